This is an optimization exercise on Yosys and OpenROAD, whose aim is small area, not a production implementation. Where RTL was checked, it was by simulation tests only, not by an equivalence proof against the original. Order is by start time. A run may have started before the one above it ended, and the first run may already hold edits. Not every run is shown, and edits may drop behaviour that the tests do not exercise. The RTL of runs 1 to 6, 15, 18, 24 and 28 was laid out without a check of its function.

## design/flow/run.sh

```bash
#!/bin/bash
# synth_recipe.tcl (not shown) runs the flow's synth.tcl, then flattens the netlist and writes it again
# the make line also repeats each setting of config.mk as NAME=value (left out here)
make -C /OpenROAD-flow-scripts/flow DESIGN_CONFIG=/design/flow/config.mk WORK_HOME=/design/flow/orfs CLKGATE_MAP_FILE= SYNTH_SCRIPT=/design/flow/synth_recipe.tcl finish
```

## design/flow/design.v

```verilog
module FIR2_MultiplyBlock (
   X,
   Y1,
   Y2,
   Y3,
   Y4,
   Y5,
   Y6,
   Y7,
   Y8,
   Y9,
   Y10,
   Y11,
   Y12,
   Y13,
   Y14,
   Y15,
   Y16,
   Y17,
   Y18,
   Y19,
   Y20,
   Y21,
   Y22,
   Y23,
   Y24,
   Y25,
   Y26,
   Y27,
   Y28,
   Y29,
   Y30,
   Y31,
   Y32,
   Y33,
   Y34,
   Y35,
   Y36,
   Y37,
   Y38,
   Y39,
   Y40,
   Y41,
   Y42,
   Y43,
   Y44,
   Y45,
   Y46,
   Y47,
   Y48,
   Y49,
   Y50,
   Y51,
   Y52,
   Y53,
   Y54,
   Y55,
   Y56,
   Y57,
   Y58,
   Y59
);
   input signed   [11:0] X;
   output signed [11:0] Y2,  Y4,  Y6,  Y8,  Y10, Y12, Y14, Y16, Y18, Y20, Y22, Y24, Y26, Y28,
                       Y32, Y34, Y36, Y38, Y40, Y42, Y44, Y46, Y48, Y50, Y52, Y54, Y56, Y58;
   output signed [14:0] Y1, Y59;
   output signed [16:0] Y3, Y57;
   output signed [17:0] Y5, Y55;
   output signed [18:0] Y7, Y53;
   output signed [19:0] Y9, Y51;
   output signed [20:0] Y11, Y49;
   output signed [21:0] Y13, Y47;
   output signed [22:0] Y15, Y17, Y43, Y45;
   output signed [23:0] Y19, Y41;
   output signed [24:0] Y21, Y23, Y37, Y39;
   output signed [25:0] Y25, Y27, Y33, Y35;
   output signed [27:0] Y29, Y30, Y31;
   wire signed [11:0] W1,  W3,  W5,  W7,  W9, W11, W13, W15, W17, W19, W21, W23, W25, W27,
                        W31, W33, W35, W37, W39, W41, W43, W45, W47, W49, W51, W53, W55, W57;
   wire signed [14:0] W0, W58;
   wire signed [16:0] W2, W56;
   wire signed [17:0] W4, W54;
   wire signed [18:0] W6, W52;
   wire signed [19:0] W8, W50;
   wire signed [20:0] W10, W48;
   wire signed [21:0] W12, W46;
   wire signed [22:0] W14, W16, W42, W44;
   wire signed [23:0] W18, W40;
   wire signed [24:0] W20, W22, W36, W38;
   wire signed [25:0] W24, W26, W32, W34;
   wire signed [27:0] W28, W29, W30;
   assign Y1 = W0;
   assign Y2 = W1;
   assign Y3 = W2;
   assign Y4 = W3;
   assign Y5 = W4;
   assign Y6 = W5;
   assign Y7 = W6;
   assign Y8 = W7;
   assign Y9 = W8;
   assign Y10 = W9;
   assign Y11 = W10;
   assign Y12 = W11;
   assign Y13 = W12;
   assign Y14 = W13;
   assign Y15 = W14;
   assign Y16 = W15;
   assign Y17 = W16;
   assign Y18 = W17;
   assign Y19 = W18;
   assign Y20 = W19;
   assign Y21 = W20;
   assign Y22 = W21;
   assign Y23 = W22;
   assign Y24 = W23;
   assign Y25 = W24;
   assign Y26 = W25;
   assign Y27 = W26;
   assign Y28 = W27;
   assign Y29 = W28;
   assign Y30 = W29;
   assign Y31 = W30;
   assign Y32 = W31;
   assign Y33 = W32;
   assign Y34 = W33;
   assign Y35 = W34;
   assign Y36 = W35;
   assign Y37 = W36;
   assign Y38 = W37;
   assign Y39 = W38;
   assign Y40 = W39;
   assign Y41 = W40;
   assign Y42 = W41;
   assign Y43 = W42;
   assign Y44 = W43;
   assign Y45 = W44;
   assign Y46 = W45;
   assign Y47 = W46;
   assign Y48 = W47;
   assign Y49 = W48;
   assign Y50 = W49;
   assign Y51 = W50;
   assign Y52 = W51;
   assign Y53 = W52;
   assign Y54 = W53;
   assign Y55 = W54;
   assign Y56 = W55;
   assign Y57 = W56;
   assign Y58 = W57;
   assign Y59 = W58;
   wire signed [11:0] w0, w1;
   wire signed [13:0] w3, w4;
   wire signed [14:0] w5, w7, w8;
   wire signed [15:0] w11, w16;
   wire signed [16:0] w17, w17_, w32;
   wire signed [17:0] w33, w44;
   wire signed [18:0] w96, w96_, w112;
   wire signed [19:0] w187, w192;
   wire signed [20:0] w264, w269, w272, w335, w335_, w352;
   wire signed [21:0] w453, w565, w640, w885, w896;
   wire signed [22:0] w906, w906_, w1401, w1408;
   wire signed [23:0] w2112, w2112_, w2260;
   wire signed [24:0] w3145, w4723, w4723_, w7080, w7168;
   wire signed [25:0] w7415, w8608, w13331, w13331_, w13595, w14160;
   wire signed [26:0] w20763;
   wire signed [27:0] w41526, w65536;
   assign w1 = X;
   assign w0 = 0;
   assign w11 = w3 + w8;
   assign w112 = w7 << 4;
   assign w13331 = w13595 - w264;
   assign w13331_ = -1 * w13331;
   assign w13595 = w14160 - w565;
   assign w1401 = w1408 - w7;
   assign w1408 = w11 << 7;
   assign w14160 = w885 << 4;
   assign w16 = w1 << 4;
   assign w17 = w1 + w16;
   assign w17_ = -1 * w17;
   assign w187 = w192 - w5;
   assign w192 = w3 << 6;
   assign w20763 = w13595 + w7168;
   assign w2112 = w33 << 6;
   assign w2112_ = -1 * w2112;
   assign w2260 = w565 << 2;
   assign w264 = w33 << 3;
   assign w269 = w272 - w3;
   assign w272 = w17 << 4;
   assign w3 = w4 - w1;
   assign w3145 = w885 + w2260;
   assign w32 = w1 << 5;
   assign w33 = w1 + w32;
   assign w335 = w352 - w17;
   assign w335_ = -1 * w335;
   assign w352 = w11 << 5;
   assign w4 = w1 << 2;
   assign w41526 = w20763 << 1;
   assign w44 = w11 << 2;
   assign w453 = w640 - w187;
   assign w4723 = w13331 - w8608;
   assign w4723_ = -1 * w4723;
   assign w5 = w1 + w4;
   assign w565 = w453 + w112;
   assign w640 = w5 << 7;
   assign w65536 = w1 << 16;
   assign w7 = w8 - w1;
   assign w7080 = w885 << 3;
   assign w7168 = w7 << 10;
   assign w7415 = w335 + w7080;
   assign w8 = w1 << 3;
   assign w8608 = w269 << 5;
   assign w885 = w896 - w11;
   assign w896 = w7 << 7;
   assign w906 = w453 << 1;
   assign w906_ = -1 * w906;
   assign w96 = w3 << 5;
   assign w96_ = -1 * w96;
   assign W0 = w5;
   assign W1 = w0;
   assign W2 = w17_;
   assign W3 = w0;
   assign W4 = w44;
   assign W5 = w0;
   assign W6 = w96_;
   assign W7 = w0;
   assign W8 = w187;
   assign W9 = w0;
   assign W10 = w335_;
   assign W11 = w0;
   assign W12 = w565;
   assign W13 = w0;
   assign W14 = w906_;
   assign W15 = w0;
   assign W16 = w1401;
   assign W17 = w0;
   assign W18 = w2112_;
   assign W19 = w0;
   assign W20 = w3145;
   assign W21 = w0;
   assign W22 = w4723_;
   assign W23 = w0;
   assign W24 = w7415; 
   assign W25 = w0;
   assign W26 = w13331_;
   assign W27 = w0;
   assign W28 = w41526;
   assign W29 = w65536;
   assign W30 = w41526;
   assign W31 = w0;
   assign W32 = w13331_;
   assign W33 = w0;
   assign W34 = w7415;
   assign W35 = w0;
   assign W36 = w4723_;
   assign W37 = w0;
   assign W38 = w3145;
   assign W39 = w0;
   assign W40 = w2112_;
   assign W41 = w0;
   assign W42 = w1401;
   assign W43 = w0;
   assign W44 = w906_;
   assign W45 = w0;
   assign W46 = w565;
   assign W47 = w0;
   assign W48 = w335_;
   assign W49 = w0;
   assign W50 = w187;
   assign W51 = w0;
   assign W52 = w96_;
   assign W53 = w0;
   assign W54 = w44;
   assign W55 = w0;
   assign W56 = w17_;
   assign W57 = w0;
   assign W58 = w5;
endmodule
module FIR2 (
   X,
   clk,
   Y,
   reset
);
   input  [11:0] X;
   input  clk;
   output [13:0] Y;
   input  reset;
   reg [13:0] Y;
   wire [29:0] Y_in;
   always@(posedge clk or posedge reset) begin
      if(reset) begin
         Y <= 14'h0000;
      end  else begin
         Y <= Y_in[29:16];
      end
   end
   wire signed [11:0] multProducts1,  multProducts3,  multProducts5,  multProducts7,  multProducts9, 
                      multProducts11, multProducts13, multProducts15, multProducts17, multProducts19, 
                      multProducts21, multProducts23, multProducts25, multProducts27, multProducts31, 
                      multProducts33, multProducts35, multProducts37, multProducts39, multProducts41, 
                      multProducts43, multProducts45, multProducts47, multProducts49, multProducts51, 
                      multProducts53, multProducts55, multProducts57;
   wire signed [14:0] multProducts0,  multProducts58;
   wire signed [16:0] multProducts2,  multProducts56;
   wire signed [17:0] multProducts4,  multProducts54;
   wire signed [18:0] multProducts6,  multProducts52;
   wire signed [19:0] multProducts8,  multProducts50;
   wire signed [20:0] multProducts10, multProducts48;
   wire signed [21:0] multProducts12, multProducts46;
   wire signed [22:0] multProducts14, multProducts16, multProducts42, multProducts44;
   wire signed [23:0] multProducts18, multProducts40;
   wire signed [24:0] multProducts20, multProducts22, multProducts36, multProducts38;
   wire signed [25:0] multProducts24, multProducts26, multProducts32, multProducts34;
   wire signed [27:0] multProducts28, multProducts29, multProducts30;
   FIR2_MultiplyBlock fir_multiply(
      .X(X),
      .Y1(multProducts0),
      .Y2(multProducts1),
      .Y3(multProducts2),
      .Y4(multProducts3),
      .Y5(multProducts4),
      .Y6(multProducts5),
      .Y7(multProducts6),
      .Y8(multProducts7),
      .Y9(multProducts8),
      .Y10(multProducts9),
      .Y11(multProducts10),
      .Y12(multProducts11),
      .Y13(multProducts12),
      .Y14(multProducts13),
      .Y15(multProducts14),
      .Y16(multProducts15),
      .Y17(multProducts16),
      .Y18(multProducts17),
      .Y19(multProducts18),
      .Y20(multProducts19),
      .Y21(multProducts20),
      .Y22(multProducts21),
      .Y23(multProducts22),
      .Y24(multProducts23),
      .Y25(multProducts24),
      .Y26(multProducts25),
      .Y27(multProducts26),
      .Y28(multProducts27),
      .Y29(multProducts28),
      .Y30(multProducts29),
      .Y31(multProducts30),
      .Y32(multProducts31),
      .Y33(multProducts32),
      .Y34(multProducts33),
      .Y35(multProducts34),
      .Y36(multProducts35),
      .Y37(multProducts36),
      .Y38(multProducts37),
      .Y39(multProducts38),
      .Y40(multProducts39),
      .Y41(multProducts40),
      .Y42(multProducts41),
      .Y43(multProducts42),
      .Y44(multProducts43),
      .Y45(multProducts44),
      .Y46(multProducts45),
      .Y47(multProducts46),
      .Y48(multProducts47),
      .Y49(multProducts48),
      .Y50(multProducts49),
      .Y51(multProducts50),
      .Y52(multProducts51),
      .Y53(multProducts52),
      .Y54(multProducts53),
      .Y55(multProducts54),
      .Y56(multProducts55),
      .Y57(multProducts56),
      .Y58(multProducts57),
      .Y59(multProducts58)
  );
   reg signed [14:0] firStep0, firStep1;
   reg signed [16:0] firStep2, firStep3;
   reg signed [18:0] firStep4, firStep5;
   reg signed [19:0] firStep6, firStep7;
   reg signed [20:0] firStep8, firStep9;
   reg signed [21:0] firStep10, firStep11;
   reg signed [22:0] firStep12, firStep13;
   reg signed [23:0] firStep14, firStep15, firStep16, firStep17;
   reg signed [24:0] firStep18, firStep19;
   reg signed [25:0] firStep20, firStep21, firStep22, firStep23;
   reg signed [26:0] firStep24, firStep25;
   reg signed [27:0] firStep26, firStep27;
   reg signed [28:0] firStep28;
   reg signed [29:0] firStep29;
   reg signed [29:0] firStep30, firStep31, firStep32, firStep33, firStep34, firStep35, firStep36, firStep37,
                     firStep38, firStep39, firStep40, firStep41, firStep42, firStep43, firStep44, firStep45,
                     firStep46, firStep47, firStep48, firStep49, firStep50, firStep51, firStep52, firStep53,
                     firStep54, firStep55, firStep56, firStep57;
   always@(posedge clk or posedge reset) begin
      if(reset) begin
         firStep0  <= 15'h0000;
         firStep1  <= 15'h0000;
         firStep2  <= 17'h00000;
         firStep3  <= 17'h00000;
         firStep4  <= 18'h00000;
         firStep5  <= 18'h00000;
         firStep6  <= 19'h00000;
         firStep7  <= 19'h00000;
         firStep8  <= 20'h00000;
         firStep9  <= 20'h00000;
         firStep10 <= 21'h000000;
         firStep11 <= 21'h000000;
         firStep12 <= 22'h000000;
         firStep13 <= 22'h000000;
         firStep14 <= 22'h000000;
         firStep15 <= 22'h000000;
         firStep16 <= 23'h000000;
         firStep17 <= 23'h000000;
         firStep18 <= 24'h000000;
         firStep19 <= 24'h000000;
         firStep20 <= 24'h000000;
         firStep21 <= 24'h000000;
         firStep22 <= 25'h0000000;
         firStep23 <= 25'h0000000;
         firStep24 <= 25'h0000000;
         firStep25 <= 25'h0000000;
         firStep26 <= 26'h0000000;
         firStep27 <= 26'h0000000;
         firStep28 <= 28'h0000000;
         firStep29 <= 29'h00000000;
         firStep30 <= 30'h00000000;
         firStep31 <= 30'h00000000;
         firStep32 <= 30'h00000000;
         firStep33 <= 30'h00000000;
         firStep34 <= 30'h00000000;
         firStep35 <= 30'h00000000;
         firStep36 <= 30'h00000000;
         firStep37 <= 30'h00000000;
         firStep38 <= 30'h00000000;
         firStep39 <= 30'h00000000;
         firStep40 <= 30'h00000000;
         firStep41 <= 30'h00000000;
         firStep42 <= 30'h00000000;
         firStep43 <= 30'h00000000;
         firStep44 <= 30'h00000000;
         firStep45 <= 30'h00000000;
         firStep46 <= 30'h00000000;
         firStep47 <= 30'h00000000;
         firStep48 <= 30'h00000000;
         firStep49 <= 30'h00000000;
         firStep50 <= 30'h00000000;
         firStep51 <= 30'h00000000;
         firStep52 <= 30'h00000000;
         firStep53 <= 30'h00000000;
         firStep54 <= 30'h00000000;
         firStep55 <= 30'h00000000;
         firStep56 <= 30'h00000000;
         firStep57 <= 30'h00000000;
      end
      else begin
         firStep0  <=  multProducts0;
         firStep1  <=  firStep0 + multProducts1;
         firStep2  <=  firStep1 + multProducts2;
         firStep3  <=  firStep2 + multProducts3;
         firStep4  <=  firStep3 + multProducts4;
         firStep5  <=  firStep4 + multProducts5;
         firStep6  <=  firStep5 + multProducts6;
         firStep7  <=  firStep6 + multProducts7;
         firStep8  <=  firStep7 + multProducts8;
         firStep9  <=  firStep8 + multProducts9;
         firStep10 <=  firStep9 + multProducts10;
         firStep11 <=  firStep10 + multProducts11;
         firStep12 <=  firStep11 + multProducts12;
         firStep13 <=  firStep12 + multProducts13;
         firStep14 <=  firStep13 + multProducts14;
         firStep15 <=  firStep14 + multProducts15;
         firStep16 <=  firStep15 + multProducts16;
         firStep17 <=  firStep16 + multProducts17;
         firStep18 <=  firStep17 + multProducts18;
         firStep19 <=  firStep18 + multProducts19;
         firStep20 <=  firStep19 + multProducts20;
         firStep21 <=  firStep20 + multProducts21;
         firStep22 <=  firStep21 + multProducts22;
         firStep23 <=  firStep22 + multProducts23;
         firStep24 <=  firStep23 + multProducts24;
         firStep25 <=  firStep24 + multProducts25;
         firStep26 <=  firStep25 + multProducts26;
         firStep27 <=  firStep26 + multProducts27;
         firStep28 <=  firStep27 + multProducts28;
         firStep29 <=  firStep28 + multProducts29;
         firStep30 <=  firStep29 + multProducts30;
         firStep31 <=  firStep30 + multProducts31;
         firStep32 <=  firStep31 + multProducts32;
         firStep33 <=  firStep32 + multProducts33;
         firStep34 <=  firStep33 + multProducts34;
         firStep35 <=  firStep34 + multProducts35;
         firStep36 <=  firStep35 + multProducts36;
         firStep37 <=  firStep36 + multProducts37;
         firStep38 <=  firStep37 + multProducts38;
         firStep39 <=  firStep38 + multProducts39;
         firStep40 <=  firStep39 + multProducts40;
         firStep41 <=  firStep40 + multProducts41;
         firStep42 <=  firStep41 + multProducts42;
         firStep43 <=  firStep42 + multProducts43;
         firStep44 <=  firStep43 + multProducts44;
         firStep45 <=  firStep44 + multProducts45;
         firStep46 <=  firStep45 + multProducts46;
         firStep47 <=  firStep46 + multProducts47;
         firStep48 <=  firStep47 + multProducts48;
         firStep49 <=  firStep48 + multProducts49;
         firStep50 <=  firStep49 + multProducts50;
         firStep51 <=  firStep50 + multProducts51;
         firStep52 <=  firStep51 + multProducts52;
         firStep53 <=  firStep52 + multProducts53;
         firStep54 <=  firStep53 + multProducts54;
         firStep55 <=  firStep54 + multProducts55;
         firStep56 <=  firStep55 + multProducts56;
         firStep57 <=  firStep56 + multProducts57;
      end
   end
   assign Y_in = firStep57+ multProducts58;
endmodule
```

## design/flow/constraint.sdc

```tcl
create_clock -name core_clock -period 15.0 [get_ports {clk}]
set_input_delay 3.0000 -clock core_clock [delete_from_list [all_inputs] [get_ports {clk}]]
set_output_delay 3.0000 -clock core_clock [all_outputs]
set_load 0.01 [all_outputs]
```

## design/flow/config.mk

```make
export PLATFORM = sky130hd
export DESIGN_NAME = FIR2
export DESIGN_NICKNAME = FIR2
export VERILOG_FILES = /design/flow/design.v
export SDC_FILE = /design/flow/constraint.sdc
export NUM_CORES = 4
export LEC_CHECK = 0
export CAP_MARGIN = 20
export CORE_MARGIN = 2
export CORE_UTILIZATION = 40
export SLEW_MARGIN = 20
```

==> impl_metrics.yaml, run 1 <==
sta:
  fin_crit_sh_pct: 96.43
  fin_ws_ns: 0.5360
  max-slew-margin-rel_pct: 11.06
  worst_slew_pin_slew_ns: 1.322
  fmax_ghz: 0.06914
  skew_ns: 0.05210
  fin_crit_ns: 14.46
  final_max_slew_viol_count: 0
  setup_viol: 0
  hold_viol: 0
final_layout:
  n_fill_cell: 18684
  syn2layout_area_growth_pct: 18.05
  multi_input_area_mm2: 0.04325
  num-nets-final: 9533
  layoutNonFillerInstCount: 11408
  final_common_cell: "dfrtp_1"
  seqCellArea_mm2: 0.03871
  drive_above_1_share_pct: 12.72
  layout_common_cells: "1547 x dfrtp_1, 1002 x ha_1, 763 x xnor2_1"
route:
  via_per_inst: 5.328
  ant_nets: 0
  vias: 60784
  drt_iter0_drc: 4328
  drc: 0
  dr.pass1.iters: 6
  wirelength_mm: 250.2
  wl_per_cell_um: 21.93
floorplan:
  start_util_pct: 40.31
  ios: 28
  die_width_um: 461.3
  row_count: 167
  core_area_mm2: 0.2075
  dieHeight_um: 461.3
  die-area_mm2: 0.2128
setup_path:
  worstPathMaxFanout: 4
  arrival_ns: 15.18
  path_class: "in2reg"
  critPathMostFrequentCell: "buf_4"
  reg2reg_slack_ns: 9.49
  ff2ff_path_depth: 16
  cp_slowest_cell: "xnor2_1"
  critPathLaunchType: "input port"
  crit_start: "X[3]"
  critPathMaxStageDelay_ns: 0.51
  r2r_start: "firStep15[0]"
  worst_setup_path_end_kind: "register"
  r2r_end: "firStep16[22]"
  cp.required_ns: 15.71
min_path:
  min_to: "firStep25[18]"
  holdPathStages: 0
  min_from: "firStep24[18]"
  min_path_type: "reg2reg"
clock_tree:
  cts_root_buffer: "clkbuf_16"
  cts-htree-levels: 4
  clkSinkCount: 1547
  clk_latency_ns: 0.86
  cts_tree: "yes"
  cts_made_buffers: 170
  clkTransAtPathRegs_ns: 0.06
  clockBufferDepth: 3
yosys:
  ys.flop_type: "dfrtp_1"
  yosysSeqAreaShare_pct: 46.29
  ys_ff_latch: 1547
  synthCells: 7646
  synthDistinctLibCells: 108
  synth_edf_count: 0
  async_flop_share_pct: 100.0
  ys_warn_count: 1
  synth_area_per_cell_um2: 10.94
  netlist_area_mm2: 0.08364
  yosysTopAreaCell: "dfrtp_1"
  yosys.area.top_type_share_pct: 46.29
  yosys-top-cells-area: "dfrtp_1 46%, ha_1 15%, xnor2_1 8.0%, a21oi_1 3.8%, xor2_1 2.5%"
grt:
  grt_max_degree: 180
  grt_pass1_vias: 62346
  grtUsageTotal_pct: 23.79
  grt_pass1_wl_mm: 380.3
  grt.overflow.total: 0
  antenna_found_initial: 12
placement:
  io_buffers: 27
  place_ws_ns: -0.7760
  dp_cells: 11091
  dp_hpwl_mm: 199.1
  gp_congestion: 0.9424
job:
  maxCapViolations: 0
outcome:
  outcome: "timing/DRC/antenna clean"
synthesized netlist by cell type (all sizes together) (16+ instances only):
library cell  number
dfrtp           1547
ha              1003
xnor2            772
a21oi            643
nor2             495
inv              452
nand2            278
o21ai            271
xor2             238
a21o             218
o21bai           213
nor3             212
nand3            146
o21a             109
nand2b            88
nor2b             86
a211oi            55
or3               55
and3              54
a31oi             50
and2              43
o31ai             40
o211ai            38
fa                37
or2               37
o41ai             27
nor4              26
a211o             25
a31o              24
nand4             24
a21boi            22
a2111oi           20
clkbuf            19
buf               18
o31a              17
a41oi             16
o21ba             16
what timing repair did:
action | CTS | global route
hold buffers | 0 | 0
setup buffers | 0 | 3
gates resized for setup | 0 | 39
endpoints found under the setup margin | 0 | 18
how the worst max path moves through the flow:
stage                    end  depth (start not counted)
6_report       firStep36[29]                         58
5_1_grt        firStep36[28]                         59
4_1_cts        firStep36[28]                         61
3_5_place_dp   firStep36[28]                         61
3_3_place_gp   firStep36[28]                         61
2_1_floorplan           Y[0]                          1
critical path, delay by kind of cell:
| kind | cells | cell delay, ns |
|---|---|---|
| and+or+nand+nor | 12 | 2.01 |
| adders and majority gates | 8 | 2.57 |
| xor gates and xnor gates | 8 | 2.10 |
| AOI/OAI and AO/OA | 15 | 3.27 |
| buffers and inverters | 15 | 2.22 |
layer usage:
layer,vias up,GRT usage [%],part of all wire [%]
met4,8,6.704,2.8
met2,1275,38.06,45
met3,367,3.281,4.4
met5,-,0,0.022
met1,30326,33.61,48
li1,28808,-,-
cell families (layout without fill, tap and decap cells):
family                     Yosys count  after routing  share of synthesized area, %
adders and majority gates         1043           1043                         15.93
xor gates and xnor gates          1023           1023                         10.98
and+or+nand+nor                   1610           1610                         9.404
other                                0              2                             0
AOI/OAI and AO/OA                 1932           1932                         15.15
buffers and inverters              489           1461                         2.232
muxes                                2              2                       0.02543
DFF                               1547           1547                         46.29
cell type report:
| cell class | instances | area share, % |
|---|---|---|
| clock buffers | 245 | 5.034 |
| diodes | 2 | 0.005069 |
| repair buffers | 698 | 5.498 |
| well taps | 2788 | 3.533 |
| flip-flops and latches | 1547 | 39.21 |
| multi-input cells | 5610 | 43.81 |
| inverters | 452 | 1.722 |
| clock inverters | 66 | 1.190 |
through the flow:
stage | instance area, µm² | utilization, % | setup TNS, ns | hold slack (ns)
after floorplan | 83640 | - | - | 0.3312
after global placement | 92360 | 44.52 | -2.369 | 0.3311
after detailed placement | 92360 | 44.52 | -5.534 | 0.3347
after CTS | 98510 | 47.48 | 0 | 0.3100
after global routing | 98720 | 47.58 | -0.1568 | 0.3104
final | 98730 | 47.58 | 0 | 0.3120
Power of run 1 is not shown: default switching activity piles up to over one toggle a cycle in this logic, so the estimate is an artifact.
## Run 2: large edit since run 1, in outline
design/flow/design.v: 518 -> 1184 lines; modules unchanged: 0
  FIR2: edited, 241 -> 1172 lines, shown in part
  FIR2_fa: new, 6 lines
  FIR2_ha: new, 6 lines
  removed: FIR2_MultiplyBlock
==> module FIR2, changes in run 2, first 66 of 1406 lines <==
@@ -1,241 +1,1172 @@
-module FIR2 (
-   X,
-   clk,
-   Y,
-   reset
-);
+module FIR2 (X, clk, Y, reset);
    input  [11:0] X;
    input  clk;
    output [13:0] Y;
    input  reset;
    reg [13:0] Y;
-   wire [29:0] Y_in;
-   always@(posedge clk or posedge reset) begin
-      if(reset) begin
-         Y <= 14'h0000;
-      end  else begin
-         Y <= Y_in[29:16];
+   reg [11:0] d1, d2, d3, d4, d5, d6, d7, d8, d9, d10, d11, d12, d13, d14, d15, d16, d17, d18, d19, d20, d21, d22, d23, d24, d25, d26, d27, d28, d29, d30, d31, d32, d33, d34, d35, d36, d37, d38, d39, d40, d41, d42, d43, d44, d45, d46, d47, d48, d49, d50, d51, d52, d53, d54, d55, d56, d57, d58;
+   always @(posedge clk or posedge reset) begin
+      if (reset) begin
+         d1 <= 12'd0;
+         d2 <= 12'd0;
+         d3 <= 12'd0;
+         d4 <= 12'd0;
+         d5 <= 12'd0;
+         d6 <= 12'd0;
+         d7 <= 12'd0;
+         d8 <= 12'd0;
+         d9 <= 12'd0;
+         d10 <= 12'd0;
+         d11 <= 12'd0;
+         d12 <= 12'd0;
+         d13 <= 12'd0;
+         d14 <= 12'd0;
+         d15 <= 12'd0;
+         d16 <= 12'd0;
+         d17 <= 12'd0;
+         d18 <= 12'd0;
+         d19 <= 12'd0;
+         d20 <= 12'd0;
+         d21 <= 12'd0;
+         d22 <= 12'd0;
+         d23 <= 12'd0;
+         d24 <= 12'd0;
+         d25 <= 12'd0;
+         d26 <= 12'd0;
+         d27 <= 12'd0;
+         d28 <= 12'd0;
+         d29 <= 12'd0;
+         d30 <= 12'd0;
+         d31 <= 12'd0;
+         d32 <= 12'd0;
+         d33 <= 12'd0;
+         d34 <= 12'd0;
+         d35 <= 12'd0;
+         d36 <= 12'd0;
+         d37 <= 12'd0;
+         d38 <= 12'd0;
+         d39 <= 12'd0;
+         d40 <= 12'd0;
+         d41 <= 12'd0;
+         d42 <= 12'd0;
+         d43 <= 12'd0;
+         d44 <= 12'd0;
==> module FIR2_fa as of run 2 <==
module FIR2_fa (a, b, c, s, co);
   input a, b, c;
   output s, co;
   assign s = a ^ b ^ c;
   assign co = (a & b) | (a & c) | (b & c);
endmodule
==> module FIR2_ha as of run 2 <==
module FIR2_ha (a, b, s, co);
   input a, b;
   output s, co;
   assign s = a ^ b;
   assign co = a & b;
endmodule
--- a/design/flow/config.mk
+++ b/design/flow/config.mk
@@ -9,3 +9,4 @@
 export CORE_MARGIN = 2
 export CORE_UTILIZATION = 40
 export SLEW_MARGIN = 20
+export SYNTH_HIERARCHICAL = 1
==> run 2 against run 1 <==
  * First-iteration DRC count decreased by 74%
  * Die area decreased by 55%
  * Final cell count decreased by 70%
  * Global-route usage decreased by 2.7 points
  * Fmax decreased by 1.5%
  * Sequential share of layout area increased by 1.3 points
  * Critical path depth decreased by 23
==> impl_metrics.yaml, run 2 <==
outcome:
  outcome: "timing/DRC/antenna clean"
final_layout:
  num-nets-final: 3080
  syn2layout_area_growth_pct: 17.22
  largest_register_ff_count: 14
  drive_above_1_share_pct: 19.79
  final_common_cell: "fa_1"
  layout_common_cells: "876 x fa_1, 710 x dfrtp_1, 207 x buf_4"
  n_fill_cell: 7814
  antennaDiodeCount: 0
  multi_input_area_mm2: 0.01977
  seqCellArea_mm2: 0.01777
  final_area_mm2: 0.04387
  regMostFlops: "Y"
  layoutNonFillerInstCount: 3397
sta:
  max-slew-margin-rel_pct: 44.80
  fin_setup_tns_ns: 0
  setup_viol: 0
  hold_viol: 0
  final_max_slew_viol_count: 0
  fin_crit_ns: 14.68
  fmax_ghz: 0.06812
  rsz0062_at_grt: "yes"
  hold_slack_ns: 0.3264
  fin_crit_sh_pct: 97.87
  skew_ns: 0.03254
  worst_slew_pin_slew_ns: 0.8281
setup_path:
  worstPathMaxFanout: 2
  critPathMaxStageDelay_ns: 0.53
  critPathLaunchType: "input port"
  path_class: "in2reg"
  critPathMostFrequentCell: "fa_2"
  cp.required_ns: 15.59
  arrival_ns: 15.27
  cp_slowest_cell: "fa_1"
  worst_setup_path_end_kind: "register"
yosys:
  async_flop_share_pct: 100.0
  yosys.cell_count.top_type: "fa_1"
  ys.flop_type: "dfrtp_1"
  synth_edf_count: 0
  ys_warn_count: 7
  yosysSeqAreaShare_pct: 47.47
  synthDistinctLibCells: 5
  synth_area_per_cell_um2: 21.39
  netlist_area_mm2: 0.03742
  yosysTopAreaCell: "fa_1"
  ys_ff_latch: 710
  yosys-top-cells-area: "fa_1 51%, dfrtp_1 47%, ha_1 0.90%, inv_1 0.58%, conb_1 0.010%"
  synthCells: 1750
  ys_top_cells_by_count: "954 x fa_1, 710 x dfrtp_1, 58 x inv_1, 27 x ha_1, 1 x conb_1"
  yosys.area.top_type_share_pct: 51.03
floorplan:
  die_width_um: 309.9
  core_area_mm2: 0.09305
  row_count: 112
  ios: 28
  start_util_pct: 40.22
  die-area_mm2: 0.09603
  dieHeight_um: 309.9
placement:
  io_buffers: 27
  gp_congestion: 0.9015
  place_area_mm2: 0.04109
  dp_hpwl_mm: 80.28
  dp_cells: 3260
grt:
  antenna_found_initial: 4
  grt_max_degree: 211
  grtUsageTotal_pct: 21.08
  grt.overflow.total: 0
  grt_pass1_wl_mm: 137.9
  grt_pass1_vias: 20196
route:
  dr.pass1.iters: 5
  wl_per_cell_um: 27.47
  drt_iter0_drc: 1137
  ant_nets: 0
  via_per_inst: 4.624
  vias: 15708
  drc: 0
  wirelength_mm: 93.31
clock_tree:
  cts_made_buffers: 72
  cts_tree: "yes"
  cts_root_buffer: "clkbuf_16"
  clkSinkCount: 710
  clkTransAtPathRegs_ns: 0.07
  cts-htree-levels: 3
  clockBufferDepth: 3
  clk_latency_ns: 0.64
job:
  maxCapViolations: 0
min_path:
  min_path_type: "reg2reg"
## run 2: cell types whose count changed after synthesis, moves of 213 or more
cell and change:
nor2_1 -494, dfrtp_1 -837, xnor2_1 -768, nand2_1 -278, a21oi_1 -640, o21bai_1 -213, o21ai_0 -266, inv_1 -390
a21o_1 -218, ha_1 -976, xor2_1 -237, fa_1 +917
## run 2: final timing paths
kind / start / slack, ns / cells after the start / end
hold / removal: d13[8] / 0.33 / 0 / d14[8]
max in group asynchronous: reset / 9.16 / 6 / d41[3]
min in group asynchronous: reset / 2.84 / 2 / d55[11]
setup reg to reg: d20[0] / 0.33 / 38 / Y[13]
setup / recovery: X[0] / 0.32 / 35 / Y[13]
hold reg to reg: d13[8] / 0.33 / 0 / d14[8]
## run 2: repair_timing
item,in CTS,in global routing
pin swaps,26,25
resized for setup,56,22
setup buffers,3,0
hold buffers,0,0
setup endpoints to repair,3,2
## run 2: area by class of cell
type	count	share of cell area, %
clock buffers	102	4.729
clock inverters	30	0.8671
inverters	58	0.5048
multi-input cells	996	45.06
flip-flops and latches	710	40.50
well taps	1254	3.577
repair buffers	247	4.766
## run 2: Yosys stat by module, one instance, submodules excluded
module | flip-flops and latches | copies in the design | area [µm²]
FIR2_fa | 0 | 954 | 20.02
FIR2_ha | 0 | 27 | 12.51
FIR2 | 710 | 1 | 17990
## run 2: stage by stage
step	setup slack, ns	util (%)
after floorplan	0.03425	-
after global placement	-1.034	44.16
after detailed placement	-1.134	44.16
after CTS	-0.01115	47.00
after global routing	-0.02989	47.15
final	0.3191	47.15
## run 2: kinds of logic after synthesis
group	synth area share [%]
adders and majority gates	51.93
buffers and inverters	0.5817
DFF	47.47
other	0.01002
## run 2: worst max-delay path, delay by kind of cell
| family | cells | cell delay, ns |
|---|---|---|
| buffers and inverters | 1 | 0.43 |
| adders and majority gates | 34 | 11.81 |
## run 2: metal layers
layer	vias to the layer above	GRT usage, %	part of all wire [%]
met4	0	4.438	1.8
li1	5964	-	-
met5	-	0	0
met2	334	32.26	48
met3	110	6.483	7.1
met1	9300	30.11	44
Power of run 2 is left out for the same reason.
## Run 3: large edit since run 2, in outline
design/flow/design.v: 1184 -> 1208 lines; modules unchanged: 2
  FIR2: edited, 1172 -> 1196 lines, shown in part
==> module FIR2 as of run 3, first 74 of 1196 lines <==
module FIR2 (X, clk, Y, reset);
   input  [11:0] X;
   input  clk;
   output [13:0] Y;
   input  reset;
   reg [13:0] Y;
   reg [11:0] d1, d2, d3, d4, d5, d6, d7, d8, d9, d10, d11, d12, d13, d14, d15, d16, d17, d18, d19, d20, d21, d22, d23, d24, d25, d26, d27, d28, d29, d30, d31, d32, d33, d34, d35, d36, d37, d38, d39, d40, d41, d42, d43, d44, d45, d46, d47, d48, d49, d50, d51, d52, d53, d54, d55, d56, d57, d58;
   always @(posedge clk) begin
      d1 <= X;
      d2 <= d1;
      d3 <= d2;
      d4 <= d3;
      d5 <= d4;
      d6 <= d5;
      d7 <= d6;
      d8 <= d7;
      d9 <= d8;
      d10 <= d9;
      d11 <= d10;
      d12 <= d11;
      d13 <= d12;
      d14 <= d13;
      d15 <= d14;
      d16 <= d15;
      d17 <= d16;
      d18 <= d17;
      d19 <= d18;
      d20 <= d19;
      d21 <= d20;
      d22 <= d21;
      d23 <= d22;
      d24 <= d23;
      d25 <= d24;
      d26 <= d25;
      d27 <= d26;
      d28 <= d27;
      d29 <= d28;
      d30 <= d29;
      d31 <= d30;
      d32 <= d31;
      d33 <= d32;
      d34 <= d33;
      d35 <= d34;
      d36 <= d35;
      d37 <= d36;
      d38 <= d37;
      d39 <= d38;
      d40 <= d39;
      d41 <= d40;
      d42 <= d41;
      d43 <= d42;
      d44 <= d43;
      d45 <= d44;
      d46 <= d45;
      d47 <= d46;
      d48 <= d47;
      d49 <= d48;
      d50 <= d49;
      d51 <= d50;
      d52 <= d51;
      d53 <= d52;
      d54 <= d53;
      d55 <= d54;
      d56 <= d55;
      d57 <= d56;
      d58 <= d57;
   end
   reg [5:0] cnt;
   always @(posedge clk or posedge reset)
      if (reset) cnt <= 6'd0;
      else if (cnt != 6'd63) cnt <= cnt + 6'd1;
   wire v2 = (cnt[5] | (cnt[4] | (cnt[3] | (cnt[2] | cnt[1]))));
   wire [11:0] m2 = ~(d2 & {12{v2}});
   wire v4 = (cnt[5] | (cnt[4] | (cnt[3] | cnt[2])));
--- a/design/flow/config.mk
+++ b/design/flow/config.mk
@@ -7,6 +7,7 @@
 export LEC_CHECK = 0
 export CAP_MARGIN = 20
 export CORE_MARGIN = 2
-export CORE_UTILIZATION = 40
+export CORE_UTILIZATION = 60
+export CTS_BUF_LIST = sky130_fd_sc_hd__clkbuf_4 sky130_fd_sc_hd__clkbuf_8
 export SLEW_MARGIN = 20
 export SYNTH_HIERARCHICAL = 1
==> run 3 against run 2 <==
  * First-iteration DRC count is 41% higher
  * Global-route usage is 14 points higher
  * Clock-buffer cell count is 58 higher
  * Register-to-register slack worse by 0.02 ns
  * Synthesized area is 3.9% lower
  * Flip-flop and latch count is 6 higher
  * Die area is 36% lower
  * Clock skew is 0.034 ns higher
  * Via count is 19% higher
  * Final cell count is 0.32% higher
  * Setup slack worse by 0.0050 ns
==> impl_metrics.yaml, run 3 <==
outcome:
  outcome: "timing/DRC/antenna clean"
yosys:
  synthCells: 2236
  yosys-top-cells-area: "fa_1 53%, dfxtp_1 39%, nand2_1 3.9%, dfrtp_1 1.4%, ha_1 1.1%"
  synth_top_family_by_area: "adder cells"
  yosys.area_share.xor_xnor_pct: 0.02436
  yosysSeqAreaShare_pct: 40.14
  yosys.area.top_type_share_pct: 52.62
  yosys.cell_count.top_type: "fa_1"
  yosys-mux-area-fraction_pct: 0.05916
  async_flop_share_pct: 2.793
  yosysTopAreaCell: "fa_1"
  synthDistinctLibCells: 32
  netlist_area_mm2: 0.03596
  ys_warn_count: 7
  synth_edf_count: 0
  ys_top_cells_by_count: "945 x fa_1, 696 x dfxtp_1, 375 x nand2_1, 70 x inv_1, 31 x ha_1"
  synth-compound-area-share_pct: 0.4350
  synth_area_per_cell_um2: 16.08
  synthSimpleGateAreaFrac_pct: 4.374
  synthAdderAreaFrac_pct: 53.69
  ys_ff_latch: 716
  ys.flop_type: "dfxtp_1"
sta:
  worst_slew_pin_slew_ns: 0.6942
  fin_crit_sh_pct: 97.91
  fmax_ghz: 0.06809
  skew_ns: 0.06609
  final_max_slew_viol_count: 0
  max-slew-margin-rel_pct: 53.51
  fin_ws_ns: 0.3141
  fin_crit_ns: 14.69
  setup_viol: 0
  hold_viol: 0
final_layout:
  layout_common_cells: "875 x fa_1, 696 x dfxtp_1, 372 x nand2_1"
  largest_register_ff_count: 14
  antennaDiodeCount: 0
  multi_input_area_mm2: 0.02132
  n_fill_cell: 3871
  regMostFlops: "Y"
  final_util_pct: 70.19
  syn2layout_area_growth_pct: 15.43
  seqCellArea_mm2: 0.01444
  num-nets-final: 3546
  drive_above_1_share_pct: 19.24
  final_common_cell: "fa_1"
grt:
  grt_max_degree: 21
  antenna_found_initial: 3
  grtUsageTotal_pct: 35.20
  grt.overflow.total: 0
  grt_pass1_vias: 22281
  grt_pass1_wl_mm: 149.0
clock_tree:
  clk_latency_ns: 0.79
  clkTransAtPathRegs_ns: 0.06
  cts-htree-levels: 3
  clockBufferDepth: 3
  cts_hold_buf: 0
  cts_made_buffers: 106
  clkSinkCount: 716
  cts_root_buffer: "clkbuf_8"
  cts_tree: "yes"
setup_path:
  cp.required_ns: 15.62
  worstPathMaxFanout: 7
  critPathMostFrequentCell: "fa_1"
  critPathMaxStageDelay_ns: 0.66
  cp_slowest_cell: "fa_2"
  arrival_ns: 15.30
  path_class: "reg2reg"
  critPathLaunchType: "register"
  worst_setup_path_end_kind: "register"
  reg2reg_slack_ns: 0.31
route:
  wl_per_cell_um: 30.37
  dr.pass1.iters: 5
  ant_nets: 0
  dr_wl_met3_mm: 10.28
  drc: 0
  m1WireLength_mm: 42.31
  wirelength_mm: 103.5
  via_per_inst: 5.495
  drt_iter0_drc: 1604
  vias: 18728
  top_layer: "met5"
  wl_met2_mm: 47.96
placement:
  dp_hpwl_mm: 90.39
  gp_congestion: 1.053
  place_ws_ns: -0.4733
  io_buffers: 27
floorplan:
  dieHeight_um: 248.8
  core_area_mm2: 0.05913
  ios: 28
  die-area_mm2: 0.06190
  row_count: 89
  die_width_um: 248.8
  start_util_pct: 60.81
min_path:
  min_path_type: "reg2reg"
job:
  maxCapViolations: 0
[run 3: worst paths after layout]
path	startpoint	endpoint	cells after the start
max	cnt[4]	Y[12]	38
min	d57[2]	d58[2]	0
max reg2reg	cnt[4]	Y[12]	38
min reg2reg	d57[2]	d58[2]	0
max in group asynchronous	reset	cnt[4]	3
min in group asynchronous	reset	Y[4]	3
[run 3: cell type report]
cell class | instances | share of cell area (%)
timing repair buffer | 248 | 4.790
inverter | 71 | 0.6482
multi-input combinational | 1413 | 51.37
clock inverter | 27 | 1.137
sequential | 716 | 34.79
clock buffer | 160 | 4.929
tap | 773 | 2.330
[run 3: layer usage]
| metal | up-vias | track usage (%) |
|---|---|---|
| met5 | - | 0 |
| met4 | 2 | 10.10 |
| met3 | 156 | 11.08 |
| met1 | 10366 | 49.48 |
| li1 | 7445 | - |
| met2 | 759 | 53.79 |
[run 3: kinds of logic after synthesis]
family | Yosys count
and+or+nand+nor | 409
DFF | 716
muxes | 2
xor gates and xnor gates | 1
buffers and inverters | 107
AOI/OAI and AO/OA | 25
adders and majority gates | 976
[run 3: modules after synthesis (local to each module, per instance)]
module / cell area, µm² / times used / cells inside / flip-flops and latches
FIR2_ha: 12.51 / 17 / 1 / 0
FIR2_fa: 20.02 / 945 / 1 / 0
FIR2: 16820 / 1 / 1274 / 716
[run 3: stage by stage]
| stage | setup TNS, ns | instance area, µm² | hold WS (ns) | std cells |
|---|---|---|---|---|
| floorplan | 0 | 35960 | 0.3096 | 2236 |
| global placement | -0.6335 | 38590 | 0.3097 | 3205 |
| detailed placement | -0.9260 | 38590 | 0.3121 | 3205 |
| CTS | 0 | 41160 | 0.2977 | 3394 |
| global route | -0.05040 | 41500 | 0.2986 | 3408 |
| finish | 0 | 41500 | 0.3017 | 3408 |
[run 3: worst max-delay path: cells and delay by family (launching register included)]
family / cells / cell delay (ns)
flops: 1 / 0.44
simple gates: 3 / 0.25
buf+inv: 3 / 0.44
fa+ha+maj: 32 / 13.41
[run 3: what timing repair did]
action,4_1_cts,5_1_grt
setup buffers,2,14
gates resized for setup,15,88
pin swaps,5,16
setup endpoints to repair,3,2
Power of run 3 is left out for the same reason.
==> run 4: changes to the inputs <==
--- a/design/flow/config.mk
+++ b/design/flow/config.mk
@@ -7,7 +7,6 @@
 export LEC_CHECK = 0
 export CAP_MARGIN = 20
 export CORE_MARGIN = 2
-export CORE_UTILIZATION = 60
-export CTS_BUF_LIST = sky130_fd_sc_hd__clkbuf_4 sky130_fd_sc_hd__clkbuf_8
+export CORE_UTILIZATION = 40
 export SLEW_MARGIN = 20
 export SYNTH_HIERARCHICAL = 1
==> run 4 against run 3 <==
  * Register-to-register slack better by 0.02 ns
  * Still clean on timing, DRC and antenna
  * Clock-buffer cell count down 63
  * Setup slack better by 0.019 ns
  * Global-route usage down 11 points
  * Critical path depth down 2
  * Die area up 49%
  * Flip-flop and latch count unchanged
==> impl_metrics.yaml, run 4 <==
outcome:
  outcome: "timing/DRC/antenna clean"
setup_path:
  critPathMaxStageDelay_ns: 0.57
  r2r_start: "cnt[3]"
  r2r_end: "Y[12]"
  crit_buf_inv: 2
  worst_setup_path_end_kind: "register"
  crit_start: "cnt[3]"
  crit_path_end: "Y[12]"
  cp_slowest_cell: "fa_2"
  ff2ff_path_depth: 36
  arrival_ns: 15.18
  worstPathMaxFanout: 6
  critical_path_depth: 36
  path_delay_family: "adder cells"
  critPathLaunchType: "register"
  critPathMostFrequentCell: "fa_1"
  path_class: "reg2reg"
  reg2reg_slack_ns: 0.33
  cp.required_ns: 15.52
grt:
  grtUsageTotal_pct: 24.44
  grt_pass1_wl_mm: 154.7
  grt_max_degree: 21
  antenna_found_initial: 4
  grt_pass1_vias: 21783
  grt.overflow.total: 0
route:
  wl_per_cell_um: 28.73
  ant_nets: 0
  drt_iter0_drc: 1439
  vias: 18064
  via_per_inst: 4.799
  drc: 0
  dr.pass1.iters: 5
  wirelength_mm: 108.1
sta:
  worst_slew_pin_slew_ns: 0.6866
  final_max_slew_viol_count: 0
  hold_viol: 0
  setup_viol: 0
  fin_crit_sh_pct: 97.78
  fmax_ghz: 0.06818
  max-slew-margin-rel_pct: 54.22
  skew_ns: 0.02736
  fin_crit_ns: 14.67
  fin_ws_ns: 0.3329
clock_tree:
  cts-htree-levels: 3
  clkTransAtPathRegs_ns: 0.06
  clockBufferDepth: 3
  cts_made_buffers: 75
  cts_tree: "yes"
  cts_hold_buf: 0
  clkSinkCount: 716
  clk_latency_ns: 0.65
  cts_root_buffer: "clkbuf_16"
yosys:
  yosysTopAreaCell: "fa_1"
  synthCells: 2236
  yosys.cell_count.top_type: "fa_1"
  ys_top_cells_by_count: "945 x fa_1, 696 x dfxtp_1, 375 x nand2_1, 70 x inv_1, 31 x ha_1"
  synth_area_per_cell_um2: 16.08
  synth_edf_count: 0
  synthDistinctLibCells: 32
  ys_warn_count: 7
  netlist_area_mm2: 0.03596
  async_flop_share_pct: 2.793
  yosys-top-cells-area: "fa_1 53%, dfxtp_1 39%, nand2_1 3.9%, dfrtp_1 1.4%, ha_1 1.1%"
  yosys.area.top_type_share_pct: 52.62
  ys.flop_type: "dfxtp_1"
  yosysSeqAreaShare_pct: 40.14
  ys_ff_latch: 716
floorplan:
  core_area_mm2: 0.08878
  start_util_pct: 40.50
  ios: 28
  row_count: 109
  dieHeight_um: 303.8
  die-area_mm2: 0.09230
  die_width_um: 303.8
placement:
  dp_hpwl_mm: 96.08
  io_buffers: 27
  gp_congestion: 0.9662
  place_ws_ns: -0.1586
final_layout:
  num-nets-final: 3537
  drive_above_1_share_pct: 16.38
  largest_register_ff_count: 14
  layout_common_cells: "900 x fa_1, 696 x dfxtp_1, 373 x nand2_1"
  regMostFlops: "Y"
  syn2layout_area_growth_pct: 17.10
  final_common_cell: "fa_1"
  final_util_pct: 47.42
min_path:
  min_path_type: "reg2reg"
job:
  maxCapViolations: 0
run 4: kinds of logic after synthesis:
family	after synthesis	share of synthesized area, %
buf+inv	107	1.270
compound gates	25	0.4350
simple gates	409	4.374
mux	2	0.05916
flops	716	40.14
xor+xnor	1	0.02436
fa+ha+maj	976	53.69
run 4: how the worst min path moves through the flow:
| stage | start | endpoint | slack [ns] | depth (start not counted) |
|---|---|---|---|---|
| floorplan | d9[0] | d10[0] | 0.31 | 0 |
| detailed placement | d15[7] | d16[7] | 0.31 | 0 |
| global route | d47[0] | d48[0] | 0.32 | 0 |
| CTS | d55[2] | d56[2] | 0.31 | 0 |
| global placement | d39[6] | d40[6] | 0.31 | 0 |
| finish | d55[2] | d56[2] | 0.31 | 0 |
run 4: layout make-up:
type | count | area [µm²]
diodes | 4 | 10.01
clock buffers | 97 | 2081
clock inverters | 28 | 345.3
fillers | 7631 | 46680
inverters | 71 | 269.0
multi-input cells | 1413 | 21220
flip-flops and latches | 716 | 14440
well taps | 1165 | 1458
repair buffers | 270 | 2283
run 4: modules after synthesis, one instance, submodules excluded:
module | cells inside | area, µm² | copies in the design
FIR2 | 1274 | 16820 | 1
FIR2_fa | 1 | 20.02 | 945
FIR2_ha | 1 | 12.51 | 17
run 4: per-layer routing:
layer / vias to the layer above / track usage (%) / share of wire [%]
met5: - / 0 / 0.012
met4: 2 / 7.567 / 3.0
met3: 149 / 6.818 / 7.5
met2: 547 / 37.61 / 46
met1: 9959 / 33.87 / 44
li1: 7407 / - / -
run 4: per-stage QoR:
stage	hold WS, ns	area [µm²]	instances	TNS [ns]
floorplan	0.3096	35960	2236	0
global placement	0.3101	39440	3628	-0.1688
detailed placement	0.3121	39440	3628	-0.2498
CTS	0.3099	41870	3753	0
global route	0.3233	42090	3760	-0.01594
finish	0.3113	42100	3764	0
run 4: what timing repair did:
item | CTS | global route
setup buffers | 0 | 7
pin swaps | 0 | 5
endpoints found under the setup margin | 2 | 3
gates cloned | 0 | 0
gates resized for setup | 3 | 63
run 4: worst reg2reg max path, delay by kind of cell (launching register included):
kind / cells / cell delay [ns]
adders and majority gates: 32 / 13.26
buffers and inverters: 2 / 0.34
DFF: 1 / 0.43
and+or+nand+nor: 2 / 0.51
Power of run 4 is left out for the same reason.
==> run 5: too many edits to list; what changed since run 4 <==
design/flow/design.v: 1208 -> 1168 lines; modules unchanged: 2
  FIR2: edited, 1196 -> 1156 lines, shown in part
==> module FIR2 as of run 5, first 74 of 1156 lines <==
module FIR2 (X, clk, Y, reset);
   input  [11:0] X;
   input  clk;
   output [13:0] Y;
   input  reset;
   reg [13:0] Y;
   reg [11:0] d1, d2, d3, d4, d5, d6, d7, d8, d9, d10, d11, d12, d13, d14, d15, d16, d17, d18, d19, d20, d21, d22, d23, d24, d25, d26, d27, d28, d29, d30, d31, d32, d33, d34, d35, d36, d37, d38, d39, d40, d41, d42, d43, d44, d45, d46, d47, d48, d49, d50, d51, d52, d53, d54, d55, d56, d57, d58;
   always @(posedge clk) begin
      d1 <= X;
      d2 <= d1;
      d3 <= d2;
      d4 <= d3;
      d5 <= d4;
      d6 <= d5;
      d7 <= d6;
      d8 <= d7;
      d9 <= d8;
      d10 <= d9;
      d11 <= d10;
      d12 <= d11;
      d13 <= d12;
      d14 <= d13;
      d15 <= d14;
      d16 <= d15;
      d17 <= d16;
      d18 <= d17;
      d19 <= d18;
      d20 <= d19;
      d21 <= d20;
      d22 <= d21;
      d23 <= d22;
      d24 <= d23;
      d25 <= d24;
      d26 <= d25;
      d27 <= d26;
      d28 <= d27;
      d29 <= d28;
      d30 <= d29;
      d31 <= d30;
      d32 <= d31;
      d33 <= d32;
      d34 <= d33;
      d35 <= d34;
      d36 <= d35;
      d37 <= d36;
      d38 <= d37;
      d39 <= d38;
      d40 <= d39;
      d41 <= d40;
      d42 <= d41;
      d43 <= d42;
      d44 <= d43;
      d45 <= d44;
      d46 <= d45;
      d47 <= d46;
      d48 <= d47;
      d49 <= d48;
      d50 <= d49;
      d51 <= d50;
      d52 <= d51;
      d53 <= d52;
      d54 <= d53;
      d55 <= d54;
      d56 <= d55;
      d57 <= d56;
      d58 <= d57;
   end
   reg [5:0] cnt;
   always @(posedge clk or posedge reset)
      if (reset) cnt <= 6'd0;
      else if (cnt != 6'd63) cnt <= cnt + 6'd1;
   wire v2 = (cnt[5] | (cnt[4] | (cnt[3] | (cnt[2] | cnt[1]))));
   wire [11:0] m2 = ~(d2 & {12{v2}});
   wire v4 = (cnt[5] | (cnt[4] | (cnt[3] | cnt[2])));
--- a/design/flow/config.mk
+++ b/design/flow/config.mk
@@ -8,5 +8,6 @@
 export CAP_MARGIN = 20
 export CORE_MARGIN = 2
 export CORE_UTILIZATION = 40
+export GPL_TIMING_DRIVEN = 0
 export SLEW_MARGIN = 20
 export SYNTH_HIERARCHICAL = 1
==> run 5 against run 4 <==
  * The layout now fails its checks (setup timing)
  * Setup slack lost 1.7 ns
  * Synthesized area down 8.4%
  * Final area shrank 10%
  * Fmax decreased by 10%
==> impl_metrics.yaml, run 5 <==
setup_path:
  r2r_start: "cnt[1]"
  critPathLaunchType: "register"
  critPathMostFrequentCell: "fa_2"
  worstPathMaxFanout: 4
  crit_start: "cnt[1]"
  arrival_ns: 16.88
  critPathMaxStageDelay_ns: 0.67
  path_class: "reg2reg"
  cp_slowest_cell: "fa_2"
  cp.required_ns: 15.56
  worst_setup_path_end_kind: "register"
yosys:
  ys_warn_count: 7
  ys_ff_latch: 716
  ys.flop_type: "dfxtp_1"
  netlist_area_mm2: 0.03292
  synthDistinctLibCells: 41
  yosys-top-cells-area: "fa_1 45%, dfxtp_1 42%, nand2_1 4.3%, ha_1 3.0%, inv_1 2.4%"
  synth_area_per_cell_um2: 14.82
  async_flop_share_pct: 2.793
  yosys.area.top_type_share_pct: 44.63
  synth_edf_count: 0
  ys_top_cells_by_count: "734 x fa_1, 696 x dfxtp_1, 374 x nand2_1, 213 x inv_1, 79 x ha_1"
  yosys.cell_count.top_type: "fa_1"
  yosysTopAreaCell: "fa_1"
  yosysSeqAreaShare_pct: 43.84
  synthCells: 2221
grt:
  grt_pass1_vias: 18830
  grt_max_degree: 21
  antenna_found_initial: 1
  grt_pass1_wl_mm: 133.9
  grtUsageTotal_pct: 22.96
  grt.overflow.total: 0
placement:
  place_ws_ns: -2.164
  io_buffers: 27
  dp_hpwl_mm: 80.78
  gp_congestion: 0.9686
outcome:
  so.violations: "setup timing"
  outcome: "finished with violations"
final_layout:
  n_fill_cell: 7107
  num-nets-final: 3185
  antennaDiodeCount: 0
  drive_above_1_share_pct: 14.93
  syn2layout_area_growth_pct: 15.07
  largest_register_ff_count: 14
  regMostFlops: "Y"
  final_common_cell: "dfxtp_1"
  layout_common_cells: "696 x dfxtp_1, 611 x fa_1, 369 x nand2_1"
  final_util_pct: 46.29
min_path:
  min_path_type: "reg2reg"
  min_from: "d43[9]"
sta:
  fmax_ghz: 0.06128
  fin_ws_ns: -1.320
  max-slew-margin-rel_pct: 36.72
  rsz0062_at_grt: "yes"
  worst_slew_pin_slew_ns: 0.9440
  final_max_slew_viol_count: 0
  setup_viol: 5
  hold_viol: 0
  fin_crit_sh_pct: 108.8
  skew_ns: 0.03352
  fin_crit_ns: 16.32
clock_tree:
  cts_hold_buf: 0
  cts_root_buffer: "clkbuf_16"
  clockBufferDepth: 3
  clkSinkCount: 716
  cts_made_buffers: 71
  cts_tree: "yes"
  clk_latency_ns: 0.63
  clkTransAtPathRegs_ns: 0.06
  cts-htree-levels: 3
route:
  vias: 16479
  wirelength_mm: 93.71
  via_per_inst: 4.734
  ant_nets: 0
  drt_iter0_drc: 1286
  drc: 0
  wl_per_cell_um: 26.92
  dr.pass1.iters: 5
floorplan:
  row_count: 105
  die_width_um: 290.9
  ios: 28
  dieHeight_um: 290.9
  core_area_mm2: 0.08185
  die-area_mm2: 0.08462
  start_util_pct: 40.22
job:
  maxCapViolations: 0
run 5: cell type report:
class	count	area, µm²	area share [%]
Multi-Input combinational cell	1255	18050	47.65
Sequential cell	716	14440	38.11
Clock buffer	98	2081	5.492
Tap cell	1070	1339	3.534
Inverter	214	812.0	2.143
Timing Repair Buffer	64	564.3	1.489
Clock inverter	28	347.8	0.9181
Buffer	36	252.7	0.6671
run 5: final timing paths:
check	endpoint	slack [ns]	depth (start not counted)
max	Y[13]	-1.32	45
min	d44[9]	0.30	0
max reg2reg	Y[13]	-1.32	45
min reg2reg	d44[9]	0.30	0
max in group asynchronous	cnt[3]	11.53	2
min in group asynchronous	Y[4]	2.85	2
run 5: per-stage QoR:
stage          cells  hold WS [ns]  area (µm²)  TNS, ns
3_5_place_dp    3318        0.3121       34890   -9.031
2_1_floorplan   2221        0.3096       33280   -1.863
6_report        3481        0.3014       37890   -4.139
4_1_cts         3476        0.3028       37790   -4.519
3_3_place_gp    3318        0.3110       34890   -8.096
5_1_grt         3481        0.3098       37890   -5.696
run 5: worst max-delay path: cells and delay by family, from the launching register on:
family	cells	cell delay [ns]
simple gates	1	0.06
fa+ha+maj	39	14.99
flops	1	0.37
buf+inv	4	0.51
compound gates	1	0.29
run 5: kinds of logic after synthesis:
group | share of synthesized area, %
AO/OA/AOI/OAI | 0.4751
adder cells (fa/ha/maj) | 47.66
flip-flops | 43.84
multiplexers | 0.06461
XOR/XNOR | 0.02661
AND/OR/NAND/NOR | 4.887
buffers and inverters | 3.040
run 5: metal layers:
metal | GRT usage, % | wire length (µm)
met2 | 37.80 | 45400
met1 | 30.92 | 39580
met4 | 8.417 | 3652
met5 | 0 | 0
met3 | 3.596 | 5080
run 5: per-module statistics from Yosys (local to each module, per instance):
module,flip-flops and latches,times used
FIR2,716,1
FIR2_fa,0,734
FIR2_ha,0,59
run 5: timing repair:
action / 4_1_cts / 5_1_grt
endpoints found under the setup margin: 8 / 7
resized for setup: 64 / 16
pin swaps: 58 / 18
setup buffers: 32 / 5
Power of run 5 is left out for the same reason.
--- run 6: outline of the changes from run 5 ---
design/flow/design.v: 1168 -> 1208 lines; modules unchanged: 2
  FIR2: edited, 1156 -> 1196 lines, shown in part
==> module FIR2 as of run 6, first 74 of 1196 lines <==
module FIR2 (X, clk, Y, reset);
   input  [11:0] X;
   input  clk;
   output [13:0] Y;
   input  reset;
   reg [13:0] Y;
   reg [11:0] d1, d2, d3, d4, d5, d6, d7, d8, d9, d10, d11, d12, d13, d14, d15, d16, d17, d18, d19, d20, d21, d22, d23, d24, d25, d26, d27, d28, d29, d30, d31, d32, d33, d34, d35, d36, d37, d38, d39, d40, d41, d42, d43, d44, d45, d46, d47, d48, d49, d50, d51, d52, d53, d54, d55, d56, d57, d58;
   always @(posedge clk) begin
      d1 <= X;
      d2 <= d1;
      d3 <= d2;
      d4 <= d3;
      d5 <= d4;
      d6 <= d5;
      d7 <= d6;
      d8 <= d7;
      d9 <= d8;
      d10 <= d9;
      d11 <= d10;
      d12 <= d11;
      d13 <= d12;
      d14 <= d13;
      d15 <= d14;
      d16 <= d15;
      d17 <= d16;
      d18 <= d17;
      d19 <= d18;
      d20 <= d19;
      d21 <= d20;
      d22 <= d21;
      d23 <= d22;
      d24 <= d23;
      d25 <= d24;
      d26 <= d25;
      d27 <= d26;
      d28 <= d27;
      d29 <= d28;
      d30 <= d29;
      d31 <= d30;
      d32 <= d31;
      d33 <= d32;
      d34 <= d33;
      d35 <= d34;
      d36 <= d35;
      d37 <= d36;
      d38 <= d37;
      d39 <= d38;
      d40 <= d39;
      d41 <= d40;
      d42 <= d41;
      d43 <= d42;
      d44 <= d43;
      d45 <= d44;
      d46 <= d45;
      d47 <= d46;
      d48 <= d47;
      d49 <= d48;
      d50 <= d49;
      d51 <= d50;
      d52 <= d51;
      d53 <= d52;
      d54 <= d53;
      d55 <= d54;
      d56 <= d55;
      d57 <= d56;
      d58 <= d57;
   end
   reg [5:0] cnt;
   always @(posedge clk or posedge reset)
      if (reset) cnt <= 6'd0;
      else if (cnt != 6'd63) cnt <= cnt + 6'd1;
   wire v2 = (cnt[5] | (cnt[4] | (cnt[3] | (cnt[2] | cnt[1]))));
   wire [11:0] m2 = ~(d2 & {12{v2}});
   wire v4 = (cnt[5] | (cnt[4] | (cnt[3] | cnt[2])));
==> run 6 against run 5 <==
  * Now clean on timing, DRC and antenna
  * Flip-flop and latch count stayed put
  * Clock-buffer cell count stayed put
  * Non-clock buffer count is 40 higher
  * Synthesized area is 9.3% higher
==> impl_metrics.yaml, run 6 <==
outcome:
  outcome: "timing/DRC/antenna clean"
setup_path:
  critPathMaxStageDelay_ns: 1.01
  r2r_end: "Y[12]"
  reg2reg_slack_ns: 0.35
  ff2ff_path_depth: 37
  cp.required_ns: 15.52
  critPathMostFrequentCell: "fa_1"
  worstPathMaxFanout: 10
  path_class: "reg2reg"
  critPathLaunchType: "register"
  arrival_ns: 15.16
  r2r_start: "cnt[2]"
  worst_setup_path_end_kind: "register"
  cp_slowest_cell: "fa_1"
final_layout:
  final_util_pct: 46.93
  largest_register_ff_count: 14
  layout_common_cells: "852 x fa_1, 696 x dfxtp_1, 369 x nand2_1"
  layoutNonFillerInstCount: 3645
  num-nets-final: 3411
  syn2layout_area_growth_pct: 15.80
  drive_above_1_share_pct: 14.97
  n_fill_cell: 7561
  final_common_cell: "fa_1"
  regMostFlops: "Y"
yosys:
  ys_ff_latch: 716
  synth_edf_count: 0
  ys_top_cells_by_count: "945 x fa_1, 696 x dfxtp_1, 375 x nand2_1, 71 x inv_1, 31 x ha_1"
  synthDistinctLibCells: 33
  yosys-top-cells-area: "fa_1 53%, dfxtp_1 39%, nand2_1 3.9%, dfrtp_1 1.4%, ha_1 1.1%"
  ys_warn_count: 7
  ys.flop_type: "dfxtp_1"
  synth_area_per_cell_um2: 16.05
  yosys.cell_count.top_type: "fa_1"
  yosysTopAreaCell: "fa_1"
  synthCells: 2241
  yosysSeqAreaShare_pct: 40.12
  async_flop_share_pct: 2.793
  netlist_area_mm2: 0.03598
  yosys.area.top_type_share_pct: 52.58
sta:
  skew_ns: 0.03083
  final_max_slew_viol_count: 0
  rsz0062_at_grt: "no"
  fin_crit_ns: 14.65
  max-slew-margin-rel_pct: 44.56
  hold_viol: 0
  fin_crit_sh_pct: 97.64
  fin_setup_tns_ns: 0
  fmax_ghz: 0.06828
  setup_viol: 0
  fin_ws_ns: 0.3546
  worst_slew_pin_slew_ns: 0.8307
min_path:
  min_to: "d40[2]"
  min_from: "d39[2]"
  min_path_type: "reg2reg"
  holdPathStages: 0
grt:
  grt.overflow.total: 0
  grt_max_degree: 16
  grt_pass1_vias: 21028
  grt_pass1_wl_mm: 147.3
  antenna_found_initial: 1
  grtUsageTotal_pct: 23.14
clock_tree:
  clockBufferDepth: 3
  cts_made_buffers: 74
  clk_latency_ns: 0.64
  clkSinkCount: 716
  cts_root_buffer: "clkbuf_16"
  clkTransAtPathRegs_ns: 0.06
  cts_tree: "yes"
  cts-htree-levels: 3
placement:
  dp_cells: 3434
  dp_hpwl_mm: 87.77
  io_buffers: 27
  place_ws_ns: -0.7412
  gp_congestion: 0.9260
job:
  maxCapViolations: 0
route:
  wirelength_mm: 103.6
  via_per_inst: 4.888
  wl_per_cell_um: 28.42
  ant_nets: 0
  drt_iter0_drc: 1372
  vias: 17816
  dr.pass1.iters: 5
  drc: 0
floorplan:
  row_count: 109
  die-area_mm2: 0.09236
  die_width_um: 303.9
  start_util_pct: 40.52
  core_area_mm2: 0.08878
  dieHeight_um: 303.9
  ios: 28
-- run 6: cell types whose count changed after synthesis, sizes merged, moves of 2 or more --
cell / previous run / this run
fa: 734 / 945
inv: 214 / 72
ha: 79 / 31
o211ai: 0 / 3
a22oi: 0 / 2
and3: 1 / 3
nand3: 5 / 7
-- run 6: per-module statistics from Yosys, one instance, submodules excluded --
module	flops+latches	area, µm²
FIR2_fa	0	20.02
FIR2	716	16850
FIR2_ha	0	12.51
-- run 6: what timing repair did --
| item | in CTS | in global routing |
|---|---|---|
| buffers inserted | 27 | 48 |
| hold buffers | 0 | 0 |
| pin swaps | 22 | 32 |
| setup endpoints to repair | 3 | 3 |
| resized for setup | 117 | 86 |
| gates cloned | 0 | 1 |
-- run 6: layout make-up --
type	count	area, µm²	area share, %
clock buffer	98	2043	4.904
multi-input combinational	1417	21560	51.75
sequential	716	14440	34.65
clock inverter	36	576.8	1.384
timing repair buffer	104	978.4	2.348
inverter	72	285.3	0.6847
antenna	1	2.502	0.006006
buffer	36	321.6	0.7718
tap	1165	1458	3.499
-- run 6: how the worst max path moves through the flow --
| stage | endpoint | slack, ns | startpoint |
|---|---|---|---|
| after floorplan | Y[12] | 0.78 | cnt[4] |
| after global placement | Y[12] | -0.70 | cnt[1] |
| after detailed placement | Y[12] | -0.74 | cnt[1] |
| after CTS | Y[12] | 0.001 | cnt[1] |
| after global routing | Y[12] | 0.0009 | cnt[4] |
| final | Y[12] | 0.35 | cnt[2] |
-- run 6: cells by family (layout without fill, tap and decap cells) --
kind of cell | count (synthesis) | count (layout) | synth area share, %
AOI/OAI and AO/OA | 24 | 24 | 0.4138
xor gates and xnor gates | 1 | 1 | 0.02435
adders and majority gates | 976 | 976 | 53.66
buffers and inverters | 108 | 346 | 1.280
DFF | 716 | 716 | 40.12
muxes | 2 | 2 | 0.05912
other | 0 | 1 | 0
and+or+nand+nor | 414 | 414 | 4.444
-- run 6: stage by stage --
stage               instance area [µm²]  hold WS, ns
floorplan                         35980       0.3096
global placement                  37710       0.3099
detailed placement                37740       0.3121
CTS                               40960       0.3073
global route                      41660       0.3139
finish                            41660       0.3106
-- run 6: layer usage --
metal / track usage (%) / wire, µm
met1: 31.88 / 44190
met2: 36.59 / 49160
met3: 5.843 / 7200
met4: 6.479 / 3031
met5: 0 / 0
-- run 6: worst max-delay path: cells and delay by family (launching register included) --
family | cells | cell delay (ns)
DFF | 1 | 0.41
adders and majority gates | 32 | 13.23
AOI/OAI and AO/OA | 1 | 0.24
buffers and inverters | 2 | 0.38
and+or+nand+nor | 2 | 0.21
Power of run 6 is left out for the same reason.
--- run 7: outline of the changes from run 6 ---
design/flow/design.v: 1208 -> 1179 lines; modules unchanged: 2
  FIR2: edited, 1196 -> 1167 lines, shown in part
==> module FIR2 as of run 7, first 74 of 1167 lines <==
module FIR2 (X, clk, Y, reset);
   input  [11:0] X;
   input  clk;
   output [13:0] Y;
   input  reset;
   reg [13:0] Y;
   reg [11:0] d1, d2, d3, d4, d5, d6, d7, d8, d9, d10, d11, d12, d13, d14, d15, d16, d17, d18, d19, d20, d21, d22, d23, d24, d25, d26, d27, d28, d29, d30, d31, d32, d33, d34, d35, d36, d37, d38, d39, d40, d41, d42, d43, d44, d45, d46, d47, d48, d49, d50, d51, d52, d53, d54, d55, d56, d57, d58;
   always @(posedge clk) begin
      d1 <= X;
      d2 <= d1;
      d3 <= d2;
      d4 <= d3;
      d5 <= d4;
      d6 <= d5;
      d7 <= d6;
      d8 <= d7;
      d9 <= d8;
      d10 <= d9;
      d11 <= d10;
      d12 <= d11;
      d13 <= d12;
      d14 <= d13;
      d15 <= d14;
      d16 <= d15;
      d17 <= d16;
      d18 <= d17;
      d19 <= d18;
      d20 <= d19;
      d21 <= d20;
      d22 <= d21;
      d23 <= d22;
      d24 <= d23;
      d25 <= d24;
      d26 <= d25;
      d27 <= d26;
      d28 <= d27;
      d29 <= d28;
      d30 <= d29;
      d31 <= d30;
      d32 <= d31;
      d33 <= d32;
      d34 <= d33;
      d35 <= d34;
      d36 <= d35;
      d37 <= d36;
      d38 <= d37;
      d39 <= d38;
      d40 <= d39;
      d41 <= d40;
      d42 <= d41;
      d43 <= d42;
      d44 <= d43;
      d45 <= d44;
      d46 <= d45;
      d47 <= d46;
      d48 <= d47;
      d49 <= d48;
      d50 <= d49;
      d51 <= d50;
      d52 <= d51;
      d53 <= d52;
      d54 <= d53;
      d55 <= d54;
      d56 <= d55;
      d57 <= d56;
      d58 <= d57;
   end
   reg [5:0] cnt;
   always @(posedge clk or posedge reset)
      if (reset) cnt <= 6'd0;
      else if (cnt != 6'd63) cnt <= cnt + 6'd1;
   wire v2 = (cnt[5] | (cnt[4] | (cnt[3] | (cnt[2] | cnt[1]))));
   wire [11:0] m2 = ~(d2 & {12{v2}});
   wire v4 = (cnt[5] | (cnt[4] | (cnt[3] | cnt[2])));
==> run 7 against run 6 <==
  * Register-to-register slack improved by 0.27 ns
  * Utilization decreased by 1.9 points
  * Non-clock buffer count decreased by 75
  * Global-route usage increased by 0.46 points
  * Critical path depth unchanged
  * Via count decreased by 6.6%
  * Largest cell class unchanged
==> impl_metrics.yaml, run 7 <==
outcome:
  outcome: "timing/DRC/antenna clean"
yosys:
  yosys.area_share.xor_xnor_pct: 0.2092
  synth-compound-area-share_pct: 0.7734
  ys.flop_type: "dfxtp_1"
  yosysTopAreaCell: "fa_1"
  synthSimpleGateAreaFrac_pct: 4.962
  synthAdderAreaFrac_pct: 48.75
  synthCells: 2215
  synth_edf_count: 0
  yosys-mux-area-fraction_pct: 0.06352
  ys_warn_count: 7
  yosys-top-cells-area: "fa_1 46%, dfxtp_1 42%, nand2_1 4.2%, ha_1 2.2%, inv_1 1.6%"
  ys_ff_latch: 716
  ys_top_cells_by_count: "777 x fa_1, 696 x dfxtp_1, 375 x nand2_1, 147 x inv_1, 60 x ha_1"
  synth_top_family_by_area: "adder cells"
  yosys.cell_count.top_type: "fa_1"
  synthDistinctLibCells: 41
  async_flop_share_pct: 2.793
  yosys.area.top_type_share_pct: 46.45
  yosysSeqAreaShare_pct: 43.10
  netlist_area_mm2: 0.03349
  synth_area_per_cell_um2: 15.12
clock_tree:
  clkSinkCount: 716
  clk_latency_ns: 0.64
  cts_made_buffers: 73
  clockBufferDepth: 3
  cts_hold_buf: 0
  ctsResizeCount: 0
  cts-htree-levels: 3
  cts_root_buffer: "clkbuf_16"
  post_cts.repair.setup_buffers: 0
  clkTransAtPathRegs_ns: 0.06
  cts_tree: "yes"
final_layout:
  n_fill_cell: 7361
  drive_above_1_share_pct: 6.103
  largest_register_ff_count: 14
  regMostFlops: "Y"
  layout_common_cells: "777 x fa_1, 696 x dfxtp_1, 375 x nand2_1"
  syn2layout_area_growth_pct: 12.09
  num-nets-final: 3170
  final_common_cell: "fa_1"
route:
  wirelength_mm: 97.74
  dr.pass1.iters: 7
  drc: 0
  via_per_inst: 4.815
  wl_per_cell_um: 28.27
  drt_iter0_drc: 1048
  ant_nets: 0
  vias: 16646
setup_path:
  path_class: "reg2reg"
  worst_setup_path_end_kind: "register"
  cp.required_ns: 15.52
  cp_slowest_cell: "a211oi_2"
  critPathLaunchType: "register"
  arrival_ns: 14.90
  critPathMostFrequentCell: "fa_1"
  critPathMaxStageDelay_ns: 0.87
  worstPathMaxFanout: 11
sta:
  fin_crit_sh_pct: 95.83
  final_max_slew_viol_count: 0
  hold_viol: 0
  fmax_ghz: 0.06957
  worst_slew_pin_slew_ns: 1.031
  rsz0062_at_grt: "no"
  fin_setup_tns_ns: 0
  fin_crit_ns: 14.37
  fin_ws_ns: 0.6255
  max-slew-margin-rel_pct: 30.55
  skew_ns: 0.03658
  setup_viol: 0
floorplan:
  ios: 28
  die_width_um: 293.3
  core_area_mm2: 0.08329
  dieHeight_um: 293.3
  die-area_mm2: 0.08605
  row_count: 106
  start_util_pct: 40.21
placement:
  place_ws_ns: 0.4774
  gp_congestion: 0.9737
  dp_hpwl_mm: 86.35
  io_buffers: 27
grt:
  grt.overflow.total: 0
  grt_pass1_vias: 19063
  antenna_found_initial: 0
  grt_pass1_wl_mm: 137.9
  grt_max_degree: 21
  grtUsageTotal_pct: 23.60
job:
  maxCapViolations: 0
min_path:
  min_path_type: "reg2reg"
[run 7: cell types whose count changed after synthesis, sizes merged, moves of 3 or more]
cell,previous run,this run
buf,34,21
xnor2,1,6
nor3,3,6
ha,31,60
fa,945,777
inv,72,147
nor2,19,24
o2111ai,0,4
a21oi,8,12
clkbuf,2,15
[run 7: critical path, delay by kind of cell, from the launching register on]
family	cells	cell delay [ns]
AO/OA/AOI/OAI	3	1.40
XOR/XNOR	1	0.14
adder cells (fa/ha/maj)	24	10.41
buffers and inverters	6	1.64
flip-flops	1	0.31
AND/OR/NAND/NOR	3	0.36
[run 7: logic make-up (layout without fill, tap and decap cells)]
logic type               Yosys count  in the layout
adder cells (fa/ha/maj)          839            839
other                              0              1
multiplexers                       2              2
flip-flops                       716            716
AO/OA/AOI/OAI                     39             39
buffers and inverters            184            345
AND/OR/NAND/NOR                  427            427
XOR/XNOR                           8              8
[run 7: cell type report]
class | instances | area [µm²] | area share, %
antenna | 1 | 2.502 | 0.006666
buffer | 36 | 160.2 | 0.4266
clock buffer | 101 | 2053 | 5.470
clock inverter | 31 | 350.3 | 0.9333
inverter | 148 | 555.5 | 1.480
multi-input combinational | 1315 | 18350 | 48.87
sequential | 716 | 14430 | 38.45
tap | 1080 | 1351 | 3.600
timing repair buffer | 29 | 285.3 | 0.7600
[run 7: layer usage]
metal / track usage (%) / vias up / routed length, µm
met2: 37.28 / 474 / 45810
met5: 0 / - / 0
li1: - / 6919 / -
met4: 6.720 / 0 / 2729
met1: 32.68 / 9132 / 42620
met3: 5.575 / 121 / 6580
[run 7: stage by stage]
| step | hold slack (ns) | std cells | area (µm²) | util [%] |
|---|---|---|---|---|
| 2_1_floorplan | 0.3096 | 2215 | 33490 | - |
| 3_3_place_gp | 0.3104 | 3322 | 35110 | 42.15 |
| 3_5_place_dp | 0.3121 | 3324 | 35130 | 42.18 |
| 4_1_cts | 0.3024 | 3456 | 37530 | 45.06 |
| 5_1_grt | 0.3135 | 3456 | 37540 | 45.07 |
| 6_report | 0.3007 | 3457 | 37540 | 45.07 |
[run 7: path summary, 6_finish.rpt]
kind | startpoint | to | slack [ns] | depth (start not counted)
worst max-delay path | cnt[5] | Y[8] | 0.63 | 37
min in group asynchronous | reset | Y[6] | 2.84 | 2
worst max register to register | cnt[5] | Y[8] | 0.63 | 37
worst min-delay path | d39[0] | d40[0] | 0.30 | 0
max in group asynchronous | reset | cnt[3] | 11.60 | 2
worst min register to register | d39[0] | d40[0] | 0.30 | 0
[run 7: modules after synthesis, one instance, submodules excluded]
module | times used | flip-flops and latches
FIR2 | 1 | 716
FIR2_fa | 774 | 0
FIR2_ha | 35 | 0
Power of run 7 is left out for the same reason.
==> run 8: changes to the inputs <==
--- a/design/flow/config.mk
+++ b/design/flow/config.mk
@@ -8,6 +8,5 @@
 export CAP_MARGIN = 20
 export CORE_MARGIN = 2
 export CORE_UTILIZATION = 40
-export GPL_TIMING_DRIVEN = 0
 export SLEW_MARGIN = 20
 export SYNTH_HIERARCHICAL = 1
==> run 8 against run 7 <==
  * Still clean
  * First-iteration DRC count is 31% higher
  * Sequential share of layout area down 0.096 points
  * Critical path depth is 5 lower
  * Fmax increased by 3.5%
  * Final cell count shrank 0.43%
  * Via count is 0.85% higher
  * Clock skew rose by 0.0046 ns
  * Die area is the same
  * Setup slack improved by 0.49 ns
  * Final area is 0.25% higher
  * Utilization is 0.11 points higher
  * Non-clock buffer count shrank 16
  * Critical path type unchanged
  * Critical endpoint is now Y[7]
==> impl_metrics.yaml, run 8 <==
outcome:
  outcome: "timing/DRC/antenna clean"
route:
  wirelength_mm: 97.84
  drt_iter0_drc: 1368
  wl_per_cell_um: 28.43
  dr.pass1.iters: 5
  via_per_inst: 4.877
  ant_nets: 0
  vias: 16787
  drc: 0
setup_path:
  worstPathMaxFanout: 19
  reg2reg_slack_ns: 1.11
  critPathLaunchType: "register"
  ff2ff_path_depth: 32
  worst_setup_path_end_kind: "register"
  crit_start: "cnt[5]"
  crit_path_end: "Y[7]"
  critPathMaxStageDelay_ns: 0.93
  arrival_ns: 14.43
  cp_slowest_cell: "nor2_1"
  critPathMostFrequentCell: "fa_1"
  cp.required_ns: 15.54
  r2r_end: "Y[7]"
  r2r_start: "cnt[5]"
  path_class: "reg2reg"
floorplan:
  die_width_um: 293.3
  dieHeight_um: 293.3
  row_count: 106
  ios: 28
  core_area_mm2: 0.08329
  start_util_pct: 40.21
  die-area_mm2: 0.08605
final_layout:
  multi_input_area_mm2: 0.01834
  largest_register_ff_count: 14
  regMostFlops: "Y"
  final_common_cell: "fa_1"
  n_fill_cell: 7308
  drive_above_1_share_pct: 6.102
  num-nets-final: 3153
  layout_common_cells: "777 x fa_1, 696 x dfxtp_1, 375 x nand2_1"
  syn2layout_area_growth_pct: 12.37
  seqCellArea_mm2: 0.01443
sta:
  fmax_ghz: 0.07200
  worst_slew_pin_slew_ns: 1.011
  rsz0062_at_grt: "no"
  fin_crit_sh_pct: 92.59
  final_max_slew_viol_count: 0
  skew_ns: 0.04123
  hold_viol: 0
  fin_crit_ns: 13.89
  fin_setup_tns_ns: 0
  max-slew-margin-rel_pct: 32.36
  setup_viol: 0
clock_tree:
  ctsResizeCount: 0
  post_cts.repair.setup_buffers: 0
  cts-htree-levels: 3
  cts_tree: "yes"
  clkSinkCount: 716
  cts_hold_buf: 0
  clockBufferDepth: 3
  clkTransAtPathRegs_ns: 0.07
  clk_latency_ns: 0.66
  cts_made_buffers: 72
  cts_root_buffer: "clkbuf_16"
yosys:
  async_flop_share_pct: 2.793
  yosys.cell_count.top_type: "fa_1"
  synthCells: 2215
  synth_edf_count: 0
  yosys-top-cells-area: "fa_1 46%, dfxtp_1 42%, nand2_1 4.2%, ha_1 2.2%, inv_1 1.6%"
  yosysTopAreaCell: "fa_1"
  ys_ff_latch: 716
  yosys.area.top_type_share_pct: 46.45
  synthDistinctLibCells: 41
  ys_warn_count: 7
  synth_area_per_cell_um2: 15.12
  ys_top_cells_by_count: "777 x fa_1, 696 x dfxtp_1, 375 x nand2_1, 147 x inv_1, 60 x ha_1"
  ys.flop_type: "dfxtp_1"
  netlist_area_mm2: 0.03349
  yosysSeqAreaShare_pct: 43.10
placement:
  gp_congestion: 0.9871
  io_buffers: 27
  dp_hpwl_mm: 86.15
min_path:
  min_path_type: "reg2reg"
grt:
  grt_pass1_wl_mm: 139.1
  grtUsageTotal_pct: 23.58
  grt.overflow.total: 0
  antenna_found_initial: 12
  grt_max_degree: 21
  grt_pass1_vias: 19545
job:
  maxCapViolations: 0
run 8: cell counts after synthesis:
No cell type changed its count.
run 8: critical path, delay by kind of cell, from the launching register on:
kind | cells | cell delay (ns)
AOI/OAI and AO/OA | 2 | 0.49
adders and majority gates | 23 | 10.85
buffers and inverters | 3 | 0.75
DFF | 1 | 0.32
and+or+nand+nor | 4 | 1.37
run 8: how the worst min path moves through the flow:
stage          cells after the start  endpoint     from
3_3_place_gp                       0    d18[2]   d17[2]
2_1_floorplan                      0    d10[0]    d9[0]
3_5_place_dp                       0   d14[10]  d13[10]
4_1_cts                            0    d42[3]   d41[3]
5_1_grt                            0    d46[7]   d45[7]
6_report                           0    d42[3]   d41[3]
run 8: layout make-up:
cell class              count  area share [%]
flip-flops and latches    716           38.35
inverters                 148           1.476
clock inverters            29           1.180
clock buffers             103           5.496
diodes                      2         0.01330
repair buffers             49           1.157
multi-input cells        1315           48.73
well taps                1080           3.591
run 8: logic make-up after synthesis:
| kind of cell | count (synthesis) | synth area share [%] |
|---|---|---|
| AOI/OAI and AO/OA | 39 | 0.7734 |
| muxes | 2 | 0.06351 |
| buffers and inverters | 184 | 2.137 |
| DFF | 716 | 43.10 |
| adders and majority gates | 839 | 48.75 |
| xor gates and xnor gates | 8 | 0.2092 |
| and+or+nand+nor | 427 | 4.962 |
run 8: metrics by stage:
step,instances,setup WS [ns],utilization [%],hold WS [ns],instance area [µm²]
5_1_grt,3440,0.5914,45.18,0.3157,37630
2_1_floorplan,2215,2.864,-,0.3096,33490
3_3_place_gp,3308,1.246,42.16,0.3098,35110
3_5_place_dp,3308,1.106,42.16,0.3121,35110
4_1_cts,3440,1.109,45.18,0.2967,37630
6_report,3442,1.112,45.18,0.2998,37630
run 8: per-layer routing:
metal | global-route usage [%] | routed length, µm | up-vias
met1 | 33.07 | 43150 | 9190
met5 | 0 | 0 | -
met2 | 37.41 | 45750 | 564
li1 | - | - | 6887
met3 | 4.826 | 6260 | 146
met4 | 6.583 | 2678 | 0
run 8: per-module statistics from Yosys (local to each module, per instance):
| module | copies in the design | cells inside | area (µm²) | flip-flops and latches |
|---|---|---|---|---|
| FIR2 | 1 | 1406 | 17560 | 716 |
| FIR2_fa | 774 | 1 | 20.02 | 0 |
| FIR2_ha | 35 | 1 | 12.51 | 0 |
Power of run 8 is left out for the same reason.
==> run 9: changes to the inputs <==
--- a/design/flow/config.mk
+++ b/design/flow/config.mk
@@ -8,5 +8,7 @@
 export CAP_MARGIN = 20
 export CORE_MARGIN = 2
 export CORE_UTILIZATION = 40
+export CTS_CLUSTER_DIAMETER = 100
+export CTS_CLUSTER_SIZE = 30
 export SLEW_MARGIN = 20
 export SYNTH_HIERARCHICAL = 1
==> run 9 against run 8 <==
  * Fmax down 0.40%
  * Die area unchanged
  * Clock-buffer cell count down 70
==> impl_metrics.yaml, run 9 <==
outcome:
  outcome: "timing/DRC/antenna clean"
grt:
  grt_pass1_wl_mm: 136.6
  grt_max_degree: 32
  gr-max-usage-layer: "met2"
  antenna_found_initial: 13
  use_met1_pct: 32.88
  use_met2_pct: 37.04
  grt_pass1_vias: 18972
  grt.overflow.total: 0
  grtUsageTotal_pct: 23.04
  use_met3_pct: 4.236
final_layout:
  layoutNonFillerInstCount: 3350
  num-nets-final: 3112
  layout_common_cells: "777 x fa_1, 696 x dfxtp_1, 375 x nand2_1"
  final_common_cell: "fa_1"
  final_area_mm2: 0.03604
  largest_register_ff_count: 14
  drive_above_1_share_pct: 2.953
  regMostFlops: "Y"
  syn2layout_area_growth_pct: 7.626
yosys:
  netlist_area_mm2: 0.03349
  ys.flop_type: "dfxtp_1"
  ys_top_cells_by_count: "777 x fa_1, 696 x dfxtp_1, 375 x nand2_1, 147 x inv_1, 60 x ha_1"
  yosys-top-cells-area: "fa_1 46%, dfxtp_1 42%, nand2_1 4.2%, ha_1 2.2%, inv_1 1.6%"
  ys_ff_latch: 716
  async_flop_share_pct: 2.793
  synth_edf_count: 0
  synthCells: 2215
  yosysTopAreaCell: "fa_1"
  yosys.cell_count.top_type: "fa_1"
  synthDistinctLibCells: 41
  yosys.area.top_type_share_pct: 46.45
  synth_area_per_cell_um2: 15.12
  ys_warn_count: 7
  yosysSeqAreaShare_pct: 43.10
sta:
  hold_viol: 0
  fin_crit_ns: 13.94
  rsz0062_at_grt: "no"
  skew_ns: 0.04776
  fin_crit_sh_pct: 92.96
  fin_setup_tns_ns: 0
  setup_viol: 0
  final_max_slew_viol_count: 0
  worst_slew_pin_slew_ns: 1.057
  max-slew-margin-rel_pct: 29.25
  fmax_ghz: 0.07172
setup_path:
  arrival_ns: 14.50
  path_delay_family: "adder cells"
  critPathMostFrequentCell: "fa_1"
  critPathLaunchType: "register"
  cp.required_ns: 15.56
  worstPathMaxFanout: 19
  crit_buf_inv: 3
  worst_setup_path_end_kind: "register"
  cp_slowest_cell: "nor2_1"
  ff2ff_path_depth: 32
  critical_path_depth: 32
  critPathMaxStageDelay_ns: 0.96
  path_class: "reg2reg"
route:
  ant_nets: 0
  wirelength_mm: 96.38
  dr.pass1.iters: 5
  drc: 0
  via_per_inst: 4.893
  wl_per_cell_um: 28.77
  drt_iter0_drc: 1335
  vias: 16392
clock_tree:
  cts-htree-levels: 1
  cts_hold_buf: 0
  ctsResizeCount: 0
  clk_latency_ns: 0.66
  clkSinkCount: 716
  cts_made_buffers: 31
  post_cts.repair.setup_buffers: 0
  cts_root_buffer: "clkbuf_16"
  clockBufferDepth: 3
  clkTransAtPathRegs_ns: 0.12
  cts_tree: "yes"
floorplan:
  start_util_pct: 40.21
  core_area_mm2: 0.08329
  ios: 28
  die-area_mm2: 0.08605
  die_width_um: 293.3
  row_count: 106
  dieHeight_um: 293.3
placement:
  dp_hpwl_mm: 86.15
  gp_congestion: 0.9871
  io_buffers: 27
  place_area_mm2: 0.03511
  dp_cells: 3308
min_path:
  min_path_type: "reg2reg"
  holdPathStages: 0
job:
  maxCapViolations: 0
## run 9: cell counts after synthesis
Identical to the previous run, type by type.
## run 9: worst reg2reg max path: cells and delay by family, from the launching register on
| family | cells | cell delay (ns) |
|---|---|---|
| compound gates | 2 | 0.49 |
| flops | 1 | 0.34 |
| fa+ha+maj | 23 | 10.87 |
| buf+inv | 3 | 0.74 |
| simple gates | 4 | 1.41 |
## run 9: kinds of logic (layout without fill, tap and decap cells)
family | count (synthesis) | count (layout) | synth area share [%]
other | 0 | 1 | 0
and+or+nand+nor | 427 | 427 | 4.962
AOI/OAI and AO/OA | 39 | 39 | 0.7734
xor gates and xnor gates | 8 | 8 | 0.2092
muxes | 2 | 2 | 0.06351
adders and majority gates | 839 | 839 | 48.75
buffers and inverters | 184 | 238 | 2.137
DFF | 716 | 716 | 43.10
## run 9: modules after synthesis, one instance, submodules excluded
module   cell area, µm²  times used  cells
FIR2_ha           12.51          35      1
FIR2_fa           20.02         774      1
FIR2              17560           1   1406
## run 9: worst paths after layout
path	start	end	slack, ns
min in group asynchronous	reset	Y[6]	2.74
worst min register to register	d21[8]	d22[8]	0.32
worst min-delay path	d21[8]	d22[8]	0.32
worst max-delay path	cnt[5]	Y[7]	1.06
worst max register to register	cnt[5]	Y[7]	1.06
max in group asynchronous	reset	Y[5]	11.79
## run 9: area by class of cell
| cell class | instances | area [µm²] |
|---|---|---|
| fillers | 7445 | 47250 |
| flip-flops and latches | 716 | 14430 |
| clock buffers | 33 | 783.3 |
| multi-input cells | 1315 | 18340 |
| inverters | 148 | 555.5 |
| diodes | 1 | 2.502 |
| well taps | 1080 | 1351 |
| repair buffers | 49 | 435.4 |
| clock inverters | 8 | 141.4 |
## run 9: layer usage
metal	wire length (µm)	vias to the layer above
li1	-	6753
met1	42630	9018
met2	45320	506
met3	6274	115
met4	2149	0
met5	0	-
## run 9: per-stage QoR
step | utilization, % | hold slack (ns) | setup slack (ns)
global route | 43.27 | 0.3294 | 0.5683
finish | 43.27 | 0.3182 | 1.056
global placement | 42.16 | 0.3098 | 1.246
CTS | 43.27 | 0.3279 | 1.097
detailed placement | 42.16 | 0.3121 | 1.106
floorplan | - | 0.3096 | 2.864
Power of run 9 is left out for the same reason.
==> run 10: changes to the inputs <==
--- a/design/flow/config.mk
+++ b/design/flow/config.mk
@@ -8,7 +8,7 @@
 export CAP_MARGIN = 20
 export CORE_MARGIN = 2
 export CORE_UTILIZATION = 40
-export CTS_CLUSTER_DIAMETER = 100
-export CTS_CLUSTER_SIZE = 30
+export CTS_CLUSTER_DIAMETER = 80
+export CTS_CLUSTER_SIZE = 20
 export SLEW_MARGIN = 20
 export SYNTH_HIERARCHICAL = 1
==> run 10 against run 9 <==
  * Sequential share of layout area is 0.43 points lower
  * Non-clock buffer count unchanged
  * Clock-buffer cell count rose by 15
  * Setup slack better by 0.014 ns
  * First-iteration DRC count decreased by 2.6%
  * Flip-flop and latch count unchanged
  * Fmax about the same
==> impl_metrics.yaml, run 10 <==
sta:
  fmax_ghz: 0.07179
  fin_setup_tns_ns: 0
  setup_viol: 0
  final_max_slew_viol_count: 0
  skew_ns: 0.02430
  worst_slew_pin_slew_ns: 1.012
  rsz0062_at_grt: "no"
  fin_crit_sh_pct: 92.87
  hold_viol: 0
  fin_crit_ns: 13.93
  max-slew-margin-rel_pct: 32.29
yosys:
  ys_warn_count: 7
  synth_edf_count: 0
  ys_top_cells_by_count: "777 x fa_1, 696 x dfxtp_1, 375 x nand2_1, 147 x inv_1, 60 x ha_1"
  ys.flop_type: "dfxtp_1"
  yosys.cell_count.top_type: "fa_1"
  async_flop_share_pct: 2.793
  yosys.area.top_type_share_pct: 46.45
  yosys-top-cells-area: "fa_1 46%, dfxtp_1 42%, nand2_1 4.2%, ha_1 2.2%, inv_1 1.6%"
  synthDistinctLibCells: 41
  synth_area_per_cell_um2: 15.12
  ys_ff_latch: 716
  yosysTopAreaCell: "fa_1"
  yosysSeqAreaShare_pct: 43.10
  synthCells: 2215
  netlist_area_mm2: 0.03349
final_layout:
  seqCellArea_mm2: 0.01443
  layout_common_cells: "777 x fa_1, 696 x dfxtp_1, 375 x nand2_1"
  final_common_cell: "fa_1"
  largest_register_ff_count: 14
  syn2layout_area_growth_pct: 8.799
  antennaDiodeCount: 0
  multi_input_area_mm2: 0.01834
  n_fill_cell: 7434
  regMostFlops: "Y"
  drive_above_1_share_pct: 3.759
  num-nets-final: 3126
floorplan:
  row_count: 106
  die-area_mm2: 0.08605
  start_util_pct: 40.21
  die_width_um: 293.3
  core_area_mm2: 0.08329
  ios: 28
  dieHeight_um: 293.3
grt:
  grt.overflow.total: 0
  grt_pass1_wl_mm: 137.1
  grt_pass1_vias: 19108
  antenna_found_initial: 11
  grt_max_degree: 22
  grtUsageTotal_pct: 23.20
setup_path:
  critPathMostFrequentCell: "fa_1"
  cp_slowest_cell: "nor2_1"
  arrival_ns: 14.44
  cp.required_ns: 15.51
  worstPathMaxFanout: 19
  worst_setup_path_end_kind: "register"
  reg2reg_slack_ns: 1.07
  path_class: "reg2reg"
  critPathLaunchType: "register"
  critPathMaxStageDelay_ns: 0.93
  ff2ff_path_depth: 32
clock_tree:
  cts_root_buffer: "clkbuf_16"
  clkTransAtPathRegs_ns: 0.09
  cts_hold_buf: 0
  clkSinkCount: 716
  clk_latency_ns: 0.62
  cts-htree-levels: 2
  ctsResizeCount: 0
  cts_made_buffers: 45
  cts_tree: "yes"
  clockBufferDepth: 3
  post_cts.repair.setup_buffers: 0
outcome:
  outcome: "timing/DRC/antenna clean"
route:
  ant_nets: 0
  vias: 16634
  drt_iter0_drc: 1300
  dr.pass1.iters: 5
  drc: 0
  wl_per_cell_um: 28.73
  wirelength_mm: 96.77
  via_per_inst: 4.939
placement:
  gp_congestion: 0.9871
  dp_hpwl_mm: 86.15
  io_buffers: 27
job:
  maxCapViolations: 0
min_path:
  holdPathStages: 0
  min_path_type: "reg2reg"
-- run 10: cell count changes in the layout (fill, tap and decap cells not counted) --
| cell | change |
|---|---|
| clkbuf_16 | +15 |
| clkinv_2 | +3 |
| clkinv_16 | -2 |
| inv_16 | +2 |
| bufinv_16 | +1 |
| diode_2 | -1 |
| inv_12 | -1 |
| inv_8 | +1 |
-- run 10: cell type report --
class | instances | area share, %
Multi-Input combinational cell | 1315 | 50.33
Sequential cell | 716 | 39.62
Tap cell | 1080 | 3.709
Clock buffer | 48 | 3.180
Inverter | 148 | 1.525
Timing Repair Buffer | 49 | 1.195
Clock inverter | 12 | 0.4430
-- run 10: worst paths after layout --
check	from	to
worst max-delay path	cnt[5]	Y[7]
worst min-delay path	d13[7]	d14[7]
worst max register to register	cnt[5]	Y[7]
worst min register to register	d13[7]	d14[7]
max in group asynchronous	reset	cnt[5]
min in group asynchronous	reset	Y[6]
-- run 10: critical path, delay by kind of cell (launching register included) --
family | cells | cell delay (ns)
AO/OA/AOI/OAI | 2 | 0.51
adder cells (fa/ha/maj) | 23 | 10.87
buffers and inverters | 3 | 0.74
flip-flops | 1 | 0.33
AND/OR/NAND/NOR | 4 | 1.37
-- run 10: Yosys stat by module (local to each module, per instance) --
module	flops+latches	cells	copies in the design
FIR2	716	1406	1
FIR2_ha	0	1	35
FIR2_fa	0	1	774
-- run 10: logic make-up after synthesis --
family	Yosys count	synth area share (%)
simple gates	427	4.962
buf+inv	184	2.137
fa+ha+maj	839	48.75
compound gates	39	0.7734
xor+xnor	8	0.2092
mux	2	0.06351
flops	716	43.10
-- run 10: stage by stage --
stage                     setup slack (ns)  instance area [µm²]  std cells  hold slack (ns)  util, %
after floorplan                      2.864                33490       2215           0.3096        -
final                                1.070                36430       3368           0.3186    43.74
after global routing                0.5699                36430       3368           0.3232    43.74
after CTS                            1.105                36430       3368           0.3236    43.74
after global placement               1.246                35110       3308           0.3098    42.16
after detailed placement             1.106                35110       3308           0.3121    42.16
-- run 10: per-layer routing --
metal	track usage (%)	vias up	routed length (µm)
met5	0	-	0
met4	5.699	0	2626
met3	4.508	134	6506
met2	37.02	574	45160
met1	32.82	9147	42480
li1	-	6779	-
Power of run 10 is left out for the same reason.
==> run 11: changes to the inputs <==
--- a/design/flow/config.mk
+++ b/design/flow/config.mk
@@ -8,7 +8,8 @@
 export CAP_MARGIN = 20
 export CORE_MARGIN = 2
 export CORE_UTILIZATION = 40
-export CTS_CLUSTER_DIAMETER = 80
-export CTS_CLUSTER_SIZE = 20
+export CTS_BUF_LIST = sky130_fd_sc_hd__clkbuf_8
+export CTS_CLUSTER_DIAMETER = 60
+export CTS_CLUSTER_SIZE = 16
 export SLEW_MARGIN = 20
 export SYNTH_HIERARCHICAL = 1
==> run 11 against run 10 <==
  * Still clean
  * Synthesized cell count stayed put
  * Utilization is 0.38 points lower
  * Critical path depth is 3 higher
  * Non-clock buffer count stayed put
  * First-iteration DRC count is 3.8% lower
  * Largest cell class unchanged
==> impl_metrics.yaml, run 11 <==
grt:
  grt.overflow.total: 0
  grt_max_degree: 21
  antenna_found_initial: 9
  grt_pass1_wl_mm: 136.6
  grt_pass1_vias: 19237
  grtUsageTotal_pct: 23.22
clock_tree:
  cts_hold_buf: 0
  cts_made_buffers: 56
  cts-htree-levels: 2
  clockBufferDepth: 3
  cts_root_buffer: "clkbuf_8"
  clkSinkCount: 716
  cts_tree: "yes"
  clkTransAtPathRegs_ns: 0.09
  ctsResizeCount: 0
  post_cts.repair.setup_buffers: 0
  clk_latency_ns: 0.70
yosys:
  synthCells: 2215
  yosysTopAreaCell: "fa_1"
  synth_area_per_cell_um2: 15.12
  ys_ff_latch: 716
  yosys-top-cells-area: "fa_1 46%, dfxtp_1 42%, nand2_1 4.2%, ha_1 2.2%, inv_1 1.6%"
  yosys.cell_count.top_type: "fa_1"
  yosys.area.top_type_share_pct: 46.45
  yosysSeqAreaShare_pct: 43.10
  netlist_area_mm2: 0.03349
  async_flop_share_pct: 2.793
  ys_top_cells_by_count: "777 x fa_1, 696 x dfxtp_1, 375 x nand2_1, 147 x inv_1, 60 x ha_1"
  synthDistinctLibCells: 41
  ys.flop_type: "dfxtp_1"
  synth_edf_count: 0
  ys_warn_count: 7
final_layout:
  syn2layout_area_growth_pct: 7.846
  num-nets-final: 3137
  layout_common_cells: "777 x fa_1, 696 x dfxtp_1, 375 x nand2_1"
  final_common_cell: "fa_1"
  largest_register_ff_count: 14
  drive_above_1_share_pct: 4.463
  regMostFlops: "Y"
sta:
  fin_ws_ns: 1.091
  hold_viol: 0
  worst_slew_pin_slew_ns: 1.026
  fmax_ghz: 0.07190
  fin_setup_tns_ns: 0
  final_max_slew_viol_count: 0
  skew_ns: 0.02609
  max-slew-margin-rel_pct: 31.32
  fin_crit_ns: 13.91
  setup_viol: 0
  fin_crit_sh_pct: 92.72
  rsz0062_at_grt: "no"
route:
  via_per_inst: 4.894
  m1WireLength_mm: 41.49
  drc: 0
  drt_iter0_drc: 1250
  ant_nets: 0
  wl_per_cell_um: 28.52
  wirelength_mm: 96.68
  dr_wl_met3_mm: 7.510
  wl_met2_mm: 45.19
  dr.pass1.iters: 5
  vias: 16591
  top_layer: "met4"
outcome:
  outcome: "timing/DRC/antenna clean"
placement:
  place_ws_ns: 1.106
  dp_hpwl_mm: 86.15
  io_buffers: 27
  gp_congestion: 0.9871
floorplan:
  ios: 28
  start_util_pct: 40.21
  core_area_mm2: 0.08329
  die-area_mm2: 0.08605
  row_count: 106
  dieHeight_um: 293.3
  die_width_um: 293.3
setup_path:
  path_delay_family: "adder cells"
  path_class: "reg2reg"
  crit_start: "cnt[5]"
  arrival_ns: 14.49
  critPathMaxStageDelay_ns: 0.93
  r2r_start: "cnt[5]"
  worst_setup_path_end_kind: "register"
  cp_slowest_cell: "nor2_1"
  worstPathMaxFanout: 19
  crit_buf_inv: 3
  cp.required_ns: 15.58
  critPathMostFrequentCell: "fa_1"
  critPathLaunchType: "register"
min_path:
  min_path_type: "reg2reg"
  min_from: "d47[10]"
job:
  maxCapViolations: 0
-- run 11: cell types whose count changed in the layout (fill, tap and decap cells not counted), moves of 2 or more --
cell	delta
diode_2	+2
clkinv_8	+2
inv_16	-3
clkbuf_16	-46
clkinvlp_4	+2
clkbuf_1	-2
inv_1	+5
clkbuf_8	+58
clkinv_2	+2
-- run 11: layout make-up --
type / instances / area [µm²]
Antenna cell: 2 / 5.005
Clock buffer: 58 / 798.3
Clock inverter: 22 / 197.7
Fill cell: 7474 / 47170
Inverter: 148 / 555.5
Multi-Input combinational cell: 1315 / 18340
Sequential cell: 716 / 14430
Tap cell: 1080 / 1351
Timing Repair Buffer: 49 / 435.4
-- run 11: kinds of logic (layout without fill, tap and decap cells) --
family	after synthesis	after routing	share of synthesized area [%]
mux	2	2	0.06351
buf+inv	184	277	2.137
compound gates	39	39	0.7734
simple gates	427	427	4.962
fa+ha+maj	839	839	48.75
other cells	0	2	0
flops	716	716	43.10
xor+xnor	8	8	0.2092
-- run 11: modules after synthesis, one instance, submodules excluded --
module	times used	cell area [µm²]	cells inside
FIR2	1	17560	1406
FIR2_fa	774	20.02	1
FIR2_ha	35	12.51	1
-- run 11: worst reg2reg max path: cells and delay by family, from the launching register on --
family / cells / cell delay, ns
xor+xnor: 1 / 0.14
fa+ha+maj: 25 / 10.65
simple gates: 4 / 1.38
flops: 1 / 0.33
buf+inv: 3 / 0.77
compound gates: 2 / 0.51
-- run 11: routing by layer --
layer	vias to the layer above	track usage (%)
li1	6813	-
met1	9087	31.81
met2	564	36.94
met3	127	6.218
met4	0	5.650
met5	-	0
-- run 11: worst paths after layout --
kind	to	slack, ns	cells past startpoint
worst min register to register	d48[10]	0.32	0
worst min-delay path	d48[10]	0.32	0
worst max-delay path	Y[8]	1.09	35
max in group asynchronous	cnt[5]	11.85	2
min in group asynchronous	cnt[0]	2.70	2
worst max register to register	Y[8]	1.09	35
-- run 11: metrics by stage --
step	std cells	instance area, µm²	util (%)	hold WS [ns]
after floorplan	2215	33490	-	0.3096
after global placement	3308	35110	42.16	0.3098
after detailed placement	3308	35110	42.16	0.3121
after CTS	3388	36110	43.36	0.3200
after global routing	3389	36110	43.36	0.3282
final	3390	36120	43.36	0.3214
Power of run 11 is left out for the same reason.
==> run 12: changes to the inputs <==
--- a/design/flow/config.mk
+++ b/design/flow/config.mk
@@ -8,8 +8,7 @@
 export CAP_MARGIN = 20
 export CORE_MARGIN = 2
 export CORE_UTILIZATION = 40
-export CTS_BUF_LIST = sky130_fd_sc_hd__clkbuf_8
-export CTS_CLUSTER_DIAMETER = 60
-export CTS_CLUSTER_SIZE = 16
+export CTS_CLUSTER_DIAMETER = 90
+export CTS_CLUSTER_SIZE = 25
 export SLEW_MARGIN = 20
 export SYNTH_HIERARCHICAL = 1
==> run 12 against run 11 <==
  * Die area unchanged
  * Critical path depth down 3
  * Register-to-register slack about the same
  * Final cell count down 0.91%
  * First-iteration DRC count up 1.5%
  * Fmax about the same
  * Flip-flop and latch count unchanged
  * Sequential share of layout area down 0.13 points
  * Highest routed layer unchanged
==> impl_metrics.yaml, run 12 <==
outcome:
  outcome: "timing/DRC/antenna clean"
yosys:
  ys_top_cells_by_count: "777 x fa_1, 696 x dfxtp_1, 375 x nand2_1, 147 x inv_1, 60 x ha_1"
  async_flop_share_pct: 2.793
  synth_edf_count: 0
  yosys.area.top_type_share_pct: 46.45
  synth_area_per_cell_um2: 15.12
  synthCells: 2215
  yosysTopAreaCell: "fa_1"
  ys.flop_type: "dfxtp_1"
  netlist_area_mm2: 0.03349
  yosys.cell_count.top_type: "fa_1"
  yosysSeqAreaShare_pct: 43.10
  ys_warn_count: 7
  synthDistinctLibCells: 41
  ys_ff_latch: 716
  yosys-top-cells-area: "fa_1 46%, dfxtp_1 42%, nand2_1 4.2%, ha_1 2.2%, inv_1 1.6%"
setup_path:
  arrival_ns: 14.41
  ff2ff_path_depth: 32
  critPathLaunchType: "register"
  critPathMostFrequentCell: "fa_1"
  reg2reg_slack_ns: 1.10
  path_class: "reg2reg"
  worst_setup_path_end_kind: "register"
  r2r_start: "cnt[5]"
  cp_slowest_cell: "nor2_1"
  r2r_end: "Y[7]"
  critPathMaxStageDelay_ns: 0.92
  cp.required_ns: 15.51
  worstPathMaxFanout: 19
sta:
  skew_ns: 0.04456
  fin_setup_tns_ns: 0
  max-slew-margin-rel_pct: 32.92
  hold_viol: 0
  fin_ws_ns: 1.099
  final_max_slew_viol_count: 0
  setup_viol: 0
  rsz0062_at_grt: "no"
  fin_crit_sh_pct: 92.67
  fin_crit_ns: 13.90
  hold_slack_ns: 0.3091
  fmax_ghz: 0.07194
  worst_slew_pin_slew_ns: 1.002
final_layout:
  syn2layout_area_growth_pct: 8.186
  final_area_mm2: 0.03623
  num-nets-final: 3118
  seqCellArea_mm2: 0.01443
  largest_register_ff_count: 14
  n_fill_cell: 7439
  drive_above_1_share_pct: 3.292
  layout_common_cells: "777 x fa_1, 696 x dfxtp_1, 375 x nand2_1"
  regMostFlops: "Y"
  multi_input_area_mm2: 0.01834
  final_common_cell: "fa_1"
placement:
  place_ws_ns: 1.106
  gp_congestion: 0.9871
  dp_hpwl_mm: 86.15
  place_area_mm2: 0.03511
  io_buffers: 27
min_path:
  holdPathStages: 0
  min_to: "d46[3]"
  min_from: "d45[3]"
  min_path_type: "reg2reg"
clock_tree:
  clkTransAtPathRegs_ns: 0.10
  ctsResizeCount: 0
  clockBufferDepth: 3
  cts_root_buffer: "clkbuf_16"
  cts_hold_buf: 0
  cts-htree-levels: 2
  clk_latency_ns: 0.61
  cts_tree: "yes"
  clkSinkCount: 716
  cts_made_buffers: 37
  post_cts.repair.setup_buffers: 0
grt:
  grt_max_degree: 27
  antenna_found_initial: 12
  grt_pass1_vias: 19022
  grt.overflow.total: 0
  grtUsageTotal_pct: 23.23
  grt_pass1_wl_mm: 137.1
floorplan:
  die_width_um: 293.3
  row_count: 106
  dieHeight_um: 293.3
  die-area_mm2: 0.08605
  core_area_mm2: 0.08329
  start_util_pct: 40.21
  ios: 28
route:
  drc: 0
  vias: 16542
  dr.pass1.iters: 5
  drt_iter0_drc: 1269
  wl_per_cell_um: 28.80
  wirelength_mm: 96.73
  ant_nets: 0
  via_per_inst: 4.925
job:
  maxCapViolations: 0
run 12: cell counts after synthesis:
No cell type changed its count.
run 12: critical path, delay by kind of cell (launching register included):
| kind | cells | cell delay, ns |
|---|---|---|
| simple gates | 4 | 1.37 |
| flops | 1 | 0.33 |
| compound gates | 2 | 0.50 |
| fa+ha+maj | 23 | 10.86 |
| buf+inv | 3 | 0.74 |
run 12: modules after synthesis, one instance, submodules excluded:
module,flip-flops and latches,copies in the design,area (µm²),cells
FIR2_ha,0,35,12.51,1
FIR2,716,1,17560,1406
FIR2_fa,0,774,20.02,1
run 12: stage by stage:
stage          instances  util [%]
2_1_floorplan       2215         -
3_3_place_gp        3308     42.16
3_5_place_dp        3308     42.16
4_1_cts             3358     43.50
5_1_grt             3358     43.50
6_report            3359     43.50
run 12: layout make-up:
cell class,count,share of cell area (%)
Antenna cell,1,0.006907
Clock buffer,41,2.625
Clock inverter,9,0.4455
Inverter,148,1.533
Multi-Input combinational cell,1315,50.62
Sequential cell,716,39.84
Tap cell,1080,3.730
Timing Repair Buffer,49,1.202
run 12: metal layers:
layer	GRT usage (%)	wire length, µm
met1	33.14	43400
met2	37.12	45340
met3	4.274	5502
met4	5.314	2499
met5	0	0
run 12: worst max-delay path by stage:
stage	start	endpoint	slack [ns]	cells after the start
CTS	cnt[5]	Y[8]	1.10	32
detailed placement	cnt[5]	Y[8]	1.11	32
floorplan	cnt[5]	Y[8]	2.86	35
global route	cnt[5]	Y[8]	0.57	35
finish	cnt[5]	Y[7]	1.10	32
global placement	cnt[5]	Y[7]	1.25	32
run 12: cell families (layout without fill, tap and decap cells):
kind of cell / count (synthesis) / after routing / synth area share, %
other: 0 / 1 / 0
DFF: 716 / 716 / 43.10
adders and majority gates: 839 / 839 / 48.75
buffers and inverters: 184 / 247 / 2.137
xor gates and xnor gates: 8 / 8 / 0.2092
AOI/OAI and AO/OA: 39 / 39 / 0.7734
muxes: 2 / 2 / 0.06351
and+or+nand+nor: 427 / 427 / 4.962
Power of run 12 is left out for the same reason.
==> run 13: changes to the inputs <==
--- a/design/flow/config.mk
+++ b/design/flow/config.mk
@@ -7,8 +7,9 @@
 export LEC_CHECK = 0
 export CAP_MARGIN = 20
 export CORE_MARGIN = 2
-export CORE_UTILIZATION = 40
-export CTS_CLUSTER_DIAMETER = 90
-export CTS_CLUSTER_SIZE = 25
+export CORE_UTILIZATION = 65
+export CTS_BUF_LIST = sky130_fd_sc_hd__clkbuf_8
+export CTS_CLUSTER_DIAMETER = 60
+export CTS_CLUSTER_SIZE = 20
 export SLEW_MARGIN = 20
 export SYNTH_HIERARCHICAL = 1
==> run 13 against run 12 <==
  * Still clean
  * First-iteration DRC count rose by 38%
  * Register-to-register slack improved by 0.15 ns
  * Fmax rose by 1.1%
  * Final cell count fell by 11%
  * Setup slack improved by 0.15 ns
  * Global-route usage rose by 15 points
  * Non-clock buffer count rose by 5
  * Clock skew fell by 0.012 ns
  * Critical path depth rose by 3
==> impl_metrics.yaml, run 13 <==
outcome:
  outcome: "timing/DRC/antenna clean"
setup_path:
  crit_buf_inv: 4
  critPathMaxStageDelay_ns: 0.72
  path_delay_family: "adder cells"
  worstPathMaxFanout: 19
  cp_slowest_cell: "fa_1"
  cp.required_ns: 15.61
  critPathLaunchType: "register"
  worst_setup_path_end_kind: "register"
  arrival_ns: 14.36
  path_class: "reg2reg"
  critPathMostFrequentCell: "fa_1"
yosys:
  yosysSeqAreaShare_pct: 43.10
  synthSimpleGateAreaFrac_pct: 4.962
  ys_ff_latch: 716
  netlist_area_mm2: 0.03349
  yosysTopAreaCell: "fa_1"
  ys_top_cells_by_count: "777 x fa_1, 696 x dfxtp_1, 375 x nand2_1, 147 x inv_1, 60 x ha_1"
  yosys-mux-area-fraction_pct: 0.06352
  ys_warn_count: 7
  synth_top_family_by_area: "adder cells"
  synth_area_per_cell_um2: 15.12
  async_flop_share_pct: 2.793
  yosys.area.top_type_share_pct: 46.45
  synthCells: 2215
  yosys.area_share.xor_xnor_pct: 0.2092
  yosys.cell_count.top_type: "fa_1"
  synthAdderAreaFrac_pct: 48.75
  synth-compound-area-share_pct: 0.7734
  ys.flop_type: "dfxtp_1"
  synth_edf_count: 0
  synthDistinctLibCells: 41
  yosys-top-cells-area: "fa_1 46%, dfxtp_1 42%, nand2_1 4.2%, ha_1 2.2%, inv_1 1.6%"
route:
  dr.pass1.iters: 5
  drc: 0
  dr_wl_met3_mm: 10.18
  m1WireLength_mm: 40.32
  wl_met2_mm: 44.13
  wl_per_cell_um: 32.59
  drt_iter0_drc: 1754
  via_per_inst: 5.866
  wirelength_mm: 97.28
  ant_nets: 0
  vias: 17510
  top_layer: "met4"
grt:
  grt.overflow.total: 0
  grtUsageTotal_pct: 38.60
  grt_pass1_wl_mm: 138.6
  grt_max_degree: 22
  antenna_found_initial: 4
  grt_pass1_vias: 19694
placement:
  dp_hpwl_mm: 85.61
  gp_congestion: 1.005
  io_buffers: 27
final_layout:
  largest_register_ff_count: 14
  final_common_cell: "fa_1"
  regMostFlops: "Y"
  multi_input_area_mm2: 0.01834
  layout_common_cells: "777 x fa_1, 696 x dfxtp_1, 375 x nand2_1"
  drive_above_1_share_pct: 4.386
  num-nets-final: 3136
  syn2layout_area_growth_pct: 6.490
  seqCellArea_mm2: 0.01443
  final_util_pct: 69.80
  n_fill_cell: 3363
floorplan:
  dieHeight_um: 231.0
  start_util_pct: 65.54
  ios: 28
  row_count: 83
  die_width_um: 231.0
  die-area_mm2: 0.05335
  core_area_mm2: 0.05109
clock_tree:
  cts_tree: "yes"
  cts_made_buffers: 50
  cts_root_buffer: "clkbuf_8"
  cts-htree-levels: 2
  clk_latency_ns: 0.73
  cts_hold_buf: 0
  clockBufferDepth: 3
  clkSinkCount: 716
  ctsResizeCount: 0
  clkTransAtPathRegs_ns: 0.12
  post_cts.repair.setup_buffers: 0
sta:
  max-slew-margin-rel_pct: 33.99
  rsz0062_at_grt: "no"
  fin_crit_ns: 13.75
  fin_setup_tns_ns: 0
  fmax_ghz: 0.07273
  fin_crit_sh_pct: 91.67
  hold_viol: 0
  skew_ns: 0.03227
  setup_viol: 0
  final_max_slew_viol_count: 0
  worst_slew_pin_slew_ns: 0.9865
min_path:
  min_path_type: "reg2reg"
job:
  maxCapViolations: 0
run 13: cell counts after synthesis:
No cell type changed its count.
run 13: path summary, 6_finish.rpt:
path / depth (start not counted) / slack [ns] / end / start
hold / removal: 0 / 0.32 / d52[6] / d51[6]
min in group asynchronous: 2 / 2.56 / Y[3] / reset
max in group asynchronous: 3 / 11.96 / Y[13] / reset
hold reg to reg: 0 / 0.32 / d52[6] / d51[6]
setup / recovery: 35 / 1.25 / Y[7] / cnt[5]
setup reg to reg: 35 / 1.25 / Y[7] / cnt[5]
run 13: modules after synthesis, one instance, submodules excluded:
module   cells  times used
FIR2_fa      1         774
FIR2      1406           1
FIR2_ha      1          35
run 13: logic make-up (layout without fill, tap and decap cells):
kind of cell    count (synthesis)  in the layout
fa+ha+maj                     839            839
flops                         716            716
simple gates                  427            427
buf+inv                       184            272
compound gates                 39             39
xor+xnor                        8              8
mux                             2              2
other cells                     0              2
run 13: per-stage QoR:
step	cell area [µm²]	hold slack, ns	instances	setup WS, ns
finish	35660	0.3228	2985	1.250
detailed placement	34640	0.3121	2912	1.532
global route	35660	0.3099	2984	0.8856
CTS	35640	0.3233	2982	1.472
global placement	34640	0.3096	2912	1.708
floorplan	33490	0.3096	2215	2.864
run 13: area by class of cell:
cell class                      instances  share of cell area, %
Tap cell                              680                  2.386
Clock inverter                         20                 0.8666
Antenna cell                            2                0.01403
Inverter                              148                  1.558
Clock buffer                           50                  1.930
Sequential cell                       716                  40.47
Timing Repair Buffer                   54                  1.347
Multi-Input combinational cell       1315                  51.42
run 13: metal layers:
layer	GRT usage, %	vias up
li1	-	6814
met1	57.24	9548
met2	58.31	981
met3	9.770	167
met4	9.718	0
met5	0	-
Power of run 13 is left out for the same reason.
==> run 14: changes to the inputs <==
--- a/design/flow/config.mk
+++ b/design/flow/config.mk
@@ -7,7 +7,7 @@
 export LEC_CHECK = 0
 export CAP_MARGIN = 20
 export CORE_MARGIN = 2
-export CORE_UTILIZATION = 65
+export CORE_UTILIZATION = 50
 export CTS_BUF_LIST = sky130_fd_sc_hd__clkbuf_8
 export CTS_CLUSTER_DIAMETER = 60
 export CTS_CLUSTER_SIZE = 20
==> run 14 against run 13 <==
  * Global-route usage fell by 9.2 points
  * Still clean on timing, DRC and antenna
  * Critical path type unchanged
  * Flip-flop and latch count did not move
  * Register-to-register slack got worse by 0.14 ns
  * Via count fell by 5.8%
  * Final cell count rose by 6.0%
==> impl_metrics.yaml, run 14 <==
outcome:
  outcome: "timing/DRC/antenna clean"
route:
  ant_nets: 0
  drc: 0
  dr.pass1.iters: 5
  via_per_inst: 5.214
  wl_per_cell_um: 30.93
  drt_iter0_drc: 1315
  vias: 16493
  wirelength_mm: 97.83
yosys:
  yosys-mux-area-fraction_pct: 0.06352
  synthSimpleGateAreaFrac_pct: 4.962
  synthCells: 2215
  yosys-top-cells-area: "fa_1 46%, dfxtp_1 42%, nand2_1 4.2%, ha_1 2.2%, inv_1 1.6%"
  synth_edf_count: 0
  ys_ff_latch: 716
  ys_warn_count: 7
  ys_top_cells_by_count: "777 x fa_1, 696 x dfxtp_1, 375 x nand2_1, 147 x inv_1, 60 x ha_1"
  netlist_area_mm2: 0.03349
  synthDistinctLibCells: 41
  synth_area_per_cell_um2: 15.12
  yosysTopAreaCell: "fa_1"
  synthAdderAreaFrac_pct: 48.75
  synth-compound-area-share_pct: 0.7734
  async_flop_share_pct: 2.793
  yosys.area.top_type_share_pct: 46.45
  yosys.cell_count.top_type: "fa_1"
  yosysSeqAreaShare_pct: 43.10
  ys.flop_type: "dfxtp_1"
  synth_top_family_by_area: "adder cells"
  yosys.area_share.xor_xnor_pct: 0.2092
final_layout:
  multi_input_area_mm2: 0.01835
  n_fill_cell: 5387
  layout_common_cells: "777 x fa_1, 696 x dfxtp_1, 375 x nand2_1"
  regMostFlops: "Y"
  largest_register_ff_count: 14
  final_common_cell: "fa_1"
  final_util_pct: 54.28
  drive_above_1_share_pct: 4.181
  num-nets-final: 3125
  seqCellArea_mm2: 0.01443
  syn2layout_area_growth_pct: 6.945
placement:
  io_buffers: 27
  place_ws_ns: 1.222
  dp_hpwl_mm: 87.11
  gp_congestion: 0.9627
setup_path:
  reg2reg_slack_ns: 1.11
  cp_slowest_cell: "fa_1"
  r2r_end: "Y[7]"
  ff2ff_path_depth: 32
  cp.required_ns: 15.60
  path_delay_family: "adder cells"
  critPathLaunchType: "register"
  worstPathMaxFanout: 19
  critPathMaxStageDelay_ns: 0.91
  crit_buf_inv: 3
  path_class: "reg2reg"
  critPathMostFrequentCell: "fa_1"
  worst_setup_path_end_kind: "register"
  arrival_ns: 14.48
  r2r_start: "cnt[5]"
sta:
  hold_viol: 0
  skew_ns: 0.05234
  fin_crit_sh_pct: 92.58
  max-slew-margin-rel_pct: 24.91
  fmax_ghz: 0.07201
  fin_setup_tns_ns: 0
  rsz0062_at_grt: "no"
  worst_slew_pin_slew_ns: 1.119
  hold_slack_ns: 0.3071
  fin_ws_ns: 1.113
  setup_viol: 0
  final_max_slew_viol_count: 0
  fin_crit_ns: 13.89
grt:
  grt.overflow.total: 0
  grtUsageTotal_pct: 29.43
  grt_max_degree: 21
  grt_pass1_wl_mm: 137.4
  grt_pass1_vias: 18655
  antenna_found_initial: 5
clock_tree:
  cts_tree: "yes"
  cts_root_buffer: "clkbuf_8"
  cts_hold_buf: 0
  ctsResizeCount: 0
  clk_latency_ns: 0.71
  clkSinkCount: 716
  clockBufferDepth: 3
  cts-htree-levels: 2
  cts_made_buffers: 50
  clkTransAtPathRegs_ns: 0.11
  post_cts.repair.setup_buffers: 0
min_path:
  min_path_type: "reg2reg"
  min_from: "d47[6]"
  holdPathStages: 0
  min_to: "d48[6]"
floorplan:
  ios: 28
  die-area_mm2: 0.06906
  die_width_um: 262.8
  row_count: 94
  start_util_pct: 50.75
  dieHeight_um: 262.8
  core_area_mm2: 0.06598
job:
  maxCapViolations: 0
-- run 14: cell counts after synthesis --
Identical to the previous run, type by type.
-- run 14: worst max-delay path by stage --
| stage | startpoint | endpoint | cells after the start |
|---|---|---|---|
| 2_1_floorplan | cnt[5] | Y[8] | 35 |
| 3_3_place_gp | cnt[5] | Y[7] | 33 |
| 3_5_place_dp | cnt[5] | Y[7] | 32 |
| 4_1_cts | cnt[5] | Y[7] | 32 |
| 5_1_grt | cnt[5] | Y[12] | 31 |
| 6_report | cnt[5] | Y[7] | 32 |
-- run 14: metrics by stage --
step / instance area, µm² / cells
2_1_floorplan: 33490 / 2215
3_3_place_gp: 34800 / 3085
3_5_place_dp: 34800 / 3085
4_1_cts: 35790 / 3159
5_1_grt: 35810 / 3161
6_report: 35810 / 3163
-- run 14: cells by family (layout without fill, tap and decap cells) --
kind of cell / after synthesis / in the layout
muxes: 2 / 2
other: 0 / 3
DFF: 716 / 716
buffers and inverters: 184 / 265
and+or+nand+nor: 427 / 427
AOI/OAI and AO/OA: 39 / 39
xor gates and xnor gates: 8 / 8
adders and majority gates: 839 / 839
-- run 14: modules after synthesis, one instance, submodules excluded --
| module | flip-flops and latches | copies in the design |
|---|---|---|
| FIR2 | 716 | 1 |
| FIR2_fa | 0 | 774 |
| FIR2_ha | 0 | 35 |
-- run 14: routing by layer --
layer	vias to the layer above	GRT usage, %	part of all wire (%)
met3	104	7.328	7.4
met2	505	44.91	46
met4	0	5.545	1.9
met5	-	0	0
met1	9102	43.44	45
li1	6782	-	-
-- run 14: area by class of cell --
type | instances | area share, %
diodes | 3 | 0.02096
clock buffers | 51 | 1.960
clock inverters | 23 | 0.8105
inverters | 148 | 1.551
multi-input cells | 1315 | 51.23
flip-flops and latches | 716 | 40.30
well taps | 864 | 3.018
repair buffers | 43 | 1.111
Power of run 14 is left out for the same reason.
==> run 15: too many edits to list; what changed since run 14 <==
design/flow/design.v: 1179 -> 1177 lines; modules unchanged: 2
  FIR2: edited, 1167 -> 1165 lines, shown in part
==> module FIR2 as of run 15, first 74 of 1165 lines <==
module FIR2 (X, clk, Y, reset);
   input  [11:0] X;
   input  clk;
   output [13:0] Y;
   input  reset;
   reg [13:0] Y;
   reg [11:0] d1, d2, d3, d4, d5, d6, d7, d8, d9, d10, d11, d12, d13, d14, d15, d16, d17, d18, d19, d20, d21, d22, d23, d24, d25, d26, d27, d28, d29, d30, d31, d32, d33, d34, d35, d36, d37, d38, d39, d40, d41, d42, d43, d44, d45, d46, d47, d48, d49, d50, d51, d52, d53, d54, d55, d56, d57, d58;
   always @(posedge clk) begin
      d1 <= X;
      d2 <= d1;
      d3 <= d2;
      d4 <= d3;
      d5 <= d4;
      d6 <= d5;
      d7 <= d6;
      d8 <= d7;
      d9 <= d8;
      d10 <= d9;
      d11 <= d10;
      d12 <= d11;
      d13 <= d12;
      d14 <= d13;
      d15 <= d14;
      d16 <= d15;
      d17 <= d16;
      d18 <= d17;
      d19 <= d18;
      d20 <= d19;
      d21 <= d20;
      d22 <= d21;
      d23 <= d22;
      d24 <= d23;
      d25 <= d24;
      d26 <= d25;
      d27 <= d26;
      d28 <= d27;
      d29 <= d28;
      d30 <= d29;
      d31 <= d30;
      d32 <= d31;
      d33 <= d32;
      d34 <= d33;
      d35 <= d34;
      d36 <= d35;
      d37 <= d36;
      d38 <= d37;
      d39 <= d38;
      d40 <= d39;
      d41 <= d40;
      d42 <= d41;
      d43 <= d42;
      d44 <= d43;
      d45 <= d44;
      d46 <= d45;
      d47 <= d46;
      d48 <= d47;
      d49 <= d48;
      d50 <= d49;
      d51 <= d50;
      d52 <= d51;
      d53 <= d52;
      d54 <= d53;
      d55 <= d54;
      d56 <= d55;
      d57 <= d56;
      d58 <= d57;
   end
   reg [5:0] cnt;
   always @(posedge clk or posedge reset)
      if (reset) cnt <= 6'd0;
      else if (cnt != 6'd63) cnt <= cnt + 6'd1;
   wire v2 = (cnt[5] | (cnt[4] | (cnt[3] | (cnt[2] | cnt[1]))));
   wire [11:0] m2 = ~(d2 & {12{v2}});
   wire v4 = (cnt[5] | (cnt[4] | (cnt[3] | cnt[2])));
--- a/design/flow/config.mk
+++ b/design/flow/config.mk
@@ -7,9 +7,9 @@
 export LEC_CHECK = 0
 export CAP_MARGIN = 20
 export CORE_MARGIN = 2
-export CORE_UTILIZATION = 50
+export CORE_UTILIZATION = 40
 export CTS_BUF_LIST = sky130_fd_sc_hd__clkbuf_8
 export CTS_CLUSTER_DIAMETER = 60
-export CTS_CLUSTER_SIZE = 20
+export CTS_CLUSTER_SIZE = 16
 export SLEW_MARGIN = 20
 export SYNTH_HIERARCHICAL = 1
==> run 15 against run 14 <==
  * First-iteration DRC count shrank 26%
  * Largest cell class unchanged
  * Via count down 3.9%
  * Register-to-register slack improved by 0.09 ns
  * Synthesized area fell by 1.7%
  * Non-clock buffer count rose by 5
  * Fmax rose by 0.65%
  * Die area up 22%
  * Worst hold slack improved by 0.0098 ns
  * Clock-buffer cell count increased by 13
==> impl_metrics.yaml, run 15 <==
route:
  ant_nets: 0
  dr.pass1.iters: 5
  via_per_inst: 4.730
  wl_per_cell_um: 27.33
  drc: 0
  wirelength_mm: 91.57
  vias: 15851
  drt_iter0_drc: 969
sta:
  worst_slew_pin_slew_ns: 1.024
  hold_viol: 0
  setup_viol: 0
  fin_crit_ns: 13.80
  rsz0062_at_grt: "no"
  max-slew-margin-rel_pct: 31.70
  final_max_slew_viol_count: 0
  fmax_ghz: 0.07248
  skew_ns: 0.03646
  fin_setup_tns_ns: 0
  fin_crit_sh_pct: 91.98
floorplan:
  ios: 28
  die-area_mm2: 0.08459
  start_util_pct: 40.28
  die_width_um: 290.9
  dieHeight_um: 290.9
  core_area_mm2: 0.08172
  row_count: 105
clock_tree:
  post_cts.repair.setup_buffers: 0
  clk_latency_ns: 0.73
  cts-htree-levels: 2
  cts_tree: "yes"
  ctsResizeCount: 0
  clkTransAtPathRegs_ns: 0.10
  cts_made_buffers: 60
  clkSinkCount: 716
  cts_hold_buf: 0
  clockBufferDepth: 3
  cts_root_buffer: "clkbuf_8"
placement:
  gp_congestion: 0.9216
  dp_hpwl_mm: 80.83
  io_buffers: 27
yosys:
  synth_edf_count: 0
  async_flop_share_pct: 2.793
  synthDistinctLibCells: 34
  yosysSeqAreaShare_pct: 43.85
  synthCells: 2179
  yosys.area.top_type_share_pct: 45.80
  yosys.cell_count.top_type: "fa_1"
  ys.flop_type: "dfxtp_1"
  yosys-top-cells-area: "fa_1 46%, dfxtp_1 42%, nand2_1 4.2%, ha_1 2.2%, inv_1 1.7%"
  ys_warn_count: 7
  ys_top_cells_by_count: "753 x fa_1, 696 x dfxtp_1, 365 x nand2_1, 147 x inv_1, 57 x ha_1"
  yosysTopAreaCell: "fa_1"
  synth_area_per_cell_um2: 15.10
  ys_ff_latch: 716
  netlist_area_mm2: 0.03291
grt:
  grt_pass1_vias: 18551
  grt_pass1_wl_mm: 131.0
  grt.overflow.total: 0
  antenna_found_initial: 2
  grt_max_degree: 21
  grtUsageTotal_pct: 22.40
final_layout:
  regMostFlops: "Y"
  n_fill_cell: 7338
  seqCellArea_mm2: 0.01443
  syn2layout_area_growth_pct: 8.542
  layout_common_cells: "753 x fa_1, 696 x dfxtp_1, 365 x nand2_1"
  drive_above_1_share_pct: 5.307
  final_common_cell: "fa_1"
  largest_register_ff_count: 14
  multi_input_area_mm2: 0.01779
  num-nets-final: 3078
setup_path:
  worstPathMaxFanout: 14
  reg2reg_slack_ns: 1.20
  arrival_ns: 14.46
  critPathLaunchType: "register"
  cp.required_ns: 15.66
  path_class: "reg2reg"
  crit_buf_inv: 2
  r2r_end: "Y[11]"
  worst_setup_path_end_kind: "register"
  ff2ff_path_depth: 39
  cp_slowest_cell: "fa_1"
  critPathMaxStageDelay_ns: 0.76
  r2r_start: "cnt[3]"
  critPathMostFrequentCell: "fa_1"
  path_delay_family: "adder cells"
min_path:
  min_from: "d31[11]"
  holdPathStages: 0
  min_to: "d32[11]"
  min_path_type: "reg2reg"
job:
  maxCapViolations: 0
outcome:
  outcome: "timing/DRC/antenna clean"
## run 15: changes by cell type after synthesis, moves of 4 or more
cell,change
fa_1,-24
buf_2,-20
clkbuf_1,+20
o21ai_1,+12
and2_1,+11
nand2_1,-10
o21ai_0,-7
nor2_1,-4
o2111ai_1,-4
## run 15: metrics by stage
stage	hold slack, ns	instances	instance area (µm²)	worst slack (ns)	util [%]
2_1_floorplan	0.3096	2179	32910	2.560	-
3_3_place_gp	0.3098	3262	34550	1.176	42.29
3_5_place_dp	0.3121	3262	34560	1.136	42.29
4_1_cts	0.3208	3350	35720	1.120	43.71
5_1_grt	0.3191	3351	35720	0.5289	43.72
6_report	0.3169	3351	35720	1.203	43.72
## run 15: logic make-up after synthesis
group,synth area share [%]
xor gates and xnor gates,0.2129
muxes,0.06463
AOI/OAI and AO/OA,0.7413
adders and majority gates,48.04
buffers and inverters,2.121
DFF,43.85
and+or+nand+nor,4.969
## run 15: per-module statistics from Yosys, one instance, submodules excluded
module,cells,flip-flops and latches
FIR2,1393,716
FIR2_fa,1,0
FIR2_ha,1,0
## run 15: worst register-to-register path: cells and delay by family, from the launching register on
family	cells	cell delay [ns]
fa+ha+maj	22	10.00
compound gates	10	2.08
simple gates	5	0.77
flops	1	0.60
buf+inv	2	0.27
## run 15: final cells by class
class	instances	share of cell area [%]
multi-input cells	1277	49.80
inverters	151	1.587
diodes	1	0.007005
repair buffers	48	1.198
flip-flops and latches	716	40.40
clock inverters	24	0.7915
well taps	1070	3.748
clock buffers	64	2.466
## run 15: worst max path at each step
stage,start,endpoint,slack [ns],cells after the start
global route,cnt[3],Y[11],0.53,39
finish,cnt[3],Y[11],1.20,39
floorplan,X[0],Y[11],2.56,31
CTS,cnt[3],Y[11],1.12,39
detailed placement,X[0],Y[11],1.14,32
global placement,cnt[3],Y[11],1.18,39
## run 15: metal layers
metal | share of wire (%) | GRT usage (%) | routed length (µm) | vias to the layer above
met5 | 0.0098 | 0 | 9 | -
li1 | - | - | - | 6693
met3 | 6.1 | 5.223 | 5580 | 104
met2 | 47 | 35.51 | 43060 | 383
met1 | 45 | 31.48 | 40780 | 8669
met4 | 2.3 | 5.131 | 2145 | 2
Power of run 15 is left out for the same reason.
==> run 16: too many edits to list; what changed since run 15 <==
design/flow/design.v: 1177 -> 1169 lines; modules unchanged: 2
  FIR2: edited, 1165 -> 1157 lines, shown in part
==> module FIR2 as of run 16, first 74 of 1157 lines <==
module FIR2 (X, clk, Y, reset);
   input  [11:0] X;
   input  clk;
   output [13:0] Y;
   input  reset;
   reg [13:0] Y;
   reg [11:0] d1, d2, d3, d4, d5, d6, d7, d8, d9, d10, d11, d12, d13, d14, d15, d16, d17, d18, d19, d20, d21, d22, d23, d24, d25, d26, d27, d28, d29, d30, d31, d32, d33, d34, d35, d36, d37, d38, d39, d40, d41, d42, d43, d44, d45, d46, d47, d48, d49, d50, d51, d52, d53, d54, d55, d56, d57, d58;
   always @(posedge clk) begin
      d1 <= X;
      d2 <= d1;
      d3 <= d2;
      d4 <= d3;
      d5 <= d4;
      d6 <= d5;
      d7 <= d6;
      d8 <= d7;
      d9 <= d8;
      d10 <= d9;
      d11 <= d10;
      d12 <= d11;
      d13 <= d12;
      d14 <= d13;
      d15 <= d14;
      d16 <= d15;
      d17 <= d16;
      d18 <= d17;
      d19 <= d18;
      d20 <= d19;
      d21 <= d20;
      d22 <= d21;
      d23 <= d22;
      d24 <= d23;
      d25 <= d24;
      d26 <= d25;
      d27 <= d26;
      d28 <= d27;
      d29 <= d28;
      d30 <= d29;
      d31 <= d30;
      d32 <= d31;
      d33 <= d32;
      d34 <= d33;
      d35 <= d34;
      d36 <= d35;
      d37 <= d36;
      d38 <= d37;
      d39 <= d38;
      d40 <= d39;
      d41 <= d40;
      d42 <= d41;
      d43 <= d42;
      d44 <= d43;
      d45 <= d44;
      d46 <= d45;
      d47 <= d46;
      d48 <= d47;
      d49 <= d48;
      d50 <= d49;
      d51 <= d50;
      d52 <= d51;
      d53 <= d52;
      d54 <= d53;
      d55 <= d54;
      d56 <= d55;
      d57 <= d56;
      d58 <= d57;
   end
   reg [5:0] cnt;
   always @(posedge clk or posedge reset)
      if (reset) cnt <= 6'd0;
      else if (cnt != 6'd63) cnt <= cnt + 6'd1;
   wire v2 = (cnt[5] | (cnt[4] | (cnt[3] | (cnt[2] | cnt[1]))));
   wire [11:0] m2 = ~(d2 & {12{v2}});
   wire v4 = (cnt[5] | (cnt[4] | (cnt[3] | cnt[2])));
==> run 16 against run 15 <==
  * Highest routed layer is now met4
  * Clock skew grew 0.016 ns
  * Critical path type unchanged
  * Final cell count shrank 0.87%
  * Via count shrank 0.44%
  * Setup slack lost 0.0063 ns
  * Synthesized area shrank 1.0%
  * Largest cell class unchanged
  * Flip-flop and latch count is the same
  * Still clean
  * Fmax is essentially flat
==> impl_metrics.yaml, run 16 <==
yosys:
  yosys.cell_count.top_type: "fa_1"
  synthCells: 2162
  synth_edf_count: 0
  ys_warn_count: 7
  synthDistinctLibCells: 44
  ys_top_cells_by_count: "732 x fa_1, 696 x dfxtp_1, 366 x nand2_1, 149 x inv_1, 59 x ha_1"
  yosys.area.top_type_share_pct: 44.99
  synth_area_per_cell_um2: 15.06
  synth_top_family_by_area: "adder cells"
  yosysSeqAreaShare_pct: 44.32
  netlist_area_mm2: 0.03257
  yosys.area_share.xor_xnor_pct: 0.2689
  yosys-mux-area-fraction_pct: 0.06531
  async_flop_share_pct: 2.793
  synthSimpleGateAreaFrac_pct: 4.998
  synth-compound-area-share_pct: 0.8567
  yosys-top-cells-area: "fa_1 45%, dfxtp_1 43%, nand2_1 4.2%, ha_1 2.3%, inv_1 1.7%"
  ys_ff_latch: 716
  synthAdderAreaFrac_pct: 47.29
  ys.flop_type: "dfxtp_1"
  yosysTopAreaCell: "fa_1"
final_layout:
  syn2layout_area_growth_pct: 8.498
  regMostFlops: "Y"
  largest_register_ff_count: 14
  final_common_cell: "fa_1"
  n_fill_cell: 7152
  final_util_pct: 43.87
  drive_above_1_share_pct: 4.867
  layout_common_cells: "732 x fa_1, 696 x dfxtp_1, 366 x nand2_1"
  num-nets-final: 3042
route:
  via_per_inst: 4.751
  wl_per_cell_um: 25.35
  wirelength_mm: 84.21
  ant_nets: 0
  drc: 0
  vias: 15782
  dr.pass1.iters: 5
  drt_iter0_drc: 1111
grt:
  grt_pass1_vias: 18341
  grt.overflow.total: 0
  grtUsageTotal_pct: 21.12
  grt_pass1_wl_mm: 122.7
  antenna_found_initial: 1
  grt_max_degree: 21
setup_path:
  path_class: "reg2reg"
  worstPathMaxFanout: 20
  crit_start: "cnt[5]"
  r2r_end: "Y[13]"
  critPathLaunchType: "register"
  cp.required_ns: 15.59
  worst_setup_path_end_kind: "register"
  critPathMaxStageDelay_ns: 0.73
  cp_slowest_cell: "fa_1"
  arrival_ns: 14.39
  reg2reg_slack_ns: 1.20
  crit_path_end: "Y[13]"
  critPathMostFrequentCell: "fa_1"
  ff2ff_path_depth: 35
  r2r_start: "cnt[5]"
sta:
  hold_slack_ns: 0.2930
  fin_setup_tns_ns: 0
  fmax_ghz: 0.07245
  skew_ns: 0.05291
  rsz0062_at_grt: "no"
  max-slew-margin-rel_pct: 40.93
  setup_viol: 0
  fin_crit_ns: 13.80
  hold_viol: 0
  fin_crit_sh_pct: 92.02
  worst_slew_pin_slew_ns: 0.8851
  final_max_slew_viol_count: 0
placement:
  io_buffers: 27
  dp_hpwl_mm: 73.79
  gp_congestion: 0.9492
clock_tree:
  cts_hold_buf: 0
  clockBufferDepth: 3
  cts_root_buffer: "clkbuf_8"
  post_cts.repair.setup_buffers: 0
  cts_made_buffers: 59
  ctsResizeCount: 0
  cts-htree-levels: 2
  clk_latency_ns: 0.72
  cts_tree: "yes"
  clkSinkCount: 716
  clkTransAtPathRegs_ns: 0.10
floorplan:
  die_width_um: 289.3
  start_util_pct: 40.43
  ios: 28
  dieHeight_um: 289.3
  row_count: 104
  die-area_mm2: 0.08372
  core_area_mm2: 0.08055
job:
  maxCapViolations: 0
outcome:
  outcome: "timing/DRC/antenna clean"
min_path:
  min_path_type: "reg2reg"
==> run 16: cell types whose count changed after synthesis, moves of 3 or more <==
cell and change:
a21oi_1 -5, buf_2 +15, o21ai_1 -11, a31oi_1 +3, o21ai_0 +6, inv_2 -3, clkbuf_1 -16, fa_1 -21
==> run 16: layout make-up <==
type                    instances  area (µm²)  area share [%]
clock buffers                  62       853.3           2.415
inverters                     151       566.8           1.604
diodes                          2       5.005         0.01416
clock inverters                22       290.3          0.8215
repair buffers                 49       435.4           1.232
flip-flops and latches        716       14430           40.85
well taps                    1060        1326           3.753
multi-input cells            1260       17430           49.31
==> run 16: routing by layer <==
layer	track usage, %	routed length (µm)	vias up
li1	-	-	6654
met1	29.51	36720	8539
met2	33.42	39350	467
met3	4.480	5701	122
met4	6.031	2436	0
met5	0	0	-
==> run 16: worst min path at each step <==
stage | cells past startpoint | to | startpoint
final | 0 | d42[0] | d41[0]
after global routing | 0 | d14[10] | d13[10]
after CTS | 0 | d42[0] | d41[0]
after detailed placement | 0 | d20[3] | d19[3]
after global placement | 0 | d50[11] | d49[11]
after floorplan | 0 | d10[0] | d9[0]
==> run 16: per-stage QoR <==
stage,instances,worst slack (ns),cell area [µm²]
after floorplan,2162,1.947,32570
after global placement,3236,1.012,34190
after detailed placement,3236,0.9151,34190
after CTS,3320,1.170,35330
after global routing,3321,0.6379,35330
final,3322,1.197,35340
==> run 16: cell families (layout without fill, tap and decap cells) <==
family / after synthesis / in the layout
fa+ha+maj: 792 / 792
flops: 716 / 716
simple gates: 417 / 417
buf+inv: 186 / 284
compound gates: 39 / 39
xor+xnor: 10 / 10
mux: 2 / 2
other cells: 0 / 2
==> run 16: critical path, delay by kind of cell, from the launching register on <==
kind,cells,cell delay [ns]
fa+ha+maj,23,10.43
compound gates,7,1.40
buf+inv,2,0.70
simple gates,2,0.68
flops,1,0.33
xor+xnor,1,0.14
==> run 16: Yosys stat by module, one instance, submodules excluded <==
| module | cells | flip-flops and latches |
|---|---|---|
| FIR2_ha | 1 | 0 |
| FIR2_fa | 1 | 0 |
| FIR2 | 1392 | 716 |
Power of run 16 is left out for the same reason.
--- run 17: outline of the changes from run 16 ---
design/flow/design.v: 1169 -> 1176 lines; modules unchanged: 2
  FIR2: edited, 1157 -> 1164 lines, shown in part
==> module FIR2 as of run 17, first 74 of 1164 lines <==
module FIR2 (X, clk, Y, reset);
   input  [11:0] X;
   input  clk;
   output [13:0] Y;
   input  reset;
   reg [13:0] Y;
   reg [11:0] d1, d2, d3, d4, d5, d6, d7, d8, d9, d10, d11, d12, d13, d14, d15, d16, d17, d18, d19, d20, d21, d22, d23, d24, d25, d26, d27, d28, d29, d30, d31, d32, d33, d34, d35, d36, d37, d38, d39, d40, d41, d42, d43, d44, d45, d46, d47, d48, d49, d50, d51, d52, d53, d54, d55, d56, d57, d58;
   always @(posedge clk) begin
      d1 <= X;
      d2 <= d1;
      d3 <= d2;
      d4 <= d3;
      d5 <= d4;
      d6 <= d5;
      d7 <= d6;
      d8 <= d7;
      d9 <= d8;
      d10 <= d9;
      d11 <= d10;
      d12 <= d11;
      d13 <= d12;
      d14 <= d13;
      d15 <= d14;
      d16 <= d15;
      d17 <= d16;
      d18 <= d17;
      d19 <= d18;
      d20 <= d19;
      d21 <= d20;
      d22 <= d21;
      d23 <= d22;
      d24 <= d23;
      d25 <= d24;
      d26 <= d25;
      d27 <= d26;
      d28 <= d27;
      d29 <= d28;
      d30 <= d29;
      d31 <= d30;
      d32 <= d31;
      d33 <= d32;
      d34 <= d33;
      d35 <= d34;
      d36 <= d35;
      d37 <= d36;
      d38 <= d37;
      d39 <= d38;
      d40 <= d39;
      d41 <= d40;
      d42 <= d41;
      d43 <= d42;
      d44 <= d43;
      d45 <= d44;
      d46 <= d45;
      d47 <= d46;
      d48 <= d47;
      d49 <= d48;
      d50 <= d49;
      d51 <= d50;
      d52 <= d51;
      d53 <= d52;
      d54 <= d53;
      d55 <= d54;
      d56 <= d55;
      d57 <= d56;
      d58 <= d57;
   end
   reg [5:0] cnt;
   always @(posedge clk or posedge reset)
      if (reset) cnt <= 6'd0;
      else if (cnt != 6'd63) cnt <= cnt + 6'd1;
   wire v2 = (cnt[5] | (cnt[4] | (cnt[3] | (cnt[2] | cnt[1]))));
   wire [11:0] m2 = ~(d2 & {12{v2}});
   wire v4 = (cnt[5] | (cnt[4] | (cnt[3] | cnt[2])));
==> run 17 against run 16 <==
  * Largest cell class unchanged
  * Final cell count up 1.0%
  * Clock-buffer cell count down 1
  * Register-to-register slack worse by 0.64 ns
  * Global-route usage down 0.70 points
  * Critical path type unchanged
  * Flip-flop and latch count unchanged
  * Critical path depth up 1
==> impl_metrics.yaml, run 17 <==
route:
  top_layer: "met4"
  m1WireLength_mm: 37.56
  dr.pass1.iters: 5
  wl_met2_mm: 38.22
  vias: 15680
  wl_per_cell_um: 24.21
  drt_iter0_drc: 931
  wirelength_mm: 81.26
  dr_wl_met3_mm: 3.653
  via_per_inst: 4.672
  ant_nets: 0
  drc: 0
yosys:
  ys_ff_latch: 716
  synth_top_family_by_area: "adder cells"
  yosysSeqAreaShare_pct: 44.47
  synth_edf_count: 0
  yosys.area.top_type_share_pct: 43.85
  synth_area_per_cell_um2: 14.82
  async_flop_share_pct: 2.793
  synth-compound-area-share_pct: 0.9482
  synthDistinctLibCells: 42
  synthAdderAreaFrac_pct: 46.66
  yosys-top-cells-area: "fa_1 44%, dfxtp_1 43%, nand2_1 4.2%, ha_1 2.8%, inv_1 2.0%"
  netlist_area_mm2: 0.03246
  ys_warn_count: 7
  synthCells: 2191
  yosys-mux-area-fraction_pct: 0.06553
  ys_top_cells_by_count: "711 x fa_1, 696 x dfxtp_1, 366 x nand2_1, 176 x inv_1, 72 x ha_1"
  yosys.area_share.xor_xnor_pct: 0.2159
  yosys.cell_count.top_type: "fa_1"
  synthSimpleGateAreaFrac_pct: 5.073
  yosysTopAreaCell: "fa_1"
  ys.flop_type: "dfxtp_1"
grt:
  grt_pass1_wl_mm: 119.9
  antenna_found_initial: 1
  grt_pass1_vias: 18098
  grtUsageTotal_pct: 20.42
  grt.overflow.total: 0
  grt_max_degree: 21
setup_path:
  critPathLaunchType: "register"
  path_class: "reg2reg"
  cp_slowest_cell: "fa_1"
  critPathMaxStageDelay_ns: 0.70
  worstPathMaxFanout: 14
  ff2ff_path_depth: 36
  cp.required_ns: 15.58
  worst_setup_path_end_kind: "register"
  reg2reg_slack_ns: 0.56
  r2r_start: "cnt[2]"
  critPathMostFrequentCell: "fa_1"
  arrival_ns: 15.02
  r2r_end: "Y[8]"
sta:
  setup_viol: 0
  skew_ns: 0.05609
  fin_crit_sh_pct: 96.26
  final_max_slew_viol_count: 0
  max-slew-margin-rel_pct: 32.92
  fin_crit_ns: 14.44
  hold_viol: 0
  fin_setup_tns_ns: 0
  fin_ws_ns: 0.5607
  fmax_ghz: 0.06926
  rsz0062_at_grt: "no"
  worst_slew_pin_slew_ns: 1.000
min_path:
  holdPathStages: 0
  min_path_type: "reg2reg"
  min_from: "d45[4]"
  min_to: "d46[4]"
final_layout:
  largest_register_ff_count: 14
  final_common_cell: "fa_1"
  drive_above_1_share_pct: 4.884
  syn2layout_area_growth_pct: 8.322
  num-nets-final: 3067
  n_fill_cell: 7220
  layout_common_cells: "711 x fa_1, 696 x dfxtp_1, 366 x nand2_1"
  regMostFlops: "Y"
floorplan:
  row_count: 104
  die_width_um: 288.9
  die-area_mm2: 0.08344
  start_util_pct: 40.36
  dieHeight_um: 288.9
  core_area_mm2: 0.08042
  ios: 28
job:
  maxCapViolations: 0
clock_tree:
  ctsResizeCount: 0
  clockBufferDepth: 3
  cts_hold_buf: 0
  post_cts.repair.setup_buffers: 0
  cts_made_buffers: 57
  clkTransAtPathRegs_ns: 0.10
  cts_tree: "yes"
  clkSinkCount: 716
  cts-htree-levels: 2
  cts_root_buffer: "clkbuf_8"
  clk_latency_ns: 0.73
placement:
  place_ws_ns: 0.1256
  io_buffers: 27
  gp_congestion: 0.9357
  dp_hpwl_mm: 70.99
outcome:
  outcome: "timing/DRC/antenna clean"
## run 17: changes by cell type after synthesis, moves of 2 or more
cell | previous run | this run
ha_1 | 59 | 72
buf_2 | 15 | 20
a21oi_1 | 8 | 12
o221ai_1 | 1 | 3
inv_1 | 149 | 176
a31oi_1 | 3 | 0
xnor2_1 | 5 | 3
clkbuf_1 | 19 | 15
o21ai_0 | 8 | 11
nand3_1 | 5 | 10
nand4_1 | 1 | 3
fa_1 | 732 | 711
## run 17: logic make-up after synthesis
family          after synthesis
flops                       716
simple gates                421
xor+xnor                      8
compound gates               45
buf+inv                     215
fa+ha+maj                   784
mux                           2
## run 17: final cells by class
type                            count  area [µm²]  share of cell area [%]
Clock inverter                     21       200.2                  0.5694
Sequential cell                   716       14430                   41.05
Clock buffer                       61       839.6                   2.388
Timing Repair Buffer               57       495.5                   1.409
Inverter                          178       668.1                   1.900
Tap cell                         1060        1326                   3.772
Antenna cell                        3       7.507                 0.02135
Multi-Input combinational cell   1260       17190                   48.89
## run 17: worst max-delay path, delay by kind of cell, from the launching register on
kind                     cells  cell delay, ns
AO/OA/AOI/OAI                4            1.08
XOR/XNOR                     1            0.14
buffers and inverters        2            0.36
adder cells (fa/ha/maj)     27           11.89
flip-flops                   1            0.59
AND/OR/NAND/NOR              2            0.22
## run 17: worst max path at each step
stage,from,endpoint,slack [ns],cells past startpoint
floorplan,X[0],Y[8],1.23,30
global placement,X[0],Y[8],0.22,31
detailed placement,X[0],Y[8],0.13,31
CTS,cnt[2],Y[8],0.54,36
global route,cnt[2],Y[13],0.01,35
finish,cnt[2],Y[8],0.56,36
## run 17: metrics by stage
step	instance area (µm²)	std cells	util (%)	hold WS, ns
5_1_grt	35160	3356	43.72	0.3041
3_5_place_dp	34110	3271	42.42	0.3121
6_report	35160	3356	43.72	0.2930
4_1_cts	35150	3353	43.71	0.2897
2_1_floorplan	32460	2191	-	0.3096
3_3_place_gp	34110	3271	42.42	0.3115
## run 17: Yosys stat by module (local to each module, per instance)
module / copies in the design / flops+latches / area (µm²)
FIR2: 1 / 716 / 17700
FIR2_fa: 708 / 0 / 20.02
FIR2_ha: 47 / 0 / 12.51
## run 17: metal layers
layer  up-vias  global-route usage, %
met5         -                      0
met4         0                  4.665
met2       323                  32.49
li1       6743                      -
met1      8527                  29.55
met3        87                  3.362
Power of run 17 is left out for the same reason.
--- run 18: outline of the changes from run 17 ---
design/flow/design.v: 1176 -> 1157 lines; modules unchanged: 2
  FIR2: edited, 1164 -> 1145 lines, shown in part
==> module FIR2 as of run 18, first 74 of 1145 lines <==
module FIR2 (X, clk, Y, reset);
   input  [11:0] X;
   input  clk;
   output [13:0] Y;
   input  reset;
   reg [13:0] Y;
   reg [11:0] d1, d2, d3, d4, d5, d6, d7, d8, d9, d10, d11, d12, d13, d14, d15, d16, d17, d18, d19, d20, d21, d22, d23, d24, d25, d26, d27, d28, d29, d30, d31, d32, d33, d34, d35, d36, d37, d38, d39, d40, d41, d42, d43, d44, d45, d46, d47, d48, d49, d50, d51, d52, d53, d54, d55, d56, d57, d58;
   always @(posedge clk) begin
      d1 <= X;
      d2 <= d1;
      d3 <= d2;
      d4 <= d3;
      d5 <= d4;
      d6 <= d5;
      d7 <= d6;
      d8 <= d7;
      d9 <= d8;
      d10 <= d9;
      d11 <= d10;
      d12 <= d11;
      d13 <= d12;
      d14 <= d13;
      d15 <= d14;
      d16 <= d15;
      d17 <= d16;
      d18 <= d17;
      d19 <= d18;
      d20 <= d19;
      d21 <= d20;
      d22 <= d21;
      d23 <= d22;
      d24 <= d23;
      d25 <= d24;
      d26 <= d25;
      d27 <= d26;
      d28 <= d27;
      d29 <= d28;
      d30 <= d29;
      d31 <= d30;
      d32 <= d31;
      d33 <= d32;
      d34 <= d33;
      d35 <= d34;
      d36 <= d35;
      d37 <= d36;
      d38 <= d37;
      d39 <= d38;
      d40 <= d39;
      d41 <= d40;
      d42 <= d41;
      d43 <= d42;
      d44 <= d43;
      d45 <= d44;
      d46 <= d45;
      d47 <= d46;
      d48 <= d47;
      d49 <= d48;
      d50 <= d49;
      d51 <= d50;
      d52 <= d51;
      d53 <= d52;
      d54 <= d53;
      d55 <= d54;
      d56 <= d55;
      d57 <= d56;
      d58 <= d57;
   end
   reg [5:0] cnt;
   always @(posedge clk or posedge reset)
      if (reset) cnt <= 6'd0;
      else if (cnt != 6'd63) cnt <= cnt + 6'd1;
   wire v2 = (cnt[5] | (cnt[4] | (cnt[3] | (cnt[2] | cnt[1]))));
   wire [11:0] m2 = ~(d2 & {12{v2}});
   wire v4 = (cnt[5] | (cnt[4] | (cnt[3] | cnt[2])));
==> run 18 against run 17 <==
  * Setup slack got worse by 0.085 ns
  * Die area increased by 0.11%
  * Via count increased by 0.38%
  * Utilization about the same
  * Fmax decreased by 0.58%
  * Worst hold slack improved by 0.018 ns
  * Final cell count decreased by 0.95%
  * First-iteration DRC count decreased by 0.43%
  * Critical path depth decreased by 2
==> impl_metrics.yaml, run 18 <==
route:
  drc: 0
  ant_nets: 0
  drt_iter0_drc: 927
  vias: 15740
  wirelength_mm: 83.36
  dr.pass1.iters: 7
  via_per_inst: 4.735
  wl_per_cell_um: 25.08
grt:
  antenna_found_initial: 3
  grt_pass1_wl_mm: 122.0
  grt.overflow.total: 0
  grt_pass1_vias: 18109
  grt_max_degree: 21
  grtUsageTotal_pct: 20.90
final_layout:
  n_fill_cell: 7231
  largest_register_ff_count: 14
  drive_above_1_share_pct: 5.524
  syn2layout_area_growth_pct: 8.197
  final_common_cell: "fa_1"
  layout_common_cells: "719 x fa_1, 696 x dfxtp_1, 369 x nand2_1"
  final_area_mm2: 0.03516
  regMostFlops: "Y"
  layoutNonFillerInstCount: 3324
  num-nets-final: 3043
clock_tree:
  cts_tree: "yes"
  cts_root_buffer: "clkbuf_8"
  clkSinkCount: 716
  cts_hold_buf: 0
  cts_made_buffers: 56
  cts-htree-levels: 2
  clockBufferDepth: 3
  ctsResizeCount: 0
  clkTransAtPathRegs_ns: 0.10
  post_cts.repair.setup_buffers: 0
  clk_latency_ns: 0.71
yosys:
  yosys.area.top_type_share_pct: 44.29
  synthCells: 2163
  yosys-mux-area-fraction_pct: 0.06546
  ys.flop_type: "dfxtp_1"
  synth_top_family_by_area: "adder cells"
  async_flop_share_pct: 2.793
  ys_top_cells_by_count: "719 x fa_1, 696 x dfxtp_1, 369 x nand2_1, 153 x inv_1, 62 x ha_1"
  yosysTopAreaCell: "fa_1"
  synth-compound-area-share_pct: 0.8086
  ys_warn_count: 7
  synth_edf_count: 0
  synth_area_per_cell_um2: 15.02
  yosysSeqAreaShare_pct: 44.42
  netlist_area_mm2: 0.03250
  yosys.area_share.xor_xnor_pct: 0.2965
  yosys-top-cells-area: "fa_1 44%, dfxtp_1 43%, nand2_1 4.3%, ha_1 2.4%, inv_1 1.8%"
  synthSimpleGateAreaFrac_pct: 5.283
  synthDistinctLibCells: 51
  synthAdderAreaFrac_pct: 46.71
  ys_ff_latch: 716
  yosys.cell_count.top_type: "fa_1"
setup_path:
  cp_slowest_cell: "fa_1"
  crit_buf_inv: 3
  path_delay_family: "adder cells"
  arrival_ns: 15.12
  critPathMaxStageDelay_ns: 0.51
  cp.required_ns: 15.59
  critPathLaunchType: "input port"
  worst_setup_path_end_kind: "register"
  path_class: "in2reg"
  worstPathMaxFanout: 3
  critPathMostFrequentCell: "fa_1"
min_path:
  min_path_type: "reg2reg"
outcome:
  outcome: "timing/DRC/antenna clean"
sta:
  final_max_slew_viol_count: 0
  fmax_ghz: 0.06885
  worst_slew_pin_slew_ns: 1.023
  max-slew-margin-rel_pct: 31.37
  setup_viol: 0
  fin_crit_sh_pct: 96.83
  fin_crit_ns: 14.52
  hold_viol: 0
  rsz0062_at_grt: "no"
  skew_ns: 0.04657
job:
  maxCapViolations: 0
placement:
  dp_hpwl_mm: 73.25
  gp_congestion: 0.9686
  place_area_mm2: 0.03415
  io_buffers: 27
  dp_cells: 3250
floorplan:
  ios: 28
  start_util_pct: 40.41
  die-area_mm2: 0.08354
  core_area_mm2: 0.08042
  row_count: 104
  dieHeight_um: 289.0
  die_width_um: 289.0
## run 18: layout make-up
class	count	area (µm²)	share of cell area (%)
Tap cell	1060	1326	3.772
Timing Repair Buffer	62	533.0	1.516
Inverter	155	581.8	1.655
Clock buffer	57	784.5	2.231
Multi-Input combinational cell	1257	17280	49.14
Clock inverter	16	221.5	0.6299
Sequential cell	716	14430	41.05
Antenna cell	1	2.502	0.007117
## run 18: cell families after synthesis
group | count (synthesis)
and+or+nand+nor | 425
adders and majority gates | 782
DFF | 716
xor gates and xnor gates | 11
muxes | 2
buffers and inverters | 190
AOI/OAI and AO/OA | 37
## run 18: per-module statistics from Yosys, one instance, submodules excluded
module | flops+latches | times used | cells
FIR2_ha | 0 | 41 | 1
FIR2 | 716 | 1 | 1407
FIR2_fa | 0 | 715 | 1
## run 18: through the flow
stage / hold WS, ns / TNS, ns / setup slack, ns / util [%]
after floorplan: 0.3096 / 0 / 0.8949 / -
after global placement: 0.3105 / -0.03124 / -0.02619 / 42.47
after detailed placement: 0.3121 / -1.373 / -0.2485 / 42.47
after CTS: 0.3018 / 0 / 0.4521 / 43.72
after global routing: 0.3094 / 0 / 0.1560 / 43.72
final: 0.3109 / 0 / 0.4759 / 43.72
## run 18: worst paths after layout
kind | start | end | slack (ns) | cells after the start
max | X[0] | Y[13] | 0.48 | 34
min reg2reg | d41[3] | d42[3] | 0.31 | 0
min | d41[3] | d42[3] | 0.31 | 0
min in group asynchronous | reset | cnt[2] | 2.72 | 2
max reg2reg | cnt[3] | Y[8] | 0.62 | 38
max in group asynchronous | reset | cnt[4] | 11.79 | 2
## run 18: layer usage
| layer | GRT usage [%] | share of wire [%] |
|---|---|---|
| met1 | 30.04 | 46 |
| met2 | 33.59 | 48 |
| met3 | 3.677 | 5.0 |
| met4 | 4.124 | 1.8 |
| met5 | 0 | 0 |
Power of run 18 is left out for the same reason.
==> run 19: changes to the inputs <==
==> design/flow/design.v: back to that of run 16 <==
==> design/flow/flow/run.sh (new file) <==
#!/bin/bash
# Standard ORFS flow (standard.sh), with the port buffers that
# buffer_ports inserts on every input and output made the smallest buffer.
set -o pipefail
export BUFFER_PORTS_ARGS="-buffer_cell sky130_fd_sc_hd__buf_1"
bash standard.sh > standard_flow.log 2>&1
==> design/flow/standard.sh (new file) <==
#!/bin/bash
# synth_recipe.tcl (not shown) runs the flow's synth.tcl, then flattens the netlist and writes it again
# the make line also repeats each setting of config.mk as NAME=value (left out here)
make -C /OpenROAD-flow-scripts/flow DESIGN_CONFIG=/design/flow/config.mk WORK_HOME=/design/flow/orfs CLKGATE_MAP_FILE= SYNTH_SCRIPT=/design/flow/synth_recipe.tcl "${@:-finish}"
removed: design/flow/run.sh
==> run 19 against run 18 <==
  * Still clean on timing, DRC and antenna
  * Non-clock buffer count shrank 12
  * Register-to-register slack improved by 0.62 ns
  * Fmax rose by 5.6%
  * Synthesized cell count about the same
  * Wire length shrank 0.17%
  * Die area up 0.22%
  * Setup slack better by 0.77 ns
  * First-iteration DRC count up 25%
  * Sequential share of layout area shrank 0.10 points
==> impl_metrics.yaml, run 19 <==
yosys:
  ys_top_cells_by_count: "732 x fa_1, 696 x dfxtp_1, 366 x nand2_1, 149 x inv_1, 59 x ha_1"
  ys_ff_latch: 716
  ys.flop_type: "dfxtp_1"
  synth_area_per_cell_um2: 15.06
  yosysSeqAreaShare_pct: 44.32
  synth_edf_count: 0
  async_flop_share_pct: 2.793
  synthCells: 2162
  yosys-top-cells-area: "fa_1 45%, dfxtp_1 43%, nand2_1 4.2%, ha_1 2.3%, inv_1 1.7%"
  synthDistinctLibCells: 44
  ys_warn_count: 7
  netlist_area_mm2: 0.03257
  yosys.cell_count.top_type: "fa_1"
  yosys.area.top_type_share_pct: 44.99
  yosysTopAreaCell: "fa_1"
clock_tree:
  cts_made_buffers: 60
  clk_latency_ns: 0.71
  clkTransAtPathRegs_ns: 0.10
  cts-htree-levels: 2
  post_cts.repair.setup_buffers: 0
  clkSinkCount: 716
  cts_tree: "yes"
  cts_root_buffer: "clkbuf_8"
  ctsResizeCount: 0
  cts_hold_buf: 0
  clockBufferDepth: 3
sta:
  rsz0062_at_grt: "no"
  setup_viol: 0
  worst_slew_pin_slew_ns: 0.8459
  fin_crit_sh_pct: 91.71
  hold_viol: 0
  fmax_ghz: 0.07270
  fin_setup_tns_ns: 0
  fin_crit_ns: 13.76
  max-slew-margin-rel_pct: 43.45
  final_max_slew_viol_count: 0
  skew_ns: 0.04901
setup_path:
  crit_buf_inv: 2
  arrival_ns: 14.33
  path_delay_family: "adder cells"
  critPathMaxStageDelay_ns: 0.70
  critPathMostFrequentCell: "fa_1"
  worst_setup_path_end_kind: "register"
  critPathLaunchType: "register"
  cp.required_ns: 15.57
  cp_slowest_cell: "fa_1"
  worstPathMaxFanout: 20
  path_class: "reg2reg"
route:
  dr.pass1.iters: 5
  drt_iter0_drc: 1155
  m1WireLength_mm: 35.75
  wl_per_cell_um: 25.04
  drc: 0
  top_layer: "met4"
  wirelength_mm: 83.22
  vias: 15749
  ant_nets: 0
  wl_met2_mm: 39.01
  via_per_inst: 4.738
  dr_wl_met3_mm: 6.325
outcome:
  outcome: "timing/DRC/antenna clean"
floorplan:
  die-area_mm2: 0.08372
  die_width_um: 289.3
  start_util_pct: 40.43
  core_area_mm2: 0.08055
  ios: 28
  row_count: 104
  dieHeight_um: 289.3
final_layout:
  layout_common_cells: "732 x fa_1, 696 x dfxtp_1, 366 x nand2_1"
  regMostFlops: "Y"
  num-nets-final: 3044
  largest_register_ff_count: 14
  syn2layout_area_growth_pct: 8.221
  layoutNonFillerInstCount: 3324
  drive_above_1_share_pct: 4.861
  final_common_cell: "fa_1"
grt:
  grt_pass1_vias: 18413
  grt_pass1_wl_mm: 122.4
  grtUsageTotal_pct: 20.95
  grt.overflow.total: 0
  antenna_found_initial: 1
  grt_max_degree: 21
placement:
  dp_hpwl_mm: 73.19
  io_buffers: 27
  gp_congestion: 0.9732
  dp_cells: 3236
min_path:
  min_path_type: "reg2reg"
job:
  maxCapViolations: 0
[run 19: final cells by class]
type	count	area [µm²]
repair buffers	50	291.5
well taps	1060	1326
clock inverters	22	321.6
diodes	1	2.502
fillers	7113	45300
multi-input cells	1260	17420
flip-flops and latches	716	14430
inverters	151	566.8
clock buffers	64	880.8
[run 19: final timing paths]
| check | start | to | slack (ns) | cells past startpoint |
|---|---|---|---|---|
| setup reg to reg | cnt[5] | Y[13] | 1.24 | 35 |
| min in group asynchronous | reset | Y[0] | 2.16 | 2 |
| max in group asynchronous | reset | Y[13] | 12.39 | 3 |
| hold reg to reg | d21[1] | d22[1] | 0.31 | 0 |
| setup / recovery | cnt[5] | Y[13] | 1.24 | 35 |
| hold / removal | d21[1] | d22[1] | 0.31 | 0 |
[run 19: cell families after synthesis]
kind of cell	count (synthesis)	share of synthesized area (%)
adder cells (fa/ha/maj)	792	47.29
flip-flops	716	44.32
AND/OR/NAND/NOR	417	4.998
buffers and inverters	186	2.201
AO/OA/AOI/OAI	39	0.8568
XOR/XNOR	10	0.2689
multiplexers	2	0.06531
[run 19: stage by stage]
stage	instance area [µm²]	util, %	hold slack [ns]	setup slack (ns)
final	35250	43.76	0.3091	1.244
after floorplan	32570	-	0.3096	1.947
after global routing	35250	43.76	0.3143	0.6422
after global placement	34020	42.23	0.3101	1.345
after detailed placement	34020	42.23	0.3121	1.175
after CTS	35220	43.72	0.3083	1.304
[run 19: Yosys stat by module, one instance, submodules excluded]
module   times used  cells inside  area [µm²]  flip-flops and latches
FIR2_ha          39             1       12.51                       0
FIR2_fa         731             1       20.02                       0
FIR2              1          1392       17450                     716
[run 19: metal layers]
metal	global-route usage, %	vias up
met3	5.772	117
met4	5.000	0
met2	33.37	490
li1	-	6672
met1	28.60	8470
met5	0	-
Power of run 19 is left out for the same reason.
==> run 20: changes to the inputs <==
==> design/flow/design.v: back to that of run 17 <==
==> run 20 against run 19 <==
  * Sequential share of layout area is 0.25 points higher
  * Wire length is 2.6% lower
  * Die area is 0.33% lower
  * Global-route usage is 0.63 points lower
  * Critical path depth is 1 higher
  * Worst hold slack worse by 0.010 ns
  * Fmax is 3.6% lower
  * Via count is 1.4% lower
  * Register-to-register slack worse by 0.51 ns
  * Clock skew hardly changed
  * Synthesized area is 0.33% lower
  * Critical path type unchanged
  * Critical endpoint is now Y[12]
==> impl_metrics.yaml, run 20 <==
outcome:
  outcome: "timing/DRC/antenna clean"
route:
  drc: 0
  wl_per_cell_um: 24.18
  vias: 15534
  via_per_inst: 4.634
  ant_nets: 0
  wirelength_mm: 81.07
  drt_iter0_drc: 917
  dr.pass1.iters: 5
yosys:
  ys_ff_latch: 716
  synth_edf_count: 0
  synthCells: 2191
  ys_warn_count: 7
  synthDistinctLibCells: 42
  yosysSeqAreaShare_pct: 44.47
  ys_top_cells_by_count: "711 x fa_1, 696 x dfxtp_1, 366 x nand2_1, 176 x inv_1, 72 x ha_1"
  netlist_area_mm2: 0.03246
  synth_area_per_cell_um2: 14.82
  yosys.cell_count.top_type: "fa_1"
  ys.flop_type: "dfxtp_1"
  async_flop_share_pct: 2.793
  yosysTopAreaCell: "fa_1"
  yosys.area.top_type_share_pct: 43.85
  yosys-top-cells-area: "fa_1 44%, dfxtp_1 43%, nand2_1 4.2%, ha_1 2.8%, inv_1 2.0%"
job:
  maxCapViolations: 0
clock_tree:
  cts_hold_buf: 0
  clkSinkCount: 716
  clkTransAtPathRegs_ns: 0.10
  cts-htree-levels: 2
  cts_root_buffer: "clkbuf_8"
  post_cts.repair.setup_buffers: 0
  ctsResizeCount: 0
  cts_made_buffers: 58
  cts_tree: "yes"
  clockBufferDepth: 3
  clk_latency_ns: 0.74
setup_path:
  crit_buf_inv: 3
  critPathMaxStageDelay_ns: 0.70
  r2r_end: "Y[12]"
  cp.required_ns: 15.57
  critPathLaunchType: "register"
  worst_setup_path_end_kind: "register"
  critPathMostFrequentCell: "fa_1"
  critical_path_depth: 36
  arrival_ns: 14.84
  ff2ff_path_depth: 36
  cp_slowest_cell: "fa_1"
  worstPathMaxFanout: 11
  crit_path_end: "Y[12]"
  path_delay_family: "adder cells"
  reg2reg_slack_ns: 0.73
  r2r_start: "cnt[4]"
  crit_start: "cnt[4]"
  path_class: "reg2reg"
grt:
  grt_pass1_vias: 17993
  grt_pass1_wl_mm: 118.4
  antenna_found_initial: 5
  grt_max_degree: 21
  grtUsageTotal_pct: 20.32
  grt.overflow.total: 0
min_path:
  min_path_type: "reg2reg"
  holdPathStages: 0
sta:
  max-slew-margin-rel_pct: 35.12
  fmax_ghz: 0.07008
  fin_crit_sh_pct: 95.13
  hold_viol: 0
  fin_crit_ns: 14.27
  setup_viol: 0
  final_max_slew_viol_count: 0
  rsz0062_at_grt: "no"
  skew_ns: 0.04900
  fin_setup_tns_ns: 0
  worst_slew_pin_slew_ns: 0.9672
final_layout:
  regMostFlops: "Y"
  layout_common_cells: "711 x fa_1, 696 x dfxtp_1, 366 x nand2_1"
  num-nets-final: 3066
  n_fill_cell: 7200
  drive_above_1_share_pct: 4.932
  largest_register_ff_count: 14
  final_area_mm2: 0.03503
  syn2layout_area_growth_pct: 7.917
  final_common_cell: "fa_1"
  final_util_pct: 43.56
placement:
  dp_hpwl_mm: 71.10
  gp_congestion: 0.9648
  place_area_mm2: 0.03393
  io_buffers: 27
floorplan:
  die-area_mm2: 0.08344
  dieHeight_um: 288.9
  start_util_pct: 40.36
  die_width_um: 288.9
  core_area_mm2: 0.08042
  ios: 28
  row_count: 104
run 20: worst min path at each step:
stage,slack [ns],to,startpoint
global route,0.31,d16[5],d15[5]
global placement,0.31,d48[10],d47[10]
detailed placement,0.31,d10[4],d9[4]
floorplan,0.31,d10[0],d9[0]
CTS,0.31,d20[2],d19[2]
finish,0.30,d46[4],d45[4]
run 20: final cells by class:
| class | count | area, µm² | area share (%) |
|---|---|---|---|
| antenna | 1 | 2.502 | 0.007144 |
| clock buffer | 59 | 812.0 | 2.318 |
| clock inverter | 23 | 282.8 | 0.8072 |
| inverter | 178 | 668.1 | 1.907 |
| multi-input combinational | 1260 | 17190 | 49.08 |
| sequential | 716 | 14430 | 41.20 |
| tap | 1060 | 1326 | 3.786 |
| timing repair buffer | 55 | 311.5 | 0.8894 |
run 20: cell families (layout without fill, tap and decap cells):
| group | Yosys count | after routing | synth area share [%] |
|---|---|---|---|
| simple gates | 421 | 421 | 5.073 |
| xor+xnor | 8 | 8 | 0.2159 |
| compound gates | 45 | 45 | 0.9483 |
| mux | 2 | 2 | 0.06553 |
| fa+ha+maj | 784 | 784 | 46.66 |
| buf+inv | 215 | 315 | 2.575 |
| flops | 716 | 716 | 44.47 |
| other cells | 0 | 1 | 0 |
run 20: through the flow:
step / worst slack [ns] / hold slack [ns] / instances
6_report: 0.7305 / 0.2990 / 3352
5_1_grt: 0.1948 / 0.3064 / 3352
2_1_floorplan: 1.230 / 0.3096 / 2191
3_3_place_gp: 0.5584 / 0.3100 / 3269
4_1_cts: 0.6379 / 0.3148 / 3351
3_5_place_dp: 0.4610 / 0.3121 / 3269
run 20: Yosys stat by module (local to each module, per instance):
| module | cells | flip-flops and latches | times used | area (µm²) |
|---|---|---|---|---|
| FIR2 | 1436 | 716 | 1 | 17700 |
| FIR2_fa | 1 | 0 | 708 | 20.02 |
| FIR2_ha | 1 | 0 | 47 | 12.51 |
run 20: per-layer routing:
metal | routed length (µm) | GRT usage, %
met3 | 4647 | 4.126
met1 | 36270 | 28.44
met4 | 2126 | 5.425
met5 | 13 | 0
met2 | 38010 | 32.46
Power of run 20 is left out for the same reason.
==> run 21: changes to the inputs <==
--- a/design/flow/config.mk
+++ b/design/flow/config.mk
@@ -8,8 +8,8 @@
 export CAP_MARGIN = 20
 export CORE_MARGIN = 2
 export CORE_UTILIZATION = 40
-export CTS_BUF_LIST = sky130_fd_sc_hd__clkbuf_8
-export CTS_CLUSTER_DIAMETER = 60
-export CTS_CLUSTER_SIZE = 16
+export CTS_BUF_LIST = sky130_fd_sc_hd__clkbuf_4
+export CTS_CLUSTER_DIAMETER = 50
+export CTS_CLUSTER_SIZE = 10
 export SLEW_MARGIN = 20
 export SYNTH_HIERARCHICAL = 1
==> run 21 against run 20 <==
  * Flip-flop and latch count is the same
  * Utilization decreased by 0.12 points
  * Worst hold slack lost 0.041 ns
  * Final area fell by 0.29%
==> impl_metrics.yaml, run 21 <==
sta:
  fmax_ghz: 0.06989
  worst_slew_pin_slew_ns: 0.9703
  setup_viol: 0
  max-slew-margin-rel_pct: 34.91
  skew_ns: 0.1052
  final_max_slew_viol_count: 0
  fin_setup_tns_ns: 0
  hold_viol: 0
  rsz0062_at_grt: "no"
  fin_crit_sh_pct: 95.39
  fin_crit_ns: 14.31
placement:
  place_area_mm2: 0.03393
  gp_congestion: 0.9648
  io_buffers: 27
  dp_hpwl_mm: 71.10
setup_path:
  worst_setup_path_end_kind: "register"
  worstPathMaxFanout: 11
  crit_buf_inv: 2
  critPathLaunchType: "register"
  arrival_ns: 15.03
  critPathMostFrequentCell: "fa_1"
  path_class: "reg2reg"
  cp_slowest_cell: "fa_1"
  critPathMaxStageDelay_ns: 0.82
  path_delay_family: "adder cells"
  cp.required_ns: 15.72
route:
  via_per_inst: 4.664
  dr.pass1.iters: 4
  drt_iter0_drc: 939
  ant_nets: 0
  wl_per_cell_um: 24.06
  wirelength_mm: 81.53
  drc: 0
  vias: 15800
yosys:
  synth_edf_count: 0
  yosys.cell_count.top_type: "fa_1"
  async_flop_share_pct: 2.793
  yosysTopAreaCell: "fa_1"
  yosys.area.top_type_share_pct: 43.85
  yosysSeqAreaShare_pct: 44.47
  synth_area_per_cell_um2: 14.82
  synthDistinctLibCells: 42
  ys_ff_latch: 716
  synthCells: 2191
  ys.flop_type: "dfxtp_1"
  ys_warn_count: 7
  netlist_area_mm2: 0.03246
  yosys-top-cells-area: "fa_1 44%, dfxtp_1 43%, nand2_1 4.2%, ha_1 2.8%, inv_1 2.0%"
  ys_top_cells_by_count: "711 x fa_1, 696 x dfxtp_1, 366 x nand2_1, 176 x inv_1, 72 x ha_1"
floorplan:
  core_area_mm2: 0.08042
  ios: 28
  row_count: 104
  dieHeight_um: 288.9
  die-area_mm2: 0.08344
  start_util_pct: 40.36
  die_width_um: 288.9
final_layout:
  n_fill_cell: 7248
  final_area_mm2: 0.03493
  layout_common_cells: "711 x fa_1, 696 x dfxtp_1, 366 x nand2_1"
  drive_above_1_share_pct: 6.363
  largest_register_ff_count: 14
  regMostFlops: "Y"
  syn2layout_area_growth_pct: 7.609
  num-nets-final: 3098
  final_common_cell: "fa_1"
clock_tree:
  clkTransAtPathRegs_ns: 0.11
  clockBufferDepth: 3
  post_cts.repair.setup_buffers: 0
  cts-htree-levels: 3
  cts_tree: "yes"
  cts_made_buffers: 90
  cts_hold_buf: 0
  ctsResizeCount: 0
  clkSinkCount: 716
  clk_latency_ns: 0.90
  cts_root_buffer: "clkbuf_4"
grt:
  antenna_found_initial: 5
  grtUsageTotal_pct: 20.48
  use_met2_pct: 32.89
  use_met3_pct: 4.378
  use_met1_pct: 28.36
  gr-max-usage-layer: "met2"
  grt_max_degree: 21
  grt_pass1_wl_mm: 119.3
  grt_pass1_vias: 18244
  grt.overflow.total: 0
min_path:
  min_path_type: "reg2reg"
outcome:
  outcome: "timing/DRC/antenna clean"
job:
  maxCapViolations: 0
[run 21: final timing paths]
| check | startpoint | end | slack [ns] | cells after the start |
|---|---|---|---|---|
| max in group asynchronous | reset | cnt[0] | 12.29 | 2 |
| worst max-delay path | cnt[4] | Y[13] | 0.69 | 34 |
| worst max register to register | cnt[4] | Y[13] | 0.69 | 34 |
| worst min-delay path | d31[0] | d32[0] | 0.26 | 0 |
| min in group asynchronous | reset | Y[1] | 2.20 | 2 |
| worst min register to register | d31[0] | d32[0] | 0.26 | 0 |
[run 21: per-layer routing]
layer,vias up,wire (µm)
met5,-,13
met4,2,1799
met3,112,5287
met2,419,38520
met1,8438,35900
li1,6829,-
[run 21: modules after synthesis (local to each module, per instance)]
| module | flip-flops and latches | cell area [µm²] | cells inside |
|---|---|---|---|
| FIR2_fa | 0 | 20.02 | 1 |
| FIR2 | 716 | 17700 | 1436 |
| FIR2_ha | 0 | 12.51 | 1 |
[run 21: kinds of logic (layout without fill, tap and decap cells)]
group,count (synthesis),count (layout),share of synthesized area [%]
adder cells (fa/ha/maj),784,784,46.66
flip-flops,716,716,44.47
AND/OR/NAND/NOR,421,421,5.073
buffers and inverters,215,350,2.575
AO/OA/AOI/OAI,45,45,0.9483
XOR/XNOR,8,8,0.2159
multiplexers,2,2,0.06553
other,0,2,0
[run 21: cell type report]
| type | count | area, µm² | share of cell area [%] |
|---|---|---|---|
| Antenna cell | 2 | 5.005 | 0.01433 |
| Clock buffer | 94 | 705.7 | 2.020 |
| Clock inverter | 23 | 286.5 | 0.8203 |
| Inverter | 178 | 668.1 | 1.913 |
| Multi-Input combinational cell | 1260 | 17190 | 49.22 |
| Sequential cell | 716 | 14430 | 41.32 |
| Tap cell | 1060 | 1326 | 3.797 |
| Timing Repair Buffer | 55 | 311.5 | 0.8919 |
[run 21: per-stage QoR]
stage | utilization (%) | hold slack (ns) | setup slack, ns | instances
6_report | 43.44 | 0.2580 | 0.6913 | 3388
2_1_floorplan | - | 0.3096 | 1.230 | 2191
4_1_cts | 43.43 | 0.2488 | 0.6549 | 3386
5_1_grt | 43.43 | 0.2681 | 0.1722 | 3387
3_5_place_dp | 42.20 | 0.3121 | 0.4610 | 3269
3_3_place_gp | 42.20 | 0.3100 | 0.5584 | 3269
Power of run 21 is left out for the same reason.
==> run 22: changes to the inputs <==
--- a/design/flow/config.mk
+++ b/design/flow/config.mk
@@ -8,8 +8,8 @@
 export CAP_MARGIN = 20
 export CORE_MARGIN = 2
 export CORE_UTILIZATION = 40
-export CTS_BUF_LIST = sky130_fd_sc_hd__clkbuf_4
+export CTS_BUF_LIST = sky130_fd_sc_hd__clkbuf_4 sky130_fd_sc_hd__clkbuf_8
 export CTS_CLUSTER_DIAMETER = 50
-export CTS_CLUSTER_SIZE = 10
+export CTS_CLUSTER_SIZE = 12
 export SLEW_MARGIN = 20
 export SYNTH_HIERARCHICAL = 1
==> run 22 against run 21 <==
  * Clock skew fell by 0.047 ns
  * Still clean on timing, DRC and antenna
  * Via count is 0.56% lower
  * Flip-flop and latch count unchanged
==> impl_metrics.yaml, run 22 <==
setup_path:
  path_class: "reg2reg"
  arrival_ns: 14.90
  ff2ff_path_depth: 34
  worst_setup_path_end_kind: "register"
  r2r_end: "Y[13]"
  worstPathMaxFanout: 11
  reg2reg_slack_ns: 0.66
  cp.required_ns: 15.56
  r2r_start: "cnt[4]"
  crit_path_end: "Y[13]"
  cp_slowest_cell: "fa_1"
  critPathMostFrequentCell: "fa_1"
  critPathMaxStageDelay_ns: 0.83
  critPathLaunchType: "register"
  crit_start: "cnt[4]"
final_layout:
  multi_input_area_mm2: 0.01719
  syn2layout_area_growth_pct: 9.571
  regMostFlops: "Y"
  n_fill_cell: 7175
  seqCellArea_mm2: 0.01443
  final_common_cell: "fa_1"
  layout_common_cells: "711 x fa_1, 696 x dfxtp_1, 366 x nand2_1"
  num-nets-final: 3091
  largest_register_ff_count: 14
  drive_above_1_share_pct: 6.849
sta:
  skew_ns: 0.05829
  final_max_slew_viol_count: 0
  fin_crit_sh_pct: 95.62
  setup_viol: 0
  max-slew-margin-rel_pct: 35.60
  fin_setup_tns_ns: 0
  fmax_ghz: 0.06972
  fin_crit_ns: 14.34
  hold_viol: 0
  rsz0062_at_grt: "no"
  worst_slew_pin_slew_ns: 0.9601
clock_tree:
  ctsResizeCount: 0
  post_cts.repair.setup_buffers: 0
  cts-htree-levels: 3
  cts_root_buffer: "clkbuf_8"
  cts_made_buffers: 83
  clkSinkCount: 716
  cts_tree: "yes"
  clk_latency_ns: 0.71
  clkTransAtPathRegs_ns: 0.08
  clockBufferDepth: 3
  cts_hold_buf: 0
route:
  wirelength_mm: 81.82
  ant_nets: 0
  top_layer: "met4"
  wl_met2_mm: 38.67
  dr_wl_met3_mm: 4.933
  m1WireLength_mm: 36.47
  dr.pass1.iters: 5
  wl_per_cell_um: 24.08
  via_per_inst: 4.624
  vias: 15711
  drt_iter0_drc: 889
  drc: 0
grt:
  grt_pass1_vias: 18213
  grt_max_degree: 21
  grt_pass1_wl_mm: 119.6
  antenna_found_initial: 3
  grtUsageTotal_pct: 20.54
  grt.overflow.total: 0
floorplan:
  start_util_pct: 40.36
  ios: 28
  die-area_mm2: 0.08344
  dieHeight_um: 288.9
  row_count: 104
  core_area_mm2: 0.08042
  die_width_um: 288.9
yosys:
  yosysTopAreaCell: "fa_1"
  netlist_area_mm2: 0.03246
  synthDistinctLibCells: 42
  yosys-top-cells-area: "fa_1 44%, dfxtp_1 43%, nand2_1 4.2%, ha_1 2.8%, inv_1 2.0%"
  ys.flop_type: "dfxtp_1"
  yosys.cell_count.top_type: "fa_1"
  async_flop_share_pct: 2.793
  synthCells: 2191
  synth_edf_count: 0
  yosysSeqAreaShare_pct: 44.47
  ys_ff_latch: 716
  ys_top_cells_by_count: "711 x fa_1, 696 x dfxtp_1, 366 x nand2_1, 176 x inv_1, 72 x ha_1"
  ys_warn_count: 7
  yosys.area.top_type_share_pct: 43.85
  synth_area_per_cell_um2: 14.82
job:
  maxCapViolations: 0
outcome:
  outcome: "timing/DRC/antenna clean"
min_path:
  min_path_type: "reg2reg"
placement:
  dp_hpwl_mm: 71.10
  io_buffers: 27
  gp_congestion: 0.9648
-- run 22: cell counts after synthesis --
No cell type changed its count.
-- run 22: cell families (layout without fill, tap and decap cells) --
family	count (synthesis)	count (layout)	synth area share [%]
AO/OA/AOI/OAI	45	45	0.9483
XOR/XNOR	8	8	0.2159
adder cells (fa/ha/maj)	784	784	46.66
buffers and inverters	215	360	2.575
flip-flops	716	716	44.47
multiplexers	2	2	0.06553
other	0	2	0
AND/OR/NAND/NOR	421	421	5.073
-- run 22: cell type report --
class                   count  area share [%]
multi-input cells        1260           48.34
flip-flops and latches    716           40.58
well taps                1060           3.729
inverters                 178           1.879
clock buffers              98           3.634
repair buffers             55          0.8760
clock inverters            29          0.9463
diodes                      2         0.01407
-- run 22: routing by layer --
metal	vias up	track usage (%)
li1	6817	-
met1	8400	28.58
met2	392	32.95
met3	102	4.323
met4	0	5.399
met5	-	0
-- run 22: Yosys stat by module (local to each module, per instance) --
module   cells inside  cell area (µm²)  times used
FIR2             1436            17700           1
FIR2_ha             1            12.51          47
FIR2_fa             1            20.02         708
-- run 22: critical path, delay by kind of cell, from the launching register on --
family	cells	cell delay, ns
buffers and inverters	2	0.56
adder cells (fa/ha/maj)	26	11.89
AND/OR/NAND/NOR	3	0.31
flip-flops	1	0.51
AO/OA/AOI/OAI	2	0.60
XOR/XNOR	1	0.32
-- run 22: worst min path at each step --
stage	to	startpoint	cells past startpoint	slack (ns)
finish	d16[5]	d15[5]	0	0.29
detailed placement	d10[4]	d9[4]	0	0.31
CTS	d16[5]	d15[5]	0	0.29
global route	d16[5]	d15[5]	0	0.30
floorplan	d10[0]	d9[0]	0	0.31
global placement	d48[10]	d47[10]	0	0.31
-- run 22: per-stage QoR --
stage,hold WS (ns),cells,utilization [%],setup slack (ns),cell area (µm²)
floorplan,0.3096,2191,-,1.230,32460
global placement,0.3100,3269,42.20,0.5584,33930
detailed placement,0.3121,3269,42.20,0.4610,33930
CTS,0.2937,3396,44.22,0.6586,35560
global route,0.2966,3397,44.22,0.1770,35560
finish,0.2870,3398,44.23,0.6575,35570
Power of run 22 is left out for the same reason.
==> run 23: changes to the inputs <==
==> design/flow/config.mk (replaced) <==
export PLATFORM = sky130hd
export DESIGN_NAME = FIR2
export DESIGN_NICKNAME = FIR2
export VERILOG_FILES = /design/flow/design.v
export SDC_FILE = /design/flow/constraint.sdc
export NUM_CORES = 4
export LEC_CHECK = 0
export ABC_AREA = 1
export CAP_MARGIN = 20
export CORE_MARGIN = 2
export CORE_UTILIZATION = 40
export CTS_BUF_LIST = sky130_fd_sc_hd__clkbuf_8
export CTS_CLUSTER_DIAMETER = 60
export CTS_CLUSTER_SIZE = 16
export GPL_TIMING_DRIVEN = 0
export SLEW_MARGIN = 20
export SYNTH_HIERARCHICAL = 1
==> run 23 against run 22 <==
  * Still clean
  * Synthesized area grew 0.12%
  * Wire length grew 4.4%
  * Fmax shrank 0.96%
  * Utilization shrank 0.56 points
  * Flip-flop and latch count is the same
  * Final cell count grew 0.24%
  * First-iteration DRC count grew 18%
  * Sequential share of layout area grew 0.52 points
  * Register-to-register slack lost 0.14 ns
  * Clock-buffer cell count shrank 36
  * Critical path type unchanged
==> impl_metrics.yaml, run 23 <==
yosys:
  ys_ff_latch: 716
  ys_warn_count: 7
  ys.flop_type: "dfxtp_1"
  netlist_area_mm2: 0.03250
  synth_edf_count: 0
  yosysSeqAreaShare_pct: 44.42
  synth_area_per_cell_um2: 14.57
  async_flop_share_pct: 2.793
  yosys-top-cells-area: "fa_1 44%, dfxtp_1 43%, nand2_1 4.6%, ha_1 2.8%, inv_1 2.3%"
  yosysTopAreaCell: "fa_1"
  synthCells: 2231
  yosys.cell_count.top_type: "fa_1"
  synthDistinctLibCells: 31
  yosys.area.top_type_share_pct: 43.80
  ys_top_cells_by_count: "711 x fa_1, 696 x dfxtp_1, 399 x nand2_1, 203 x inv_1, 72 x ha_1"
grt:
  grt_max_degree: 21
  grt_pass1_vias: 18152
  grt.overflow.total: 0
  grt_pass1_wl_mm: 123.8
  grtUsageTotal_pct: 21.32
  antenna_found_initial: 2
floorplan:
  ios: 28
  die-area_mm2: 0.08354
  die_width_um: 289.0
  core_area_mm2: 0.08042
  start_util_pct: 40.41
  dieHeight_um: 289.0
  row_count: 104
sta:
  fin_setup_tns_ns: 0
  worst_slew_pin_slew_ns: 0.9831
  setup_viol: 0
  max-slew-margin-rel_pct: 34.22
  fin_crit_sh_pct: 96.54
  final_max_slew_viol_count: 0
  hold_viol: 0
  skew_ns: 0.02262
  fmax_ghz: 0.06906
  fin_crit_ns: 14.48
  rsz0062_at_grt: "no"
final_layout:
  n_fill_cell: 7260
  largest_register_ff_count: 14
  drive_above_1_share_pct: 5.077
  final_util_pct: 43.66
  regMostFlops: "Y"
  layout_common_cells: "711 x fa_1, 696 x dfxtp_1, 399 x nand2_1"
  syn2layout_area_growth_pct: 8.047
  num-nets-final: 3115
  final_common_cell: "fa_1"
setup_path:
  cp_slowest_cell: "fa_1"
  path_class: "reg2reg"
  cp.required_ns: 15.59
  arrival_ns: 15.07
  critPathMaxStageDelay_ns: 0.68
  worst_setup_path_end_kind: "register"
  worstPathMaxFanout: 10
  critPathMostFrequentCell: "fa_1"
  critPathLaunchType: "register"
clock_tree:
  cts_tree: "yes"
  cts_made_buffers: 58
  cts-htree-levels: 2
  cts_hold_buf: 0
  clkTransAtPathRegs_ns: 0.10
  cts_root_buffer: "clkbuf_8"
  post_cts.repair.setup_buffers: 0
  clkSinkCount: 716
  clk_latency_ns: 0.71
  clockBufferDepth: 3
route:
  vias: 15912
  drc: 0
  wirelength_mm: 85.39
  ant_nets: 0
  dr.pass1.iters: 5
  drt_iter0_drc: 1045
  wl_per_cell_um: 25.07
  via_per_inst: 4.672
placement:
  gp_congestion: 0.9712
  dp_hpwl_mm: 75.12
  io_buffers: 27
outcome:
  outcome: "timing/DRC/antenna clean"
job:
  maxCapViolations: 0
min_path:
  min_path_type: "reg2reg"
run 23: cell count changes in the layout (fill, tap and decap cells not counted), moves of 11 or more:
cell and change:
buf_2 +11, clkbuf_8 -27, inv_1 +34, inv_2 +11
clkbuf_1 +19, nand2_1 +33, and2_1 -12, buf_4 -28
run 23: cells by family after synthesis:
logic type,Yosys count,share of synthesized area [%]
XOR/XNOR,9,0.2657
buffers and inverters,248,2.907
flip-flops,716,44.42
AO/OA/AOI/OAI,30,0.5622
adder cells (fa/ha/maj),783,46.57
AND/OR/NAND/NOR,445,5.279
run 23: area by class of cell:
cell class | count | area [µm²] | area share (%)
inverters | 214 | 803.3 | 2.288
well taps | 1060 | 1326 | 3.777
clock buffers | 62 | 853.3 | 2.430
diodes | 2 | 5.005 | 0.01425
repair buffers | 27 | 101.3 | 0.2886
plain buffers | 34 | 145.1 | 0.4134
multi-input cells | 1267 | 17120 | 48.76
flip-flops and latches | 716 | 14430 | 41.11
clock inverters | 24 | 322.8 | 0.9194
run 23: path summary, 6_finish.rpt:
path,to,cells past startpoint,start,slack (ns)
worst max-delay path,Y[8],43,cnt[3],0.52
worst min-delay path,d8[8],0,d7[8],0.31
worst max register to register,Y[8],43,cnt[3],0.52
worst min register to register,d8[8],0,d7[8],0.31
max in group asynchronous,Y[4],2,reset,11.95
min in group asynchronous,cnt[4],2,reset,2.47
run 23: what timing repair did:
action / in CTS / in global routing
gates resized for setup: 0 / 7
endpoints found under the setup margin: 0 / 6
endpoints found under the hold margin: 0 / 0
run 23: metrics by stage:
stage                     cell area (µm²)  setup WS [ns]  instances  hold WS, ns
final                               35110         0.5189       3406       0.3140
after global placement              33930         0.1823       3318       0.3105
after detailed placement            33930         0.1018       3318       0.3121
after CTS                           35100        0.05763       3404       0.3155
after floorplan                     32500          1.146       2231       0.3096
after global routing                35110        0.06005       3406       0.3213
run 23: critical path, delay by kind of cell (launching register included):
kind,cells,cell delay (ns)
AOI/OAI and AO/OA,2,0.40
xor gates and xnor gates,1,0.13
adders and majority gates,27,11.74
buffers and inverters,6,0.83
DFF,1,0.33
and+or+nand+nor,7,0.93
run 23: per-module statistics from Yosys, one instance, submodules excluded:
module,cells inside,flops+latches
FIR2,1476,716
FIR2_ha,1,0
FIR2_fa,1,0
run 23: metal layers:
layer / global-route usage (%) / vias up / routed length (µm) / part of all wire [%]
met2: 34.98 / 378 / 41120 / 48
met5: 0 / - / 0 / 0
met3: 2.480 / 79 / 3977 / 4.7
li1: - / 6795 / - / -
met1: 30.94 / 8660 / 38960 / 46
met4: 4.008 / 0 / 1334 / 1.6
Power of run 23 is left out for the same reason.
## Run 24: large edit since run 23, in outline
design/flow/design.v: 1176 -> 1156 lines; modules unchanged: 2
  FIR2: edited, 1164 -> 1144 lines, shown in part
==> module FIR2 as of run 24, first 74 of 1144 lines <==
module FIR2 (X, clk, Y, reset);
   input  [11:0] X;
   input  clk;
   output [13:0] Y;
   input  reset;
   reg [13:0] Y;
   reg [11:0] d1, d2, d3, d4, d5, d6, d7, d8, d9, d10, d11, d12, d13, d14, d15, d16, d17, d18, d19, d20, d21, d22, d23, d24, d25, d26, d27, d28, d29, d30, d31, d32, d33, d34, d35, d36, d37, d38, d39, d40, d41, d42, d43, d44, d45, d46, d47, d48, d49, d50, d51, d52, d53, d54, d55, d56, d57, d58;
   always @(posedge clk) begin
      d1 <= X;
      d2 <= d1;
      d3 <= d2;
      d4 <= d3;
      d5 <= d4;
      d6 <= d5;
      d7 <= d6;
      d8 <= d7;
      d9 <= d8;
      d10 <= d9;
      d11 <= d10;
      d12 <= d11;
      d13 <= d12;
      d14 <= d13;
      d15 <= d14;
      d16 <= d15;
      d17 <= d16;
      d18 <= d17;
      d19 <= d18;
      d20 <= d19;
      d21 <= d20;
      d22 <= d21;
      d23 <= d22;
      d24 <= d23;
      d25 <= d24;
      d26 <= d25;
      d27 <= d26;
      d28 <= d27;
      d29 <= d28;
      d30 <= d29;
      d31 <= d30;
      d32 <= d31;
      d33 <= d32;
      d34 <= d33;
      d35 <= d34;
      d36 <= d35;
      d37 <= d36;
      d38 <= d37;
      d39 <= d38;
      d40 <= d39;
      d41 <= d40;
      d42 <= d41;
      d43 <= d42;
      d44 <= d43;
      d45 <= d44;
      d46 <= d45;
      d47 <= d46;
      d48 <= d47;
      d49 <= d48;
      d50 <= d49;
      d51 <= d50;
      d52 <= d51;
      d53 <= d52;
      d54 <= d53;
      d55 <= d54;
      d56 <= d55;
      d57 <= d56;
      d58 <= d57;
   end
   reg [5:0] cnt;
   always @(posedge clk or posedge reset)
      if (reset) cnt <= 6'd0;
      else if (cnt != 6'd63) cnt <= cnt + 6'd1;
   wire v2 = (cnt[5] | (cnt[4] | (cnt[3] | (cnt[2] | cnt[1]))));
   wire [11:0] m2 = ~(d2 & {12{v2}});
   wire v4 = (cnt[5] | (cnt[4] | (cnt[3] | cnt[2])));
--- a/design/flow/config.mk
+++ b/design/flow/config.mk
@@ -5,7 +5,6 @@
 export SDC_FILE = /design/flow/constraint.sdc
 export NUM_CORES = 4
 export LEC_CHECK = 0
-export ABC_AREA = 1
 export CAP_MARGIN = 20
 export CORE_MARGIN = 2
 export CORE_UTILIZATION = 40
==> run 24 against run 23 <==
  * Via count shrank 1.1%
  * Critical endpoint is now Y[13]
  * Non-clock buffer count increased by 8
  * Synthesized cell count fell by 3.4%
  * Wire length decreased by 1.0%
  * First-iteration DRC count is 8.6% lower
  * Final cell count decreased by 2.3%
  * Largest cell class unchanged
  * Sequential share of layout area is 0.33 points higher
  * Die area fell by 0.60%
  * Synthesized area shrank 0.62%
  * Flip-flop and latch count did not move
  * Still clean on timing, DRC and antenna
  * Clock-buffer cell count shrank 4
==> impl_metrics.yaml, run 24 <==
yosys:
  yosys-top-cells-area: "fa_1 45%, dfxtp_1 43%, nand2_1 4.3%, ha_1 2.1%, inv_1 1.8%"
  netlist_area_mm2: 0.03230
  ys_ff_latch: 716
  async_flop_share_pct: 2.793
  ys.flop_type: "dfxtp_1"
  synthDistinctLibCells: 45
  ys_warn_count: 7
  synthCells: 2156
  yosysSeqAreaShare_pct: 44.69
  yosys.area.top_type_share_pct: 44.63
  synth_edf_count: 0
  yosys.cell_count.top_type: "fa_1"
  synth_area_per_cell_um2: 14.98
  ys_top_cells_by_count: "720 x fa_1, 696 x dfxtp_1, 368 x nand2_1, 158 x inv_1, 54 x ha_1"
  yosysTopAreaCell: "fa_1"
sta:
  max-slew-margin-rel_pct: 26.98
  fmax_ghz: 0.06822
  fin_crit_ns: 14.66
  hold_viol: 0
  fin_crit_sh_pct: 97.73
  setup_viol: 0
  skew_ns: 0.06941
  worst_slew_pin_slew_ns: 1.088
  final_max_slew_viol_count: 0
setup_path:
  arrival_ns: 15.21
  critPathMostFrequentCell: "fa_1"
  critPathMaxStageDelay_ns: 0.63
  path_class: "in2reg"
  reg2reg_slack_ns: 0.34
  worstPathMaxFanout: 3
  cp.required_ns: 15.55
  worst_setup_path_end_kind: "register"
  critPathLaunchType: "input port"
  crit_path_end: "Y[13]"
  crit_start: "X[0]"
  cp_slowest_cell: "fa_1"
  ff2ff_path_depth: 36
  r2r_start: "cnt[5]"
  r2r_end: "Y[13]"
grt:
  grt_pass1_wl_mm: 122.1
  grt.overflow.total: 0
  antenna_found_initial: 1
  grt_max_degree: 21
  grtUsageTotal_pct: 21.29
  grt_pass1_vias: 18078
clock_tree:
  clkSinkCount: 716
  clockBufferDepth: 3
  cts_made_buffers: 57
  cts-htree-levels: 2
  cts_root_buffer: "clkbuf_8"
  cts_tree: "yes"
  cts_hold_buf: 0
  clk_latency_ns: 0.72
  clkTransAtPathRegs_ns: 0.09
route:
  wl_per_cell_um: 25.42
  wirelength_mm: 84.54
  top_layer: "met4"
  drt_iter0_drc: 955
  wl_met2_mm: 40.17
  via_per_inst: 4.733
  m1WireLength_mm: 37.53
  drc: 0
  ant_nets: 0
  dr_wl_met3_mm: 5.348
  vias: 15742
  dr.pass1.iters: 7
floorplan:
  start_util_pct: 40.23
  die-area_mm2: 0.08303
  core_area_mm2: 0.08029
  die_width_um: 288.2
  dieHeight_um: 288.2
  ios: 28
  row_count: 104
placement:
  dp_hpwl_mm: 74.39
  io_buffers: 27
  dp_cells: 3246
  gp_congestion: 0.9640
final_layout:
  layout_common_cells: "719 x fa_1, 696 x dfxtp_1, 367 x nand2_1"
  num-nets-final: 3037
  drive_above_1_share_pct: 5.033
  syn2layout_area_growth_pct: 7.841
  regMostFlops: "Y"
  largest_register_ff_count: 14
  layoutNonFillerInstCount: 3326
  final_common_cell: "fa_1"
outcome:
  outcome: "timing/DRC/antenna clean"
min_path:
  min_path_type: "reg2reg"
  holdPathStages: 0
job:
  maxCapViolations: 0
[run 24: changes by cell type in the layout (fill, tap and decap cells not counted), sizes merged, moves of 5 or more]
cell / previous run / this run
nor2: 33 / 17
and2: 0 / 11
nand2: 406 / 368
bufinv: 5 / 0
fa: 711 / 720
ha: 72 / 54
buf: 39 / 44
inv: 230 / 171
clkinvlp: 0 / 5
[run 24: worst min-delay path by stage]
| stage | from | to | slack, ns |
|---|---|---|---|
| floorplan | d9[0] | d10[0] | 0.31 |
| global placement | d51[9] | d52[9] | 0.31 |
| detailed placement | d9[8] | d10[8] | 0.31 |
| CTS | d13[7] | d14[7] | 0.30 |
| global route | d43[4] | d44[4] | 0.31 |
| finish | d13[7] | d14[7] | 0.28 |
[run 24: through the flow]
step	TNS (ns)	hold slack (ns)	utilization (%)	worst slack, ns	instance area, µm²
finish	0	0.2820	43.38	0.3411	34830
global placement	-1.241	0.3097	42.01	-0.4176	33720
global route	-0.002727	0.3109	43.38	-0.002727	34830
detailed placement	-2.160	0.3121	42.03	-0.5509	33750
floorplan	0	0.3096	-	0.4291	32300
CTS	0	0.3048	43.27	0.05067	34740
[run 24: final cells by class]
class / instances / area (µm²)
Antenna cell: 1 / 2.502
Buffer: 35 / 162.7
Clock buffer: 58 / 798.3
Clock inverter: 17 / 172.7
Fill cell: 7222 / 45460
Inverter: 160 / 608.1
Multi-Input combinational cell: 1245 / 17170
Sequential cell: 716 / 14430
Tap cell: 1060 / 1326
Timing Repair Buffer: 34 / 153.9
[run 24: cells by family (layout without fill, tap and decap cells)]
family | count (synthesis) | after routing | share of synthesized area, %
adders and majority gates | 774 | 774 | 46.72
AOI/OAI and AO/OA | 41 | 41 | 0.8445
muxes | 2 | 2 | 0.06586
xor gates and xnor gates | 8 | 8 | 0.2170
other | 0 | 1 | 0
and+or+nand+nor | 420 | 420 | 5.152
DFF | 716 | 716 | 44.69
buffers and inverters | 195 | 304 | 2.309
[run 24: per-module statistics from Yosys (local to each module, per instance)]
module   copies in the design  cell area, µm²  cells inside  flops+latches
FIR2                        1           17450          1399            716
FIR2_ha                    41           12.51             1              0
FIR2_fa                   716           20.02             1              0
[run 24: timing repair]
item	4_1_cts	5_1_grt
setup buffers	0	4
setup endpoints to repair	3	7
gates resized for setup	8	23
[run 24: worst max-delay path, delay by kind of cell]
| kind | cells | cell delay, ns |
|---|---|---|
| compound gates | 1 | 0.32 |
| buf+inv | 1 | 0.12 |
| simple gates | 2 | 0.57 |
| fa+ha+maj | 27 | 11.20 |
[run 24: metal layers]
| layer | track usage (%) | up-vias |
|---|---|---|
| met5 | 0 | - |
| met4 | 4.223 | 0 |
| met3 | 4.502 | 84 |
| met2 | 34.26 | 382 |
| met1 | 30.09 | 8632 |
| li1 | - | 6644 |
Power of run 24 is left out for the same reason.
==> run 25: changes to the inputs <==
==> design/flow/design.v: back to that of run 17 <==
==> run 25 against run 24 <==
  * Worst hold slack improved by 0.018 ns
  * Sequential share of layout area barely moved
  * Register-to-register slack improved by 0.17 ns
  * Setup slack improved by 0.17 ns
  * Critical path type is now reg2reg
==> impl_metrics.yaml, run 25 <==
setup_path:
  ff2ff_path_depth: 35
  cp_slowest_cell: "fa_1"
  critPathMaxStageDelay_ns: 0.88
  cp.required_ns: 15.57
  critPathLaunchType: "register"
  reg2reg_slack_ns: 0.51
  critPathMostFrequentCell: "fa_1"
  arrival_ns: 15.06
  r2r_end: "Y[13]"
  r2r_start: "cnt[5]"
  path_class: "reg2reg"
  worstPathMaxFanout: 10
  worst_setup_path_end_kind: "register"
route:
  vias: 15760
  via_per_inst: 4.703
  wirelength_mm: 83.97
  wl_per_cell_um: 25.06
  dr.pass1.iters: 5
  drc: 0
  drt_iter0_drc: 1037
  ant_nets: 0
min_path:
  holdPathStages: 0
  min_from: "d3[6]"
  min_to: "d4[6]"
  min_path_type: "reg2reg"
sta:
  fin_crit_sh_pct: 96.58
  final_max_slew_viol_count: 0
  hold_viol: 0
  setup_viol: 0
  skew_ns: 0.04282
  max-slew-margin-rel_pct: 34.84
  fin_crit_ns: 14.49
  fin_setup_tns_ns: 0
  rsz0062_at_grt: "no"
  worst_slew_pin_slew_ns: 0.9738
  fmax_ghz: 0.06903
yosys:
  synthCells: 2191
  ys.flop_type: "dfxtp_1"
  synth_edf_count: 0
  ys_warn_count: 7
  yosys.area.top_type_share_pct: 43.85
  netlist_area_mm2: 0.03246
  async_flop_share_pct: 2.793
  yosysSeqAreaShare_pct: 44.47
  yosys-top-cells-area: "fa_1 44%, dfxtp_1 43%, nand2_1 4.2%, ha_1 2.8%, inv_1 2.0%"
  yosys.cell_count.top_type: "fa_1"
  ys_top_cells_by_count: "711 x fa_1, 696 x dfxtp_1, 366 x nand2_1, 176 x inv_1, 72 x ha_1"
  yosysTopAreaCell: "fa_1"
  synth_area_per_cell_um2: 14.82
  synthDistinctLibCells: 42
  ys_ff_latch: 716
clock_tree:
  clockBufferDepth: 3
  clk_latency_ns: 0.71
  cts-htree-levels: 2
  cts_tree: "yes"
  clkSinkCount: 716
  cts_root_buffer: "clkbuf_8"
  clkTransAtPathRegs_ns: 0.10
  post_cts.repair.setup_buffers: 0
  cts_made_buffers: 55
floorplan:
  core_area_mm2: 0.08042
  die_width_um: 288.9
  ios: 28
  row_count: 104
  dieHeight_um: 288.9
  start_util_pct: 40.36
  die-area_mm2: 0.08344
grt:
  antenna_found_initial: 2
  gr-max-usage-layer: "met2"
  grtUsageTotal_pct: 21.01
  grt_max_degree: 21
  use_met1_pct: 29.93
  grt.overflow.total: 0
  use_met3_pct: 3.685
  use_met2_pct: 33.62
  grt_pass1_vias: 18067
  grt_pass1_wl_mm: 121.7
final_layout:
  num-nets-final: 3071
  drive_above_1_share_pct: 4.369
  regMostFlops: "Y"
  final_common_cell: "fa_1"
  layout_common_cells: "709 x fa_1, 696 x dfxtp_1, 366 x nand2_1"
  syn2layout_area_growth_pct: 7.281
  largest_register_ff_count: 14
job:
  maxCapViolations: 0
outcome:
  outcome: "timing/DRC/antenna clean"
placement:
  dp_hpwl_mm: 73.66
  gp_congestion: 0.9675
  io_buffers: 27
[run 25: through the flow]
step / worst slack (ns) / instance area [µm²] / utilization [%] / instances / hold slack [ns]
2_1_floorplan: 1.230 / 32460 / - / 2191 / 0.3096
3_3_place_gp: 0.4528 / 33890 / 42.14 / 3278 / 0.3100
3_5_place_dp: 0.3289 / 33890 / 42.14 / 3278 / 0.3121
4_1_cts: 0.3197 / 34810 / 43.28 / 3350 / 0.2992
5_1_grt: 0.0006182 / 34820 / 43.30 / 3351 / 0.2837
6_report: 0.5136 / 34820 / 43.30 / 3351 / 0.3002
[run 25: routing by layer]
layer  part of all wire (%)  up-vias  routed length, µm
met5                      0        -                  0
met4                    2.4        0               1975
met3                    5.9      101               4937
met2                     47      386              39590
met1                     45     8538              37470
li1                       -     6735                  -
[run 25: Yosys stat by module (local to each module, per instance)]
module	cells inside	times used	area [µm²]
FIR2_fa	1	708	20.02
FIR2	1436	1	17700
FIR2_ha	1	47	12.51
[run 25: worst max path at each step]
stage                      start  endpoint  slack [ns]  cells after the start
final                     cnt[5]     Y[13]        0.51                     35
after global routing      cnt[4]      Y[8]      0.0006                     37
after CTS                 cnt[3]     Y[13]        0.32                     36
after detailed placement  cnt[3]     Y[13]        0.33                     35
after global placement    cnt[3]     Y[13]        0.45                     35
after floorplan             X[0]      Y[8]        1.23                     30
[run 25: repair_timing]
action                     in CTS  in global routing
resized for setup               0                  9
setup endpoints to repair       0                  5
hold buffers                    0                  0
[run 25: kinds of logic (layout without fill, tap and decap cells)]
| logic type | after synthesis | count (layout) | synth area share [%] |
|---|---|---|---|
| compound gates | 45 | 45 | 0.9483 |
| xor+xnor | 8 | 8 | 0.2159 |
| fa+ha+maj | 784 | 784 | 46.66 |
| buf+inv | 215 | 313 | 2.575 |
| flops | 716 | 716 | 44.47 |
| mux | 2 | 2 | 0.06553 |
| other cells | 0 | 2 | 0 |
| simple gates | 421 | 421 | 5.073 |
[run 25: cell type report]
class	count	area [µm²]
clock inverters	16	148.9
flip-flops and latches	716	14430
multi-input cells	1260	17200
inverters	178	668.1
fillers	7262	45590
plain buffers	36	166.4
clock buffers	56	770.7
diodes	2	5.005
repair buffers	27	101.3
well taps	1060	1326
[run 25: worst max-delay path, delay by kind of cell (launching register included)]
kind                     cells  cell delay [ns]
adder cells (fa/ha/maj)     26            11.88
buffers and inverters        3             0.92
AND/OR/NAND/NOR              4             0.71
flip-flops                   1             0.36
XOR/XNOR                     1             0.33
AO/OA/AOI/OAI                1             0.16
Power of run 25 is left out for the same reason.
==> run 26: changes to the inputs <==
--- a/design/flow/config.mk
+++ b/design/flow/config.mk
@@ -7,7 +7,7 @@
 export LEC_CHECK = 0
 export CAP_MARGIN = 20
 export CORE_MARGIN = 2
-export CORE_UTILIZATION = 40
+export CORE_UTILIZATION = 55
 export CTS_BUF_LIST = sky130_fd_sc_hd__clkbuf_8
 export CTS_CLUSTER_DIAMETER = 60
 export CTS_CLUSTER_SIZE = 16
==> run 26 against run 25 <==
  * Fmax about the same
  * Clock-buffer cell count decreased by 1
  * Still clean on timing, DRC and antenna
  * Worst hold slack improved by 0.0029 ns
  * Critical path depth unchanged
  * Register-to-register slack about the same
  * Utilization increased by 15 points
  * Flip-flop and latch count unchanged
  * Setup slack improved by 0.0013 ns
  * Non-clock buffer count unchanged
  * First-iteration DRC count increased by 5.9%
  * Die area decreased by 27%
  * Critical endpoint unchanged
  * Clock skew decreased by 0.00084 ns
==> impl_metrics.yaml, run 26 <==
floorplan:
  start_util_pct: 55.31
  die_width_um: 246.9
  die-area_mm2: 0.06098
  ios: 28
  dieHeight_um: 246.9
  core_area_mm2: 0.05869
  row_count: 89
clock_tree:
  ctsResizeCount: 0
  cts_made_buffers: 55
  cts_tree: "yes"
  cts_hold_buf: 0
  clk_latency_ns: 0.72
  clockBufferDepth: 3
  post_cts.repair.setup_buffers: 0
  cts_root_buffer: "clkbuf_8"
  clkSinkCount: 716
  clkTransAtPathRegs_ns: 0.10
  cts-htree-levels: 2
setup_path:
  worst_setup_path_end_kind: "register"
  worstPathMaxFanout: 12
  critPathMostFrequentCell: "fa_1"
  cp_slowest_cell: "fa_1"
  critPathLaunchType: "register"
  cp.required_ns: 15.59
  critPathMaxStageDelay_ns: 0.74
  arrival_ns: 15.07
  crit_buf_inv: 2
  path_delay_family: "adder cells"
  path_class: "reg2reg"
yosys:
  ys_warn_count: 7
  ys_ff_latch: 716
  ys.flop_type: "dfxtp_1"
  async_flop_share_pct: 2.793
  netlist_area_mm2: 0.03246
  yosys-top-cells-area: "fa_1 44%, dfxtp_1 43%, nand2_1 4.2%, ha_1 2.8%, inv_1 2.0%"
  yosys.area.top_type_share_pct: 43.85
  synth_edf_count: 0
  ys_top_cells_by_count: "711 x fa_1, 696 x dfxtp_1, 366 x nand2_1, 176 x inv_1, 72 x ha_1"
  synthCells: 2191
  yosys.cell_count.top_type: "fa_1"
  synthDistinctLibCells: 42
  yosysSeqAreaShare_pct: 44.47
  yosysTopAreaCell: "fa_1"
  synth_area_per_cell_um2: 14.82
sta:
  hold_slack_ns: 0.3031
  hold_viol: 0
  skew_ns: 0.04199
  max-slew-margin-rel_pct: 31.43
  fin_crit_sh_pct: 96.57
  fin_crit_ns: 14.49
  fmax_ghz: 0.06904
  fin_setup_tns_ns: 0
  rsz0062_at_grt: "no"
  final_max_slew_viol_count: 0
  worst_slew_pin_slew_ns: 1.022
  setup_viol: 0
route:
  drc: 0
  dr.pass1.iters: 4
  ant_nets: 0
  wl_per_cell_um: 27.92
  wirelength_mm: 85.50
  vias: 15944
  drt_iter0_drc: 1098
  via_per_inst: 5.207
final_layout:
  largest_register_ff_count: 14
  n_fill_cell: 4678
  layout_common_cells: "711 x fa_1, 696 x dfxtp_1, 366 x nand2_1"
  syn2layout_area_growth_pct: 6.271
  drive_above_1_share_pct: 4.152
  regMostFlops: "Y"
  num-nets-final: 3071
  final_common_cell: "fa_1"
grt:
  grt_pass1_vias: 17969
  antenna_found_initial: 3
  grtUsageTotal_pct: 29.52
  grt.overflow.total: 0
  grt_max_degree: 21
  grt_pass1_wl_mm: 122.4
placement:
  dp_hpwl_mm: 74.95
  gp_congestion: 0.9866
  io_buffers: 27
min_path:
  min_path_type: "reg2reg"
outcome:
  outcome: "timing/DRC/antenna clean"
job:
  maxCapViolations: 0
-- run 26: cell counts after synthesis --
No cell type changed its count.
-- run 26: layout make-up --
cell class | count | area (µm²) | area share, %
Buffer | 36 | 163.9 | 0.4752
Tap cell | 773 | 967.2 | 2.804
Multi-Input combinational cell | 1260 | 17200 | 49.85
Clock buffer | 55 | 757.0 | 2.194
Sequential cell | 716 | 14430 | 41.84
Timing Repair Buffer | 27 | 101.3 | 0.2938
Antenna cell | 1 | 2.502 | 0.007254
Inverter | 178 | 668.1 | 1.937
Clock inverter | 16 | 206.4 | 0.5985
-- run 26: per-stage QoR --
stage                     utilization (%)  instances  setup slack (ns)  instance area [µm²]
after floorplan                         -       2191             1.230                32460
after global placement              57.13       2991            0.3713                33530
after detailed placement            57.13       2991            0.2747                33530
after CTS                           58.77       3062            0.2034                34490
after global routing                58.78       3062           0.03481                34500
final                               58.78       3062            0.5148                34500
-- run 26: modules after synthesis, one instance, submodules excluded --
module	flip-flops and latches	cell area [µm²]	times used	cells inside
FIR2_fa	0	20.02	708	1
FIR2_ha	0	12.51	47	1
FIR2	716	17700	1	1436
-- run 26: final timing paths --
| check | end | depth (start not counted) | from | slack, ns |
|---|---|---|---|---|
| hold reg to reg | d2[5] | 0 | d1[5] | 0.30 |
| hold / removal | d2[5] | 0 | d1[5] | 0.30 |
| min in group asynchronous | cnt[5] | 2 | reset | 2.37 |
| setup reg to reg | Y[13] | 35 | cnt[5] | 0.51 |
| setup / recovery | Y[13] | 35 | cnt[5] | 0.51 |
| max in group asynchronous | cnt[4] | 2 | reset | 12.14 |
-- run 26: kinds of logic after synthesis --
logic type      count (synthesis)  share of synthesized area, %
fa+ha+maj                     784                         46.66
flops                         716                         44.47
mux                             2                       0.06553
compound gates                 45                        0.9483
xor+xnor                        8                        0.2159
simple gates                  421                         5.073
buf+inv                       215                         2.575
-- run 26: metal layers --
layer | GRT usage [%] | wire (µm) | vias up
met5 | 0 | 0 | -
met4 | 8.611 | 2716 | 0
met3 | 5.188 | 4561 | 120
met2 | 45.44 | 39080 | 426
met1 | 43.49 | 39140 | 8659
li1 | - | - | 6739
Power of run 26 is left out for the same reason.
--- run 27: outline of the changes from run 26 ---
design/flow/design.v: 1176 -> 1171 lines; modules unchanged: 2
  FIR2: edited, 1164 -> 1159 lines, shown in part
==> module FIR2 as of run 27, first 74 of 1159 lines <==
module FIR2 (X, clk, Y, reset);
   input  [11:0] X;
   input  clk;
   output [13:0] Y;
   input  reset;
   reg [13:0] Y;
   reg [11:0] d1, d2, d3, d4, d5, d6, d7, d8, d9, d10, d11, d12, d13, d14, d15, d16, d17, d18, d19, d20, d21, d22, d23, d24, d25, d26, d27, d28, d29, d30, d31, d32, d33, d34, d35, d36, d37, d38, d39, d40, d41, d42, d43, d44, d45, d46, d47, d48, d49, d50, d51, d52, d53, d54, d55, d56, d57, d58;
   always @(posedge clk) begin
      d1 <= X;
      d2 <= d1;
      d3 <= d2;
      d4 <= d3;
      d5 <= d4;
      d6 <= d5;
      d7 <= d6;
      d8 <= d7;
      d9 <= d8;
      d10 <= d9;
      d11 <= d10;
      d12 <= d11;
      d13 <= d12;
      d14 <= d13;
      d15 <= d14;
      d16 <= d15;
      d17 <= d16;
      d18 <= d17;
      d19 <= d18;
      d20 <= d19;
      d21 <= d20;
      d22 <= d21;
      d23 <= d22;
      d24 <= d23;
      d25 <= d24;
      d26 <= d25;
      d27 <= d26;
      d28 <= d27;
      d29 <= d28;
      d30 <= d29;
      d31 <= d30;
      d32 <= d31;
      d33 <= d32;
      d34 <= d33;
      d35 <= d34;
      d36 <= d35;
      d37 <= d36;
      d38 <= d37;
      d39 <= d38;
      d40 <= d39;
      d41 <= d40;
      d42 <= d41;
      d43 <= d42;
      d44 <= d43;
      d45 <= d44;
      d46 <= d45;
      d47 <= d46;
      d48 <= d47;
      d49 <= d48;
      d50 <= d49;
      d51 <= d50;
      d52 <= d51;
      d53 <= d52;
      d54 <= d53;
      d55 <= d54;
      d56 <= d55;
      d57 <= d56;
      d58 <= d57;
   end
   reg [5:0] cnt;
   always @(posedge clk or posedge reset)
      if (reset) cnt <= 6'd0;
      else if (cnt != 6'd63) cnt <= cnt + 6'd1;
   wire v2 = (cnt[5] | (cnt[4] | (cnt[3] | (cnt[2] | cnt[1]))));
   wire [11:0] m2 = ~(d2 & {12{v2}});
   wire v4 = (cnt[5] | (cnt[4] | (cnt[3] | cnt[2])));
--- a/design/flow/config.mk
+++ b/design/flow/config.mk
@@ -7,7 +7,7 @@
 export LEC_CHECK = 0
 export CAP_MARGIN = 20
 export CORE_MARGIN = 2
-export CORE_UTILIZATION = 55
+export CORE_UTILIZATION = 40
 export CTS_BUF_LIST = sky130_fd_sc_hd__clkbuf_8
 export CTS_CLUSTER_DIAMETER = 60
 export CTS_CLUSTER_SIZE = 16
==> run 27 against run 26 <==
  * Flip-flop and latch count is the same
  * Non-clock buffer count is the same
  * Critical path depth rose by 3
  * Final area grew 0.36%
  * Setup slack worse by 0.078 ns
  * Die area grew 36%
  * First-iteration DRC count decreased by 2.2%
  * Clock-buffer cell count is 4 higher
  * Critical endpoint unchanged
  * Worst hold slack improved by 0.0079 ns
  * Sequential share of layout area down 0.15 points
  * Synthesized area decreased by 0.92%
==> impl_metrics.yaml, run 27 <==
setup_path:
  worst_setup_path_end_kind: "register"
  path_class: "reg2reg"
  reg2reg_slack_ns: 0.44
  cp.required_ns: 15.60
  crit_buf_inv: 4
  worstPathMaxFanout: 10
  path_delay_family: "adder cells"
  ff2ff_path_depth: 38
  cp_slowest_cell: "fa_1"
  r2r_start: "cnt[3]"
  arrival_ns: 15.16
  critPathMostFrequentCell: "fa_1"
  critPathMaxStageDelay_ns: 0.54
  r2r_end: "Y[13]"
  critPathLaunchType: "register"
yosys:
  synthCells: 2165
  ys_top_cells_by_count: "698 x fa_1, 696 x dfxtp_1, 366 x nand2_1, 169 x inv_1, 76 x ha_1"
  synth_edf_count: 0
  async_flop_share_pct: 2.793
  yosysSeqAreaShare_pct: 44.88
  yosys.cell_count.top_type: "fa_1"
  ys.flop_type: "dfxtp_1"
  ys_ff_latch: 716
  ys_warn_count: 7
  yosys.area.top_type_share_pct: 43.45
  synthDistinctLibCells: 41
  yosysTopAreaCell: "fa_1"
  netlist_area_mm2: 0.03216
  synth_area_per_cell_um2: 14.86
  yosys-top-cells-area: "fa_1 43%, dfxtp_1 43%, nand2_1 4.3%, ha_1 3.0%, inv_1 2.0%"
floorplan:
  die_width_um: 287.6
  core_area_mm2: 0.07926
  die-area_mm2: 0.08269
  row_count: 103
  start_util_pct: 40.58
  ios: 28
  dieHeight_um: 287.6
placement:
  io_buffers: 27
  gp_congestion: 0.9731
  dp_hpwl_mm: 75.27
job:
  maxCapViolations: 0
final_layout:
  regMostFlops: "Y"
  final_common_cell: "fa_1"
  n_fill_cell: 7133
  drive_above_1_share_pct: 4.453
  largest_register_ff_count: 14
  num-nets-final: 3040
  syn2layout_area_growth_pct: 7.641
  layout_common_cells: "697 x fa_1, 696 x dfxtp_1, 366 x nand2_1"
clock_tree:
  post_cts.repair.setup_buffers: 0
  clockBufferDepth: 3
  cts_tree: "yes"
  clk_latency_ns: 0.69
  cts-htree-levels: 2
  clkTransAtPathRegs_ns: 0.10
  cts_root_buffer: "clkbuf_8"
  clkSinkCount: 716
  cts_made_buffers: 57
  cts_hold_buf: 0
sta:
  hold_viol: 0
  rsz0062_at_grt: "yes"
  final_max_slew_viol_count: 0
  skew_ns: 0.02607
  worst_slew_pin_slew_ns: 1.025
  fmax_ghz: 0.06867
  fin_setup_tns_ns: 0
  max-slew-margin-rel_pct: 31.17
  fin_crit_sh_pct: 97.08
  setup_viol: 0
  fin_crit_ns: 14.56
min_path:
  holdPathStages: 0
  min_path_type: "reg2reg"
  min_from: "d21[9]"
  min_to: "d22[9]"
route:
  wirelength_mm: 84.78
  drt_iter0_drc: 1074
  via_per_inst: 4.713
  wl_per_cell_um: 25.54
  vias: 15642
  dr.pass1.iters: 5
  ant_nets: 0
  drc: 0
grt:
  grt_pass1_vias: 18022
  grt_max_degree: 21
  grtUsageTotal_pct: 21.23
  grt_pass1_wl_mm: 121.8
  antenna_found_initial: 2
  grt.overflow.total: 0
outcome:
  outcome: "timing/DRC/antenna clean"
[run 27: changes by cell type after synthesis, sizes merged, moves of 4 or more]
| cell | change |
|---|---|
| a31oi | +4 |
| buf | -16 |
| clkbuf | +14 |
| fa | -13 |
| ha | +4 |
| inv | -5 |
| nand3 | -4 |
| nor3 | +4 |
| o21ai | -4 |
[run 27: worst max path at each step]
stage,startpoint,endpoint,cells after the start
6_report,cnt[3],Y[13],38
5_1_grt,cnt[5],Y[13],38
4_1_cts,cnt[3],Y[13],38
3_5_place_dp,X[0],Y[11],31
3_3_place_gp,X[0],Y[12],31
2_1_floorplan,X[0],Y[8],30
[run 27: routing by layer]
metal / vias up / track usage, % / routed length (µm)
met5: - / 0 / 0
li1: 6672 / - / -
met3: 104 / 3.724 / 4625
met2: 372 / 33.69 / 39560
met1: 8494 / 30.30 / 38470
met4: 0 / 5.508 / 2129
[run 27: cell families after synthesis]
family                     synth area share, %
and+or+nand+nor                          5.104
DFF                                      44.88
buffers and inverters                    2.424
adders and majority gates                46.44
xor gates and xnor gates                0.3268
muxes                                  0.06613
AOI/OAI and AO/OA                       0.7625
[run 27: layout make-up]
cell class	instances	area (µm²)	share of cell area, %
multi-input cells	1243	16970	49.01
flip-flops and latches	716	14430	41.69
well taps	1050	1314	3.795
clock buffers	59	812.0	2.346
inverters	171	641.9	1.854
clock inverters	16	182.7	0.5277
plain buffers	35	150.1	0.4337
repair buffers	28	116.4	0.3361
diodes	1	2.502	0.007228
[run 27: worst register-to-register path, delay by kind of cell, from the launching register on]
family / cells / cell delay [ns]
xor+xnor: 1 / 0.15
buf+inv: 4 / 0.60
fa+ha+maj: 29 / 12.31
simple gates: 4 / 0.96
flops: 1 / 0.44
[run 27: through the flow]
step / hold WS (ns) / utilization, % / area [µm²] / setup slack [ns] / cells
after floorplan: 0.3096 / - / 32160 / 0.8403 / 2165
after global placement: 0.3106 / 42.36 / 33580 / -0.05728 / 3242
after detailed placement: 0.3121 / 42.36 / 33580 / -0.09546 / 3242
after CTS: 0.3040 / 43.62 / 34570 / 0.02857 / 3317
after global routing: 0.3132 / 43.68 / 34620 / -0.01249 / 3319
final: 0.3110 / 43.68 / 34620 / 0.4373 / 3319
[run 27: Yosys stat by module (local to each module, per instance)]
| module | cells | times used |
|---|---|---|
| FIR2_ha | 1 | 54 |
| FIR2_fa | 1 | 696 |
| FIR2 | 1415 | 1 |
[run 27: what timing repair did]
item / 4_1_cts / 5_1_grt
resized for setup: 0 / 25
setup endpoints to repair: 0 / 7
endpoints found under the hold margin: 0 / 0
Power of run 27 is left out for the same reason.
--- run 28: outline of the changes from run 27 ---
design/flow/design.v: 1171 -> 1160 lines; modules unchanged: 2
  FIR2: edited, 1159 -> 1148 lines, shown in part
==> module FIR2 as of run 28, first 74 of 1148 lines <==
module FIR2 (X, clk, Y, reset);
   input  [11:0] X;
   input  clk;
   output [13:0] Y;
   input  reset;
   reg [13:0] Y;
   reg [11:0] d1, d2, d3, d4, d5, d6, d7, d8, d9, d10, d11, d12, d13, d14, d15, d16, d17, d18, d19, d20, d21, d22, d23, d24, d25, d26, d27, d28, d29, d30, d31, d32, d33, d34, d35, d36, d37, d38, d39, d40, d41, d42, d43, d44, d45, d46, d47, d48, d49, d50, d51, d52, d53, d54, d55, d56, d57, d58;
   always @(posedge clk) begin
      d1 <= X;
      d2 <= d1;
      d3 <= d2;
      d4 <= d3;
      d5 <= d4;
      d6 <= d5;
      d7 <= d6;
      d8 <= d7;
      d9 <= d8;
      d10 <= d9;
      d11 <= d10;
      d12 <= d11;
      d13 <= d12;
      d14 <= d13;
      d15 <= d14;
      d16 <= d15;
      d17 <= d16;
      d18 <= d17;
      d19 <= d18;
      d20 <= d19;
      d21 <= d20;
      d22 <= d21;
      d23 <= d22;
      d24 <= d23;
      d25 <= d24;
      d26 <= d25;
      d27 <= d26;
      d28 <= d27;
      d29 <= d28;
      d30 <= d29;
      d31 <= d30;
      d32 <= d31;
      d33 <= d32;
      d34 <= d33;
      d35 <= d34;
      d36 <= d35;
      d37 <= d36;
      d38 <= d37;
      d39 <= d38;
      d40 <= d39;
      d41 <= d40;
      d42 <= d41;
      d43 <= d42;
      d44 <= d43;
      d45 <= d44;
      d46 <= d45;
      d47 <= d46;
      d48 <= d47;
      d49 <= d48;
      d50 <= d49;
      d51 <= d50;
      d52 <= d51;
      d53 <= d52;
      d54 <= d53;
      d55 <= d54;
      d56 <= d55;
      d57 <= d56;
      d58 <= d57;
   end
   reg [5:0] cnt;
   always @(posedge clk or posedge reset)
      if (reset) cnt <= 6'd0;
      else if (cnt != 6'd63) cnt <= cnt + 6'd1;
   wire v2 = (cnt[5] | (cnt[4] | (cnt[3] | (cnt[2] | cnt[1]))));
   wire [11:0] m2 = ~(d2 & {12{v2}});
   wire v4 = (cnt[5] | (cnt[4] | (cnt[3] | cnt[2])));
==> run 28 against run 27 <==
  * Synthesized area is 0.17% higher
  * Non-clock buffer count is 36 higher
  * Sequential share of layout area down 1.0 points
  * Fmax down 0.93%
  * Utilization rose by 0.63 points
  * Setup slack got worse by 0.14 ns
  * First-iteration DRC count increased by 13%
  * Largest cell class unchanged
  * Critical endpoint is now Y[12]
  * Wire length is 3.3% higher
==> impl_metrics.yaml, run 28 <==
outcome:
  outcome: "timing/DRC/antenna clean"
setup_path:
  crit_buf_inv: 1
  path_delay_family: "adder cells"
  cp.required_ns: 15.60
  worstPathMaxFanout: 4
  worst_setup_path_end_kind: "register"
  critPathMaxStageDelay_ns: 0.61
  path_class: "in2reg"
  critPathLaunchType: "input port"
  critPathMostFrequentCell: "fa_2"
  cp_slowest_cell: "fa_2"
  arrival_ns: 15.30
route:
  wirelength_mm: 87.58
  dr.pass1.iters: 7
  drc: 0
  vias: 15905
  ant_nets: 0
  wl_per_cell_um: 26.08
  drt_iter0_drc: 1215
  via_per_inst: 4.736
job:
  maxCapViolations: 0
final_layout:
  drive_above_1_share_pct: 13.28
  regMostFlops: "Y"
  largest_register_ff_count: 14
  final_common_cell: "dfxtp_1"
  layoutNonFillerInstCount: 3358
  seqCellArea_mm2: 0.01444
  layout_common_cells: "696 x dfxtp_1, 577 x fa_1, 361 x nand2_1"
  syn2layout_area_growth_pct: 10.24
  num-nets-final: 3070
  multi_input_area_mm2: 0.01750
  final_util_pct: 44.31
  n_fill_cell: 7216
placement:
  io_buffers: 27
  gp_congestion: 0.9815
  dp_cells: 3241
  dp_hpwl_mm: 76.36
  place_ws_ns: -0.7976
yosys:
  yosys.area.top_type_share_pct: 43.56
  yosys-top-cells-area: "fa_1 44%, dfxtp_1 43%, nand2_1 4.2%, ha_1 3.0%, inv_1 1.8%"
  synthAdderAreaFrac_pct: 46.62
  synthCells: 2154
  synthSimpleGateAreaFrac_pct: 5.103
  ys_warn_count: 7
  ys_top_cells_by_count: "701 x fa_1, 696 x dfxtp_1, 364 x nand2_1, 153 x inv_1, 77 x ha_1"
  synth_top_family_by_area: "adder cells"
  yosysTopAreaCell: "fa_1"
  yosys-mux-area-fraction_pct: 0.06602
  ys_ff_latch: 716
  synthDistinctLibCells: 40
  netlist_area_mm2: 0.03222
  yosysSeqAreaShare_pct: 44.80
  async_flop_share_pct: 2.793
  yosys.area_share.xor_xnor_pct: 0.2719
  ys.flop_type: "dfxtp_1"
  synth_area_per_cell_um2: 14.96
  synth-compound-area-share_pct: 0.8156
  synth_edf_count: 0
  yosys.cell_count.top_type: "fa_1"
sta:
  final_max_slew_viol_count: 0
  skew_ns: 0.06175
  hold_viol: 0
  max-slew-margin-rel_pct: 37.93
  fmax_ghz: 0.06803
  rsz0062_at_grt: "yes"
  fin_crit_ns: 14.70
  fin_crit_sh_pct: 97.99
  setup_viol: 0
  worst_slew_pin_slew_ns: 0.9301
  fin_ws_ns: 0.3011
min_path:
  min_path_type: "reg2reg"
clock_tree:
  cts_hold_buf: 0
  cts_made_buffers: 58
  cts-htree-levels: 2
  cts_tree: "yes"
  cts_root_buffer: "clkbuf_8"
  clkTransAtPathRegs_ns: 0.11
  clkSinkCount: 716
  clockBufferDepth: 3
  clk_latency_ns: 0.73
grt:
  grtUsageTotal_pct: 21.86
  grt_pass1_vias: 17896
  grt_max_degree: 21
  grt.overflow.total: 0
  grt_pass1_wl_mm: 124.9
  antenna_found_initial: 1
floorplan:
  die_width_um: 287.8
  dieHeight_um: 287.8
  core_area_mm2: 0.08016
  start_util_pct: 40.19
  row_count: 104
  ios: 28
  die-area_mm2: 0.08283
[run 28: cell count changes after synthesis, moves of 3 or more]
cell / before / now
fa_1: 698 / 701
inv_1: 169 / 153
nand3_1: 6 / 9
o21ai_0: 1 / 11
clkbuf_1: 29 / 8
o21ai_1: 7 / 0
buf_2: 5 / 25
[run 28: metrics by stage]
stage | hold WS [ns] | area (µm²) | setup TNS, ns
finish | 0.2932 | 35520 | 0
global route | 0.2981 | 35520 | -0.01585
CTS | 0.3008 | 35060 | 0
detailed placement | 0.3121 | 33790 | -4.302
global placement | 0.3100 | 33790 | -3.567
floorplan | 0.3096 | 32370 | -0.005613
[run 28: what timing repair did]
action                                  CTS  global route
pin swaps                                 4            36
cloned                                    0             0
endpoints found under the hold margin     0             0
resized for setup                        78            62
buffers inserted                          3            34
endpoints found under the setup margin    7             7
[run 28: cell type report]
| cell class | instances | area share, % |
|---|---|---|
| antenna | 1 | 0.007046 |
| sequential | 716 | 40.65 |
| clock buffer | 60 | 2.325 |
| tap | 1060 | 3.734 |
| clock inverter | 19 | 0.5566 |
| multi-input combinational | 1248 | 49.28 |
| inverter | 155 | 1.666 |
| timing repair buffer | 64 | 1.067 |
| buffer | 35 | 0.7151 |
[run 28: routing by layer]
layer	up-vias	wire length [µm]	global-route usage, %
li1	6716	-	-
met1	8629	38100	30.69
met2	455	42220	36.03
met3	105	5039	3.225
met4	0	2217	5.078
met5	-	0	0
[run 28: cells by family after synthesis]
kind of cell / Yosys count
buf+inv: 190
xor+xnor: 10
compound gates: 37
fa+ha+maj: 780
flops: 716
mux: 2
simple gates: 419
[run 28: per-module statistics from Yosys, one instance, submodules excluded]
module,flops+latches,copies in the design
FIR2,716,1
FIR2_fa,0,698
FIR2_ha,0,56
[run 28: worst reg2reg max path: cells and delay by family (launching register included)]
family	cells	cell delay (ns)
and+or+nand+nor	3	0.43
xor gates and xnor gates	1	0.15
adders and majority gates	29	12.19
buffers and inverters	3	0.43
AOI/OAI and AO/OA	4	0.83
DFF	1	0.44
[run 28: final timing paths]
path                         start  endpoint  slack (ns)  cells after the start
setup / recovery              X[0]     Y[12]        0.30                     35
hold / removal             d47[11]   d48[11]        0.29                      0
setup reg to reg            cnt[3]     Y[12]        0.39                     40
hold reg to reg            d47[11]   d48[11]        0.29                      0
max in group asynchronous    reset    cnt[3]       11.94                      2
min in group asynchronous    reset    cnt[1]        2.44                      2
Power of run 28 is left out for the same reason.
==> run 29: changes to the inputs <==
==> design/flow/design.v: back to that of run 27 <==
--- a/design/flow/config.mk
+++ b/design/flow/config.mk
@@ -8,9 +8,9 @@
 export CAP_MARGIN = 20
 export CORE_MARGIN = 2
 export CORE_UTILIZATION = 40
-export CTS_BUF_LIST = sky130_fd_sc_hd__clkbuf_8
-export CTS_CLUSTER_DIAMETER = 60
-export CTS_CLUSTER_SIZE = 16
+export CTS_BUF_LIST = sky130_fd_sc_hd__clkbuf_16
+export CTS_CLUSTER_DIAMETER = 80
+export CTS_CLUSTER_SIZE = 24
 export GPL_TIMING_DRIVEN = 0
 export SLEW_MARGIN = 20
 export SYNTH_HIERARCHICAL = 1
==> run 29 against run 28 <==
  * Still clean on timing, DRC and antenna
  * Synthesized area down 0.17%
  * Utilization shrank 0.41 points
  * Register-to-register slack better by 0.07 ns
  * Fmax up 1.1%
  * Clock-buffer cell count decreased by 20
  * Final area decreased by 2.0%
  * Final cell count fell by 1.8%
  * Critical endpoint is now Y[13]
  * Largest cell class unchanged
  * Highest routed layer unchanged
==> impl_metrics.yaml, run 29 <==
route:
  vias: 15632
  wirelength_mm: 84.92
  drt_iter0_drc: 1122
  wl_per_cell_um: 25.77
  via_per_inst: 4.743
  drc: 0
  dr.pass1.iters: 5
  ant_nets: 0
setup_path:
  cp_slowest_cell: "fa_1"
  path_class: "reg2reg"
  critPathMaxStageDelay_ns: 0.60
  reg2reg_slack_ns: 0.46
  r2r_start: "cnt[5]"
  arrival_ns: 15.06
  critPathMostFrequentCell: "fa_1"
  ff2ff_path_depth: 38
  worstPathMaxFanout: 10
  cp.required_ns: 15.52
  critPathLaunchType: "register"
  worst_setup_path_end_kind: "register"
  r2r_end: "Y[13]"
clock_tree:
  clkSinkCount: 716
  clkTransAtPathRegs_ns: 0.09
  cts_tree: "yes"
  clk_latency_ns: 0.61
  clockBufferDepth: 3
  cts_root_buffer: "clkbuf_16"
  cts_made_buffers: 39
  cts_hold_buf: 0
  cts-htree-levels: 2
grt:
  antenna_found_initial: 0
  grt.overflow.total: 0
  grt_pass1_wl_mm: 121.8
  grt_max_degree: 26
  grt_pass1_vias: 17969
  grtUsageTotal_pct: 21.23
yosys:
  yosysSeqAreaShare_pct: 44.88
  netlist_area_mm2: 0.03216
  ys.flop_type: "dfxtp_1"
  synthCells: 2165
  yosys.area.top_type_share_pct: 43.45
  synthDistinctLibCells: 41
  ys_top_cells_by_count: "698 x fa_1, 696 x dfxtp_1, 366 x nand2_1, 169 x inv_1, 76 x ha_1"
  ys_warn_count: 7
  ys_ff_latch: 716
  synth_area_per_cell_um2: 14.86
  yosys.cell_count.top_type: "fa_1"
  async_flop_share_pct: 2.793
  synth_edf_count: 0
  yosysTopAreaCell: "fa_1"
  yosys-top-cells-area: "fa_1 43%, dfxtp_1 43%, nand2_1 4.3%, ha_1 3.0%, inv_1 2.0%"
final_layout:
  drive_above_1_share_pct: 3.563
  final_area_mm2: 0.03479
  final_util_pct: 43.90
  syn2layout_area_growth_pct: 8.174
  layout_common_cells: "696 x dfxtp_1, 695 x fa_1, 366 x nand2_1"
  final_common_cell: "dfxtp_1"
  num-nets-final: 3022
  largest_register_ff_count: 14
  regMostFlops: "Y"
floorplan:
  dieHeight_um: 287.6
  die-area_mm2: 0.08269
  start_util_pct: 40.58
  ios: 28
  core_area_mm2: 0.07926
  die_width_um: 287.6
  row_count: 103
sta:
  worst_slew_pin_slew_ns: 1.022
  fin_crit_sh_pct: 96.92
  final_max_slew_viol_count: 0
  fin_crit_ns: 14.54
  hold_viol: 0
  setup_viol: 0
  rsz0062_at_grt: "yes"
  max-slew-margin-rel_pct: 31.36
  fmax_ghz: 0.06879
  skew_ns: 0.02999
min_path:
  holdPathStages: 0
  min_from: "d5[0]"
  min_path_type: "reg2reg"
  min_to: "d6[0]"
placement:
  dp_hpwl_mm: 75.27
  place_area_mm2: 0.03358
  io_buffers: 27
  gp_congestion: 0.9731
outcome:
  outcome: "timing/DRC/antenna clean"
job:
  maxCapViolations: 0
[run 29: cell count changes after synthesis, sizes merged, moves of 3 or more]
cell | previous run | this run
buf | 27 | 6
clkbuf | 8 | 29
fa | 701 | 698
inv | 153 | 171
nand3 | 9 | 6
nor2 | 22 | 19
o21ai | 11 | 8
[run 29: area by class of cell]
| class | instances | area, µm² |
|---|---|---|
| Clock buffer | 40 | 1001 |
| Buffer | 35 | 150.1 |
| Antenna cell | 1 | 2.502 |
| Sequential cell | 716 | 14430 |
| Timing Repair Buffer | 28 | 116.4 |
| Tap cell | 1050 | 1314 |
| Fill cell | 7101 | 44470 |
| Multi-Input combinational cell | 1243 | 16970 |
| Clock inverter | 12 | 157.7 |
| Inverter | 171 | 641.9 |
[run 29: metal layers]
| layer | track usage [%] | part of all wire (%) | up-vias |
|---|---|---|---|
| li1 | - | - | 6633 |
| met1 | 30.19 | 46 | 8539 |
| met2 | 33.80 | 47 | 363 |
| met3 | 3.764 | 5.3 | 97 |
| met4 | 5.482 | 2.5 | 0 |
| met5 | 0 | 0 | - |
[run 29: worst max-delay path by stage]
stage | start | end | slack (ns) | depth (start not counted)
3_3_place_gp | X[0] | Y[12] | -0.06 | 31
3_5_place_dp | X[0] | Y[11] | -0.1 | 31
4_1_cts | cnt[5] | Y[13] | 0.04 | 38
2_1_floorplan | X[0] | Y[8] | 0.84 | 30
6_report | cnt[5] | Y[13] | 0.46 | 38
5_1_grt | cnt[5] | Y[13] | -0.04 | 38
[run 29: stage by stage]
stage	setup slack, ns	TNS [ns]	cells	hold slack (ns)
global route	-0.04149	-0.04149	3295	0.3161
detailed placement	-0.09546	-0.3735	3242	0.3121
floorplan	0.8403	0	2165	0.3096
finish	0.4624	0	3296	0.3137
CTS	0.04464	0	3294	0.3116
global placement	-0.05728	-0.2050	3242	0.3106
[run 29: cell families (layout without fill, tap and decap cells)]
kind of cell | count (synthesis) | after routing | synth area share [%]
adders and majority gates | 775 | 775 | 46.44
AOI/OAI and AO/OA | 37 | 37 | 0.7625
other | 0 | 1 | 0
buffers and inverters | 206 | 286 | 2.424
and+or+nand+nor | 417 | 417 | 5.104
DFF | 716 | 716 | 44.88
xor gates and xnor gates | 12 | 12 | 0.3268
muxes | 2 | 2 | 0.06613
[run 29: modules after synthesis (local to each module, per instance)]
module	cells inside	times used	area (µm²)	flip-flops and latches
FIR2_fa	1	696	20.02	0
FIR2	1415	1	17550	716
FIR2_ha	1	54	12.51	0
[run 29: timing repair]
action                     4_1_cts  5_1_grt
buffers inserted                 0        0
setup endpoints to repair        0        7
gates resized for setup          0       28
[run 29: worst max-delay path: cells and delay by family, from the launching register on]
kind | cells | cell delay (ns)
xor gates and xnor gates | 1 | 0.15
adders and majority gates | 29 | 12.45
buffers and inverters | 4 | 0.71
DFF | 1 | 0.37
and+or+nand+nor | 4 | 0.79
Power of run 29 is left out for the same reason.
==> run 30: changes to the inputs <==
==> design/flow/config.mk (replaced) <==
export PLATFORM = sky130hd
export DESIGN_NAME = FIR2
export DESIGN_NICKNAME = FIR2
export VERILOG_FILES = /design/flow/design.v
export SDC_FILE = /design/flow/constraint.sdc
export NUM_CORES = 4
export LEC_CHECK = 0
export CAP_MARGIN = 20
export CORE_MARGIN = 2
export CORE_UTILIZATION = 45
export CTS_BUF_LIST = sky130_fd_sc_hd__clkbuf_8
export CTS_CLUSTER_DIAMETER = 60
export CTS_CLUSTER_SIZE = 18
export GPL_TIMING_DRIVEN = 0
export SLEW_MARGIN = 20
export SYNTH_HIERARCHICAL = 1
==> run 30 against run 29 <==
  * Final cell count decreased by 2.5%
  * Die area fell by 11%
  * First-iteration DRC count shrank 2.0%
  * Global-route usage grew 2.2 points
  * Sequential share of layout area rose by 0.42 points
  * Clock-buffer cell count is 13 higher
  * Worst hold slack gained 0.0030 ns
  * Critical path type unchanged
  * Critical path depth shrank 3
  * Via count is 0.40% lower
  * Flip-flop and latch count is the same
  * Utilization is 4.5 points higher
  * Clock skew fell by 0.0097 ns
==> impl_metrics.yaml, run 30 <==
outcome:
  outcome: "timing/DRC/antenna clean"
grt:
  grtUsageTotal_pct: 23.47
  grt_pass1_vias: 17763
  grt.overflow.total: 0
  antenna_found_initial: 2
  grt_max_degree: 21
  grt_pass1_wl_mm: 120.2
clock_tree:
  cts_made_buffers: 52
  clkSinkCount: 716
  cts_tree: "yes"
  clk_latency_ns: 0.68
  cts_hold_buf: 0
  clkTransAtPathRegs_ns: 0.10
  cts-htree-levels: 2
  clockBufferDepth: 3
  cts_root_buffer: "clkbuf_8"
placement:
  place_area_mm2: 0.03345
  dp_hpwl_mm: 74.25
  gp_congestion: 0.9573
  io_buffers: 27
floorplan:
  ios: 28
  dieHeight_um: 271.3
  die_width_um: 271.3
  row_count: 98
  die-area_mm2: 0.07363
  core_area_mm2: 0.07112
  start_util_pct: 45.22
sta:
  fin_crit_ns: 14.56
  max-slew-margin-rel_pct: 30.43
  fmax_ghz: 0.06869
  setup_viol: 0
  hold_viol: 0
  fin_crit_sh_pct: 97.06
  rsz0062_at_grt: "no"
  final_max_slew_viol_count: 0
  skew_ns: 0.02030
  worst_slew_pin_slew_ns: 1.036
final_layout:
  num-nets-final: 3034
  multi_input_area_mm2: 0.01697
  drive_above_1_share_pct: 4.198
  final_common_cell: "dfxtp_1"
  layout_common_cells: "696 x dfxtp_1, 692 x fa_1, 366 x nand2_1"
  seqCellArea_mm2: 0.01443
  n_fill_cell: 6172
  regMostFlops: "Y"
  final_area_mm2: 0.03444
  largest_register_ff_count: 14
  syn2layout_area_growth_pct: 7.080
setup_path:
  worst_setup_path_end_kind: "register"
  critPathMaxStageDelay_ns: 0.68
  critPathLaunchType: "register"
  cp_slowest_cell: "fa_1"
  arrival_ns: 15.16
  path_class: "reg2reg"
  cp.required_ns: 15.60
  worstPathMaxFanout: 10
  critPathMostFrequentCell: "fa_1"
yosys:
  yosysSeqAreaShare_pct: 44.88
  ys_warn_count: 7
  synth-compound-area-share_pct: 0.7625
  yosys.area.top_type_share_pct: 43.45
  synthDistinctLibCells: 41
  ys_top_cells_by_count: "698 x fa_1, 696 x dfxtp_1, 366 x nand2_1, 169 x inv_1, 76 x ha_1"
  synthSimpleGateAreaFrac_pct: 5.104
  yosys.area_share.xor_xnor_pct: 0.3268
  synthAdderAreaFrac_pct: 46.44
  yosysTopAreaCell: "fa_1"
  async_flop_share_pct: 2.793
  synthCells: 2165
  netlist_area_mm2: 0.03216
  yosys-mux-area-fraction_pct: 0.06613
  ys_ff_latch: 716
  ys.flop_type: "dfxtp_1"
  yosys-top-cells-area: "fa_1 43%, dfxtp_1 43%, nand2_1 4.3%, ha_1 3.0%, inv_1 2.0%"
  synth_area_per_cell_um2: 14.86
  synth_edf_count: 0
  synth_top_family_by_area: "adder cells"
  yosys.cell_count.top_type: "fa_1"
route:
  ant_nets: 0
  wirelength_mm: 83.65
  vias: 15569
  dr.pass1.iters: 7
  drc: 0
  via_per_inst: 4.843
  drt_iter0_drc: 1100
  wl_per_cell_um: 26.02
job:
  maxCapViolations: 0
min_path:
  min_path_type: "reg2reg"
## run 30: path summary, 6_finish.rpt
path | endpoint | slack [ns] | depth (start not counted) | from
hold / removal | d20[8] | 0.32 | 0 | d19[8]
setup / recovery | Y[13] | 0.44 | 35 | cnt[1]
hold reg to reg | d20[8] | 0.32 | 0 | d19[8]
min in group asynchronous | Y[4] | 2.39 | 2 | reset
setup reg to reg | Y[13] | 0.44 | 35 | cnt[1]
max in group asynchronous | cnt[0] | 12.16 | 2 | reset
## run 30: worst max-delay path: cells and delay by family, from the launching register on
family	cells	cell delay, ns
AO/OA/AOI/OAI	1	0.31
AND/OR/NAND/NOR	2	0.37
adder cells (fa/ha/maj)	29	12.63
buffers and inverters	2	0.44
XOR/XNOR	1	0.15
flip-flops	1	0.54
## run 30: layout make-up
cell class | count | share of cell area, %
Clock inverter | 18 | 0.6358
Tap cell | 950 | 3.451
Buffer | 35 | 0.4323
Inverter | 171 | 1.864
Multi-Input combinational cell | 1243 | 49.28
Antenna cell | 2 | 0.01453
Clock buffer | 53 | 2.118
Sequential cell | 716 | 41.91
Timing Repair Buffer | 27 | 0.2943
## run 30: cells by family after synthesis
family	count (synthesis)
xor gates and xnor gates	12
adders and majority gates	775
buffers and inverters	206
muxes	2
DFF	716
and+or+nand+nor	417
AOI/OAI and AO/OA	37
## run 30: per-stage QoR
stage / std cells / setup WS [ns] / hold slack, ns / util (%) / TNS [ns]
detailed placement: 3142 / -0.1692 / 0.3121 / 47.04 / -0.9438
global placement: 3142 / -0.09715 / 0.3101 / 47.04 / -0.4520
floorplan: 2165 / 0.8403 / 0.3096 / - / 0
finish: 3215 / 0.4417 / 0.3167 / 48.43 / 0
CTS: 3213 / 0.06725 / 0.3190 / 48.37 / 0
global route: 3215 / 0.003837 / 0.3178 / 48.43 / 0
## run 30: repair_timing
| item | CTS | global route |
|---|---|---|
| endpoints found under the setup margin | 1 | 7 |
| pin swaps | 0 | 1 |
| gates resized for setup | 1 | 23 |
| setup buffers | 0 | 0 |
## run 30: per-module statistics from Yosys, one instance, submodules excluded
module / times used / flip-flops and latches / cells inside
FIR2: 1 / 716 / 1415
FIR2_fa: 696 / 0 / 1
FIR2_ha: 54 / 0 / 1
## run 30: per-layer routing
layer,vias to the layer above,GRT usage [%],wire length [µm]
met2,381,37.59,39360
met4,0,5.422,2065
met5,-,0,0
met3,102,2.636,3524
li1,6661,-,-
met1,8425,34.68,38690
Power of run 30 is left out for the same reason.

-- separate check: timing with driven ports --
In the flow no input, the clock included, has a driving cell. The finished layouts below were timed again as built, in two steps.
Step 1 assumes that a clkbuf_16 drives the clock port and a buf_2 every other input.
Step 2 adds t to the input delays and takes it off the output delays; t is the mean of the earliest and latest rising clock arrival at the registers after step 1. Input paths then give back, and output paths get back, about the clock's delay inside the block.
a / b / c = ideal ports / drivers / drivers and shift; a / b = the first two.
| run | shift t [ns] | slack for setup (ns) | worst setup path at the end | latest minus earliest clock arrival (ns) |
|---|---|---|---|---|
| run 1 | 0.917 | 0.536 / 0.537 / -0.381 | input to register | 0.057 / 0.057 |
| run 2 | 0.695 | 0.319 / 0.327 / -0.332 | input to register | 0.035 / 0.035 |
| run 3 | 0.813 | 0.314 / 0.314 / 0.149 | input to register | 0.068 / 0.068 |
| run 4 | 0.703 | 0.333 / 0.333 / 0.189 | input to register | 0.030 / 0.031 |
| run 5 | 0.671 | -1.320 / -1.320 / -1.320 | register to register | 0.033 / 0.033 |
| run 6 | 0.691 | 0.355 / 0.355 / 0.013 | input to register | 0.034 / 0.034 |
| run 7 | 0.684 | 0.626 / 0.626 / 0.626 | register to register | 0.038 / 0.039 |
| run 8 | 0.700 | 1.112 / 1.112 / 1.112 | register to register | 0.049 / 0.049 |
| run 9 | 0.698 | 1.056 / 1.056 / 1.056 | register to register | 0.048 / 0.048 |
| run 10 | 0.664 | 1.070 / 1.070 / 1.070 | register to register | 0.025 / 0.026 |
| run 11 | 0.758 | 1.091 / 1.091 / 1.091 | register to register | 0.038 / 0.038 |
| run 12 | 0.659 | 1.099 / 1.099 / 1.099 | register to register | 0.045 / 0.045 |
| run 13 | 0.760 | 1.250 / 1.250 / 1.250 | register to register | 0.041 / 0.041 |
| run 14 | 0.754 | 1.113 / 1.113 / 1.113 | register to register | 0.062 / 0.061 |
| run 15 | 0.775 | 1.203 / 1.203 / 1.190 | input to register | 0.042 / 0.042 |
| run 16 | 0.756 | 1.197 / 1.197 / 1.015 | input to register | 0.063 / 0.062 |
| run 17 | 0.767 | 0.561 / 0.561 / 0.171 | input to register | 0.056 / 0.056 |
| run 18 | 0.743 | 0.476 / 0.508 / -0.235 | input to register | 0.050 / 0.050 |
| run 19 | 0.741 | 1.244 / 1.244 / 1.228 | input to register | 0.053 / 0.054 |
| run 20 | 0.766 | 0.730 / 0.730 / 0.592 | input to register | 0.064 / 0.064 |
| run 21 | 0.907 | 0.691 / 0.691 / 0.569 | input to register | 0.114 / 0.115 |
| run 22 | 0.740 | 0.657 / 0.657 / 0.585 | input to register | 0.068 / 0.068 |
| run 23 | 0.752 | 0.519 / 0.519 / 0.401 | input to register | 0.033 / 0.033 |
| run 24 | 0.741 | 0.341 / 0.342 / -0.365 | input to register | 0.070 / 0.070 |
| run 25 | 0.748 | 0.514 / 0.514 / 0.514 | register to register | 0.045 / 0.045 |
| run 26 | 0.759 | 0.515 / 0.515 / 0.515 | register to register | 0.050 / 0.050 |
| run 27 | 0.738 | 0.437 / 0.437 / -0.050 | input to register | 0.038 / 0.038 |
| run 28 | 0.758 | 0.301 / 0.339 / -0.420 | input to register | 0.067 / 0.067 |
| run 29 | 0.652 | 0.462 / 0.462 / -0.011 | input to register | 0.032 / 0.032 |
| run 30 | 0.732 | 0.442 / 0.442 / -0.110 | input to register | 0.027 / 0.028 |
With both steps, setup timing fails in 8 of these runs, where it was met with ideal ports. For run 1, which loses most, drivers alone change the setup slack by +0.001 ns; drivers and shift together by -0.917 ns.
